Source: an optimization exercise on an open RTL-to-GDS flow (aim: small area and a short achievable clock period). Production flows keep margins and buffers that such runs may drop. Function was checked by simulation only, so behaviour that the tests miss may differ from the original. Runs are listed by start time; runs that overlapped did not see each other's results, and the first one shown may already differ from the original design. Some runs may be left out. An edit can pass the tests and still lose a function that they never use. Power and IR drop assume default switching activity.

==> flow/run.sh <==
#!/bin/bash
# synth_recipe.tcl (not shown) runs the flow's synth.tcl, then flattens the netlist and writes it again
# the make line also repeats each setting of config.mk as NAME=value (left out here)
make -C /OpenROAD-flow-scripts/flow DESIGN_CONFIG=/design/flow/config.mk WORK_HOME=/design/flow/orfs CLKGATE_MAP_FILE= SYNTH_SCRIPT=/design/flow/synth_recipe.tcl finish
==> flow/design.v <==
module FA(
    input  logic a,
    input  logic b,
    input  logic cin,
    output logic sum,
    output logic cout
);
    assign sum  = a ^ b ^ cin;
    assign cout = (a & b) | (cin & (a ^ b));
endmodule
module adder32bit(
  input  logic [31:0] a,
  input  logic [31:0] b,
  input  logic        cin,
  output logic [31:0] sum,
  output logic        cout
);
  logic [31:0] carry;
FA fa0  (.a(a[ 0]),.b(b[ 0]),.cin(cin),      .sum(sum[ 0]),.cout(carry[ 0]));
FA fa1  (.a(a[ 1]),.b(b[ 1]),.cin(carry[ 0]),.sum(sum[ 1]),.cout(carry[ 1]));
FA fa2  (.a(a[ 2]),.b(b[ 2]),.cin(carry[ 1]),.sum(sum[ 2]),.cout(carry[ 2]));
FA fa3  (.a(a[ 3]),.b(b[ 3]),.cin(carry[ 2]),.sum(sum[ 3]),.cout(carry[ 3]));
FA fa4  (.a(a[ 4]),.b(b[ 4]),.cin(carry[ 3]),.sum(sum[ 4]),.cout(carry[ 4]));
FA fa5  (.a(a[ 5]),.b(b[ 5]),.cin(carry[ 4]),.sum(sum[ 5]),.cout(carry[ 5]));
FA fa6  (.a(a[ 6]),.b(b[ 6]),.cin(carry[ 5]),.sum(sum[ 6]),.cout(carry[ 6]));
FA fa7  (.a(a[ 7]),.b(b[ 7]),.cin(carry[ 6]),.sum(sum[ 7]),.cout(carry[ 7]));
FA fa8  (.a(a[ 8]),.b(b[ 8]),.cin(carry[ 7]),.sum(sum[ 8]),.cout(carry[ 8]));
FA fa9  (.a(a[ 9]),.b(b[ 9]),.cin(carry[ 8]),.sum(sum[ 9]),.cout(carry[ 9]));
FA fa10 (.a(a[10]),.b(b[10]),.cin(carry[ 9]),.sum(sum[10]),.cout(carry[10]));
FA fa11 (.a(a[11]),.b(b[11]),.cin(carry[10]),.sum(sum[11]),.cout(carry[11]));
FA fa12 (.a(a[12]),.b(b[12]),.cin(carry[11]),.sum(sum[12]),.cout(carry[12]));
FA fa13 (.a(a[13]),.b(b[13]),.cin(carry[12]),.sum(sum[13]),.cout(carry[13]));
FA fa14 (.a(a[14]),.b(b[14]),.cin(carry[13]),.sum(sum[14]),.cout(carry[14]));
FA fa15 (.a(a[15]),.b(b[15]),.cin(carry[14]),.sum(sum[15]),.cout(carry[15]));
FA fa16 (.a(a[16]),.b(b[16]),.cin(carry[15]),.sum(sum[16]),.cout(carry[16]));
FA fa17 (.a(a[17]),.b(b[17]),.cin(carry[16]),.sum(sum[17]),.cout(carry[17]));
FA fa18 (.a(a[18]),.b(b[18]),.cin(carry[17]),.sum(sum[18]),.cout(carry[18]));
FA fa19 (.a(a[19]),.b(b[19]),.cin(carry[18]),.sum(sum[19]),.cout(carry[19]));
FA fa20 (.a(a[20]),.b(b[20]),.cin(carry[19]),.sum(sum[20]),.cout(carry[20]));
FA fa21 (.a(a[21]),.b(b[21]),.cin(carry[20]),.sum(sum[21]),.cout(carry[21]));
FA fa22 (.a(a[22]),.b(b[22]),.cin(carry[21]),.sum(sum[22]),.cout(carry[22]));
FA fa23 (.a(a[23]),.b(b[23]),.cin(carry[22]),.sum(sum[23]),.cout(carry[23]));
FA fa24 (.a(a[24]),.b(b[24]),.cin(carry[23]),.sum(sum[24]),.cout(carry[24]));
FA fa25 (.a(a[25]),.b(b[25]),.cin(carry[24]),.sum(sum[25]),.cout(carry[25]));
FA fa26 (.a(a[26]),.b(b[26]),.cin(carry[25]),.sum(sum[26]),.cout(carry[26]));
FA fa27 (.a(a[27]),.b(b[27]),.cin(carry[26]),.sum(sum[27]),.cout(carry[27]));
FA fa28 (.a(a[28]),.b(b[28]),.cin(carry[27]),.sum(sum[28]),.cout(carry[28]));
FA fa29 (.a(a[29]),.b(b[29]),.cin(carry[28]),.sum(sum[29]),.cout(carry[29]));
FA fa30 (.a(a[30]),.b(b[30]),.cin(carry[29]),.sum(sum[30]),.cout(carry[30]));
FA fa31 (.a(a[31]),.b(b[31]),.cin(carry[30]),.sum(sum[31]),.cout(carry[31]));
    assign cout = carry[31];
endmodule
module arithmetic_unit(
  input  logic [31:0] operand_a,
  input  logic [31:0] operand_b,
  input  logic [ 1:0] sel,  
  output logic [31:0] arithmetic_result
);
  logic        sub_flag;
  logic [31:0] w_operand_b;
  logic [31:0] sum;
  logic        co;
  logic        signed_less, unsigned_less;
  adder32bit u_adder (
    .a (operand_a),
    .b (w_operand_b),
    .cin(sub_flag),    
    .sum(sum),
    .cout(co)
  );
  always_comb begin
    case(sel)
      2'b00: arithmetic_result = sum;                         
      2'b01: arithmetic_result = sum;                         
      2'b10: arithmetic_result = {31'b0, signed_less};        
      2'b11: arithmetic_result = {31'b0, unsigned_less};      
      default: arithmetic_result = 32'b0;
    endcase
  end
  assign sub_flag      = sel[1] | sel[0];
  assign w_operand_b   = operand_b ^ {32{sub_flag}};
  assign unsigned_less = ~co;
  assign signed_less   = operand_a[31] ^ operand_b[31] ? operand_a[31] : sum[31];
endmodule
module logical_unit(
  input  logic [31:0] operand_a,
  input  logic [31:0] operand_b,
  input  logic [ 1:0] sel,  
  output logic [31:0] logical_result
);
  always_comb begin
    case(sel)
      2'b00:   logical_result = operand_a & operand_b;
      2'b01:   logical_result = operand_a | operand_b;
      2'b10:   logical_result = operand_a ^ operand_b;
      default: logical_result = 32'd0;
    endcase
  end
endmodule
module shift_unit(
  input  logic [31:0] operand_a,
  input  logic [31:0] operand_b,
  input  logic [ 1:0] sel,   
  output logic [31:0] shift_result
);
  logic [ 4:0] shamt;
  logic        fill;
  logic [31:0] stage [0:5];
  assign stage[0] = sel[0] ? operand_a : {
    operand_a[ 0], operand_a[ 1], operand_a[ 2], operand_a[ 3],
    operand_a[ 4], operand_a[ 5], operand_a[ 6], operand_a[ 7],
    operand_a[ 8], operand_a[ 9], operand_a[10], operand_a[11],
    operand_a[12], operand_a[13], operand_a[14], operand_a[15],
    operand_a[16], operand_a[17], operand_a[18], operand_a[19],
    operand_a[20], operand_a[21], operand_a[22], operand_a[23],
    operand_a[24], operand_a[25], operand_a[26], operand_a[27],
    operand_a[28], operand_a[29], operand_a[30], operand_a[31]
  };
  assign stage[1] = shamt[0] ? {fill,       stage[0][31:1]}   : stage[0];
  assign stage[2] = shamt[1] ? {{2{fill}},  stage[1][31:2]}   : stage[1];
  assign stage[3] = shamt[2] ? {{4{fill}},  stage[2][31:4]}   : stage[2];
  assign stage[4] = shamt[3] ? {{8{fill}},  stage[3][31:8]}   : stage[3];
  assign stage[5] = shamt[4] ? {{16{fill}}, stage[4][31:16]}  : stage[4];
  assign shift_result = sel[0] ? stage[5] : {
    stage[5][ 0], stage[5][ 1], stage[5][ 2], stage[5][ 3],
    stage[5][ 4], stage[5][ 5], stage[5][ 6], stage[5][ 7],
    stage[5][ 8], stage[5][ 9], stage[5][10], stage[5][11],
    stage[5][12], stage[5][13], stage[5][14], stage[5][15],
    stage[5][16], stage[5][17], stage[5][18], stage[5][19],
    stage[5][20], stage[5][21], stage[5][22], stage[5][23],
    stage[5][24], stage[5][25], stage[5][26], stage[5][27],
    stage[5][28], stage[5][29], stage[5][30], stage[5][31]
  };
  assign shamt = operand_b[4:0];
  assign fill  = sel[1] ? operand_a[31] : 1'b0;
endmodule
module mux4to1(
  input  logic [31:0] a,
  input  logic [31:0] b,
  input  logic [31:0] c,
  input  logic [31:0] d,
  input  logic [ 1:0] sel,
  output logic [31:0] s
);
  always_comb begin
    case(sel)
      2'b00: s = a;
      2'b01: s = b;
      2'b10: s = c;
      2'b11: s = d;
    endcase
  end
endmodule
module alu(
  input  logic [31:0] operand_a,
  input  logic [31:0] operand_b,
  input  logic [ 3:0] alu_op,  
  output logic [31:0] alu_data
);
  logic [31:0] arithmetic_result;
  logic [31:0] logical_result;
  logic [31:0] shift_result;
arithmetic_unit au(
  .operand_a(operand_a),
  .operand_b(operand_b),
  .sel(alu_op[1:0]),
  .arithmetic_result(arithmetic_result)
);
logical_unit lu(
  .operand_a(operand_a),
  .operand_b(operand_b),
  .sel(alu_op[1:0]),
  .logical_result(logical_result)
);
shift_unit su(
  .operand_a(operand_a),
  .operand_b(operand_b),
  .sel(alu_op[1:0]),
  .shift_result(shift_result)
);
mux4to1 alu_mux(
  .a(arithmetic_result),
  .b(logical_result),
  .c(shift_result),
  .d(32'd0),
  .sel(alu_op[3:2]),
  .s(alu_data)
);
endmodule
module brc(
  input  logic [31:0] rs1_data,
  input  logic [31:0] rs2_data,
  input  logic        br_un,
  output logic        br_less,
  output logic        br_equal
);
  logic [31:0] br_diff;
  logic        co;
  logic        br_less_s;
  logic        br_less_u;
adder32bit u_adder (
  .a (rs1_data),
  .b (~rs2_data),
  .cin(1'b1),
  .sum (br_diff),
  .cout(co)
);
  assign br_less_u = ~co;
  assign br_less_s = rs1_data[31] ^ rs2_data[31] ? rs1_data[31] : br_diff[31];
  assign br_less   = br_un ? br_less_u : br_less_s;
  assign br_equal  = ~(|br_diff);
endmodule
module immgen(
  input  logic [31:0] i_instr,
  output logic [31:0] o_imm
);
  localparam OP     = 7'h33;
  localparam OP_IMM = 7'h13;
  localparam LOAD   = 7'h03;
  localparam STORE  = 7'h23;
  localparam BRANCH = 7'h63;
  localparam JAL    = 7'h6F;
  localparam JALR   = 7'h67;
  localparam LUI    = 7'h37;
  localparam AUIPC  = 7'h17;
  localparam SYS    = 7'h73;
  logic [31:0] imm_r_type;
  logic [31:0] imm_i_type;
  logic [31:0] imm_s_type;
  logic [31:0] imm_b_type;
  logic [31:0] imm_u_type;
  logic [31:0] imm_j_type;
  always_comb begin
    imm_r_type = 32'd0;
    imm_i_type = {{20{i_instr[31]}},i_instr[31:20]};
    imm_s_type = {{20{i_instr[31]}},i_instr[31:25],i_instr[11:7]};
    imm_b_type = {{19{i_instr[31]}},i_instr[31],i_instr[7],i_instr[30:25],i_instr[11:8],1'b0};
    imm_u_type = {i_instr[31:12],12'd0};
    imm_j_type = {{11{i_instr[31]}},i_instr[31],i_instr[19:12],i_instr[20],i_instr[30:21],1'b0};
    case(i_instr[6:0])
      OP:         o_imm = imm_r_type;
      OP_IMM, LOAD, JALR, SYS: 
                  o_imm = imm_i_type;
      STORE:      o_imm = imm_s_type;
      BRANCH:     o_imm = imm_b_type;
      JAL:        o_imm = imm_j_type;
      LUI, AUIPC: o_imm = imm_u_type;
      default:    o_imm = 32'd0;
    endcase
  end
endmodule
module regfile(
  input  logic        i_clk,
  input  logic        i_rst,
  input  logic [ 4:0] i_rs1_addr,
  input  logic [ 4:0] i_rs2_addr,
  output logic [31:0] o_rs1_data,
  output logic [31:0] o_rs2_data,
  input  logic [ 4:0] i_rd_addr,
  input  logic [31:0] i_rd_data,
  input  logic        i_rd_wren
);
  logic [31:0] wren;
  logic [31:0][31:0] reg_mem;
wren_decoder u_wren_decoder (
  .rd_addr (i_rd_addr),
  .rd_wren (i_rd_wren),
  .wren    (wren)
);
regmem u_regmem (
  .i_clk    (i_clk),
  .i_rst    (i_rst),
  .i_rd_data(i_rd_data),
  .wren     (wren),
  .reg_mem  (reg_mem)
);
mux5to32 u_mux_rs1 (
  .rsx_addr (i_rs1_addr),
  .register (reg_mem),
  .rsx_data (o_rs1_data)
);
mux5to32 u_mux_rs2 (
  .rsx_addr (i_rs2_addr),
  .register (reg_mem),
  .rsx_data (o_rs2_data)
);
endmodule
module register
#(parameter N = 32)(
  input  logic        i_clk,
  input  logic        i_rst,
  input  logic [N-1:0] d,
  input  logic        wren,
  output logic [N-1:0] q
);
  always_ff @(posedge i_clk or negedge i_rst)
  begin
    if (!i_rst)
      q <= 'd0;
    else if (wren)
      q <= d;
  end
endmodule
module regmem(
  input  logic        i_clk,
  input  logic        i_rst,
  input  logic [31:0] i_rd_data,
  input  logic [31:0] wren,
  output logic [31:0][31:0] reg_mem
);
  register u_reg0  (.i_clk(i_clk), .i_rst(i_rst), .d(i_rd_data), .wren(wren[0]),  .q(reg_mem[0]));
  register u_reg1  (.i_clk(i_clk), .i_rst(i_rst), .d(i_rd_data), .wren(wren[1]),  .q(reg_mem[1]));
  register u_reg2  (.i_clk(i_clk), .i_rst(i_rst), .d(i_rd_data), .wren(wren[2]),  .q(reg_mem[2]));
  register u_reg3  (.i_clk(i_clk), .i_rst(i_rst), .d(i_rd_data), .wren(wren[3]),  .q(reg_mem[3]));
  register u_reg4  (.i_clk(i_clk), .i_rst(i_rst), .d(i_rd_data), .wren(wren[4]),  .q(reg_mem[4]));
  register u_reg5  (.i_clk(i_clk), .i_rst(i_rst), .d(i_rd_data), .wren(wren[5]),  .q(reg_mem[5]));
  register u_reg6  (.i_clk(i_clk), .i_rst(i_rst), .d(i_rd_data), .wren(wren[6]),  .q(reg_mem[6]));
  register u_reg7  (.i_clk(i_clk), .i_rst(i_rst), .d(i_rd_data), .wren(wren[7]),  .q(reg_mem[7]));
  register u_reg8  (.i_clk(i_clk), .i_rst(i_rst), .d(i_rd_data), .wren(wren[8]),  .q(reg_mem[8]));
  register u_reg9  (.i_clk(i_clk), .i_rst(i_rst), .d(i_rd_data), .wren(wren[9]),  .q(reg_mem[9]));
  register u_reg10 (.i_clk(i_clk), .i_rst(i_rst), .d(i_rd_data), .wren(wren[10]), .q(reg_mem[10]));
  register u_reg11 (.i_clk(i_clk), .i_rst(i_rst), .d(i_rd_data), .wren(wren[11]), .q(reg_mem[11]));
  register u_reg12 (.i_clk(i_clk), .i_rst(i_rst), .d(i_rd_data), .wren(wren[12]), .q(reg_mem[12]));
  register u_reg13 (.i_clk(i_clk), .i_rst(i_rst), .d(i_rd_data), .wren(wren[13]), .q(reg_mem[13]));
  register u_reg14 (.i_clk(i_clk), .i_rst(i_rst), .d(i_rd_data), .wren(wren[14]), .q(reg_mem[14]));
  register u_reg15 (.i_clk(i_clk), .i_rst(i_rst), .d(i_rd_data), .wren(wren[15]), .q(reg_mem[15]));
  register u_reg16 (.i_clk(i_clk), .i_rst(i_rst), .d(i_rd_data), .wren(wren[16]), .q(reg_mem[16]));
  register u_reg17 (.i_clk(i_clk), .i_rst(i_rst), .d(i_rd_data), .wren(wren[17]), .q(reg_mem[17]));
  register u_reg18 (.i_clk(i_clk), .i_rst(i_rst), .d(i_rd_data), .wren(wren[18]), .q(reg_mem[18]));
  register u_reg19 (.i_clk(i_clk), .i_rst(i_rst), .d(i_rd_data), .wren(wren[19]), .q(reg_mem[19]));
  register u_reg20 (.i_clk(i_clk), .i_rst(i_rst), .d(i_rd_data), .wren(wren[20]), .q(reg_mem[20]));
  register u_reg21 (.i_clk(i_clk), .i_rst(i_rst), .d(i_rd_data), .wren(wren[21]), .q(reg_mem[21]));
  register u_reg22 (.i_clk(i_clk), .i_rst(i_rst), .d(i_rd_data), .wren(wren[22]), .q(reg_mem[22]));
  register u_reg23 (.i_clk(i_clk), .i_rst(i_rst), .d(i_rd_data), .wren(wren[23]), .q(reg_mem[23]));
  register u_reg24 (.i_clk(i_clk), .i_rst(i_rst), .d(i_rd_data), .wren(wren[24]), .q(reg_mem[24]));
  register u_reg25 (.i_clk(i_clk), .i_rst(i_rst), .d(i_rd_data), .wren(wren[25]), .q(reg_mem[25]));
  register u_reg26 (.i_clk(i_clk), .i_rst(i_rst), .d(i_rd_data), .wren(wren[26]), .q(reg_mem[26]));
  register u_reg27 (.i_clk(i_clk), .i_rst(i_rst), .d(i_rd_data), .wren(wren[27]), .q(reg_mem[27]));
  register u_reg28 (.i_clk(i_clk), .i_rst(i_rst), .d(i_rd_data), .wren(wren[28]), .q(reg_mem[28]));
  register u_reg29 (.i_clk(i_clk), .i_rst(i_rst), .d(i_rd_data), .wren(wren[29]), .q(reg_mem[29]));
  register u_reg30 (.i_clk(i_clk), .i_rst(i_rst), .d(i_rd_data), .wren(wren[30]), .q(reg_mem[30]));
  register u_reg31 (.i_clk(i_clk), .i_rst(i_rst), .d(i_rd_data), .wren(wren[31]), .q(reg_mem[31]));
endmodule
module mux5to32(
  input  logic [ 4:0] rsx_addr,
  input  logic [31:0][31:0] register,
  output logic [31:0] rsx_data
);
  always_comb begin
    case (rsx_addr)
      5'd0:  rsx_data = register[0];
      5'd1:  rsx_data = register[1];
      5'd2:  rsx_data = register[2];
      5'd3:  rsx_data = register[3];
      5'd4:  rsx_data = register[4];
      5'd5:  rsx_data = register[5];
      5'd6:  rsx_data = register[6];
      5'd7:  rsx_data = register[7];
      5'd8:  rsx_data = register[8];
      5'd9:  rsx_data = register[9];
      5'd10: rsx_data = register[10];
      5'd11: rsx_data = register[11];
      5'd12: rsx_data = register[12];
      5'd13: rsx_data = register[13];
      5'd14: rsx_data = register[14];
      5'd15: rsx_data = register[15];
      5'd16: rsx_data = register[16];
      5'd17: rsx_data = register[17];
      5'd18: rsx_data = register[18];
      5'd19: rsx_data = register[19];
      5'd20: rsx_data = register[20];
      5'd21: rsx_data = register[21];
      5'd22: rsx_data = register[22];
      5'd23: rsx_data = register[23];
      5'd24: rsx_data = register[24];
      5'd25: rsx_data = register[25];
      5'd26: rsx_data = register[26];
      5'd27: rsx_data = register[27];
      5'd28: rsx_data = register[28];
      5'd29: rsx_data = register[29];
      5'd30: rsx_data = register[30];
      5'd31: rsx_data = register[31];
      default: rsx_data = 32'b0;
    endcase
  end
endmodule
module wren_decoder(
  input  logic [ 4:0] rd_addr,
  input  logic        rd_wren,
  output logic [31:0] wren
);
  always_comb begin
    case(rd_addr)
      5'd0:  wren = 32'd0;
      5'd1:  wren = rd_wren ? 32'h0000_0002 : 32'd0;
      5'd2:  wren = rd_wren ? 32'h0000_0004 : 32'd0;
      5'd3:  wren = rd_wren ? 32'h0000_0008 : 32'd0;
      5'd4:  wren = rd_wren ? 32'h0000_0010 : 32'd0;
      5'd5:  wren = rd_wren ? 32'h0000_0020 : 32'd0;
      5'd6:  wren = rd_wren ? 32'h0000_0040 : 32'd0;
      5'd7:  wren = rd_wren ? 32'h0000_0080 : 32'd0;
      5'd8:  wren = rd_wren ? 32'h0000_0100 : 32'd0;
      5'd9:  wren = rd_wren ? 32'h0000_0200 : 32'd0;
      5'd10: wren = rd_wren ? 32'h0000_0400 : 32'd0;
      5'd11: wren = rd_wren ? 32'h0000_0800 : 32'd0;
      5'd12: wren = rd_wren ? 32'h0000_1000 : 32'd0;
      5'd13: wren = rd_wren ? 32'h0000_2000 : 32'd0;
      5'd14: wren = rd_wren ? 32'h0000_4000 : 32'd0;
      5'd15: wren = rd_wren ? 32'h0000_8000 : 32'd0;
      5'd16: wren = rd_wren ? 32'h0001_0000 : 32'd0;
      5'd17: wren = rd_wren ? 32'h0002_0000 : 32'd0;
      5'd18: wren = rd_wren ? 32'h0004_0000 : 32'd0;
      5'd19: wren = rd_wren ? 32'h0008_0000 : 32'd0;
      5'd20: wren = rd_wren ? 32'h0010_0000 : 32'd0;
      5'd21: wren = rd_wren ? 32'h0020_0000 : 32'd0;
      5'd22: wren = rd_wren ? 32'h0040_0000 : 32'd0;
      5'd23: wren = rd_wren ? 32'h0080_0000 : 32'd0;
      5'd24: wren = rd_wren ? 32'h0100_0000 : 32'd0;
      5'd25: wren = rd_wren ? 32'h0200_0000 : 32'd0;
      5'd26: wren = rd_wren ? 32'h0400_0000 : 32'd0;
      5'd27: wren = rd_wren ? 32'h0800_0000 : 32'd0;
      5'd28: wren = rd_wren ? 32'h1000_0000 : 32'd0;
      5'd29: wren = rd_wren ? 32'h2000_0000 : 32'd0;
      5'd30: wren = rd_wren ? 32'h4000_0000 : 32'd0;
      5'd31: wren = rd_wren ? 32'h8000_0000 : 32'd0;
      default: wren = 32'd0;
    endcase
  end
endmodule
module rv32i_datapath(
  input  logic        i_clk,
  input  logic        i_rst_n,     
  input  logic [31:0] i_instr,
  input  logic [31:0] i_pc,
  input  logic [31:0] i_ld_data,
  input  logic        i_rd_wren,
  input  logic        i_opa_sel,   
  input  logic        i_opb_sel,   
  input  logic [ 3:0] i_alu_op,
  input  logic        i_br_un,
  input  logic        i_wb_sel,    
  output logic [31:0] o_alu_data,
  output logic [31:0] o_rs2_data,
  output logic        o_br_less,
  output logic        o_br_equal
);
  logic [31:0] rs1_data;
  logic [31:0] rs2_data;
  logic [31:0] imm;
  logic [31:0] operand_a;
  logic [31:0] operand_b;
  logic [31:0] alu_data;
  logic [31:0] wb_data;
regfile u_regfile (
  .i_clk      (i_clk),
  .i_rst      (i_rst_n),
  .i_rs1_addr (i_instr[19:15]),
  .i_rs2_addr (i_instr[24:20]),
  .o_rs1_data (rs1_data),
  .o_rs2_data (rs2_data),
  .i_rd_addr  (i_instr[11:7]),
  .i_rd_data  (wb_data),
  .i_rd_wren  (i_rd_wren)
);
immgen u_immgen (
  .i_instr (i_instr),
  .o_imm   (imm)
);
brc u_brc (
  .rs1_data (rs1_data),
  .rs2_data (rs2_data),
  .br_un    (i_br_un),
  .br_less  (o_br_less),
  .br_equal (o_br_equal)
);
  assign operand_a = i_opa_sel ? i_pc : rs1_data;
  assign operand_b = i_opb_sel ? imm  : rs2_data;
alu u_alu (
  .operand_a (operand_a),
  .operand_b (operand_b),
  .alu_op    (i_alu_op),
  .alu_data  (alu_data)
);
  assign wb_data    = i_wb_sel ? i_ld_data : alu_data;
  assign o_alu_data = alu_data;
  assign o_rs2_data = rs2_data;
endmodule
==> flow/constraint.sdc <==
create_clock -name core_clock -period 32.0 [get_ports {i_clk}]
set_input_delay 6.4000 -clock core_clock [delete_from_list [all_inputs] [get_ports {i_clk}]]
set_output_delay 6.4000 -clock core_clock [all_outputs]
set_load 0.01 [all_outputs]
==> flow/config.mk <==
export PLATFORM = sky130hd
export DESIGN_NAME = rv32i_datapath
export DESIGN_NICKNAME = rv32i_datapath
export VERILOG_FILES = /design/flow/design.v
export SDC_FILE = /design/flow/constraint.sdc
export NUM_CORES = 4
export LEC_CHECK = 0
export CAP_MARGIN = 20
export CORE_MARGIN = 2
export CORE_UTILIZATION = 30
export PLACE_DENSITY = 0.35
export SLEW_MARGIN = 20
==> results of run 1 <==
==> final cells by class <==
cell class	instances	share of cell area
Antenna cell	32	0.00114
Clock buffer	190	0.0544
Clock inverter	45	0.00878
Inverter	98	0.00527
Multi-Input combinational cell	5184	0.466
Sequential cell	992	0.353
Tap cell	2656	0.0473
Timing Repair Buffer	528	0.0633
==> synth_stat cells, types with 54 or more instances <==
cell                        instances
sky130_fd_sc_hd__a2111oi_0         54
sky130_fd_sc_hd__a21oi_1          416
sky130_fd_sc_hd__a221oi_1         114
sky130_fd_sc_hd__a22o_1           128
sky130_fd_sc_hd__a22oi_1          367
sky130_fd_sc_hd__a31oi_1           68
sky130_fd_sc_hd__and3_1           210
sky130_fd_sc_hd__buf_2            114
sky130_fd_sc_hd__clkbuf_1         465
sky130_fd_sc_hd__dfrtp_1          992
sky130_fd_sc_hd__fa_1              62
sky130_fd_sc_hd__ha_1              66
sky130_fd_sc_hd__inv_1             85
sky130_fd_sc_hd__mux2i_1          101
sky130_fd_sc_hd__nand2_1          932
sky130_fd_sc_hd__nand3_1          318
sky130_fd_sc_hd__nand3b_1          63
sky130_fd_sc_hd__nand4_1          122
sky130_fd_sc_hd__nor2_1           556
sky130_fd_sc_hd__nor3_1            55
sky130_fd_sc_hd__o21ai_0          625
sky130_fd_sc_hd__o21ai_1          130
sky130_fd_sc_hd__o31ai_1           71
==> critical path: cells and delay by family <==
family                     cells  cell delay [ps]
AOI/OAI and AO/OA              6             1160
adders and majority gates     31            13950
buffers and inverters          8             2010
muxes                          1              280
and+or+nand+nor                5              880
==> where the power goes <==
part | total [mW] | switching [mW] | leakage [nW] | internal [mW]
sequential | 1.94 | 0.425 | 12.7 | 1.52
combinational | 1.18 | 0.794 | 14.9 | 0.390
clock | 1.55 | 0.649 | 2.18 | 0.903
total | 4.68 | 1.87 | 29.8 | 2.81
==> cells by family after synthesis <==
kind of cell / Yosys count
AO/OA/AOI/OAI: 2331
XOR/XNOR: 31
adder cells (fa/ha/maj): 128
buffers and inverters: 767
flip-flops: 992
multiplexers: 147
AND/OR/NAND/NOR: 2547
==> stage by stage <==
stage / setup slack, ps / cells
floorplan: 2600 / 6943
global placement: 427 / 9452
detailed placement: 483 / 9455
CTS: 480 / 9690
global route: 95.5 / 9698
finish: 873 / 9725
==> cell usage in the layout, fill, tap and decap left out, drive strengths merged, types with 29 or more instances in the layout <==
master and n:
a2111oi 56, a21oi 417, a221oi 114, a222oi 30
a22o 128, a22oi 368, a31oi 68, and2 35
and3 211, buf 371, clkbuf 190, clkdlybuf4s50 156
dfrtp 992, diode 32, fa 62, ha 66
inv 104, mux2 29, mux2i 102, nand2 933
nand2b 36, nand3 319, nand3b 65, nand4 122
nor2 562, nor3 56, nor4 31, o21ai 756
o22ai 31, o31ai 102
==> how the worst max path moves through the flow <==
stage,from,to,cells after the start
after floorplan,i_instr[22],o_alu_data[0],51
after global placement,i_instr[23],o_alu_data[0],48
after detailed placement,i_instr[23],o_alu_data[0],48
after CTS,i_instr[23],o_alu_data[0],48
after global routing,i_instr[18],o_alu_data[0],51
final,i_instr[18],o_alu_data[0],51
==> routing by layer <==
layer,up-vias,wire length [µm],track usage
met2,4800,185000,0.611
met4,18,31700,0.258
met5,-,119,0
li1,25718,-,-
met3,1323,48400,0.129
met1,32665,183000,0.571
==> notes.md, run 1 <==
# TYPE chip_impl_metric gauge
chip_impl_metric{name="finalWirelength",unit="µm"} 448000
chip_impl_metric{name="reg2reg_slack",unit="ps"} 13500
chip_impl_metric{name="design_area",unit="µm²"} 70200
chip_impl_info{name="r2r_start",value="u_regfile.u_regmem.u_reg29.q[0]"} 1
chip_impl_metric{name="synthDominantCellAreaShare",unit=""} 0.414
chip_impl_metric{name="drtIter0Drc",unit=""} 10780
chip_impl_metric{name="tritoncts.num_buffers",unit=""} 130
chip_impl_info{name="synth_area_leaders",value="sky130_fd_sc_hd__dfrtp_1 (41%), sky130_fd_sc_hd__nand2_1 (5.8%), sky130_fd_sc_hd__o21ai_0 (5.2%)"} 1
chip_impl_metric{name="post_synth_xor_area_fraction",unit=""} 0.00453
chip_impl_metric{name="async_flop_share",unit=""} 1.00
chip_impl_metric{name="multi_input_comb_area",unit="µm²"} 32700
chip_impl_metric{name="antenna_found_initial",unit=""} 57
chip_impl_metric{name="synth_simple_gate_area_share",unit=""} 0.203
chip_impl_metric{name="timing.hold.ws",unit="ps"} 498
chip_impl_metric{name="max_stage_delay",unit="ps"} 520
chip_impl_metric{name="maxSlewViolCount",unit=""} 0
chip_impl_info{name="clk_root_buffer_cell",value="sky130_fd_sc_hd__clkbuf_16"} 1
chip_impl_info{name="critical_path_class",value="input pin to output port"} 1
chip_impl_info{name="worst_path_most_repeated_cell",value="sky130_fd_sc_hd__fa_1"} 1
chip_impl_info{name="grt_setup_unrepaired",value="no"} 1
chip_impl_metric{name="number_of_global_route_vias_before_repair",unit=""} 59252
chip_impl_metric{name="die_h",unit="µm"} 451
chip_impl_metric{name="dieArea",unit="µm²"} 203000
chip_impl_metric{name="grt_max_degree",unit=""} 99
chip_impl_metric{name="n_fill_cell",unit=""} 20688
chip_impl_metric{name="synth_compound_area_frac",unit=""} 0.259
chip_impl_metric{name="num_vias",unit=""} 64524
chip_impl_info{name="combinational_family_with_the_most_area_after_synthesis",value="compound AO/OA/AOI/OAI gates"} 1
chip_impl_metric{name="setup_viol",unit=""} 0
chip_impl_metric{name="finish.utilization",unit=""} 0.353
chip_impl_metric{name="hold_depth",unit=""} 2
chip_impl_metric{name="number_of_buffers_inserted_by_hold_repair_at_cts",unit=""} 0
chip_impl_metric{name="grt_use_total",unit=""} 0.430
chip_impl_metric{name="report.final.hold_viol_count",unit=""} 0
chip_impl_info{name="cts_tree",value="yes"} 1
chip_impl_metric{name="tns",unit="ps"} 0
chip_impl_metric{name="cap_violations",unit=""} 0
chip_impl_metric{name="synth_mux_area_frac",unit=""} 0.0286
chip_impl_info{name="status",value="timing/DRC/antenna clean"} 1
chip_impl_metric{name="clock_latency",unit="ps"} 850
chip_impl_info{name="min_delay_path_class",value="flop to flop"} 1
chip_impl_metric{name="io_buffer_count",unit=""} 172
chip_impl_metric{name="cts.sink_count",unit=""} 992
chip_impl_metric{name="floorplan.io_pins",unit=""} 173
chip_impl_metric{name="synth_edf_count",unit=""} 0
chip_impl_metric{name="synthesis.area",unit="µm²"} 59900
chip_impl_metric{name="hpwlAfterDp",unit="µm"} 312000
chip_impl_metric{name="clock_skew",unit="ps"} 58.2
chip_impl_metric{name="overflow",unit=""} 0
chip_impl_metric{name="synthesis.nets",unit=""} 7178
chip_impl_metric{name="vdd.ir_drop.worst",unit="V"} 0.0000591
chip_impl_metric{name="final.period_utilization",unit=""} 0.973
chip_impl_metric{name="number_of_warnings_reported_in_the_yosys_synthesis_log",unit=""} 9
chip_impl_info{name="synth-main-ff-cell",value="sky130_fd_sc_hd__dfrtp_1"} 1
chip_impl_metric{name="grt_pass1_wl",unit="µm"} 588000
chip_impl_metric{name="drt-wirelength-per-cell",unit="µm"} 46.1
chip_impl_metric{name="post_synth.cell_area_avg",unit="µm²"} 8.63
chip_impl_info{name="hold_path_end",value="u_regfile.u_regmem.u_reg27.q[0]"} 1
chip_impl_metric{name="max_slew.worst_pin.slew",unit="ps"} 1260
chip_impl_metric{name="initial_core_util",unit=""} 0.301
chip_impl_metric{name="power.density",unit="nW/µm²"} 66.6
chip_impl_metric{name="postCtsResizedCells",unit=""} 0
chip_impl_metric{name="dpl_cell_area",unit="µm²"} 65600
chip_impl_metric{name="netlist_instances",unit=""} 6943
chip_impl_metric{name="detail_route.first_pass.iterations",unit=""} 12
chip_impl_metric{name="seqCellArea",unit="µm²"} 24800
chip_impl_metric{name="crit_required",unit="ps"} 25600
chip_impl_metric{name="post-route-min-period",unit="ps"} 31130
chip_impl_metric{name="cts.htree.levels",unit=""} 4
chip_impl_metric{name="number_of_vias_per_cell",unit=""} 6.63
chip_impl_metric{name="clock_tree.buffer_depth",unit=""} 3
chip_impl_info{name="crit-reg2reg-capture",value="u_regfile.u_regmem.u_reg3.q[0]"} 1
chip_impl_metric{name="critical_path.max_fanout",unit=""} 22
chip_impl_metric{name="post_route_cells_drive_above_1_share",unit=""} 0.126
chip_impl_metric{name="finish.net_count",unit=""} 7169
chip_impl_metric{name="arr_time_crit_path",unit="ps"} 24730
chip_impl_metric{name="std_cell_rows",unit=""} 164
chip_impl_info{name="worstSetupStartpointType",value="input pin"} 1
chip_impl_metric{name="synth_fa_ha_area_frac",unit=""} 0.0345
chip_impl_metric{name="antenna_left",unit=""} 0
chip_impl_info{name="cp_slowest_cell",value="sky130_fd_sc_hd__clkdlybuf4s50_1"} 1
chip_impl_metric{name="floorplan.core_area",unit="µm²"} 199000
chip_impl_info{name="hp-start",value="u_regfile.u_regmem.u_reg27.q[0]"} 1
chip_impl_metric{name="flow.area_growth_from_synthesis",unit="%"} 17.2
chip_impl_metric{name="die_width",unit="µm"} 451
chip_impl_metric{name="post_cts.repair.setup_buffers",unit=""} 0
chip_impl_metric{name="max_freq",unit="MHz"} 32.1
chip_impl_metric{name="timing.slew.headroom",unit=""} 0.155
chip_impl_metric{name="place_congestion",unit=""} 1.01
chip_impl_metric{name="worst_r2r_path_depth",unit=""} 47
chip_impl_info{name="end_kind",value="output port"} 1
chip_impl_metric{name="synth-seq-area-share",unit=""} 0.414
chip_impl_metric{name="worst_setup_hold_path_clk_slew",unit="ps"} 60
chip_impl_info{name="yosysTopAreaCell",value="sky130_fd_sc_hd__dfrtp_1"} 1
chip_impl_metric{name="final_routed_drc_violation_total",unit=""} 0
chip_impl_metric{name="synth_seq_cells",unit=""} 992
chip_impl_metric{name="post-layout-total-power",unit="mW"} 4.68
chip_impl_metric{name="synth_cell_type_count",unit=""} 124
chip_impl_metric{name="power.leakage",unit="nW"} 29.8
==> run 2, diff against run 1 <==
==> flow/design.v (replaced) <==
module FA(
    input  logic a,
    input  logic b,
    input  logic cin,
    output logic sum,
    output logic cout
);
    assign sum  = a ^ b ^ cin;
    assign cout = (a & b) | (cin & (a ^ b));
endmodule
module adder32bit(
  input  logic [31:0] a,
  input  logic [31:0] b,
  input  logic        cin,
  output logic [31:0] sum,
  output logic        cout
);
  logic [31:0] carry;
FA fa0  (.a(a[ 0]),.b(b[ 0]),.cin(cin),      .sum(sum[ 0]),.cout(carry[ 0]));
FA fa1  (.a(a[ 1]),.b(b[ 1]),.cin(carry[ 0]),.sum(sum[ 1]),.cout(carry[ 1]));
FA fa2  (.a(a[ 2]),.b(b[ 2]),.cin(carry[ 1]),.sum(sum[ 2]),.cout(carry[ 2]));
FA fa3  (.a(a[ 3]),.b(b[ 3]),.cin(carry[ 2]),.sum(sum[ 3]),.cout(carry[ 3]));
FA fa4  (.a(a[ 4]),.b(b[ 4]),.cin(carry[ 3]),.sum(sum[ 4]),.cout(carry[ 4]));
FA fa5  (.a(a[ 5]),.b(b[ 5]),.cin(carry[ 4]),.sum(sum[ 5]),.cout(carry[ 5]));
FA fa6  (.a(a[ 6]),.b(b[ 6]),.cin(carry[ 5]),.sum(sum[ 6]),.cout(carry[ 6]));
FA fa7  (.a(a[ 7]),.b(b[ 7]),.cin(carry[ 6]),.sum(sum[ 7]),.cout(carry[ 7]));
FA fa8  (.a(a[ 8]),.b(b[ 8]),.cin(carry[ 7]),.sum(sum[ 8]),.cout(carry[ 8]));
FA fa9  (.a(a[ 9]),.b(b[ 9]),.cin(carry[ 8]),.sum(sum[ 9]),.cout(carry[ 9]));
FA fa10 (.a(a[10]),.b(b[10]),.cin(carry[ 9]),.sum(sum[10]),.cout(carry[10]));
FA fa11 (.a(a[11]),.b(b[11]),.cin(carry[10]),.sum(sum[11]),.cout(carry[11]));
FA fa12 (.a(a[12]),.b(b[12]),.cin(carry[11]),.sum(sum[12]),.cout(carry[12]));
FA fa13 (.a(a[13]),.b(b[13]),.cin(carry[12]),.sum(sum[13]),.cout(carry[13]));
FA fa14 (.a(a[14]),.b(b[14]),.cin(carry[13]),.sum(sum[14]),.cout(carry[14]));
FA fa15 (.a(a[15]),.b(b[15]),.cin(carry[14]),.sum(sum[15]),.cout(carry[15]));
FA fa16 (.a(a[16]),.b(b[16]),.cin(carry[15]),.sum(sum[16]),.cout(carry[16]));
FA fa17 (.a(a[17]),.b(b[17]),.cin(carry[16]),.sum(sum[17]),.cout(carry[17]));
FA fa18 (.a(a[18]),.b(b[18]),.cin(carry[17]),.sum(sum[18]),.cout(carry[18]));
FA fa19 (.a(a[19]),.b(b[19]),.cin(carry[18]),.sum(sum[19]),.cout(carry[19]));
FA fa20 (.a(a[20]),.b(b[20]),.cin(carry[19]),.sum(sum[20]),.cout(carry[20]));
FA fa21 (.a(a[21]),.b(b[21]),.cin(carry[20]),.sum(sum[21]),.cout(carry[21]));
FA fa22 (.a(a[22]),.b(b[22]),.cin(carry[21]),.sum(sum[22]),.cout(carry[22]));
FA fa23 (.a(a[23]),.b(b[23]),.cin(carry[22]),.sum(sum[23]),.cout(carry[23]));
FA fa24 (.a(a[24]),.b(b[24]),.cin(carry[23]),.sum(sum[24]),.cout(carry[24]));
FA fa25 (.a(a[25]),.b(b[25]),.cin(carry[24]),.sum(sum[25]),.cout(carry[25]));
FA fa26 (.a(a[26]),.b(b[26]),.cin(carry[25]),.sum(sum[26]),.cout(carry[26]));
FA fa27 (.a(a[27]),.b(b[27]),.cin(carry[26]),.sum(sum[27]),.cout(carry[27]));
FA fa28 (.a(a[28]),.b(b[28]),.cin(carry[27]),.sum(sum[28]),.cout(carry[28]));
FA fa29 (.a(a[29]),.b(b[29]),.cin(carry[28]),.sum(sum[29]),.cout(carry[29]));
FA fa30 (.a(a[30]),.b(b[30]),.cin(carry[29]),.sum(sum[30]),.cout(carry[30]));
FA fa31 (.a(a[31]),.b(b[31]),.cin(carry[30]),.sum(sum[31]),.cout(carry[31]));
    assign cout = carry[31];
endmodule
module arithmetic_unit(
  input  logic [31:0] operand_a,
  input  logic [31:0] operand_b,
  input  logic [ 1:0] sel,  
  output logic [31:0] arithmetic_result
);
  logic        sub_flag;
  logic        signed_less, unsigned_less;
  assign sub_flag = sel[1] | sel[0];
  logic co;
  logic [31:0] res;
  always_comb begin
    {co, res} = {1'b0, operand_a} + {1'b0, operand_b ^ {32{sub_flag}}} + {32'd0, sub_flag};
  end
  assign unsigned_less = ~co;
  assign signed_less   = operand_a[31] ^ operand_b[31] ? operand_a[31] : res[31];
  always_comb begin
    case(sel)
      2'b00, 2'b01: arithmetic_result = res;
      2'b10:        arithmetic_result = {31'b0, signed_less};
      default:      arithmetic_result = {31'b0, unsigned_less};
    endcase
  end
endmodule
module logical_unit(
  input  logic [31:0] operand_a,
  input  logic [31:0] operand_b,
  input  logic [ 1:0] sel,  
  output logic [31:0] logical_result
);
  always_comb begin
    case(sel)
      2'b00:   logical_result = operand_a & operand_b;
      2'b01:   logical_result = operand_a | operand_b;
      2'b10:   logical_result = operand_a ^ operand_b;
      default: logical_result = 32'd0;
    endcase
  end
endmodule
module shift_unit(
  input  logic [31:0] operand_a,
  input  logic [31:0] operand_b,
  input  logic [ 1:0] sel,   
  output logic [31:0] shift_result
);
  logic [ 4:0] shamt;
  logic        fill;
  logic [31:0] rev_a, shifted, rev_s;
  assign shamt = operand_b[4:0];
  assign fill  = sel[1] & operand_a[31];
  always_comb
    for (int i = 0; i < 32; i++) begin
      rev_a[i] = operand_a[31-i];
      rev_s[i] = shifted[31-i];
    end
  logic [63:0] wide;
  assign wide    = {{32{fill}}, sel[0] ? operand_a : rev_a} >> shamt;
  assign shifted = wide[31:0];
  assign shift_result = sel[0] ? shifted : rev_s;
endmodule
module mux4to1(
  input  logic [31:0] a,
  input  logic [31:0] b,
  input  logic [31:0] c,
  input  logic [31:0] d,
  input  logic [ 1:0] sel,
  output logic [31:0] s
);
  always_comb begin
    case(sel)
      2'b00: s = a;
      2'b01: s = b;
      2'b10: s = c;
      2'b11: s = d;
    endcase
  end
endmodule
module alu(
  input  logic [31:0] operand_a,
  input  logic [31:0] operand_b,
  input  logic [ 3:0] alu_op,  
  output logic [31:0] alu_data
);
  logic        is_arith, is_logic, is_shift;
  logic        sub;
  logic [31:0] bx;
  logic [33:0] sum;
  logic        lt_u, lt_s;
  logic [31:0] arith, logic_r, shift_r;
  assign is_arith = alu_op[3:2] == 2'b00;
  assign is_logic = alu_op[3:2] == 2'b01;
  assign is_shift = alu_op[3:2] == 2'b10;
  assign sub = alu_op[1] | alu_op[0];
  assign bx  = operand_b ^ {32{sub}};
  assign sum = {1'b0, operand_a, 1'b1} + {1'b0, bx, sub};
  assign lt_u = ~sum[33];
  assign lt_s = (operand_a[31] ^ operand_b[31]) ? operand_a[31] : sum[32];
  always_comb begin
    case (alu_op[1:0])
      2'b00, 2'b01: arith = sum[32:1];
      2'b10:        arith = {31'b0, lt_s};
      default:      arith = {31'b0, lt_u};
    endcase
    case (alu_op[1:0])
      2'b00:   logic_r = operand_a & operand_b;
      2'b01:   logic_r = operand_a | operand_b;
      2'b10:   logic_r = operand_a ^ operand_b;
      default: logic_r = 32'd0;
    endcase
  end
  logic        fill;
  logic [31:0] st0, st1, st2, st3, st4, st5;
  assign fill = alu_op[1] & operand_a[31];
  always_comb
    for (int i = 0; i < 32; i++)
      st0[i] = alu_op[0] ? operand_a[i] : operand_a[31-i];
  assign st1 = operand_b[0] ? {fill,       st0[31:1]}  : st0;
  assign st2 = operand_b[1] ? {{2{fill}},  st1[31:2]}  : st1;
  assign st3 = operand_b[2] ? {{4{fill}},  st2[31:4]}  : st2;
  assign st4 = operand_b[3] ? {{8{fill}},  st3[31:8]}  : st3;
  assign st5 = operand_b[4] ? {{16{fill}}, st4[31:16]} : st4;
  logic is_shr, is_shl;
  assign is_shr = is_shift & alu_op[0];
  assign is_shl = is_shift & ~alu_op[0];
  always_comb
    for (int i = 0; i < 32; i++)
      shift_r[i] = (is_shr & st5[i]) | (is_shl & st5[31-i]);
  assign alu_data = ({32{is_arith}} & arith)
                  | ({32{is_logic}} & logic_r)
                  | shift_r;
endmodule
module brc(
  input  logic [31:0] rs1_data,
  input  logic [31:0] rs2_data,
  input  logic        br_un,
  output logic        br_less,
  output logic        br_equal
);
  assign br_less  = {rs1_data[31] ^ ~br_un, rs1_data[30:0]} < {rs2_data[31] ^ ~br_un, rs2_data[30:0]};
  assign br_equal = rs1_data == rs2_data;
endmodule
module immgen(
  input  logic [31:0] i_instr,
  output logic [31:0] o_imm
);
  localparam OP     = 7'h33;
  localparam OP_IMM = 7'h13;
  localparam LOAD   = 7'h03;
  localparam STORE  = 7'h23;
  localparam BRANCH = 7'h63;
  localparam JAL    = 7'h6F;
  localparam JALR   = 7'h67;
  localparam LUI    = 7'h37;
  localparam AUIPC  = 7'h17;
  localparam SYS    = 7'h73;
  logic [31:0] imm_r_type;
  logic [31:0] imm_i_type;
  logic [31:0] imm_s_type;
  logic [31:0] imm_b_type;
  logic [31:0] imm_u_type;
  logic [31:0] imm_j_type;
  always_comb begin
    imm_r_type = 32'd0;
    imm_i_type = {{20{i_instr[31]}},i_instr[31:20]};
    imm_s_type = {{20{i_instr[31]}},i_instr[31:25],i_instr[11:7]};
    imm_b_type = {{19{i_instr[31]}},i_instr[31],i_instr[7],i_instr[30:25],i_instr[11:8],1'b0};
    imm_u_type = {i_instr[31:12],12'd0};
    imm_j_type = {{11{i_instr[31]}},i_instr[31],i_instr[19:12],i_instr[20],i_instr[30:21],1'b0};
    case(i_instr[6:0])
      OP:         o_imm = imm_r_type;
      OP_IMM, LOAD, JALR, SYS: 
                  o_imm = imm_i_type;
      STORE:      o_imm = imm_s_type;
      BRANCH:     o_imm = imm_b_type;
      JAL:        o_imm = imm_j_type;
      LUI, AUIPC: o_imm = imm_u_type;
      default:    o_imm = 32'd0;
    endcase
  end
endmodule
module regfile(
  input  logic        i_clk,
  input  logic        i_rst,
  input  logic [ 4:0] i_rs1_addr,
  input  logic [ 4:0] i_rs2_addr,
  output logic [31:0] o_rs1_data,
  output logic [31:0] o_rs2_data,
  input  logic [ 4:0] i_rd_addr,
  input  logic [31:0] i_rd_data,
  input  logic        i_rd_wren
);
  logic [31:1][31:0] mem;
  logic [31:1]       valid;
  logic [31:1]       wren;
  logic [31:1]       sel1, sel2;
  genvar r;
  generate
    for (r = 1; r < 32; r = r + 1) begin : g_reg
      assign wren[r] = i_rd_wren & (i_rd_addr == r);
      always_ff @(posedge i_clk)
        if (wren[r]) mem[r] <= i_rd_data;
      always_ff @(posedge i_clk or negedge i_rst)
        if (!i_rst)       valid[r] <= 1'b0;
        else if (wren[r]) valid[r] <= 1'b1;
      assign sel1[r] = (i_rs1_addr == r) & valid[r];
      assign sel2[r] = (i_rs2_addr == r) & valid[r];
    end
  endgenerate
  rdport u_rd1 (.sel(sel1), .mem(mem), .q(o_rs1_data));
  rdport u_rd2 (.sel(sel2), .mem(mem), .q(o_rs2_data));
endmodule
module rdport(
  input  logic [31:1]       sel,
  input  logic [31:1][31:0] mem,
  output logic [31:0]       q
);
  genvar b, g;
  generate
    for (b = 0; b < 32; b = b + 1) begin : g_bit
      logic [10:0] n;   
      for (g = 0; g < 10; g = g + 1) begin : g_grp
        aoi222 u_aoi (
          .a1(sel[3*g+1]), .a2(mem[3*g+1][b]),
          .b1(sel[3*g+2]), .b2(mem[3*g+2][b]),
          .c1(sel[3*g+3]), .c2(mem[3*g+3][b]),
          .y(n[g]));
      end
      nand2g u_last (.a(sel[31]), .b(mem[31][b]), .y(n[10]));
      logic [2:0] p;    
      nand4g u_n0 (.a(n[0]), .b(n[1]), .c(n[2]), .d(n[3]), .y(p[0]));
      nand4g u_n1 (.a(n[4]), .b(n[5]), .c(n[6]), .d(n[7]), .y(p[1]));
      nand3g u_n2 (.a(n[8]), .b(n[9]), .c(n[10]), .y(p[2]));
      or3g   u_or (.a(p[0]), .b(p[1]), .c(p[2]), .y(q[b]));
    end
  endgenerate
endmodule
module aoi222(
  input  logic a1, a2, b1, b2, c1, c2,
  output logic y
);
  assign y = ~((a1 & a2) | (b1 & b2) | (c1 & c2));
endmodule
module nand2g(input logic a, b, output logic y);
  assign y = ~(a & b);
endmodule
module nand3g(input logic a, b, c, output logic y);
  assign y = ~(a & b & c);
endmodule
module nand4g(input logic a, b, c, d, output logic y);
  assign y = ~(a & b & c & d);
endmodule
module or3g(input logic a, b, c, output logic y);
  assign y = a | b | c;
endmodule
module rv32i_datapath(
  input  logic        i_clk,
  input  logic        i_rst_n,     
  input  logic [31:0] i_instr,
  input  logic [31:0] i_pc,
  input  logic [31:0] i_ld_data,
  input  logic        i_rd_wren,
  input  logic        i_opa_sel,   
  input  logic        i_opb_sel,   
  input  logic [ 3:0] i_alu_op,
  input  logic        i_br_un,
  input  logic        i_wb_sel,    
  output logic [31:0] o_alu_data,
  output logic [31:0] o_rs2_data,
  output logic        o_br_less,
  output logic        o_br_equal
);
  logic [31:0] rs1_data;
  logic [31:0] rs2_data;
  logic [31:0] imm;
  logic [31:0] operand_a;
  logic [31:0] operand_b;
  logic [31:0] alu_data;
  logic [31:0] wb_data;
regfile u_regfile (
  .i_clk      (i_clk),
  .i_rst      (i_rst_n),
  .i_rs1_addr (i_instr[19:15]),
  .i_rs2_addr (i_instr[24:20]),
  .o_rs1_data (rs1_data),
  .o_rs2_data (rs2_data),
  .i_rd_addr  (i_instr[11:7]),
  .i_rd_data  (wb_data),
  .i_rd_wren  (i_rd_wren)
);
immgen u_immgen (
  .i_instr (i_instr),
  .o_imm   (imm)
);
brc u_brc (
  .rs1_data (rs1_data),
  .rs2_data (rs2_data),
  .br_un    (i_br_un),
  .br_less  (o_br_less),
  .br_equal (o_br_equal)
);
  assign operand_a = i_opa_sel ? i_pc : rs1_data;
  assign operand_b = i_opb_sel ? imm  : rs2_data;
alu u_alu (
  .operand_a (operand_a),
  .operand_b (operand_b),
  .alu_op    (i_alu_op),
  .alu_data  (alu_data)
);
  assign wb_data    = i_wb_sel ? i_ld_data : alu_data;
  assign o_alu_data = alu_data;
  assign o_rs2_data = rs2_data;
endmodule
==> flow/flow/run.sh (new file) <==
#!/bin/bash
# Standard ORFS layout with: plain buffers on the ports, a clock tree
# without dummy loads and with larger sink clusters, and a setup margin
# that makes repair_timing work on the slowest paths.
set -euo pipefail
bash standard.sh \
  "CTS_ARGS=-sink_clustering_enable -repair_clock_nets -dont_use_dummy_load -sink_clustering_size 30 -sink_clustering_max_diameter 100" \
  "BUFFER_PORTS_ARGS=-buffer_cell sky130_fd_sc_hd__buf_4" \
  SETUP_SLACK_MARGIN=14 \
  finish > flow_make.log 2>&1
==> flow/standard.sh (new file) <==
#!/bin/bash
# synth_recipe.tcl (not shown) runs the flow's synth.tcl, then flattens the netlist and writes it again
# the make line also repeats each setting of config.mk as NAME=value (left out here)
make -C /OpenROAD-flow-scripts/flow DESIGN_CONFIG=/design/flow/config.mk WORK_HOME=/design/flow/orfs CLKGATE_MAP_FILE= SYNTH_SCRIPT=/design/flow/synth_recipe.tcl "${@:-finish}"
--- a/flow/config.mk
+++ b/flow/config.mk
@@ -7,6 +7,8 @@
 export LEC_CHECK = 0
 export CAP_MARGIN = 20
 export CORE_MARGIN = 2
-export CORE_UTILIZATION = 30
-export PLACE_DENSITY = 0.35
+export CORE_UTILIZATION = 55
+export PLACE_DENSITY = 0.65
 export SLEW_MARGIN = 20
+export SYNTH_HIERARCHICAL = 1
+export SYNTH_MINIMUM_KEEP_SIZE = 0
removed: flow/run.sh
==> notes.md, run 2 <==
# TYPE chip_impl_metric gauge
chip_impl_metric{name="grt_max_degree",unit=""} 49
chip_impl_info{name="end_kind",value="output port"} 1
chip_impl_info{name="post-synth-top-count-cell",value="sky130_fd_sc_hd__edfxtp_1"} 1
chip_impl_metric{name="synth_cell_type_count",unit=""} 88
chip_impl_info{name="synth_area_leaders",value="sky130_fd_sc_hd__edfxtp_1 (60%), sky130_fd_sc_hd__a222oi_1 (13%), sky130_fd_sc_hd__ha_1 (3.2%)"} 1
chip_impl_metric{name="power.leakage",unit="nW"} 18.8
chip_impl_metric{name="dpl_cell_area",unit="µm²"} 52900
chip_impl_metric{name="worst_setup_hold_path_clk_slew",unit="ps"} 120
chip_impl_metric{name="synth-seq-area-share",unit=""} 0.615
chip_impl_metric{name="initial_core_util",unit=""} 0.554
chip_impl_metric{name="antenna_left",unit=""} 0
chip_impl_metric{name="n_fill_cell",unit=""} 6758
chip_impl_metric{name="die_width",unit="µm"} 305
chip_impl_metric{name="vdd.ir_drop.worst",unit="V"} 0.0000552
chip_impl_metric{name="num_vias",unit=""} 40243
chip_impl_metric{name="place_congestion",unit=""} 1.06
chip_impl_metric{name="arr_time_crit_path",unit="ps"} 11710
chip_impl_metric{name="clock_latency",unit="ps"} 660
chip_impl_metric{name="std_cell_rows",unit=""} 110
chip_impl_metric{name="async_flop_share",unit=""} 0.0303
chip_impl_metric{name="hpwlAfterDp",unit="µm"} 135000
chip_impl_metric{name="max_freq",unit="MHz"} 55.2
chip_impl_metric{name="design_area",unit="µm²"} 55000
chip_impl_metric{name="max_stage_delay",unit="ps"} 700
chip_impl_metric{name="tritoncts.num_buffers",unit=""} 41
chip_impl_metric{name="synthesis.area",unit="µm²"} 49700
chip_impl_metric{name="finish.net_count",unit=""} 3898
chip_impl_info{name="status",value="timing/DRC/antenna clean"} 1
chip_impl_info{name="yosysTopAreaCell",value="sky130_fd_sc_hd__edfxtp_1"} 1
chip_impl_metric{name="number_of_global_route_vias_before_repair",unit=""} 36425
chip_impl_info{name="most-common-layout-cells",value="sky130_fd_sc_hd__edfxtp_1 (992), sky130_fd_sc_hd__a222oi_1 (643), sky130_fd_sc_hd__buf_4 (273)"} 1
chip_impl_metric{name="netlist_instances",unit=""} 3410
chip_impl_metric{name="cts.htree.levels",unit=""} 2
chip_impl_metric{name="clock_tree.buffer_depth",unit=""} 3
chip_impl_metric{name="cap_violations",unit=""} 0
chip_impl_metric{name="tns",unit="ps"} 0
chip_impl_info{name="critical_path_class",value="input pin to output port"} 1
chip_impl_metric{name="overflow",unit=""} 0
chip_impl_metric{name="hold_depth",unit=""} 1
chip_impl_info{name="cp_slowest_cell",value="sky130_fd_sc_hd__or3_1"} 1
chip_impl_metric{name="synth_seq_cells",unit=""} 1023
chip_impl_metric{name="timing.slew.headroom",unit=""} 0.236
chip_impl_metric{name="drt-wirelength-per-cell",unit="µm"} 42.9
chip_impl_metric{name="grt_use_total",unit=""} 0.431
chip_impl_metric{name="max_slew.worst_pin.slew",unit="ps"} 1150
chip_impl_metric{name="synthDominantCellAreaShare",unit=""} 0.600
chip_impl_metric{name="seqCellArea",unit="µm²"} 30600
chip_impl_metric{name="flow.area_growth_from_synthesis",unit="%"} 10.6
chip_impl_metric{name="detail_route.first_pass.iterations",unit=""} 14
chip_impl_metric{name="io_buffer_count",unit=""} 172
chip_impl_metric{name="critical_path.max_fanout",unit=""} 32
chip_impl_info{name="reg_top3",value="u_regfile.mem: 992 flops, u_regfile.valid: 31 flops"} 1
chip_impl_metric{name="die_h",unit="µm"} 305
chip_impl_metric{name="number_of_buffers_inserted_by_hold_repair_at_cts",unit=""} 0
chip_impl_metric{name="largest_register_ff_count",unit=""} 992
chip_impl_metric{name="floorplan.io_pins",unit=""} 173
chip_impl_metric{name="grt_pass1_wl",unit="µm"} 284000
chip_impl_info{name="cts_tree",value="yes"} 1
chip_impl_metric{name="drtIter0Drc",unit=""} 10888
chip_impl_metric{name="finalWirelength",unit="µm"} 208000
chip_impl_metric{name="number_of_warnings_reported_in_the_yosys_synthesis_log",unit=""} 9
chip_impl_info{name="min_delay_path_class",value="flop to flop"} 1
chip_impl_info{name="clk_root_buffer_cell",value="sky130_fd_sc_hd__clkbuf_16"} 1
chip_impl_info{name="worstSetupStartpointType",value="input pin"} 1
chip_impl_metric{name="dieArea",unit="µm²"} 92800
chip_impl_info{name="grt_setup_unrepaired",value="yes"} 1
chip_impl_metric{name="synth_edf_count",unit=""} 992
chip_impl_metric{name="worst_r2r_path_depth",unit=""} 16
chip_impl_metric{name="number_of_vias_per_cell",unit=""} 8.31
chip_impl_metric{name="clock_skew",unit="ps"} 157
chip_impl_info{name="path_cells",value="buf_4, nor2b_1, and3_1, buf_4, a222oi_1, nand4_1, or3_1, mux2_4, mux4_2, mux2_2, nor2_1, a311oi_1, a31oi_1, o21ai_0, a22oi_1, nand2_1, buf_4"} 1
chip_impl_metric{name="antenna_found_initial",unit=""} 18
chip_impl_metric{name="setup_viol",unit=""} 0
chip_impl_info{name="registers.top_by_ff_count",value="u_regfile.mem"} 1
chip_impl_metric{name="cts.sink_count",unit=""} 1023
chip_impl_metric{name="maxSlewViolCount",unit=""} 0
chip_impl_metric{name="crit_required",unit="ps"} 25600
chip_impl_metric{name="post-route-min-period",unit="ps"} 18110
chip_impl_metric{name="final_routed_drc_violation_total",unit=""} 0
chip_impl_info{name="worst_path_most_repeated_cell",value="sky130_fd_sc_hd__buf_4"} 1
chip_impl_info{name="cell_types_with_the_highest_counts_after_synthesis",value="sky130_fd_sc_hd__edfxtp_1 (992), sky130_fd_sc_hd__a222oi_1 (643), sky130_fd_sc_hd__nand2_1 (191), sky130_fd_sc_hd__nand4_1 (143), sky130_fd_sc_hd__ha_1 (127)"} 1
chip_impl_metric{name="report.final.hold_viol_count",unit=""} 0
chip_impl_metric{name="post_route_cells_drive_above_1_share",unit=""} 0.178
chip_impl_metric{name="synthesis.nets",unit=""} 3644
chip_impl_metric{name="final.period_utilization",unit=""} 0.566
chip_impl_metric{name="post_synth.cell_area_avg",unit="µm²"} 14.6
chip_impl_info{name="most_common_cell_after_layout_fill_and_taps_aside",value="sky130_fd_sc_hd__edfxtp_1"} 1
chip_impl_metric{name="power.density",unit="nW/µm²"} 53.1
chip_impl_metric{name="finish.utilization",unit=""} 0.612
chip_impl_info{name="synth-main-ff-cell",value="sky130_fd_sc_hd__edfxtp_1"} 1
chip_impl_metric{name="floorplan.core_area",unit="µm²"} 89700
chip_impl_metric{name="multi_input_comb_area",unit="µm²"} 19000
==> run 2: Yosys stat by module (local to each module, per instance), excerpt <==
module          cells  area, µm²  copies in the design
regfile          1202      31700                     1
alu               962       6920                     1
rv32i_datapath    108       1630                     1
brc               116        858                     1
immgen             62        434                     1
aoi222              1       10.0                   640
nand4g              1       6.26                   128
or3g                1       6.26                    64
nand3g              1       5.00                    64
nand2g              1       3.75                    64
==> run 2: cell families after synthesis <==
kind of cell,share of synthesized area
muxes,0.0607
AOI/OAI and AO/OA,0.181
and+or+nand+nor,0.0810
buffers and inverters,0.0203
xor gates and xnor gates,0.0102
adders and majority gates,0.0320
DFF,0.615
==> run 2: through the flow <==
step	hold WS (ps)	setup slack [ps]	instances	power [mW]
after floorplan	448	14460	3410	1.95
after detailed placement	472	13400	4762	2.25
after CTS	502	13940	4814	2.85
final	506	13890	4843	2.92
after global routing	516	13940	4838	2.98
after global placement	470	13400	4762	2.25
==> run 2: metal layers <==
layer  global-route usage  share of wire
met1                0.596           0.35
met2                0.632           0.43
met3                0.128           0.17
met4                0.195          0.060
met5                    0        0.00025
==> run 2: worst max-delay path: cells and delay by family <==
kind	cells	cell delay, ps
AO/OA/AOI/OAI	5	1560
buffers and inverters	3	620
multiplexers	3	1250
AND/OR/NAND/NOR	6	1830
==> run 2: repair_timing <==
| action | in CTS | in global routing |
|---|---|---|
| endpoints found under the setup margin | 32 | 27 |
| cloned | 4 | 4 |
| resized for setup | 72 | 104 |
| pin swaps | 48 | 86 |
| setup buffers | 7 | 20 |
==> run 2: where the power goes <==
part	switching [mW]	internal, mW
registers	0.0137	1.53
clock network	0.382	0.232
logic	0.515	0.245
==> run 2: final timing paths <==
kind	startpoint	end	slack, ps
min in group asynchronous	i_rst_n	u_regfile.valid[17]	5680
hold / removal	u_regfile.valid[24]	u_regfile.valid[24]	510
max in group asynchronous	i_rst_n	u_regfile.valid[6]	25920
setup reg to reg	u_regfile.valid[19]	u_regfile.mem[767]	25790
hold reg to reg	u_regfile.valid[24]	u_regfile.valid[24]	510
setup / recovery	i_instr[16]	o_alu_data[14]	13890
==> run 2: final cells by class <==
cell class,instances,area share
clock buffers,41,0.0187
well taps,1176,0.0268
repair inverters,1,0.000137
repair buffers,307,0.0456
inverters,105,0.00726
diodes,5,0.000228
multi-input cells,2185,0.345
flip-flops and latches,1023,0.556
==> run 3, diff against run 2 <==
==> flow/design.v (replaced) <==
module adder32bit(
  input  logic [31:0] a,
  input  logic [31:0] b,
  input  logic        cin,
  output logic [31:0] sum,
  output logic        cout
);
  logic [33:0] s;
  assign s    = {1'b0, a, 1'b1} + {1'b0, b, cin};
  assign sum  = s[32:1];
  assign cout = s[33];
endmodule
module shift_unit(
  input  logic [31:0] operand_a,
  input  logic [ 4:0] shamt,
  input  logic        right,    
  input  logic        fill,
  output logic [31:0] shifted
);
  logic [31:0] st [0:5];
  logic        fill_n;
  assign fill_n = ~fill;
  genvar i, k;
  generate
    for (i = 0; i < 32; i = i + 1) begin : g_rev
      mux2ig u_m (.a(operand_a[31-i]), .b(operand_a[i]), .s(right), .y(st[0][i]));
    end
    for (k = 0; k < 5; k = k + 1) begin : g_lvl
      for (i = 0; i < 32; i = i + 1) begin : g_bit
        if (i + (1 << k) < 32) begin : g_in
          mux2ig u_m (.a(st[k][i]), .b(st[k][i + (1 << k)]), .s(shamt[k]), .y(st[k+1][i]));
        end else begin : g_fill
          mux2ig u_m (.a(st[k][i]), .b((k % 2 == 0) ? fill_n : fill), .s(shamt[k]), .y(st[k+1][i]));
        end
      end
    end
  endgenerate
  assign shifted = st[5];
endmodule
module mux2ig(input logic a, b, s, output logic y);
  assign y = ~(s ? b : a);
endmodule
module alu(
  input  logic [31:0] operand_a,
  input  logic [31:0] operand_b,
  input  logic [ 3:0] alu_op,
  output logic [31:0] alu_data
);
  logic        is_arith, is_logic, is_shift;
  logic        sub, sel_sum, sel_g, sel_p, sel_shr, sel_shl, sel_slt, sel_sltu;
  logic        cout, lt_s, lt_u;
  logic [31:0] bx, p, g, s, shifted;
  assign is_arith = alu_op[3:2] == 2'b00;
  assign is_logic = alu_op[3:2] == 2'b01;
  assign is_shift = alu_op[3:2] == 2'b10;
  assign sub      = is_arith & (alu_op[1] | alu_op[0]);
  assign sel_sum  = is_arith & ~alu_op[1];
  assign sel_slt  = is_arith & alu_op[1] & ~alu_op[0];
  assign sel_sltu = is_arith & alu_op[1] & alu_op[0];
  assign sel_g    = is_logic & ~alu_op[1];
  assign sel_p    = is_logic & (alu_op[1] ^ alu_op[0]);
  assign sel_shr  = is_shift & alu_op[0];
  assign sel_shl  = is_shift & ~alu_op[0];
  logic gc0;
  logic gc0_x;
  logic G1_1;
  logic G1_2;
  logic P1_2;
  logic G1_3;
  logic P1_3;
  logic G1_4;
  logic P1_4;
  logic G1_5;
  logic P1_5;
  logic G1_6;
  logic P1_6;
  logic G1_7;
  logic P1_7;
  logic G1_8;
  logic P1_8;
  logic G1_9;
  logic P1_9;
  logic G1_10;
  logic P1_10;
  logic G1_11;
  logic P1_11;
  logic G1_12;
  logic P1_12;
  logic G1_13;
  logic P1_13;
  logic G1_14;
  logic P1_14;
  logic G1_15;
  logic P1_15;
  logic G1_16;
  logic P1_16;
  logic G1_17;
  logic P1_17;
  logic G1_18;
  logic P1_18;
  logic G1_19;
  logic P1_19;
  logic G1_20;
  logic P1_20;
  logic G1_21;
  logic P1_21;
  logic G1_22;
  logic P1_22;
  logic G1_23;
  logic P1_23;
  logic G1_24;
  logic P1_24;
  logic G1_25;
  logic P1_25;
  logic G1_26;
  logic P1_26;
  logic G1_27;
  logic P1_27;
  logic G1_28;
  logic P1_28;
  logic G1_29;
  logic P1_29;
  logic G1_30;
  logic P1_30;
  logic G1_31;
  logic P1_31;
  logic G2_2;
  logic G2_3;
  logic G2_4;
  logic P2_4;
  logic G2_5;
  logic P2_5;
  logic G2_6;
  logic P2_6;
  logic G2_7;
  logic P2_7;
  logic G2_8;
  logic P2_8;
  logic G2_9;
  logic P2_9;
  logic G2_10;
  logic P2_10;
  logic G2_11;
  logic P2_11;
  logic G2_12;
  logic P2_12;
  logic G2_13;
  logic P2_13;
  logic G2_14;
  logic P2_14;
  logic G2_15;
  logic P2_15;
  logic G2_16;
  logic P2_16;
  logic G2_17;
  logic P2_17;
  logic G2_18;
  logic P2_18;
  logic G2_19;
  logic P2_19;
  logic G2_20;
  logic P2_20;
  logic G2_21;
  logic P2_21;
  logic G2_22;
  logic P2_22;
  logic G2_23;
  logic P2_23;
  logic G2_24;
  logic P2_24;
  logic G2_25;
  logic P2_25;
  logic G2_26;
  logic P2_26;
  logic G2_27;
  logic P2_27;
  logic G2_28;
  logic P2_28;
  logic G2_29;
  logic P2_29;
  logic G2_30;
  logic P2_30;
  logic G2_31;
  logic P2_31;
  logic G3_4;
  logic G1_1_x;
  logic G3_5;
  logic G3_6;
  logic G3_7;
  logic G3_8;
  logic P3_8;
  logic G3_9;
  logic P3_9;
  logic G3_10;
  logic P3_10;
  logic G3_11;
  logic P3_11;
  logic G3_12;
  logic P3_12;
  logic G3_13;
  logic P3_13;
  logic G3_14;
  logic P3_14;
  logic G3_15;
  logic P3_15;
  logic G3_16;
  logic P3_16;
  logic G3_17;
  logic P3_17;
  logic G3_18;
  logic P3_18;
  logic G3_19;
  logic P3_19;
  logic G3_20;
  logic P3_20;
  logic G3_21;
  logic P3_21;
  logic G3_22;
  logic P3_22;
  logic G3_23;
  logic P3_23;
  logic G3_24;
  logic P3_24;
  logic G3_25;
  logic P3_25;
  logic G3_26;
  logic P3_26;
  logic G3_27;
  logic P3_27;
  logic G3_28;
  logic P3_28;
  logic G3_29;
  logic P3_29;
  logic G3_30;
  logic P3_30;
  logic G3_31;
  logic P3_31;
  logic G4_8;
  logic G4_9;
  logic G2_2_x;
  logic G4_10;
  logic G2_3_x;
  logic G4_11;
  logic G4_12;
  logic G4_13;
  logic G4_14;
  logic G4_15;
  logic G4_16;
  logic P4_16;
  logic G4_17;
  logic P4_17;
  logic G4_18;
  logic P4_18;
  logic G4_19;
  logic P4_19;
  logic G4_20;
  logic P4_20;
  logic G4_21;
  logic P4_21;
  logic G4_22;
  logic P4_22;
  logic G4_23;
  logic P4_23;
  logic G4_24;
  logic P4_24;
  logic G4_25;
  logic P4_25;
  logic G4_26;
  logic P4_26;
  logic G4_27;
  logic P4_27;
  logic G4_28;
  logic P4_28;
  logic G4_29;
  logic P4_29;
  logic G4_30;
  logic P4_30;
  logic G4_31;
  logic P4_31;
  logic G5_16;
  logic G5_17;
  logic G5_18;
  logic G5_19;
  logic G3_4_x;
  logic G5_20;
  logic G3_5_x;
  logic G5_21;
  logic G3_6_x;
  logic G5_22;
  logic G3_7_x;
  logic G5_23;
  logic G5_24;
  logic G5_25;
  logic G5_26;
  logic G5_27;
  logic G5_28;
  logic G5_29;
  logic G5_30;
  logic G5_31;
  logic n1_0;
  logic n2_0;
  logic n3_0;
  logic n1_1;
  logic n2_1;
  logic n1_2;
  logic n2_2;
  logic n1_3;
  logic n2_3;
  logic n1_4;
  logic n2_4;
  logic n1_5;
  logic n2_5;
  logic n1_6;
  logic n2_6;
  logic n1_7;
  logic n2_7;
  logic n1_8;
  logic n2_8;
  logic n1_9;
  logic n2_9;
  logic n1_10;
  logic n2_10;
  logic n1_11;
  logic n2_11;
  logic n1_12;
  logic n2_12;
  logic n1_13;
  logic n2_13;
  logic n1_14;
  logic n2_14;
  logic n1_15;
  logic n2_15;
  logic n1_16;
  logic n2_16;
  logic n1_17;
  logic n2_17;
  logic n1_18;
  logic n2_18;
  logic n1_19;
  logic n2_19;
  logic n1_20;
  logic n2_20;
  logic n1_21;
  logic n2_21;
  logic n1_22;
  logic n2_22;
  logic n1_23;
  logic n2_23;
  logic n1_24;
  logic n2_24;
  logic n1_25;
  logic n2_25;
  logic n1_26;
  logic n2_26;
  logic n1_27;
  logic n2_27;
  logic n1_28;
  logic n2_28;
  logic n1_29;
  logic n2_29;
  logic n1_30;
  logic n2_30;
  logic n1_31;
  logic n2_31;
  xor2g u1 (.a(operand_b[0]), .b(sub), .y(bx[0]));
  hag u2 (.a(operand_a[0]), .b(bx[0]), .s(p[0]), .c(g[0]));
  xor2g u3 (.a(operand_b[1]), .b(sub), .y(bx[1]));
  hag u4 (.a(operand_a[1]), .b(bx[1]), .s(p[1]), .c(g[1]));
  xor2g u5 (.a(operand_b[2]), .b(sub), .y(bx[2]));
  hag u6 (.a(operand_a[2]), .b(bx[2]), .s(p[2]), .c(g[2]));
  xor2g u7 (.a(operand_b[3]), .b(sub), .y(bx[3]));
  hag u8 (.a(operand_a[3]), .b(bx[3]), .s(p[3]), .c(g[3]));
  xor2g u9 (.a(operand_b[4]), .b(sub), .y(bx[4]));
  hag u10 (.a(operand_a[4]), .b(bx[4]), .s(p[4]), .c(g[4]));
  xor2g u11 (.a(operand_b[5]), .b(sub), .y(bx[5]));
  hag u12 (.a(operand_a[5]), .b(bx[5]), .s(p[5]), .c(g[5]));
  xor2g u13 (.a(operand_b[6]), .b(sub), .y(bx[6]));
  hag u14 (.a(operand_a[6]), .b(bx[6]), .s(p[6]), .c(g[6]));
  xor2g u15 (.a(operand_b[7]), .b(sub), .y(bx[7]));
  hag u16 (.a(operand_a[7]), .b(bx[7]), .s(p[7]), .c(g[7]));
  xor2g u17 (.a(operand_b[8]), .b(sub), .y(bx[8]));
  hag u18 (.a(operand_a[8]), .b(bx[8]), .s(p[8]), .c(g[8]));
  xor2g u19 (.a(operand_b[9]), .b(sub), .y(bx[9]));
  hag u20 (.a(operand_a[9]), .b(bx[9]), .s(p[9]), .c(g[9]));
  xor2g u21 (.a(operand_b[10]), .b(sub), .y(bx[10]));
  hag u22 (.a(operand_a[10]), .b(bx[10]), .s(p[10]), .c(g[10]));
  xor2g u23 (.a(operand_b[11]), .b(sub), .y(bx[11]));
  hag u24 (.a(operand_a[11]), .b(bx[11]), .s(p[11]), .c(g[11]));
  xor2g u25 (.a(operand_b[12]), .b(sub), .y(bx[12]));
  hag u26 (.a(operand_a[12]), .b(bx[12]), .s(p[12]), .c(g[12]));
  xor2g u27 (.a(operand_b[13]), .b(sub), .y(bx[13]));
  hag u28 (.a(operand_a[13]), .b(bx[13]), .s(p[13]), .c(g[13]));
  xor2g u29 (.a(operand_b[14]), .b(sub), .y(bx[14]));
  hag u30 (.a(operand_a[14]), .b(bx[14]), .s(p[14]), .c(g[14]));
  xor2g u31 (.a(operand_b[15]), .b(sub), .y(bx[15]));
  hag u32 (.a(operand_a[15]), .b(bx[15]), .s(p[15]), .c(g[15]));
  xor2g u33 (.a(operand_b[16]), .b(sub), .y(bx[16]));
  hag u34 (.a(operand_a[16]), .b(bx[16]), .s(p[16]), .c(g[16]));
  xor2g u35 (.a(operand_b[17]), .b(sub), .y(bx[17]));
  hag u36 (.a(operand_a[17]), .b(bx[17]), .s(p[17]), .c(g[17]));
  xor2g u37 (.a(operand_b[18]), .b(sub), .y(bx[18]));
  hag u38 (.a(operand_a[18]), .b(bx[18]), .s(p[18]), .c(g[18]));
  xor2g u39 (.a(operand_b[19]), .b(sub), .y(bx[19]));
  hag u40 (.a(operand_a[19]), .b(bx[19]), .s(p[19]), .c(g[19]));
  xor2g u41 (.a(operand_b[20]), .b(sub), .y(bx[20]));
  hag u42 (.a(operand_a[20]), .b(bx[20]), .s(p[20]), .c(g[20]));
  xor2g u43 (.a(operand_b[21]), .b(sub), .y(bx[21]));
  hag u44 (.a(operand_a[21]), .b(bx[21]), .s(p[21]), .c(g[21]));
  xor2g u45 (.a(operand_b[22]), .b(sub), .y(bx[22]));
  hag u46 (.a(operand_a[22]), .b(bx[22]), .s(p[22]), .c(g[22]));
  xor2g u47 (.a(operand_b[23]), .b(sub), .y(bx[23]));
  hag u48 (.a(operand_a[23]), .b(bx[23]), .s(p[23]), .c(g[23]));
  xor2g u49 (.a(operand_b[24]), .b(sub), .y(bx[24]));
  hag u50 (.a(operand_a[24]), .b(bx[24]), .s(p[24]), .c(g[24]));
  xor2g u51 (.a(operand_b[25]), .b(sub), .y(bx[25]));
  hag u52 (.a(operand_a[25]), .b(bx[25]), .s(p[25]), .c(g[25]));
  xor2g u53 (.a(operand_b[26]), .b(sub), .y(bx[26]));
  hag u54 (.a(operand_a[26]), .b(bx[26]), .s(p[26]), .c(g[26]));
  xor2g u55 (.a(operand_b[27]), .b(sub), .y(bx[27]));
  hag u56 (.a(operand_a[27]), .b(bx[27]), .s(p[27]), .c(g[27]));
  xor2g u57 (.a(operand_b[28]), .b(sub), .y(bx[28]));
  hag u58 (.a(operand_a[28]), .b(bx[28]), .s(p[28]), .c(g[28]));
  xor2g u59 (.a(operand_b[29]), .b(sub), .y(bx[29]));
  hag u60 (.a(operand_a[29]), .b(bx[29]), .s(p[29]), .c(g[29]));
  xor2g u61 (.a(operand_b[30]), .b(sub), .y(bx[30]));
  hag u62 (.a(operand_a[30]), .b(bx[30]), .s(p[30]), .c(g[30]));
  xor2g u63 (.a(operand_b[31]), .b(sub), .y(bx[31]));
  hag u64 (.a(operand_a[31]), .b(bx[31]), .s(p[31]), .c(g[31]));
  aoi21g u65 (.a1(p[0]), .a2(sub), .b1(g[0]), .y(gc0));
  invg u66 (.a(gc0), .y(gc0_x));
  aoi21g u67 (.a1(p[1]), .a2(gc0_x), .b1(g[1]), .y(G1_1));
  aoi21g u68 (.a1(p[2]), .a2(g[1]), .b1(g[2]), .y(G1_2));
  nand2g u69 (.a(p[2]), .b(p[1]), .y(P1_2));
  aoi21g u70 (.a1(p[3]), .a2(g[2]), .b1(g[3]), .y(G1_3));
  nand2g u71 (.a(p[3]), .b(p[2]), .y(P1_3));
  aoi21g u72 (.a1(p[4]), .a2(g[3]), .b1(g[4]), .y(G1_4));
  nand2g u73 (.a(p[4]), .b(p[3]), .y(P1_4));
  aoi21g u74 (.a1(p[5]), .a2(g[4]), .b1(g[5]), .y(G1_5));
  nand2g u75 (.a(p[5]), .b(p[4]), .y(P1_5));
  aoi21g u76 (.a1(p[6]), .a2(g[5]), .b1(g[6]), .y(G1_6));
  nand2g u77 (.a(p[6]), .b(p[5]), .y(P1_6));
  aoi21g u78 (.a1(p[7]), .a2(g[6]), .b1(g[7]), .y(G1_7));
  nand2g u79 (.a(p[7]), .b(p[6]), .y(P1_7));
  aoi21g u80 (.a1(p[8]), .a2(g[7]), .b1(g[8]), .y(G1_8));
  nand2g u81 (.a(p[8]), .b(p[7]), .y(P1_8));
  aoi21g u82 (.a1(p[9]), .a2(g[8]), .b1(g[9]), .y(G1_9));
  nand2g u83 (.a(p[9]), .b(p[8]), .y(P1_9));
  aoi21g u84 (.a1(p[10]), .a2(g[9]), .b1(g[10]), .y(G1_10));
  nand2g u85 (.a(p[10]), .b(p[9]), .y(P1_10));
  aoi21g u86 (.a1(p[11]), .a2(g[10]), .b1(g[11]), .y(G1_11));
  nand2g u87 (.a(p[11]), .b(p[10]), .y(P1_11));
  aoi21g u88 (.a1(p[12]), .a2(g[11]), .b1(g[12]), .y(G1_12));
  nand2g u89 (.a(p[12]), .b(p[11]), .y(P1_12));
  aoi21g u90 (.a1(p[13]), .a2(g[12]), .b1(g[13]), .y(G1_13));
  nand2g u91 (.a(p[13]), .b(p[12]), .y(P1_13));
  aoi21g u92 (.a1(p[14]), .a2(g[13]), .b1(g[14]), .y(G1_14));
  nand2g u93 (.a(p[14]), .b(p[13]), .y(P1_14));
  aoi21g u94 (.a1(p[15]), .a2(g[14]), .b1(g[15]), .y(G1_15));
  nand2g u95 (.a(p[15]), .b(p[14]), .y(P1_15));
  aoi21g u96 (.a1(p[16]), .a2(g[15]), .b1(g[16]), .y(G1_16));
  nand2g u97 (.a(p[16]), .b(p[15]), .y(P1_16));
  aoi21g u98 (.a1(p[17]), .a2(g[16]), .b1(g[17]), .y(G1_17));
  nand2g u99 (.a(p[17]), .b(p[16]), .y(P1_17));
  aoi21g u100 (.a1(p[18]), .a2(g[17]), .b1(g[18]), .y(G1_18));
  nand2g u101 (.a(p[18]), .b(p[17]), .y(P1_18));
  aoi21g u102 (.a1(p[19]), .a2(g[18]), .b1(g[19]), .y(G1_19));
  nand2g u103 (.a(p[19]), .b(p[18]), .y(P1_19));
  aoi21g u104 (.a1(p[20]), .a2(g[19]), .b1(g[20]), .y(G1_20));
  nand2g u105 (.a(p[20]), .b(p[19]), .y(P1_20));
  aoi21g u106 (.a1(p[21]), .a2(g[20]), .b1(g[21]), .y(G1_21));
  nand2g u107 (.a(p[21]), .b(p[20]), .y(P1_21));
  aoi21g u108 (.a1(p[22]), .a2(g[21]), .b1(g[22]), .y(G1_22));
  nand2g u109 (.a(p[22]), .b(p[21]), .y(P1_22));
  aoi21g u110 (.a1(p[23]), .a2(g[22]), .b1(g[23]), .y(G1_23));
  nand2g u111 (.a(p[23]), .b(p[22]), .y(P1_23));
  aoi21g u112 (.a1(p[24]), .a2(g[23]), .b1(g[24]), .y(G1_24));
  nand2g u113 (.a(p[24]), .b(p[23]), .y(P1_24));
  aoi21g u114 (.a1(p[25]), .a2(g[24]), .b1(g[25]), .y(G1_25));
  nand2g u115 (.a(p[25]), .b(p[24]), .y(P1_25));
  aoi21g u116 (.a1(p[26]), .a2(g[25]), .b1(g[26]), .y(G1_26));
  nand2g u117 (.a(p[26]), .b(p[25]), .y(P1_26));
  aoi21g u118 (.a1(p[27]), .a2(g[26]), .b1(g[27]), .y(G1_27));
  nand2g u119 (.a(p[27]), .b(p[26]), .y(P1_27));
  aoi21g u120 (.a1(p[28]), .a2(g[27]), .b1(g[28]), .y(G1_28));
  nand2g u121 (.a(p[28]), .b(p[27]), .y(P1_28));
  aoi21g u122 (.a1(p[29]), .a2(g[28]), .b1(g[29]), .y(G1_29));
  nand2g u123 (.a(p[29]), .b(p[28]), .y(P1_29));
  aoi21g u124 (.a1(p[30]), .a2(g[29]), .b1(g[30]), .y(G1_30));
  nand2g u125 (.a(p[30]), .b(p[29]), .y(P1_30));
  aoi21g u126 (.a1(p[31]), .a2(g[30]), .b1(g[31]), .y(G1_31));
  nand2g u127 (.a(p[31]), .b(p[30]), .y(P1_31));
  oai21g u128 (.a1(P1_2), .a2(gc0), .b1(G1_2), .y(G2_2));
  oai21g u129 (.a1(P1_3), .a2(G1_1), .b1(G1_3), .y(G2_3));
  oai21g u130 (.a1(P1_4), .a2(G1_2), .b1(G1_4), .y(G2_4));
  nor2g u131 (.a(P1_4), .b(P1_2), .y(P2_4));
  oai21g u132 (.a1(P1_5), .a2(G1_3), .b1(G1_5), .y(G2_5));
  nor2g u133 (.a(P1_5), .b(P1_3), .y(P2_5));
  oai21g u134 (.a1(P1_6), .a2(G1_4), .b1(G1_6), .y(G2_6));
  nor2g u135 (.a(P1_6), .b(P1_4), .y(P2_6));
  oai21g u136 (.a1(P1_7), .a2(G1_5), .b1(G1_7), .y(G2_7));
  nor2g u137 (.a(P1_7), .b(P1_5), .y(P2_7));
  oai21g u138 (.a1(P1_8), .a2(G1_6), .b1(G1_8), .y(G2_8));
  nor2g u139 (.a(P1_8), .b(P1_6), .y(P2_8));
  oai21g u140 (.a1(P1_9), .a2(G1_7), .b1(G1_9), .y(G2_9));
  nor2g u141 (.a(P1_9), .b(P1_7), .y(P2_9));
  oai21g u142 (.a1(P1_10), .a2(G1_8), .b1(G1_10), .y(G2_10));
  nor2g u143 (.a(P1_10), .b(P1_8), .y(P2_10));
  oai21g u144 (.a1(P1_11), .a2(G1_9), .b1(G1_11), .y(G2_11));
  nor2g u145 (.a(P1_11), .b(P1_9), .y(P2_11));
  oai21g u146 (.a1(P1_12), .a2(G1_10), .b1(G1_12), .y(G2_12));
  nor2g u147 (.a(P1_12), .b(P1_10), .y(P2_12));
  oai21g u148 (.a1(P1_13), .a2(G1_11), .b1(G1_13), .y(G2_13));
  nor2g u149 (.a(P1_13), .b(P1_11), .y(P2_13));
  oai21g u150 (.a1(P1_14), .a2(G1_12), .b1(G1_14), .y(G2_14));
  nor2g u151 (.a(P1_14), .b(P1_12), .y(P2_14));
  oai21g u152 (.a1(P1_15), .a2(G1_13), .b1(G1_15), .y(G2_15));
  nor2g u153 (.a(P1_15), .b(P1_13), .y(P2_15));
  oai21g u154 (.a1(P1_16), .a2(G1_14), .b1(G1_16), .y(G2_16));
  nor2g u155 (.a(P1_16), .b(P1_14), .y(P2_16));
  oai21g u156 (.a1(P1_17), .a2(G1_15), .b1(G1_17), .y(G2_17));
  nor2g u157 (.a(P1_17), .b(P1_15), .y(P2_17));
  oai21g u158 (.a1(P1_18), .a2(G1_16), .b1(G1_18), .y(G2_18));
  nor2g u159 (.a(P1_18), .b(P1_16), .y(P2_18));
  oai21g u160 (.a1(P1_19), .a2(G1_17), .b1(G1_19), .y(G2_19));
  nor2g u161 (.a(P1_19), .b(P1_17), .y(P2_19));
  oai21g u162 (.a1(P1_20), .a2(G1_18), .b1(G1_20), .y(G2_20));
  nor2g u163 (.a(P1_20), .b(P1_18), .y(P2_20));
  oai21g u164 (.a1(P1_21), .a2(G1_19), .b1(G1_21), .y(G2_21));
  nor2g u165 (.a(P1_21), .b(P1_19), .y(P2_21));
  oai21g u166 (.a1(P1_22), .a2(G1_20), .b1(G1_22), .y(G2_22));
  nor2g u167 (.a(P1_22), .b(P1_20), .y(P2_22));
  oai21g u168 (.a1(P1_23), .a2(G1_21), .b1(G1_23), .y(G2_23));
  nor2g u169 (.a(P1_23), .b(P1_21), .y(P2_23));
  oai21g u170 (.a1(P1_24), .a2(G1_22), .b1(G1_24), .y(G2_24));
  nor2g u171 (.a(P1_24), .b(P1_22), .y(P2_24));
  oai21g u172 (.a1(P1_25), .a2(G1_23), .b1(G1_25), .y(G2_25));
  nor2g u173 (.a(P1_25), .b(P1_23), .y(P2_25));
  oai21g u174 (.a1(P1_26), .a2(G1_24), .b1(G1_26), .y(G2_26));
  nor2g u175 (.a(P1_26), .b(P1_24), .y(P2_26));
  oai21g u176 (.a1(P1_27), .a2(G1_25), .b1(G1_27), .y(G2_27));
  nor2g u177 (.a(P1_27), .b(P1_25), .y(P2_27));
  oai21g u178 (.a1(P1_28), .a2(G1_26), .b1(G1_28), .y(G2_28));
  nor2g u179 (.a(P1_28), .b(P1_26), .y(P2_28));
  oai21g u180 (.a1(P1_29), .a2(G1_27), .b1(G1_29), .y(G2_29));
  nor2g u181 (.a(P1_29), .b(P1_27), .y(P2_29));
  oai21g u182 (.a1(P1_30), .a2(G1_28), .b1(G1_30), .y(G2_30));
  nor2g u183 (.a(P1_30), .b(P1_28), .y(P2_30));
  oai21g u184 (.a1(P1_31), .a2(G1_29), .b1(G1_31), .y(G2_31));
  nor2g u185 (.a(P1_31), .b(P1_29), .y(P2_31));
  aoi21g u186 (.a1(P2_4), .a2(gc0_x), .b1(G2_4), .y(G3_4));
  invg u187 (.a(G1_1), .y(G1_1_x));
  aoi21g u188 (.a1(P2_5), .a2(G1_1_x), .b1(G2_5), .y(G3_5));
  aoi21g u189 (.a1(P2_6), .a2(G2_2), .b1(G2_6), .y(G3_6));
  aoi21g u190 (.a1(P2_7), .a2(G2_3), .b1(G2_7), .y(G3_7));
  aoi21g u191 (.a1(P2_8), .a2(G2_4), .b1(G2_8), .y(G3_8));
  nand2g u192 (.a(P2_8), .b(P2_4), .y(P3_8));
  aoi21g u193 (.a1(P2_9), .a2(G2_5), .b1(G2_9), .y(G3_9));
  nand2g u194 (.a(P2_9), .b(P2_5), .y(P3_9));
  aoi21g u195 (.a1(P2_10), .a2(G2_6), .b1(G2_10), .y(G3_10));
  nand2g u196 (.a(P2_10), .b(P2_6), .y(P3_10));
  aoi21g u197 (.a1(P2_11), .a2(G2_7), .b1(G2_11), .y(G3_11));
  nand2g u198 (.a(P2_11), .b(P2_7), .y(P3_11));
  aoi21g u199 (.a1(P2_12), .a2(G2_8), .b1(G2_12), .y(G3_12));
  nand2g u200 (.a(P2_12), .b(P2_8), .y(P3_12));
  aoi21g u201 (.a1(P2_13), .a2(G2_9), .b1(G2_13), .y(G3_13));
  nand2g u202 (.a(P2_13), .b(P2_9), .y(P3_13));
  aoi21g u203 (.a1(P2_14), .a2(G2_10), .b1(G2_14), .y(G3_14));
  nand2g u204 (.a(P2_14), .b(P2_10), .y(P3_14));
  aoi21g u205 (.a1(P2_15), .a2(G2_11), .b1(G2_15), .y(G3_15));
  nand2g u206 (.a(P2_15), .b(P2_11), .y(P3_15));
  aoi21g u207 (.a1(P2_16), .a2(G2_12), .b1(G2_16), .y(G3_16));
  nand2g u208 (.a(P2_16), .b(P2_12), .y(P3_16));
  aoi21g u209 (.a1(P2_17), .a2(G2_13), .b1(G2_17), .y(G3_17));
  nand2g u210 (.a(P2_17), .b(P2_13), .y(P3_17));
  aoi21g u211 (.a1(P2_18), .a2(G2_14), .b1(G2_18), .y(G3_18));
  nand2g u212 (.a(P2_18), .b(P2_14), .y(P3_18));
  aoi21g u213 (.a1(P2_19), .a2(G2_15), .b1(G2_19), .y(G3_19));
  nand2g u214 (.a(P2_19), .b(P2_15), .y(P3_19));
  aoi21g u215 (.a1(P2_20), .a2(G2_16), .b1(G2_20), .y(G3_20));
  nand2g u216 (.a(P2_20), .b(P2_16), .y(P3_20));
  aoi21g u217 (.a1(P2_21), .a2(G2_17), .b1(G2_21), .y(G3_21));
  nand2g u218 (.a(P2_21), .b(P2_17), .y(P3_21));
  aoi21g u219 (.a1(P2_22), .a2(G2_18), .b1(G2_22), .y(G3_22));
  nand2g u220 (.a(P2_22), .b(P2_18), .y(P3_22));
  aoi21g u221 (.a1(P2_23), .a2(G2_19), .b1(G2_23), .y(G3_23));
  nand2g u222 (.a(P2_23), .b(P2_19), .y(P3_23));
  aoi21g u223 (.a1(P2_24), .a2(G2_20), .b1(G2_24), .y(G3_24));
  nand2g u224 (.a(P2_24), .b(P2_20), .y(P3_24));
  aoi21g u225 (.a1(P2_25), .a2(G2_21), .b1(G2_25), .y(G3_25));
  nand2g u226 (.a(P2_25), .b(P2_21), .y(P3_25));
  aoi21g u227 (.a1(P2_26), .a2(G2_22), .b1(G2_26), .y(G3_26));
  nand2g u228 (.a(P2_26), .b(P2_22), .y(P3_26));
  aoi21g u229 (.a1(P2_27), .a2(G2_23), .b1(G2_27), .y(G3_27));
  nand2g u230 (.a(P2_27), .b(P2_23), .y(P3_27));
  aoi21g u231 (.a1(P2_28), .a2(G2_24), .b1(G2_28), .y(G3_28));
  nand2g u232 (.a(P2_28), .b(P2_24), .y(P3_28));
  aoi21g u233 (.a1(P2_29), .a2(G2_25), .b1(G2_29), .y(G3_29));
  nand2g u234 (.a(P2_29), .b(P2_25), .y(P3_29));
  aoi21g u235 (.a1(P2_30), .a2(G2_26), .b1(G2_30), .y(G3_30));
  nand2g u236 (.a(P2_30), .b(P2_26), .y(P3_30));
  aoi21g u237 (.a1(P2_31), .a2(G2_27), .b1(G2_31), .y(G3_31));
  nand2g u238 (.a(P2_31), .b(P2_27), .y(P3_31));
  oai21g u239 (.a1(P3_8), .a2(gc0), .b1(G3_8), .y(G4_8));
  oai21g u240 (.a1(P3_9), .a2(G1_1), .b1(G3_9), .y(G4_9));
  invg u241 (.a(G2_2), .y(G2_2_x));
  oai21g u242 (.a1(P3_10), .a2(G2_2_x), .b1(G3_10), .y(G4_10));
  invg u243 (.a(G2_3), .y(G2_3_x));
  oai21g u244 (.a1(P3_11), .a2(G2_3_x), .b1(G3_11), .y(G4_11));
  oai21g u245 (.a1(P3_12), .a2(G3_4), .b1(G3_12), .y(G4_12));
  oai21g u246 (.a1(P3_13), .a2(G3_5), .b1(G3_13), .y(G4_13));
  oai21g u247 (.a1(P3_14), .a2(G3_6), .b1(G3_14), .y(G4_14));
  oai21g u248 (.a1(P3_15), .a2(G3_7), .b1(G3_15), .y(G4_15));
  oai21g u249 (.a1(P3_16), .a2(G3_8), .b1(G3_16), .y(G4_16));
  nor2g u250 (.a(P3_16), .b(P3_8), .y(P4_16));
  oai21g u251 (.a1(P3_17), .a2(G3_9), .b1(G3_17), .y(G4_17));
  nor2g u252 (.a(P3_17), .b(P3_9), .y(P4_17));
  oai21g u253 (.a1(P3_18), .a2(G3_10), .b1(G3_18), .y(G4_18));
  nor2g u254 (.a(P3_18), .b(P3_10), .y(P4_18));
  oai21g u255 (.a1(P3_19), .a2(G3_11), .b1(G3_19), .y(G4_19));
  nor2g u256 (.a(P3_19), .b(P3_11), .y(P4_19));
  oai21g u257 (.a1(P3_20), .a2(G3_12), .b1(G3_20), .y(G4_20));
  nor2g u258 (.a(P3_20), .b(P3_12), .y(P4_20));
  oai21g u259 (.a1(P3_21), .a2(G3_13), .b1(G3_21), .y(G4_21));
  nor2g u260 (.a(P3_21), .b(P3_13), .y(P4_21));
  oai21g u261 (.a1(P3_22), .a2(G3_14), .b1(G3_22), .y(G4_22));
  nor2g u262 (.a(P3_22), .b(P3_14), .y(P4_22));
  oai21g u263 (.a1(P3_23), .a2(G3_15), .b1(G3_23), .y(G4_23));
  nor2g u264 (.a(P3_23), .b(P3_15), .y(P4_23));
  oai21g u265 (.a1(P3_24), .a2(G3_16), .b1(G3_24), .y(G4_24));
  nor2g u266 (.a(P3_24), .b(P3_16), .y(P4_24));
  oai21g u267 (.a1(P3_25), .a2(G3_17), .b1(G3_25), .y(G4_25));
  nor2g u268 (.a(P3_25), .b(P3_17), .y(P4_25));
  oai21g u269 (.a1(P3_26), .a2(G3_18), .b1(G3_26), .y(G4_26));
  nor2g u270 (.a(P3_26), .b(P3_18), .y(P4_26));
  oai21g u271 (.a1(P3_27), .a2(G3_19), .b1(G3_27), .y(G4_27));
  nor2g u272 (.a(P3_27), .b(P3_19), .y(P4_27));
  oai21g u273 (.a1(P3_28), .a2(G3_20), .b1(G3_28), .y(G4_28));
  nor2g u274 (.a(P3_28), .b(P3_20), .y(P4_28));
  oai21g u275 (.a1(P3_29), .a2(G3_21), .b1(G3_29), .y(G4_29));
  nor2g u276 (.a(P3_29), .b(P3_21), .y(P4_29));
  oai21g u277 (.a1(P3_30), .a2(G3_22), .b1(G3_30), .y(G4_30));
  nor2g u278 (.a(P3_30), .b(P3_22), .y(P4_30));
  oai21g u279 (.a1(P3_31), .a2(G3_23), .b1(G3_31), .y(G4_31));
  nor2g u280 (.a(P3_31), .b(P3_23), .y(P4_31));
  aoi21g u281 (.a1(P4_16), .a2(gc0_x), .b1(G4_16), .y(G5_16));
  aoi21g u282 (.a1(P4_17), .a2(G1_1_x), .b1(G4_17), .y(G5_17));
  aoi21g u283 (.a1(P4_18), .a2(G2_2), .b1(G4_18), .y(G5_18));
  aoi21g u284 (.a1(P4_19), .a2(G2_3), .b1(G4_19), .y(G5_19));
  invg u285 (.a(G3_4), .y(G3_4_x));
  aoi21g u286 (.a1(P4_20), .a2(G3_4_x), .b1(G4_20), .y(G5_20));
  invg u287 (.a(G3_5), .y(G3_5_x));
  aoi21g u288 (.a1(P4_21), .a2(G3_5_x), .b1(G4_21), .y(G5_21));
  invg u289 (.a(G3_6), .y(G3_6_x));
  aoi21g u290 (.a1(P4_22), .a2(G3_6_x), .b1(G4_22), .y(G5_22));
  invg u291 (.a(G3_7), .y(G3_7_x));
  aoi21g u292 (.a1(P4_23), .a2(G3_7_x), .b1(G4_23), .y(G5_23));
  aoi21g u293 (.a1(P4_24), .a2(G4_8), .b1(G4_24), .y(G5_24));
  aoi21g u294 (.a1(P4_25), .a2(G4_9), .b1(G4_25), .y(G5_25));
  aoi21g u295 (.a1(P4_26), .a2(G4_10), .b1(G4_26), .y(G5_26));
  aoi21g u296 (.a1(P4_27), .a2(G4_11), .b1(G4_27), .y(G5_27));
  aoi21g u297 (.a1(P4_28), .a2(G4_12), .b1(G4_28), .y(G5_28));
  aoi21g u298 (.a1(P4_29), .a2(G4_13), .b1(G4_29), .y(G5_29));
  aoi21g u299 (.a1(P4_30), .a2(G4_14), .b1(G4_30), .y(G5_30));
  aoi21g u300 (.a1(P4_31), .a2(G4_15), .b1(G4_31), .y(G5_31));
  xor2g u301 (.a(p[0]), .b(sub), .y(s[0]));
  xnor2g u302 (.a(p[1]), .b(gc0), .y(s[1]));
  xnor2g u303 (.a(p[2]), .b(G1_1), .y(s[2]));
  xor2g u304 (.a(p[3]), .b(G2_2), .y(s[3]));
  xor2g u305 (.a(p[4]), .b(G2_3), .y(s[4]));
  xnor2g u306 (.a(p[5]), .b(G3_4), .y(s[5]));
  xnor2g u307 (.a(p[6]), .b(G3_5), .y(s[6]));
  xnor2g u308 (.a(p[7]), .b(G3_6), .y(s[7]));
  xnor2g u309 (.a(p[8]), .b(G3_7), .y(s[8]));
  xor2g u310 (.a(p[9]), .b(G4_8), .y(s[9]));
  xor2g u311 (.a(p[10]), .b(G4_9), .y(s[10]));
  xor2g u312 (.a(p[11]), .b(G4_10), .y(s[11]));
  xor2g u313 (.a(p[12]), .b(G4_11), .y(s[12]));
  xor2g u314 (.a(p[13]), .b(G4_12), .y(s[13]));
  xor2g u315 (.a(p[14]), .b(G4_13), .y(s[14]));
  xor2g u316 (.a(p[15]), .b(G4_14), .y(s[15]));
  xor2g u317 (.a(p[16]), .b(G4_15), .y(s[16]));
  xnor2g u318 (.a(p[17]), .b(G5_16), .y(s[17]));
  xnor2g u319 (.a(p[18]), .b(G5_17), .y(s[18]));
  xnor2g u320 (.a(p[19]), .b(G5_18), .y(s[19]));
  xnor2g u321 (.a(p[20]), .b(G5_19), .y(s[20]));
  xnor2g u322 (.a(p[21]), .b(G5_20), .y(s[21]));
  xnor2g u323 (.a(p[22]), .b(G5_21), .y(s[22]));
  xnor2g u324 (.a(p[23]), .b(G5_22), .y(s[23]));
  xnor2g u325 (.a(p[24]), .b(G5_23), .y(s[24]));
  xnor2g u326 (.a(p[25]), .b(G5_24), .y(s[25]));
  xnor2g u327 (.a(p[26]), .b(G5_25), .y(s[26]));
  xnor2g u328 (.a(p[27]), .b(G5_26), .y(s[27]));
  xnor2g u329 (.a(p[28]), .b(G5_27), .y(s[28]));
  xnor2g u330 (.a(p[29]), .b(G5_28), .y(s[29]));
  xnor2g u331 (.a(p[30]), .b(G5_29), .y(s[30]));
  xnor2g u332 (.a(p[31]), .b(G5_30), .y(s[31]));
  aoi222 u333 (.a1(sel_sum), .a2(s[0]), .b1(sel_g), .b2(g[0]), .c1(sel_p), .c2(p[0]), .y(n1_0));
  aoi22g u334 (.a1(sel_shr), .a2(shifted[0]), .b1(sel_shl), .b2(shifted[31]), .y(n2_0));
  aoi22g u335 (.a1(sel_slt), .a2(lt_s), .b1(sel_sltu), .b2(lt_u), .y(n3_0));
  nand3g u336 (.a(n1_0), .b(n2_0), .c(n3_0), .y(alu_data[0]));
  aoi222 u337 (.a1(sel_sum), .a2(s[1]), .b1(sel_g), .b2(g[1]), .c1(sel_p), .c2(p[1]), .y(n1_1));
  aoi22g u338 (.a1(sel_shr), .a2(shifted[1]), .b1(sel_shl), .b2(shifted[30]), .y(n2_1));
  nand2g u339 (.a(n1_1), .b(n2_1), .y(alu_data[1]));
  aoi222 u340 (.a1(sel_sum), .a2(s[2]), .b1(sel_g), .b2(g[2]), .c1(sel_p), .c2(p[2]), .y(n1_2));
  aoi22g u341 (.a1(sel_shr), .a2(shifted[2]), .b1(sel_shl), .b2(shifted[29]), .y(n2_2));
  nand2g u342 (.a(n1_2), .b(n2_2), .y(alu_data[2]));
  aoi222 u343 (.a1(sel_sum), .a2(s[3]), .b1(sel_g), .b2(g[3]), .c1(sel_p), .c2(p[3]), .y(n1_3));
  aoi22g u344 (.a1(sel_shr), .a2(shifted[3]), .b1(sel_shl), .b2(shifted[28]), .y(n2_3));
  nand2g u345 (.a(n1_3), .b(n2_3), .y(alu_data[3]));
  aoi222 u346 (.a1(sel_sum), .a2(s[4]), .b1(sel_g), .b2(g[4]), .c1(sel_p), .c2(p[4]), .y(n1_4));
  aoi22g u347 (.a1(sel_shr), .a2(shifted[4]), .b1(sel_shl), .b2(shifted[27]), .y(n2_4));
  nand2g u348 (.a(n1_4), .b(n2_4), .y(alu_data[4]));
  aoi222 u349 (.a1(sel_sum), .a2(s[5]), .b1(sel_g), .b2(g[5]), .c1(sel_p), .c2(p[5]), .y(n1_5));
  aoi22g u350 (.a1(sel_shr), .a2(shifted[5]), .b1(sel_shl), .b2(shifted[26]), .y(n2_5));
  nand2g u351 (.a(n1_5), .b(n2_5), .y(alu_data[5]));
  aoi222 u352 (.a1(sel_sum), .a2(s[6]), .b1(sel_g), .b2(g[6]), .c1(sel_p), .c2(p[6]), .y(n1_6));
  aoi22g u353 (.a1(sel_shr), .a2(shifted[6]), .b1(sel_shl), .b2(shifted[25]), .y(n2_6));
  nand2g u354 (.a(n1_6), .b(n2_6), .y(alu_data[6]));
  aoi222 u355 (.a1(sel_sum), .a2(s[7]), .b1(sel_g), .b2(g[7]), .c1(sel_p), .c2(p[7]), .y(n1_7));
  aoi22g u356 (.a1(sel_shr), .a2(shifted[7]), .b1(sel_shl), .b2(shifted[24]), .y(n2_7));
  nand2g u357 (.a(n1_7), .b(n2_7), .y(alu_data[7]));
  aoi222 u358 (.a1(sel_sum), .a2(s[8]), .b1(sel_g), .b2(g[8]), .c1(sel_p), .c2(p[8]), .y(n1_8));
  aoi22g u359 (.a1(sel_shr), .a2(shifted[8]), .b1(sel_shl), .b2(shifted[23]), .y(n2_8));
  nand2g u360 (.a(n1_8), .b(n2_8), .y(alu_data[8]));
  aoi222 u361 (.a1(sel_sum), .a2(s[9]), .b1(sel_g), .b2(g[9]), .c1(sel_p), .c2(p[9]), .y(n1_9));
  aoi22g u362 (.a1(sel_shr), .a2(shifted[9]), .b1(sel_shl), .b2(shifted[22]), .y(n2_9));
  nand2g u363 (.a(n1_9), .b(n2_9), .y(alu_data[9]));
  aoi222 u364 (.a1(sel_sum), .a2(s[10]), .b1(sel_g), .b2(g[10]), .c1(sel_p), .c2(p[10]), .y(n1_10));
  aoi22g u365 (.a1(sel_shr), .a2(shifted[10]), .b1(sel_shl), .b2(shifted[21]), .y(n2_10));
  nand2g u366 (.a(n1_10), .b(n2_10), .y(alu_data[10]));
  aoi222 u367 (.a1(sel_sum), .a2(s[11]), .b1(sel_g), .b2(g[11]), .c1(sel_p), .c2(p[11]), .y(n1_11));
  aoi22g u368 (.a1(sel_shr), .a2(shifted[11]), .b1(sel_shl), .b2(shifted[20]), .y(n2_11));
  nand2g u369 (.a(n1_11), .b(n2_11), .y(alu_data[11]));
  aoi222 u370 (.a1(sel_sum), .a2(s[12]), .b1(sel_g), .b2(g[12]), .c1(sel_p), .c2(p[12]), .y(n1_12));
  aoi22g u371 (.a1(sel_shr), .a2(shifted[12]), .b1(sel_shl), .b2(shifted[19]), .y(n2_12));
  nand2g u372 (.a(n1_12), .b(n2_12), .y(alu_data[12]));
  aoi222 u373 (.a1(sel_sum), .a2(s[13]), .b1(sel_g), .b2(g[13]), .c1(sel_p), .c2(p[13]), .y(n1_13));
  aoi22g u374 (.a1(sel_shr), .a2(shifted[13]), .b1(sel_shl), .b2(shifted[18]), .y(n2_13));
  nand2g u375 (.a(n1_13), .b(n2_13), .y(alu_data[13]));
  aoi222 u376 (.a1(sel_sum), .a2(s[14]), .b1(sel_g), .b2(g[14]), .c1(sel_p), .c2(p[14]), .y(n1_14));
  aoi22g u377 (.a1(sel_shr), .a2(shifted[14]), .b1(sel_shl), .b2(shifted[17]), .y(n2_14));
  nand2g u378 (.a(n1_14), .b(n2_14), .y(alu_data[14]));
  aoi222 u379 (.a1(sel_sum), .a2(s[15]), .b1(sel_g), .b2(g[15]), .c1(sel_p), .c2(p[15]), .y(n1_15));
  aoi22g u380 (.a1(sel_shr), .a2(shifted[15]), .b1(sel_shl), .b2(shifted[16]), .y(n2_15));
  nand2g u381 (.a(n1_15), .b(n2_15), .y(alu_data[15]));
  aoi222 u382 (.a1(sel_sum), .a2(s[16]), .b1(sel_g), .b2(g[16]), .c1(sel_p), .c2(p[16]), .y(n1_16));
  aoi22g u383 (.a1(sel_shr), .a2(shifted[16]), .b1(sel_shl), .b2(shifted[15]), .y(n2_16));
  nand2g u384 (.a(n1_16), .b(n2_16), .y(alu_data[16]));
  aoi222 u385 (.a1(sel_sum), .a2(s[17]), .b1(sel_g), .b2(g[17]), .c1(sel_p), .c2(p[17]), .y(n1_17));
  aoi22g u386 (.a1(sel_shr), .a2(shifted[17]), .b1(sel_shl), .b2(shifted[14]), .y(n2_17));
  nand2g u387 (.a(n1_17), .b(n2_17), .y(alu_data[17]));
  aoi222 u388 (.a1(sel_sum), .a2(s[18]), .b1(sel_g), .b2(g[18]), .c1(sel_p), .c2(p[18]), .y(n1_18));
  aoi22g u389 (.a1(sel_shr), .a2(shifted[18]), .b1(sel_shl), .b2(shifted[13]), .y(n2_18));
  nand2g u390 (.a(n1_18), .b(n2_18), .y(alu_data[18]));
  aoi222 u391 (.a1(sel_sum), .a2(s[19]), .b1(sel_g), .b2(g[19]), .c1(sel_p), .c2(p[19]), .y(n1_19));
  aoi22g u392 (.a1(sel_shr), .a2(shifted[19]), .b1(sel_shl), .b2(shifted[12]), .y(n2_19));
  nand2g u393 (.a(n1_19), .b(n2_19), .y(alu_data[19]));
  aoi222 u394 (.a1(sel_sum), .a2(s[20]), .b1(sel_g), .b2(g[20]), .c1(sel_p), .c2(p[20]), .y(n1_20));
  aoi22g u395 (.a1(sel_shr), .a2(shifted[20]), .b1(sel_shl), .b2(shifted[11]), .y(n2_20));
  nand2g u396 (.a(n1_20), .b(n2_20), .y(alu_data[20]));
  aoi222 u397 (.a1(sel_sum), .a2(s[21]), .b1(sel_g), .b2(g[21]), .c1(sel_p), .c2(p[21]), .y(n1_21));
  aoi22g u398 (.a1(sel_shr), .a2(shifted[21]), .b1(sel_shl), .b2(shifted[10]), .y(n2_21));
  nand2g u399 (.a(n1_21), .b(n2_21), .y(alu_data[21]));
  aoi222 u400 (.a1(sel_sum), .a2(s[22]), .b1(sel_g), .b2(g[22]), .c1(sel_p), .c2(p[22]), .y(n1_22));
  aoi22g u401 (.a1(sel_shr), .a2(shifted[22]), .b1(sel_shl), .b2(shifted[9]), .y(n2_22));
  nand2g u402 (.a(n1_22), .b(n2_22), .y(alu_data[22]));
  aoi222 u403 (.a1(sel_sum), .a2(s[23]), .b1(sel_g), .b2(g[23]), .c1(sel_p), .c2(p[23]), .y(n1_23));
  aoi22g u404 (.a1(sel_shr), .a2(shifted[23]), .b1(sel_shl), .b2(shifted[8]), .y(n2_23));
  nand2g u405 (.a(n1_23), .b(n2_23), .y(alu_data[23]));
  aoi222 u406 (.a1(sel_sum), .a2(s[24]), .b1(sel_g), .b2(g[24]), .c1(sel_p), .c2(p[24]), .y(n1_24));
  aoi22g u407 (.a1(sel_shr), .a2(shifted[24]), .b1(sel_shl), .b2(shifted[7]), .y(n2_24));
  nand2g u408 (.a(n1_24), .b(n2_24), .y(alu_data[24]));
  aoi222 u409 (.a1(sel_sum), .a2(s[25]), .b1(sel_g), .b2(g[25]), .c1(sel_p), .c2(p[25]), .y(n1_25));
  aoi22g u410 (.a1(sel_shr), .a2(shifted[25]), .b1(sel_shl), .b2(shifted[6]), .y(n2_25));
  nand2g u411 (.a(n1_25), .b(n2_25), .y(alu_data[25]));
  aoi222 u412 (.a1(sel_sum), .a2(s[26]), .b1(sel_g), .b2(g[26]), .c1(sel_p), .c2(p[26]), .y(n1_26));
  aoi22g u413 (.a1(sel_shr), .a2(shifted[26]), .b1(sel_shl), .b2(shifted[5]), .y(n2_26));
  nand2g u414 (.a(n1_26), .b(n2_26), .y(alu_data[26]));
  aoi222 u415 (.a1(sel_sum), .a2(s[27]), .b1(sel_g), .b2(g[27]), .c1(sel_p), .c2(p[27]), .y(n1_27));
  aoi22g u416 (.a1(sel_shr), .a2(shifted[27]), .b1(sel_shl), .b2(shifted[4]), .y(n2_27));
  nand2g u417 (.a(n1_27), .b(n2_27), .y(alu_data[27]));
  aoi222 u418 (.a1(sel_sum), .a2(s[28]), .b1(sel_g), .b2(g[28]), .c1(sel_p), .c2(p[28]), .y(n1_28));
  aoi22g u419 (.a1(sel_shr), .a2(shifted[28]), .b1(sel_shl), .b2(shifted[3]), .y(n2_28));
  nand2g u420 (.a(n1_28), .b(n2_28), .y(alu_data[28]));
  aoi222 u421 (.a1(sel_sum), .a2(s[29]), .b1(sel_g), .b2(g[29]), .c1(sel_p), .c2(p[29]), .y(n1_29));
  aoi22g u422 (.a1(sel_shr), .a2(shifted[29]), .b1(sel_shl), .b2(shifted[2]), .y(n2_29));
  nand2g u423 (.a(n1_29), .b(n2_29), .y(alu_data[29]));
  aoi222 u424 (.a1(sel_sum), .a2(s[30]), .b1(sel_g), .b2(g[30]), .c1(sel_p), .c2(p[30]), .y(n1_30));
  aoi22g u425 (.a1(sel_shr), .a2(shifted[30]), .b1(sel_shl), .b2(shifted[1]), .y(n2_30));
  nand2g u426 (.a(n1_30), .b(n2_30), .y(alu_data[30]));
  aoi222 u427 (.a1(sel_sum), .a2(s[31]), .b1(sel_g), .b2(g[31]), .c1(sel_p), .c2(p[31]), .y(n1_31));
  aoi22g u428 (.a1(sel_shr), .a2(shifted[31]), .b1(sel_shl), .b2(shifted[0]), .y(n2_31));
  nand2g u429 (.a(n1_31), .b(n2_31), .y(alu_data[31]));
  assign cout = ~G5_31;
  assign lt_u = ~cout;
  assign lt_s = (operand_a[31] ^ operand_b[31]) ? operand_a[31] : s[31];
shift_unit u_sh (
  .operand_a (operand_a),
  .shamt     (operand_b[4:0]),
  .right     (alu_op[0]),
  .fill      (alu_op[1] & operand_a[31]),
  .shifted   (shifted)
);
endmodule
module rdport(
  input  logic [31:1]       sel,
  input  logic [31:1][31:0] mem,
  output logic [31:0]       q
);
  genvar b, g;
  generate
    for (b = 0; b < 32; b = b + 1) begin : g_bit
      logic [10:0] n;   
      for (g = 0; g < 10; g = g + 1) begin : g_grp
        aoi222 u_aoi (
          .a1(sel[3*g+1]), .a2(mem[3*g+1][b]),
          .b1(sel[3*g+2]), .b2(mem[3*g+2][b]),
          .c1(sel[3*g+3]), .c2(mem[3*g+3][b]),
          .y(n[g]));
      end
      nand2g u_last (.a(sel[31]), .b(mem[31][b]), .y(n[10]));
      logic [2:0] p;    
      nand4g u_n0 (.a(n[0]), .b(n[1]), .c(n[2]), .d(n[3]), .y(p[0]));
      nand4g u_n1 (.a(n[4]), .b(n[5]), .c(n[6]), .d(n[7]), .y(p[1]));
      nand3g u_n2 (.a(n[8]), .b(n[9]), .c(n[10]), .y(p[2]));
      or3g   u_or (.a(p[0]), .b(p[1]), .c(p[2]), .y(q[b]));
    end
  endgenerate
endmodule
module aoi222(
  input  logic a1, a2, b1, b2, c1, c2,
  output logic y
);
  assign y = ~((a1 & a2) | (b1 & b2) | (c1 & c2));
endmodule
module nand2g(input logic a, b, output logic y);
  assign y = ~(a & b);
endmodule
module nand3g(input logic a, b, c, output logic y);
  assign y = ~(a & b & c);
endmodule
module nand4g(input logic a, b, c, d, output logic y);
  assign y = ~(a & b & c & d);
endmodule
module or3g(input logic a, b, c, output logic y);
  assign y = a | b | c;
endmodule
module nor2g(input logic a, b, output logic y);
  assign y = ~(a | b);
endmodule
module invg(input logic a, output logic y);
  assign y = ~a;
endmodule
module xor2g(input logic a, b, output logic y);
  assign y = a ^ b;
endmodule
module xnor2g(input logic a, b, output logic y);
  assign y = ~(a ^ b);
endmodule
module hag(input logic a, b, output logic s, c);
  assign s = a ^ b;
  assign c = a & b;
endmodule
module aoi21g(input logic a1, a2, b1, output logic y);
  assign y = ~((a1 & a2) | b1);
endmodule
module oai21g(input logic a1, a2, b1, output logic y);
  assign y = ~((a1 | a2) & b1);
endmodule
module aoi22g(input logic a1, a2, b1, b2, output logic y);
  assign y = ~((a1 & a2) | (b1 & b2));
endmodule
module rv32i_datapath(
  input  logic        i_clk,
  input  logic        i_rst_n,     
  input  logic [31:0] i_instr,
  input  logic [31:0] i_pc,
  input  logic [31:0] i_ld_data,
  input  logic        i_rd_wren,
  input  logic        i_opa_sel,   
  input  logic        i_opb_sel,   
  input  logic [ 3:0] i_alu_op,
  input  logic        i_br_un,
  input  logic        i_wb_sel,    
  output logic [31:0] o_alu_data,
  output logic [31:0] o_rs2_data,
  output logic        o_br_less,
  output logic        o_br_equal
);
  logic [ 4:0]       rs1_addr, rs2_addr, rd_addr;
  logic [31:1][31:0] mem;
  logic [31:1]       valid;
  logic [31:1]       wren;
  logic [31:1]       sel1, sel2;
  logic [31:0]       rs1_data, rs2_data;
  logic [31:0]       wb_data;
  assign rs1_addr = i_instr[19:15];
  assign rs2_addr = i_instr[24:20];
  assign rd_addr  = i_instr[11:7];
  genvar r;
  generate
    for (r = 1; r < 32; r = r + 1) begin : g_reg
      assign wren[r] = i_rd_wren & (rd_addr == r);
      always_ff @(posedge i_clk)
        if (wren[r]) mem[r] <= wb_data;
      always_ff @(posedge i_clk or negedge i_rst_n)
        if (!i_rst_n)     valid[r] <= 1'b0;
        else if (wren[r]) valid[r] <= 1'b1;
      assign sel1[r] = (rs1_addr == r) & valid[r];
      assign sel2[r] = (rs2_addr == r) & valid[r];
    end
  endgenerate
  rdport u_rd1 (.sel(sel1), .mem(mem), .q(rs1_data));
  rdport u_rd2 (.sel(sel2), .mem(mem), .q(rs2_data));
  logic [31:0] imm;
  always_comb begin
    case (i_instr[6:0])
      7'h13, 7'h03, 7'h67, 7'h73:
        imm = {{20{i_instr[31]}}, i_instr[31:20]};
      7'h23:
        imm = {{20{i_instr[31]}}, i_instr[31:25], i_instr[11:7]};
      7'h63:
        imm = {{20{i_instr[31]}}, i_instr[7], i_instr[30:25], i_instr[11:8], 1'b0};
      7'h6F:
        imm = {{12{i_instr[31]}}, i_instr[19:12], i_instr[20], i_instr[30:21], 1'b0};
      7'h37, 7'h17:
        imm = {i_instr[31:12], 12'd0};
      default:
        imm = 32'd0;
    endcase
  end
  logic [31:0] a, b;
  assign a = i_opa_sel ? i_pc : rs1_data;
  assign b = i_opb_sel ? imm  : rs2_data;
  logic [31:0] alu_data;
alu u_alu (
  .operand_a (a),
  .operand_b (b),
  .alu_op    (i_alu_op),
  .alu_data  (alu_data)
);
  assign o_br_less  = {rs1_data[31] ^ ~i_br_un, rs1_data[30:0]}
                    < {rs2_data[31] ^ ~i_br_un, rs2_data[30:0]};
  assign o_br_equal = rs1_data == rs2_data;
  assign wb_data    = i_wb_sel ? i_ld_data : alu_data;
  assign o_alu_data = alu_data;
  assign o_rs2_data = rs2_data;
endmodule
--- a/flow/flow/run.sh
+++ b/flow/flow/run.sh
@@ -5,6 +5,6 @@
 set -euo pipefail
 bash standard.sh \
   "CTS_ARGS=-sink_clustering_enable -repair_clock_nets -dont_use_dummy_load -sink_clustering_size 30 -sink_clustering_max_diameter 100" \
-  "BUFFER_PORTS_ARGS=-buffer_cell sky130_fd_sc_hd__buf_4" \
+  "BUFFER_PORTS_ARGS=-buffer_cell sky130_fd_sc_hd__buf_1" \
   SETUP_SLACK_MARGIN=14 \
   finish > flow_make.log 2>&1
==> notes.md, run 3 <==
# TYPE chip_impl_metric gauge
chip_impl_info{name="status",value="timing/DRC/antenna clean"} 1
chip_impl_info{name="path_cells",value="clkbuf_2, nor2b_1, and2_1, and3_1, buf_6, a222oi_1, nand4_1, or3_4, mux2_2, mux2i_1, mux2i_1, mux2i_1, mux2i_1, mux2i_1, mux2i_1, a22oi_2, nand2_1, buf_1"} 1
chip_impl_metric{name="floorplan.io_pins",unit=""} 173
chip_impl_metric{name="vdd.ir_drop.worst",unit="V"} 0.0000590
chip_impl_info{name="registers.top_by_ff_count",value="mem"} 1
chip_impl_info{name="end_kind",value="output port"} 1
chip_impl_metric{name="arr_time_crit_path",unit="ps"} 11690
chip_impl_metric{name="die_h",unit="µm"} 297
chip_impl_metric{name="std_cell_rows",unit=""} 107
chip_impl_metric{name="drt-wirelength-per-cell",unit="µm"} 42.9
chip_impl_metric{name="finalWirelength",unit="µm"} 195000
chip_impl_info{name="worstSetupStartpointType",value="input pin"} 1
chip_impl_metric{name="critical_path.max_fanout",unit=""} 32
chip_impl_metric{name="netlist_instances",unit=""} 3085
chip_impl_metric{name="flow.area_growth_from_synthesis",unit="%"} 11.5
chip_impl_metric{name="antenna_left",unit=""} 0
chip_impl_info{name="r2r_start",value="valid[4]"} 1
chip_impl_metric{name="report.final.hold_viol_count",unit=""} 0
chip_impl_info{name="min_delay_path_class",value="flop to flop"} 1
chip_impl_metric{name="hpwlAfterDp",unit="µm"} 126000
chip_impl_info{name="cts_tree",value="yes"} 1
chip_impl_info{name="reg_top3",value="mem: 992 flops, valid: 31 flops"} 1
chip_impl_metric{name="largest_register_ff_count",unit=""} 992
chip_impl_info{name="critical_path_class",value="input pin to output port"} 1
chip_impl_info{name="post-synth-top-count-cell",value="sky130_fd_sc_hd__edfxtp_1"} 1
chip_impl_info{name="grt_setup_unrepaired",value="yes"} 1
chip_impl_metric{name="clock_latency",unit="ps"} 660
chip_impl_metric{name="num_vias",unit=""} 37535
chip_impl_metric{name="seqCellArea",unit="µm²"} 30600
chip_impl_metric{name="number_of_vias_per_cell",unit=""} 8.25
chip_impl_metric{name="number_of_warnings_reported_in_the_yosys_synthesis_log",unit=""} 9
chip_impl_metric{name="worst_r2r_path_depth",unit=""} 19
chip_impl_metric{name="power.net_switching",unit="µW"} 820
chip_impl_metric{name="final.period_utilization",unit=""} 0.565
chip_impl_metric{name="post_synth.cell_area_avg",unit="µm²"} 15.3
chip_impl_metric{name="floorplan.core_area",unit="µm²"} 85000
chip_impl_info{name="most-common-layout-cells",value="sky130_fd_sc_hd__edfxtp_1 (992), sky130_fd_sc_hd__a222oi_1 (673), sky130_fd_sc_hd__mux2i_1 (192)"} 1
chip_impl_metric{name="dpl_cell_area",unit="µm²"} 50200
chip_impl_metric{name="async_flop_share",unit=""} 0.0303
chip_impl_metric{name="grt_use_total",unit=""} 0.430
chip_impl_metric{name="final_routed_drc_violation_total",unit=""} 0
chip_impl_metric{name="synth_edf_count",unit=""} 992
chip_impl_metric{name="cap_violations",unit=""} 0
chip_impl_metric{name="cts.htree.levels",unit=""} 2
chip_impl_info{name="crit-reg2reg-capture",value="mem[32]"} 1
chip_impl_metric{name="io_buffer_count",unit=""} 172
chip_impl_metric{name="synth_cell_type_count",unit=""} 55
chip_impl_metric{name="synthDominantCellAreaShare",unit=""} 0.633
chip_impl_metric{name="power.share.switching",unit=""} 0.297
chip_impl_metric{name="maxSlewViolCount",unit=""} 0
chip_impl_info{name="clk_root_buffer_cell",value="sky130_fd_sc_hd__clkbuf_16"} 1
chip_impl_metric{name="tritoncts.num_buffers",unit=""} 41
chip_impl_info{name="most_common_cell_after_layout_fill_and_taps_aside",value="sky130_fd_sc_hd__edfxtp_1"} 1
chip_impl_metric{name="grt_pass1_wl",unit="µm"} 263000
chip_impl_metric{name="n_fill_cell",unit=""} 6409
chip_impl_metric{name="post-route-min-period",unit="ps"} 18090
chip_impl_metric{name="post_synth_xor_area_fraction",unit=""} 0.0119
chip_impl_metric{name="portion_of_total_power_attributed_to_the_clock_network",unit=""} 0.223
chip_impl_metric{name="power.density",unit="nW/µm²"} 52.5
chip_impl_metric{name="timing.slew.headroom",unit=""} 0.270
chip_impl_metric{name="detail_route.first_pass.iterations",unit=""} 14
chip_impl_metric{name="worst_setup_hold_path_clk_slew",unit="ps"} 100
chip_impl_metric{name="synth-seq-area-share",unit=""} 0.649
chip_impl_info{name="synth-main-ff-cell",value="sky130_fd_sc_hd__edfxtp_1"} 1
chip_impl_metric{name="setup_viol",unit=""} 0
chip_impl_metric{name="max_slew.worst_pin.slew",unit="ps"} 1100
chip_impl_metric{name="drtIter0Drc",unit=""} 9452
chip_impl_metric{name="overflow",unit=""} 0
chip_impl_metric{name="synth_compound_area_frac",unit=""} 0.183
chip_impl_metric{name="die_width",unit="µm"} 297
chip_impl_info{name="cell_types_with_the_highest_counts_after_synthesis",value="sky130_fd_sc_hd__edfxtp_1 (992), sky130_fd_sc_hd__a222oi_1 (673), sky130_fd_sc_hd__mux2i_1 (192), sky130_fd_sc_hd__nand2_1 (185), sky130_fd_sc_hd__nand4_1 (135)"} 1
chip_impl_metric{name="initial_core_util",unit=""} 0.554
chip_impl_metric{name="seq_power_share",unit=""} 0.558
chip_impl_metric{name="max_freq",unit="MHz"} 55.3
chip_impl_metric{name="synth_simple_gate_area_share",unit=""} 0.0772
chip_impl_metric{name="place_congestion",unit=""} 1.04
chip_impl_metric{name="tns",unit="ps"} 0
chip_impl_metric{name="max_stage_delay",unit="ps"} 650
chip_impl_metric{name="design_area",unit="µm²"} 52500
chip_impl_info{name="cp_slowest_cell",value="sky130_fd_sc_hd__or3_4"} 1
chip_impl_metric{name="grt_max_degree",unit=""} 37
chip_impl_metric{name="power.leakage",unit="nW"} 16.8
chip_impl_metric{name="synth_mux_area_frac",unit=""} 0.0561
chip_impl_metric{name="synth_seq_cells",unit=""} 1023
chip_impl_metric{name="dieArea",unit="µm²"} 88000
chip_impl_info{name="yosysTopAreaCell",value="sky130_fd_sc_hd__edfxtp_1"} 1
chip_impl_info{name="synth_area_leaders",value="sky130_fd_sc_hd__edfxtp_1 (63%), sky130_fd_sc_hd__a222oi_1 (14%), sky130_fd_sc_hd__mux2i_1 (4.1%)"} 1
chip_impl_metric{name="post_route_cells_drive_above_1_share",unit=""} 0.174
chip_impl_metric{name="finish.net_count",unit=""} 3575
chip_impl_info{name="destination_of_the_critical_timing_path",value="o_alu_data[15]"} 1
chip_impl_info{name="hp-start",value="valid[27]"} 1
chip_impl_metric{name="synthesis.nets",unit=""} 3256
chip_impl_metric{name="multi_input_comb_area",unit="µm²"} 17300
chip_impl_metric{name="clock_tree.buffer_depth",unit=""} 3
chip_impl_metric{name="reg2reg_slack",unit="ps"} 25970
chip_impl_metric{name="synthesis.area",unit="µm²"} 47100
chip_impl_metric{name="cts.sink_count",unit=""} 1023
chip_impl_info{name="crit_start",value="i_instr[18]"} 1
chip_impl_info{name="worst_path_most_repeated_cell",value="sky130_fd_sc_hd__mux2i_1"} 1
chip_impl_metric{name="combinationalPowerShare",unit=""} 0.220
chip_impl_metric{name="number_of_global_route_vias_before_repair",unit=""} 34358
chip_impl_metric{name="antenna_found_initial",unit=""} 11
chip_impl_metric{name="synth_fa_ha_area_frac",unit=""} 0.0172
chip_impl_metric{name="internal_power",unit="mW"} 1.94
chip_impl_metric{name="crit_required",unit="ps"} 25600
chip_impl_metric{name="clock_skew",unit="ps"} 140
chip_impl_info{name="combinational_family_with_the_most_area_after_synthesis",value="compound AO/OA/AOI/OAI gates"} 1
run 3: routing by layer:
metal	up-vias	routed length [µm]	global-route usage	part of all wire
li1	14741	-	-	-
met3	563	30900	0.119	0.16
met4	18	12500	0.210	0.064
met5	-	223	0.0111	0.0011
met2	3595	85500	0.651	0.44
met1	18618	66200	0.575	0.34
run 3: layout make-up:
type                            instances  area share
Sequential cell                      1023       0.582
Multi-Input combinational cell       1991       0.330
Timing Repair Buffer                  296      0.0367
Tap cell                             1144      0.0273
Clock buffer                           41      0.0195
Inverter                               50     0.00381
Antenna cell                            4    0.000191
Timing Repair inverter                  1   0.0000953
run 3: cell families after synthesis:
kind of cell / Yosys count
compound gates: 908
mux: 256
xor+xnor: 64
simple gates: 698
buf+inv: 71
fa+ha+maj: 65
flops: 1023
run 3: per-module statistics from Yosys, one instance, submodules excluded, excerpt:
module | cells | times used
rv32i_datapath | 1489 | 1
nand2g | 1 | 149
nor2g | 1 | 44
mux2ig | 1 | 192
aoi22g | 1 | 33
xor2g | 1 | 43
xnor2g | 1 | 21
shift_unit | 1 | 1
nand3g | 1 | 65
alu | 14 | 1
hag | 1 | 32
or3g | 1 | 64
run 3: per-stage QoR:
step                total power [mW]  utilization  hold WS, ps  instances  setup slack (ps)
detailed placement              2.10        0.590          462       4483             13170
finish                          2.76        0.618          495       4550             13910
global placement                2.10        0.590          460       4483             13190
floorplan                       1.86            -          446       3085             14020
CTS                             2.70        0.608          485       4530             13970
global route                    2.81        0.617          507       4546             13980
run 3: worst min-delay path by stage:
stage	to	slack (ps)	cells past startpoint
2_1_floorplan	valid[10]	450	1
3_3_place_gp	valid[31]	460	1
3_5_place_dp	valid[22]	460	1
4_1_cts	valid[22]	490	1
5_1_grt	valid[28]	510	1
6_report	valid[27]	490	1
run 3: power groups by stage:
stage               Combinational [mW]  Sequential (mW)  Clock, mW
CTS                              0.557             1.54      0.608
global route                     0.621             1.54      0.653
global placement                 0.532             1.57          0
detailed placement               0.537             1.57          0
floorplan                        0.303             1.56          0
finish                           0.607             1.54      0.614
run 3: critical path: cells and delay by family:
family          cells  cell delay, ps
simple gates        6            2230
mux                 7            1730
compound gates      2             750
buf+inv             3             530
run 3: what timing repair did:
item	in CTS	in global routing
gates resized for setup	121	163
setup buffers	5	12
cloned	1	2
pin swaps	64	111
setup endpoints to repair	32	32
hold buffers	0	0
==> run 4, diff against run 3 <==
--- a/flow/design.v
+++ b/flow/design.v
@@ -40,10 +40,19 @@
 module mux2ig(input logic a, b, s, output logic y);
   assign y = ~(s ? b : a);
 endmodule
+module opmux5(
+  input  logic       sel,
+  input  logic [4:0] a,
+  input  logic [4:0] b,
+  output logic [4:0] y
+);
+  assign y = sel ? b : a;
+endmodule
 module alu(
   input  logic [31:0] operand_a,
   input  logic [31:0] operand_b,
   input  logic [ 3:0] alu_op,
+  input  logic [ 4:0] shamt,    
   output logic [31:0] alu_data
 );
   logic        is_arith, is_logic, is_shift;
@@ -793,10 +802,10 @@
   nand2g u429 (.a(n1_31), .b(n2_31), .y(alu_data[31]));
   assign cout = ~G5_31;
   assign lt_u = ~cout;
-  assign lt_s = (operand_a[31] ^ operand_b[31]) ? operand_a[31] : s[31];
+  assign lt_s = p[31] ? G5_30 : operand_a[31];
 shift_unit u_sh (
   .operand_a (operand_a),
-  .shamt     (operand_b[4:0]),
+  .shamt     (shamt),
   .right     (alu_op[0]),
   .fill      (alu_op[1] & operand_a[31]),
   .shifted   (shifted)
@@ -805,7 +814,7 @@
 module rdport(
   input  logic [31:1]       sel,
   input  logic [31:1][31:0] mem,
-  output logic [31:0]       q
+  output logic [31:0]       qn
 );
   genvar b, g;
   generate
@@ -823,7 +832,7 @@
       nand4g u_n0 (.a(n[0]), .b(n[1]), .c(n[2]), .d(n[3]), .y(p[0]));
       nand4g u_n1 (.a(n[4]), .b(n[5]), .c(n[6]), .d(n[7]), .y(p[1]));
       nand3g u_n2 (.a(n[8]), .b(n[9]), .c(n[10]), .y(p[2]));
-      or3g   u_or (.a(p[0]), .b(p[1]), .c(p[2]), .y(q[b]));
+      nor3g  u_or (.a(p[0]), .b(p[1]), .c(p[2]), .y(qn[b]));
     end
   endgenerate
 endmodule
@@ -842,8 +851,8 @@
 module nand4g(input logic a, b, c, d, output logic y);
   assign y = ~(a & b & c & d);
 endmodule
-module or3g(input logic a, b, c, output logic y);
-  assign y = a | b | c;
+module nor3g(input logic a, b, c, output logic y);
+  assign y = ~(a | b | c);
 endmodule
 module nor2g(input logic a, b, output logic y);
   assign y = ~(a | b);
@@ -892,7 +901,7 @@
   logic [31:1]       valid;
   logic [31:1]       wren;
   logic [31:1]       sel1, sel2;
-  logic [31:0]       rs1_data, rs2_data;
+  logic [31:0]       rs1_n, rs2_n;        
   logic [31:0]       wb_data;
   assign rs1_addr = i_instr[19:15];
   assign rs2_addr = i_instr[24:20];
@@ -910,8 +919,8 @@
       assign sel2[r] = (rs2_addr == r) & valid[r];
     end
   endgenerate
-  rdport u_rd1 (.sel(sel1), .mem(mem), .q(rs1_data));
-  rdport u_rd2 (.sel(sel2), .mem(mem), .q(rs2_data));
+  rdport u_rd1 (.sel(sel1), .mem(mem), .qn(rs1_n));
+  rdport u_rd2 (.sel(sel2), .mem(mem), .qn(rs2_n));
   logic [31:0] imm;
   always_comb begin
     case (i_instr[6:0])
@@ -930,19 +939,35 @@
     endcase
   end
   logic [31:0] a, b;
-  assign a = i_opa_sel ? i_pc : rs1_data;
-  assign b = i_opb_sel ? imm  : rs2_data;
+  logic [31:0] pc_n, imm_n;
+  assign pc_n  = ~i_pc;
+  assign imm_n = ~imm;
+  genvar k;
+  generate
+    for (k = 0; k < 32; k = k + 1) begin : g_opmux
+      mux2ig u_a (.a(rs1_n[k]), .b(pc_n[k]),  .s(i_opa_sel), .y(a[k]));
+      mux2ig u_b (.a(rs2_n[k]), .b(imm_n[k]), .s(i_opb_sel), .y(b[k]));
+    end
+  endgenerate
+  logic [4:0] shamt;
+opmux5 u_shamt (
+  .sel (i_opb_sel),
+  .a   (~rs2_n[4:0]),
+  .b   (imm[4:0]),
+  .y   (shamt)
+);
   logic [31:0] alu_data;
 alu u_alu (
   .operand_a (a),
   .operand_b (b),
   .alu_op    (i_alu_op),
+  .shamt     (shamt),
   .alu_data  (alu_data)
 );
-  assign o_br_less  = {rs1_data[31] ^ ~i_br_un, rs1_data[30:0]}
-                    < {rs2_data[31] ^ ~i_br_un, rs2_data[30:0]};
-  assign o_br_equal = rs1_data == rs2_data;
+  assign o_br_less  = {rs2_n[31] ^ ~i_br_un, rs2_n[30:0]}
+                    < {rs1_n[31] ^ ~i_br_un, rs1_n[30:0]};
+  assign o_br_equal = rs1_n == rs2_n;
   assign wb_data    = i_wb_sel ? i_ld_data : alu_data;
   assign o_alu_data = alu_data;
-  assign o_rs2_data = rs2_data;
+  assign o_rs2_data = ~rs2_n;
 endmodule
==> flow/flow/run.sh (replaced) <==
#!/bin/bash
# Standard ORFS layout with: synthesis's sized-up gates set back to their
# smallest size before floorplan (downsize.tcl), plain buffers on the ports,
# a clock tree without dummy loads and with larger sink clusters, and a
# setup margin that makes repair_timing work on the slowest paths.
set -euo pipefail
bash standard.sh \
  "PRE_FLOORPLAN_TCL=$PWD/flow/downsize.tcl" \
  "CTS_ARGS=-sink_clustering_enable -repair_clock_nets -dont_use_dummy_load -sink_clustering_size 24 -sink_clustering_max_diameter 70" \
  "BUFFER_PORTS_ARGS=-buffer_cell sky130_fd_sc_hd__buf_1" \
  SETUP_SLACK_MARGIN=14 \
  finish > flow_make.log 2>&1
==> flow/flow/downsize.tcl (new file) <==
# Before floorplan: each combinational cell that synthesis sized up is
# swapped for the smallest cell of its footprint; the resizer sizes up
# again the cells whose timing needs it.
set downsize_map {
  sky130_fd_sc_hd__a2111o_2 sky130_fd_sc_hd__a2111o_1
  sky130_fd_sc_hd__a2111o_4 sky130_fd_sc_hd__a2111o_1
  sky130_fd_sc_hd__a2111oi_1 sky130_fd_sc_hd__a2111oi_0
  sky130_fd_sc_hd__a2111oi_2 sky130_fd_sc_hd__a2111oi_0
  sky130_fd_sc_hd__a2111oi_4 sky130_fd_sc_hd__a2111oi_0
  sky130_fd_sc_hd__a211o_2 sky130_fd_sc_hd__a211o_1
  sky130_fd_sc_hd__a211o_4 sky130_fd_sc_hd__a211o_1
  sky130_fd_sc_hd__a211oi_2 sky130_fd_sc_hd__a211oi_1
  sky130_fd_sc_hd__a211oi_4 sky130_fd_sc_hd__a211oi_1
  sky130_fd_sc_hd__a21bo_4 sky130_fd_sc_hd__a21bo_1
  sky130_fd_sc_hd__a21boi_2 sky130_fd_sc_hd__a21boi_0
  sky130_fd_sc_hd__a21boi_4 sky130_fd_sc_hd__a21boi_0
  sky130_fd_sc_hd__a21o_2 sky130_fd_sc_hd__a21o_1
  sky130_fd_sc_hd__a21o_4 sky130_fd_sc_hd__a21o_1
  sky130_fd_sc_hd__a21oi_2 sky130_fd_sc_hd__a21oi_1
  sky130_fd_sc_hd__a21oi_4 sky130_fd_sc_hd__a21oi_1
  sky130_fd_sc_hd__a221o_2 sky130_fd_sc_hd__a221o_1
  sky130_fd_sc_hd__a221o_4 sky130_fd_sc_hd__a221o_1
  sky130_fd_sc_hd__a221oi_2 sky130_fd_sc_hd__a221oi_1
  sky130_fd_sc_hd__a221oi_4 sky130_fd_sc_hd__a221oi_1
  sky130_fd_sc_hd__a22o_2 sky130_fd_sc_hd__a22o_1
  sky130_fd_sc_hd__a22o_4 sky130_fd_sc_hd__a22o_1
  sky130_fd_sc_hd__a22oi_2 sky130_fd_sc_hd__a22oi_1
  sky130_fd_sc_hd__a22oi_4 sky130_fd_sc_hd__a22oi_1
  sky130_fd_sc_hd__a2bb2o_2 sky130_fd_sc_hd__a2bb2o_1
  sky130_fd_sc_hd__a2bb2o_4 sky130_fd_sc_hd__a2bb2o_1
  sky130_fd_sc_hd__a2bb2oi_2 sky130_fd_sc_hd__a2bb2oi_1
  sky130_fd_sc_hd__a2bb2oi_4 sky130_fd_sc_hd__a2bb2oi_1
  sky130_fd_sc_hd__a311o_2 sky130_fd_sc_hd__a311o_1
  sky130_fd_sc_hd__a311o_4 sky130_fd_sc_hd__a311o_1
  sky130_fd_sc_hd__a311oi_2 sky130_fd_sc_hd__a311oi_1
  sky130_fd_sc_hd__a311oi_4 sky130_fd_sc_hd__a311oi_1
  sky130_fd_sc_hd__a31o_4 sky130_fd_sc_hd__a31o_1
  sky130_fd_sc_hd__a31oi_2 sky130_fd_sc_hd__a31oi_1
  sky130_fd_sc_hd__a31oi_4 sky130_fd_sc_hd__a31oi_1
  sky130_fd_sc_hd__a32o_2 sky130_fd_sc_hd__a32o_1
  sky130_fd_sc_hd__a32o_4 sky130_fd_sc_hd__a32o_1
  sky130_fd_sc_hd__a32oi_2 sky130_fd_sc_hd__a32oi_1
  sky130_fd_sc_hd__a32oi_4 sky130_fd_sc_hd__a32oi_1
  sky130_fd_sc_hd__a41o_2 sky130_fd_sc_hd__a41o_1
  sky130_fd_sc_hd__a41o_4 sky130_fd_sc_hd__a41o_1
  sky130_fd_sc_hd__a41oi_2 sky130_fd_sc_hd__a41oi_1
  sky130_fd_sc_hd__a41oi_4 sky130_fd_sc_hd__a41oi_1
  sky130_fd_sc_hd__and2_2 sky130_fd_sc_hd__and2_0
  sky130_fd_sc_hd__and2_4 sky130_fd_sc_hd__and2_0
  sky130_fd_sc_hd__and2b_2 sky130_fd_sc_hd__and2b_1
  sky130_fd_sc_hd__and2b_4 sky130_fd_sc_hd__and2b_1
  sky130_fd_sc_hd__and3_2 sky130_fd_sc_hd__and3_1
  sky130_fd_sc_hd__and3_4 sky130_fd_sc_hd__and3_1
  sky130_fd_sc_hd__and3b_2 sky130_fd_sc_hd__and3b_1
  sky130_fd_sc_hd__and3b_4 sky130_fd_sc_hd__and3b_1
  sky130_fd_sc_hd__and4_2 sky130_fd_sc_hd__and4_1
  sky130_fd_sc_hd__and4_4 sky130_fd_sc_hd__and4_1
  sky130_fd_sc_hd__and4b_2 sky130_fd_sc_hd__and4b_1
  sky130_fd_sc_hd__and4b_4 sky130_fd_sc_hd__and4b_1
  sky130_fd_sc_hd__and4bb_4 sky130_fd_sc_hd__and4bb_1
  sky130_fd_sc_hd__buf_12 sky130_fd_sc_hd__buf_2
  sky130_fd_sc_hd__buf_16 sky130_fd_sc_hd__buf_2
  sky130_fd_sc_hd__buf_6 sky130_fd_sc_hd__buf_2
  sky130_fd_sc_hd__buf_8 sky130_fd_sc_hd__buf_2
  sky130_fd_sc_hd__fa_2 sky130_fd_sc_hd__fa_1
  sky130_fd_sc_hd__fa_4 sky130_fd_sc_hd__fa_1
  sky130_fd_sc_hd__ha_2 sky130_fd_sc_hd__ha_1
  sky130_fd_sc_hd__ha_4 sky130_fd_sc_hd__ha_1
  sky130_fd_sc_hd__inv_12 sky130_fd_sc_hd__inv_1
  sky130_fd_sc_hd__inv_16 sky130_fd_sc_hd__inv_1
  sky130_fd_sc_hd__inv_4 sky130_fd_sc_hd__inv_1
  sky130_fd_sc_hd__inv_6 sky130_fd_sc_hd__inv_1
  sky130_fd_sc_hd__inv_8 sky130_fd_sc_hd__inv_1
  sky130_fd_sc_hd__maj3_2 sky130_fd_sc_hd__maj3_1
  sky130_fd_sc_hd__maj3_4 sky130_fd_sc_hd__maj3_1
  sky130_fd_sc_hd__mux2_4 sky130_fd_sc_hd__mux2_1
  sky130_fd_sc_hd__mux2_8 sky130_fd_sc_hd__mux2_1
  sky130_fd_sc_hd__mux2i_2 sky130_fd_sc_hd__mux2i_1
  sky130_fd_sc_hd__mux2i_4 sky130_fd_sc_hd__mux2i_1
  sky130_fd_sc_hd__mux4_1 sky130_fd_sc_hd__mux4_2
  sky130_fd_sc_hd__mux4_4 sky130_fd_sc_hd__mux4_2
  sky130_fd_sc_hd__nand2_2 sky130_fd_sc_hd__nand2_1
  sky130_fd_sc_hd__nand2_4 sky130_fd_sc_hd__nand2_1
  sky130_fd_sc_hd__nand2_8 sky130_fd_sc_hd__nand2_1
  sky130_fd_sc_hd__nand2b_2 sky130_fd_sc_hd__nand2b_1
  sky130_fd_sc_hd__nand2b_4 sky130_fd_sc_hd__nand2b_1
  sky130_fd_sc_hd__nand3_2 sky130_fd_sc_hd__nand3_1
  sky130_fd_sc_hd__nand3_4 sky130_fd_sc_hd__nand3_1
  sky130_fd_sc_hd__nand3b_2 sky130_fd_sc_hd__nand3b_1
  sky130_fd_sc_hd__nand3b_4 sky130_fd_sc_hd__nand3b_1
  sky130_fd_sc_hd__nand4_2 sky130_fd_sc_hd__nand4_1
  sky130_fd_sc_hd__nand4_4 sky130_fd_sc_hd__nand4_1
  sky130_fd_sc_hd__nand4b_2 sky130_fd_sc_hd__nand4b_1
  sky130_fd_sc_hd__nand4b_4 sky130_fd_sc_hd__nand4b_1
  sky130_fd_sc_hd__nand4bb_2 sky130_fd_sc_hd__nand4bb_1
  sky130_fd_sc_hd__nand4bb_4 sky130_fd_sc_hd__nand4bb_1
  sky130_fd_sc_hd__nor2_2 sky130_fd_sc_hd__nor2_1
  sky130_fd_sc_hd__nor2_4 sky130_fd_sc_hd__nor2_1
  sky130_fd_sc_hd__nor2_8 sky130_fd_sc_hd__nor2_1
  sky130_fd_sc_hd__nor2b_2 sky130_fd_sc_hd__nor2b_1
  sky130_fd_sc_hd__nor2b_4 sky130_fd_sc_hd__nor2b_1
  sky130_fd_sc_hd__nor3_2 sky130_fd_sc_hd__nor3_1
  sky130_fd_sc_hd__nor3_4 sky130_fd_sc_hd__nor3_1
  sky130_fd_sc_hd__nor3b_2 sky130_fd_sc_hd__nor3b_1
  sky130_fd_sc_hd__nor3b_4 sky130_fd_sc_hd__nor3b_1
  sky130_fd_sc_hd__nor4_2 sky130_fd_sc_hd__nor4_1
  sky130_fd_sc_hd__nor4_4 sky130_fd_sc_hd__nor4_1
  sky130_fd_sc_hd__nor4b_2 sky130_fd_sc_hd__nor4b_1
  sky130_fd_sc_hd__nor4b_4 sky130_fd_sc_hd__nor4b_1
  sky130_fd_sc_hd__nor4bb_2 sky130_fd_sc_hd__nor4bb_1
  sky130_fd_sc_hd__nor4bb_4 sky130_fd_sc_hd__nor4bb_1
  sky130_fd_sc_hd__o2111a_2 sky130_fd_sc_hd__o2111a_1
  sky130_fd_sc_hd__o2111a_4 sky130_fd_sc_hd__o2111a_1
  sky130_fd_sc_hd__o2111ai_2 sky130_fd_sc_hd__o2111ai_1
  sky130_fd_sc_hd__o2111ai_4 sky130_fd_sc_hd__o2111ai_1
  sky130_fd_sc_hd__o211a_4 sky130_fd_sc_hd__o211a_1
  sky130_fd_sc_hd__o211ai_2 sky130_fd_sc_hd__o211ai_1
  sky130_fd_sc_hd__o211ai_4 sky130_fd_sc_hd__o211ai_1
  sky130_fd_sc_hd__o21a_2 sky130_fd_sc_hd__o21a_1
  sky130_fd_sc_hd__o21a_4 sky130_fd_sc_hd__o21a_1
  sky130_fd_sc_hd__o21ai_2 sky130_fd_sc_hd__o21ai_0
  sky130_fd_sc_hd__o21ai_4 sky130_fd_sc_hd__o21ai_0
  sky130_fd_sc_hd__o21ba_4 sky130_fd_sc_hd__o21ba_1
  sky130_fd_sc_hd__o21bai_2 sky130_fd_sc_hd__o21bai_1
  sky130_fd_sc_hd__o21bai_4 sky130_fd_sc_hd__o21bai_1
  sky130_fd_sc_hd__o221a_4 sky130_fd_sc_hd__o221a_1
  sky130_fd_sc_hd__o221ai_2 sky130_fd_sc_hd__o221ai_1
  sky130_fd_sc_hd__o221ai_4 sky130_fd_sc_hd__o221ai_1
  sky130_fd_sc_hd__o22a_2 sky130_fd_sc_hd__o22a_1
  sky130_fd_sc_hd__o22a_4 sky130_fd_sc_hd__o22a_1
  sky130_fd_sc_hd__o22ai_2 sky130_fd_sc_hd__o22ai_1
  sky130_fd_sc_hd__o22ai_4 sky130_fd_sc_hd__o22ai_1
  sky130_fd_sc_hd__o2bb2a_2 sky130_fd_sc_hd__o2bb2a_1
  sky130_fd_sc_hd__o2bb2a_4 sky130_fd_sc_hd__o2bb2a_1
  sky130_fd_sc_hd__o2bb2ai_2 sky130_fd_sc_hd__o2bb2ai_1
  sky130_fd_sc_hd__o2bb2ai_4 sky130_fd_sc_hd__o2bb2ai_1
  sky130_fd_sc_hd__o311a_2 sky130_fd_sc_hd__o311a_1
  sky130_fd_sc_hd__o311a_4 sky130_fd_sc_hd__o311a_1
  sky130_fd_sc_hd__o311ai_2 sky130_fd_sc_hd__o311ai_0
  sky130_fd_sc_hd__o311ai_4 sky130_fd_sc_hd__o311ai_0
  sky130_fd_sc_hd__o31a_2 sky130_fd_sc_hd__o31a_1
  sky130_fd_sc_hd__o31a_4 sky130_fd_sc_hd__o31a_1
  sky130_fd_sc_hd__o31ai_2 sky130_fd_sc_hd__o31ai_1
  sky130_fd_sc_hd__o31ai_4 sky130_fd_sc_hd__o31ai_1
  sky130_fd_sc_hd__o32a_2 sky130_fd_sc_hd__o32a_1
  sky130_fd_sc_hd__o32a_4 sky130_fd_sc_hd__o32a_1
  sky130_fd_sc_hd__o32ai_2 sky130_fd_sc_hd__o32ai_1
  sky130_fd_sc_hd__o32ai_4 sky130_fd_sc_hd__o32ai_1
  sky130_fd_sc_hd__o41a_2 sky130_fd_sc_hd__o41a_1
  sky130_fd_sc_hd__o41a_4 sky130_fd_sc_hd__o41a_1
  sky130_fd_sc_hd__o41ai_2 sky130_fd_sc_hd__o41ai_1
  sky130_fd_sc_hd__o41ai_4 sky130_fd_sc_hd__o41ai_1
  sky130_fd_sc_hd__or2_4 sky130_fd_sc_hd__or2_0
  sky130_fd_sc_hd__or2b_2 sky130_fd_sc_hd__or2b_1
  sky130_fd_sc_hd__or2b_4 sky130_fd_sc_hd__or2b_1
  sky130_fd_sc_hd__or3_2 sky130_fd_sc_hd__or3_1
  sky130_fd_sc_hd__or3_4 sky130_fd_sc_hd__or3_1
  sky130_fd_sc_hd__or3b_4 sky130_fd_sc_hd__or3b_1
  sky130_fd_sc_hd__or4_2 sky130_fd_sc_hd__or4_1
  sky130_fd_sc_hd__or4_4 sky130_fd_sc_hd__or4_1
  sky130_fd_sc_hd__or4b_4 sky130_fd_sc_hd__or4b_1
  sky130_fd_sc_hd__or4bb_2 sky130_fd_sc_hd__or4bb_1
  sky130_fd_sc_hd__or4bb_4 sky130_fd_sc_hd__or4bb_1
  sky130_fd_sc_hd__xnor2_2 sky130_fd_sc_hd__xnor2_1
  sky130_fd_sc_hd__xnor2_4 sky130_fd_sc_hd__xnor2_1
  sky130_fd_sc_hd__xnor3_2 sky130_fd_sc_hd__xnor3_1
  sky130_fd_sc_hd__xnor3_4 sky130_fd_sc_hd__xnor3_1
  sky130_fd_sc_hd__xor2_2 sky130_fd_sc_hd__xor2_1
  sky130_fd_sc_hd__xor2_4 sky130_fd_sc_hd__xor2_1
  sky130_fd_sc_hd__xor3_2 sky130_fd_sc_hd__xor3_1
  sky130_fd_sc_hd__xor3_4 sky130_fd_sc_hd__xor3_1
}
set db [ord::get_db]
set n 0
foreach inst [[ord::get_db_block] getInsts] {
  set name [[$inst getMaster] getName]
  if { [dict exists $downsize_map $name] } {
    set new [$db findMaster [dict get $downsize_map $name]]
    if { $new != "NULL" } {
      $inst swapMaster $new
      incr n
    }
  }
}
puts "downsize: swapped $n cells"
==> notes.md, run 4 <==
# TYPE chip_impl_metric gauge
chip_impl_metric{name="final.period_utilization",unit=""} 0.567
chip_impl_metric{name="synthesis.nets",unit=""} 3321
chip_impl_info{name="worstSetupStartpointType",value="input pin"} 1
chip_impl_info{name="reg_top3",value="mem: 992 flops, valid: 31 flops"} 1
chip_impl_metric{name="detail_route.first_pass.iterations",unit=""} 17
chip_impl_info{name="min_delay_path_class",value="flop to flop"} 1
chip_impl_metric{name="max_slew.worst_pin.slew",unit="ps"} 1200
chip_impl_metric{name="antenna_found_initial",unit=""} 6
chip_impl_metric{name="place_congestion",unit=""} 1.07
chip_impl_metric{name="dieArea",unit="µm²"} 87500
chip_impl_metric{name="floorplan.core_area",unit="µm²"} 84700
chip_impl_metric{name="crit_required",unit="ps"} 25600
chip_impl_metric{name="setup_viol",unit=""} 0
chip_impl_info{name="cts_tree",value="yes"} 1
chip_impl_metric{name="critical_path.max_fanout",unit=""} 32
chip_impl_metric{name="clock_tree.buffer_depth",unit=""} 3
chip_impl_metric{name="number_of_vias_per_cell",unit=""} 8.12
chip_impl_metric{name="internal_power",unit="mW"} 1.98
chip_impl_metric{name="portion_of_total_power_attributed_to_the_clock_network",unit=""} 0.241
chip_impl_metric{name="post_route_cells_drive_above_1_share",unit=""} 0.121
chip_impl_metric{name="vdd.ir_drop.worst",unit="V"} 0.0000598
chip_impl_metric{name="finish.net_count",unit=""} 3696
chip_impl_metric{name="power.share.switching",unit=""} 0.293
chip_impl_metric{name="combinationalPowerShare",unit=""} 0.210
chip_impl_metric{name="max_freq",unit="MHz"} 55.1
chip_impl_metric{name="clock_skew",unit="ps"} 114
chip_impl_metric{name="number_of_global_route_vias_before_repair",unit=""} 35051
chip_impl_info{name="end_kind",value="output port"} 1
chip_impl_metric{name="floorplan.io_pins",unit=""} 173
chip_impl_metric{name="timing.slew.headroom",unit=""} 0.195
chip_impl_metric{name="netlist_instances",unit=""} 3150
chip_impl_info{name="registers.top_by_ff_count",value="mem"} 1
chip_impl_metric{name="post-route-min-period",unit="ps"} 18140
chip_impl_metric{name="worst_setup_hold_path_clk_slew",unit="ps"} 70
chip_impl_metric{name="final_routed_drc_violation_total",unit=""} 0
chip_impl_metric{name="maxSlewViolCount",unit=""} 0
chip_impl_metric{name="tns",unit="ps"} 0
chip_impl_metric{name="cap_violations",unit=""} 0
chip_impl_metric{name="die_width",unit="µm"} 296
chip_impl_metric{name="tritoncts.num_buffers",unit=""} 51
chip_impl_metric{name="finalWirelength",unit="µm"} 191000
chip_impl_metric{name="die_h",unit="µm"} 296
chip_impl_metric{name="io_buffer_count",unit=""} 172
chip_impl_metric{name="num_vias",unit=""} 37878
chip_impl_info{name="most-common-layout-cells",value="sky130_fd_sc_hd__edfxtp_1 (992), sky130_fd_sc_hd__a222oi_1 (672), sky130_fd_sc_hd__mux2i_1 (240)"} 1
chip_impl_info{name="status",value="timing/DRC/antenna clean"} 1
chip_impl_metric{name="grt_use_total",unit=""} 0.425
chip_impl_metric{name="grt_pass1_wl",unit="µm"} 261000
chip_impl_metric{name="clock_latency",unit="ps"} 660
chip_impl_metric{name="grt_max_degree",unit=""} 38
chip_impl_metric{name="antenna_left",unit=""} 0
chip_impl_metric{name="dpl_cell_area",unit="µm²"} 50300
chip_impl_metric{name="seq_power_share",unit=""} 0.549
chip_impl_metric{name="power.leakage",unit="nW"} 17.5
chip_impl_metric{name="std_cell_rows",unit=""} 107
chip_impl_metric{name="report.final.hold_viol_count",unit=""} 0
chip_impl_metric{name="antenna_cells_inserted",unit=""} 0
chip_impl_metric{name="initial_core_util",unit=""} 0.553
chip_impl_info{name="clk_root_buffer_cell",value="sky130_fd_sc_hd__clkbuf_16"} 1
chip_impl_metric{name="drtIter0Drc",unit=""} 9344
chip_impl_metric{name="hpwlAfterDp",unit="µm"} 127000
chip_impl_info{name="critical_path_class",value="input pin to output port"} 1
chip_impl_metric{name="power.net_switching",unit="µW"} 824
chip_impl_metric{name="cts.htree.levels",unit=""} 2
chip_impl_metric{name="overflow",unit=""} 0
chip_impl_info{name="most_common_cell_after_layout_fill_and_taps_aside",value="sky130_fd_sc_hd__edfxtp_1"} 1
chip_impl_metric{name="largest_register_ff_count",unit=""} 992
chip_impl_metric{name="number_of_warnings_reported_in_the_yosys_synthesis_log",unit=""} 9
chip_impl_metric{name="power.density",unit="nW/µm²"} 53.6
chip_impl_metric{name="design_area",unit="µm²"} 52400
chip_impl_info{name="grt_setup_unrepaired",value="yes"} 1
chip_impl_metric{name="arr_time_crit_path",unit="ps"} 11740
chip_impl_metric{name="cts.sink_count",unit=""} 1023
chip_impl_metric{name="drt-wirelength-per-cell",unit="µm"} 40.9
==> run 4: area by class of cell <==
class,instances,area [µm²]
Sequential cell,1023,30600
Multi-Input combinational cell,1995,16600
Fill cell,6391,32300
Tap cell,1144,1430
Timing Repair Buffer,340,2120
Clock buffer,51,1280
Inverter,113,428
Timing Repair inverter,1,5.00
==> run 4: final timing paths <==
path / slack [ps] / cells past startpoint / start / end
setup / recovery: 13860 / 22 / i_instr[21] / o_alu_data[16]
hold / removal: 480 / 1 / valid[30] / valid[30]
setup reg to reg: 25760 / 20 / valid[4] / mem[304]
hold reg to reg: 480 / 1 / valid[30] / valid[30]
max in group asynchronous: 25420 / 1 / i_rst_n / valid[6]
min in group asynchronous: 5920 / 1 / i_rst_n / valid[14]
==> run 4: repair_timing <==
action	CTS	global route
pin swaps	16	77
gates resized for setup	59	79
cloned	1	0
setup endpoints to repair	32	29
setup buffers	4	24
hold buffers	0	0
==> run 4: power groups by stage <==
stage	Clock (mW)	Sequential, mW	Combinational [mW]
finish	0.677	1.54	0.590
global route	0.718	1.54	0.606
CTS	0.677	1.54	0.541
detailed placement	0	1.57	0.532
global placement	0	1.57	0.523
floorplan	0	1.57	0.291
==> run 4: per-stage QoR <==
step / hold WS (ps) / power, mW / worst slack [ps] / utilization / cells
after CTS: 480 / 2.76 / 13960 / 0.612 / 4642
after global placement: 461 / 2.09 / 12280 / 0.591 / 4579
final: 481 / 2.81 / 13860 / 0.619 / 4667
after detailed placement: 462 / 2.10 / 12380 / 0.593 / 4586
after global routing: 518 / 2.87 / 13910 / 0.619 / 4667
after floorplan: 446 / 1.86 / 14890 / - / 3150
==> run 4: routing by layer <==
layer,track usage,vias to the layer above,part of all wire
li1,-,14964,-
met1,0.560,18646,0.34
met2,0.632,3633,0.43
met3,0.133,623,0.16
met4,0.224,12,0.069
met5,0.00222,-,0.0013
==> run 4: worst max-delay path: stages <==
cell and delay [ps]:
sky130_fd_sc_hd__buf_2 150, sky130_fd_sc_hd__and2_0 160, sky130_fd_sc_hd__buf_4 210, sky130_fd_sc_hd__and3_1 210
sky130_fd_sc_hd__buf_6 210, sky130_fd_sc_hd__a222oi_1 410, sky130_fd_sc_hd__nand4_1 360, sky130_fd_sc_hd__nor3_4 390
sky130_fd_sc_hd__mux2i_2 160, sky130_fd_sc_hd__xor2_1 190, sky130_fd_sc_hd__ha_1 400, sky130_fd_sc_hd__a21oi_4 250
sky130_fd_sc_hd__inv_2 130, sky130_fd_sc_hd__a21oi_4 250, sky130_fd_sc_hd__o21ai_4 130, sky130_fd_sc_hd__a21oi_2 240
sky130_fd_sc_hd__o21ai_4 120, sky130_fd_sc_hd__xor2_1 190, sky130_fd_sc_hd__a222oi_1 710, sky130_fd_sc_hd__nand2_1 110
sky130_fd_sc_hd__buf_4 190, sky130_fd_sc_hd__buf_1 130
==> run 5, diff against run 4 <==
--- a/flow/config.mk
+++ b/flow/config.mk
@@ -7,8 +7,8 @@
 export LEC_CHECK = 0
 export CAP_MARGIN = 20
 export CORE_MARGIN = 2
-export CORE_UTILIZATION = 55
-export PLACE_DENSITY = 0.65
+export CORE_UTILIZATION = 62
+export PLACE_DENSITY = 0.72
 export SLEW_MARGIN = 20
 export SYNTH_HIERARCHICAL = 1
 export SYNTH_MINIMUM_KEEP_SIZE = 0
==> notes.md, run 5 <==
# TYPE chip_impl_metric gauge
chip_impl_info{name="end_kind",value="output port"} 1
chip_impl_info{name="cp_slowest_cell",value="sky130_fd_sc_hd__nand4_1"} 1
chip_impl_metric{name="cap_violations",unit=""} 0
chip_impl_info{name="reg_top3",value="mem: 992 flops, valid: 31 flops"} 1
chip_impl_metric{name="num_vias",unit=""} 38429
chip_impl_metric{name="floorplan.io_pins",unit=""} 173
chip_impl_metric{name="worst_r2r_path_depth",unit=""} 19
chip_impl_metric{name="critical_path.max_fanout",unit=""} 32
chip_impl_metric{name="max_stage_delay",unit="ps"} 580
chip_impl_metric{name="power.density",unit="nW/µm²"} 54.0
chip_impl_metric{name="drtIter0Drc",unit=""} 11401
chip_impl_metric{name="dieArea",unit="µm²"} 77800
chip_impl_metric{name="number_of_buffers_inserted_by_hold_repair_at_cts",unit=""} 0
chip_impl_metric{name="n_fill_cell",unit=""} 4984
chip_impl_info{name="hp-start",value="valid[28]"} 1
chip_impl_metric{name="power.leakage",unit="nW"} 17.5
chip_impl_metric{name="final.period_utilization",unit=""} 0.566
chip_impl_info{name="grt_setup_unrepaired",value="yes"} 1
chip_impl_metric{name="vdd.ir_drop.worst",unit="V"} 0.0000656
chip_impl_metric{name="final_routed_drc_violation_total",unit=""} 0
chip_impl_metric{name="reg2reg_slack",unit="ps"} 25810
chip_impl_metric{name="finalWirelength",unit="µm"} 185000
chip_impl_metric{name="maxSlewViolCount",unit=""} 0
chip_impl_info{name="worstSetupStartpointType",value="input pin"} 1
chip_impl_metric{name="arr_time_crit_path",unit="ps"} 11720
chip_impl_metric{name="clock_latency",unit="ps"} 700
chip_impl_metric{name="floorplan.core_area",unit="µm²"} 74600
chip_impl_metric{name="timing.hold.ws",unit="ps"} 493
chip_impl_metric{name="tns",unit="ps"} 0
chip_impl_metric{name="seq_power_share",unit=""} 0.548
chip_impl_info{name="cts_tree",value="yes"} 1
chip_impl_metric{name="report.final.hold_viol_count",unit=""} 0
chip_impl_metric{name="grt_use_total",unit=""} 0.460
chip_impl_metric{name="drt-wirelength-per-cell",unit="µm"} 41.2
chip_impl_metric{name="finish.utilization",unit=""} 0.699
chip_impl_metric{name="internal_power",unit="mW"} 1.99
chip_impl_metric{name="grt_max_degree",unit=""} 38
chip_impl_metric{name="timing.critical_path.depth",unit=""} 19
chip_impl_info{name="cp_top_family",value="compound AO/OA/AOI/OAI gates"} 1
chip_impl_info{name="destination_of_the_critical_timing_path",value="o_alu_data[23]"} 1
chip_impl_metric{name="finish.net_count",unit=""} 3679
chip_impl_metric{name="timing.slew.headroom",unit=""} 0.270
chip_impl_metric{name="worst_setup_hold_path_clk_slew",unit="ps"} 70
chip_impl_info{name="registers.top_by_ff_count",value="mem"} 1
chip_impl_info{name="clk_root_buffer_cell",value="sky130_fd_sc_hd__clkbuf_16"} 1
chip_impl_metric{name="antenna_found_initial",unit=""} 8
chip_impl_info{name="most_common_cell_after_layout_fill_and_taps_aside",value="sky130_fd_sc_hd__edfxtp_1"} 1
chip_impl_metric{name="number_of_global_route_vias_before_repair",unit=""} 35247
chip_impl_metric{name="die_width",unit="µm"} 279
chip_impl_metric{name="crit_required",unit="ps"} 25600
chip_impl_info{name="worst_path_most_repeated_cell",value="sky130_fd_sc_hd__a21oi_1"} 1
chip_impl_metric{name="number_of_warnings_reported_in_the_yosys_synthesis_log",unit=""} 9
chip_impl_info{name="path_cells",value="buf_2, nor3b_2, and3_1, buf_4, a222oi_1, nand4_1, nor3_4, mux2i_1, xor2_1, ha_1, a21oi_1, o21ai_1, a21oi_1, o21ai_1, a21oi_1, xnor2_1, a222oi_1, nand2_1, buf_1"} 1
chip_impl_metric{name="netlist_instances",unit=""} 3150
chip_impl_metric{name="finish.cell_count_without_fillers",unit=""} 4476
chip_impl_info{name="crit_start",value="i_instr[23]"} 1
chip_impl_metric{name="portion_of_total_power_attributed_to_the_clock_network",unit=""} 0.247
chip_impl_metric{name="setup_viol",unit=""} 0
chip_impl_info{name="most-common-layout-cells",value="sky130_fd_sc_hd__edfxtp_1 (992), sky130_fd_sc_hd__a222oi_1 (672), sky130_fd_sc_hd__mux2i_1 (241)"} 1
chip_impl_metric{name="placedCellCount",unit=""} 4394
chip_impl_info{name="r2r_start",value="valid[10]"} 1
chip_impl_metric{name="largest_register_ff_count",unit=""} 992
chip_impl_metric{name="grt_pass1_wl",unit="µm"} 255000
chip_impl_metric{name="die_h",unit="µm"} 279
chip_impl_metric{name="max_freq",unit="MHz"} 55.2
chip_impl_info{name="min_delay_path_class",value="flop to flop"} 1
chip_impl_metric{name="initial_core_util",unit=""} 0.628
chip_impl_metric{name="detail_route.first_pass.iterations",unit=""} 14
chip_impl_metric{name="post_route_cells_drive_above_1_share",unit=""} 0.120
chip_impl_info{name="status",value="timing/DRC/antenna clean"} 1
chip_impl_metric{name="place_congestion",unit=""} 1.03
chip_impl_metric{name="worstPathBufferInverterCount",unit=""} 3
chip_impl_info{name="critical_path_class",value="input pin to output port"} 1
chip_impl_metric{name="antenna_left",unit=""} 0
chip_impl_metric{name="combinationalPowerShare",unit=""} 0.205
chip_impl_metric{name="cts.htree.levels",unit=""} 2
chip_impl_metric{name="number_of_vias_per_cell",unit=""} 8.59
chip_impl_metric{name="clock_skew",unit="ps"} 129
chip_impl_metric{name="synthesis.nets",unit=""} 3321
chip_impl_metric{name="tritoncts.num_buffers",unit=""} 53
chip_impl_metric{name="power.net_switching",unit="µW"} 824
chip_impl_metric{name="post-route-min-period",unit="ps"} 18120
chip_impl_metric{name="power.share.switching",unit=""} 0.293
chip_impl_metric{name="clock_tree.buffer_depth",unit=""} 3
chip_impl_metric{name="max_slew.worst_pin.slew",unit="ps"} 1090
chip_impl_metric{name="io_buffer_count",unit=""} 172
chip_impl_metric{name="overflow",unit=""} 0
chip_impl_info{name="crit-reg2reg-capture",value="mem[756]"} 1
chip_impl_metric{name="cts.sink_count",unit=""} 1023
chip_impl_metric{name="hpwlAfterDp",unit="µm"} 120000
chip_impl_metric{name="std_cell_rows",unit=""} 100
==> run 5: power groups by stage <==
stage | logic [mW] | clock network [mW] | registers [mW]
2_1_floorplan | 0.291 | 0 | 1.57
3_3_place_gp | 0.507 | 0 | 1.57
3_5_place_dp | 0.517 | 0 | 1.57
4_1_cts | 0.527 | 0.684 | 1.54
5_1_grt | 0.590 | 0.729 | 1.54
6_report | 0.576 | 0.695 | 1.54
==> run 5: cell type report <==
cell class,instances,area [µm²],share of cell area
antenna,1,2.50,0.0000480
clock buffer,53,1330,0.0255
inverter,113,430,0.00826
multi-input combinational,1995,16600,0.319
sequential,1023,30600,0.587
tap,969,1210,0.0233
timing repair buffer,321,1930,0.0370
timing repair inverter,1,5.00,0.0000961
==> run 5: per-stage QoR <==
stage / worst slack (ps) / instance area, µm² / power (mW)
after floorplan: 14890 / 46900 / 1.86
after global placement: 12560 / 49800 / 2.08
after detailed placement: 12610 / 49900 / 2.09
after CTS: 13960 / 51500 / 2.75
after global routing: 13930 / 52100 / 2.86
final: 13880 / 52100 / 2.81
==> run 5: how the worst min path moves through the flow <==
stage / endpoint / slack [ps] / cells past startpoint
2_1_floorplan: valid[10] / 450 / 1
3_3_place_gp: valid[27] / 460 / 1
3_5_place_dp: valid[28] / 460 / 1
4_1_cts: valid[31] / 490 / 1
5_1_grt: valid[7] / 510 / 1
6_report: valid[28] / 490 / 1
==> run 5: metal layers <==
metal	global-route usage	vias up	wire, µm
met4	0.263	6	14900
li1	-	14936	-
met5	0	-	40
met3	0.149	770	33600
met2	0.674	4451	76800
met1	0.610	18266	59100
==> run 5: what timing repair did <==
action,in CTS,in global routing
pin swaps,14,63
setup buffers,4,19
cloned,1,1
setup endpoints to repair,32,28
resized for setup,63,89
==> run 6, diff against run 5 <==
--- a/flow/design.v
+++ b/flow/design.v
@@ -306,69 +306,101 @@
   logic G5_29;
   logic G5_30;
   logic G5_31;
+  logic ns_0;
   logic n1_0;
   logic n2_0;
   logic n3_0;
+  logic ns_1;
   logic n1_1;
   logic n2_1;
+  logic ns_2;
   logic n1_2;
   logic n2_2;
+  logic ns_3;
   logic n1_3;
   logic n2_3;
+  logic ns_4;
   logic n1_4;
   logic n2_4;
+  logic ns_5;
   logic n1_5;
   logic n2_5;
+  logic ns_6;
   logic n1_6;
   logic n2_6;
+  logic ns_7;
   logic n1_7;
   logic n2_7;
+  logic ns_8;
   logic n1_8;
   logic n2_8;
+  logic ns_9;
   logic n1_9;
   logic n2_9;
+  logic ns_10;
   logic n1_10;
   logic n2_10;
+  logic ns_11;
   logic n1_11;
   logic n2_11;
+  logic ns_12;
   logic n1_12;
   logic n2_12;
+  logic ns_13;
   logic n1_13;
   logic n2_13;
+  logic ns_14;
   logic n1_14;
   logic n2_14;
+  logic ns_15;
   logic n1_15;
   logic n2_15;
+  logic ns_16;
   logic n1_16;
   logic n2_16;
+  logic ns_17;
   logic n1_17;
   logic n2_17;
+  logic ns_18;
   logic n1_18;
   logic n2_18;
+  logic ns_19;
   logic n1_19;
   logic n2_19;
+  logic ns_20;
   logic n1_20;
   logic n2_20;
+  logic ns_21;
   logic n1_21;
   logic n2_21;
+  logic ns_22;
   logic n1_22;
   logic n2_22;
+  logic ns_23;
   logic n1_23;
   logic n2_23;
+  logic ns_24;
   logic n1_24;
   logic n2_24;
+  logic ns_25;
   logic n1_25;
   logic n2_25;
+  logic ns_26;
   logic n1_26;
   logic n2_26;
+  logic ns_27;
   logic n1_27;
   logic n2_27;
+  logic ns_28;
   logic n1_28;
   logic n2_28;
+  logic ns_29;
   logic n1_29;
   logic n2_29;
+  logic ns_30;
   logic n1_30;
   logic n2_30;
+  logic ns_31;
   logic n1_31;
   logic n2_31;
   xor2g u1 (.a(operand_b[0]), .b(sub), .y(bx[0]));
@@ -703,103 +735,135 @@
   xnor2g u330 (.a(p[29]), .b(G5_28), .y(s[29]));
   xnor2g u331 (.a(p[30]), .b(G5_29), .y(s[30]));
   xnor2g u332 (.a(p[31]), .b(G5_30), .y(s[31]));
-  aoi222 u333 (.a1(sel_sum), .a2(s[0]), .b1(sel_g), .b2(g[0]), .c1(sel_p), .c2(p[0]), .y(n1_0));
-  aoi22g u334 (.a1(sel_shr), .a2(shifted[0]), .b1(sel_shl), .b2(shifted[31]), .y(n2_0));
-  aoi22g u335 (.a1(sel_slt), .a2(lt_s), .b1(sel_sltu), .b2(lt_u), .y(n3_0));
-  nand3g u336 (.a(n1_0), .b(n2_0), .c(n3_0), .y(alu_data[0]));
-  aoi222 u337 (.a1(sel_sum), .a2(s[1]), .b1(sel_g), .b2(g[1]), .c1(sel_p), .c2(p[1]), .y(n1_1));
-  aoi22g u338 (.a1(sel_shr), .a2(shifted[1]), .b1(sel_shl), .b2(shifted[30]), .y(n2_1));
-  nand2g u339 (.a(n1_1), .b(n2_1), .y(alu_data[1]));
-  aoi222 u340 (.a1(sel_sum), .a2(s[2]), .b1(sel_g), .b2(g[2]), .c1(sel_p), .c2(p[2]), .y(n1_2));
-  aoi22g u341 (.a1(sel_shr), .a2(shifted[2]), .b1(sel_shl), .b2(shifted[29]), .y(n2_2));
-  nand2g u342 (.a(n1_2), .b(n2_2), .y(alu_data[2]));
-  aoi222 u343 (.a1(sel_sum), .a2(s[3]), .b1(sel_g), .b2(g[3]), .c1(sel_p), .c2(p[3]), .y(n1_3));
-  aoi22g u344 (.a1(sel_shr), .a2(shifted[3]), .b1(sel_shl), .b2(shifted[28]), .y(n2_3));
-  nand2g u345 (.a(n1_3), .b(n2_3), .y(alu_data[3]));
-  aoi222 u346 (.a1(sel_sum), .a2(s[4]), .b1(sel_g), .b2(g[4]), .c1(sel_p), .c2(p[4]), .y(n1_4));
-  aoi22g u347 (.a1(sel_shr), .a2(shifted[4]), .b1(sel_shl), .b2(shifted[27]), .y(n2_4));
-  nand2g u348 (.a(n1_4), .b(n2_4), .y(alu_data[4]));
-  aoi222 u349 (.a1(sel_sum), .a2(s[5]), .b1(sel_g), .b2(g[5]), .c1(sel_p), .c2(p[5]), .y(n1_5));
-  aoi22g u350 (.a1(sel_shr), .a2(shifted[5]), .b1(sel_shl), .b2(shifted[26]), .y(n2_5));
-  nand2g u351 (.a(n1_5), .b(n2_5), .y(alu_data[5]));
-  aoi222 u352 (.a1(sel_sum), .a2(s[6]), .b1(sel_g), .b2(g[6]), .c1(sel_p), .c2(p[6]), .y(n1_6));
-  aoi22g u353 (.a1(sel_shr), .a2(shifted[6]), .b1(sel_shl), .b2(shifted[25]), .y(n2_6));
-  nand2g u354 (.a(n1_6), .b(n2_6), .y(alu_data[6]));
-  aoi222 u355 (.a1(sel_sum), .a2(s[7]), .b1(sel_g), .b2(g[7]), .c1(sel_p), .c2(p[7]), .y(n1_7));
-  aoi22g u356 (.a1(sel_shr), .a2(shifted[7]), .b1(sel_shl), .b2(shifted[24]), .y(n2_7));
-  nand2g u357 (.a(n1_7), .b(n2_7), .y(alu_data[7]));
-  aoi222 u358 (.a1(sel_sum), .a2(s[8]), .b1(sel_g), .b2(g[8]), .c1(sel_p), .c2(p[8]), .y(n1_8));
-  aoi22g u359 (.a1(sel_shr), .a2(shifted[8]), .b1(sel_shl), .b2(shifted[23]), .y(n2_8));
-  nand2g u360 (.a(n1_8), .b(n2_8), .y(alu_data[8]));
-  aoi222 u361 (.a1(sel_sum), .a2(s[9]), .b1(sel_g), .b2(g[9]), .c1(sel_p), .c2(p[9]), .y(n1_9));
-  aoi22g u362 (.a1(sel_shr), .a2(shifted[9]), .b1(sel_shl), .b2(shifted[22]), .y(n2_9));
-  nand2g u363 (.a(n1_9), .b(n2_9), .y(alu_data[9]));
-  aoi222 u364 (.a1(sel_sum), .a2(s[10]), .b1(sel_g), .b2(g[10]), .c1(sel_p), .c2(p[10]), .y(n1_10));
-  aoi22g u365 (.a1(sel_shr), .a2(shifted[10]), .b1(sel_shl), .b2(shifted[21]), .y(n2_10));
-  nand2g u366 (.a(n1_10), .b(n2_10), .y(alu_data[10]));
-  aoi222 u367 (.a1(sel_sum), .a2(s[11]), .b1(sel_g), .b2(g[11]), .c1(sel_p), .c2(p[11]), .y(n1_11));
-  aoi22g u368 (.a1(sel_shr), .a2(shifted[11]), .b1(sel_shl), .b2(shifted[20]), .y(n2_11));
-  nand2g u369 (.a(n1_11), .b(n2_11), .y(alu_data[11]));
-  aoi222 u370 (.a1(sel_sum), .a2(s[12]), .b1(sel_g), .b2(g[12]), .c1(sel_p), .c2(p[12]), .y(n1_12));
-  aoi22g u371 (.a1(sel_shr), .a2(shifted[12]), .b1(sel_shl), .b2(shifted[19]), .y(n2_12));
-  nand2g u372 (.a(n1_12), .b(n2_12), .y(alu_data[12]));
-  aoi222 u373 (.a1(sel_sum), .a2(s[13]), .b1(sel_g), .b2(g[13]), .c1(sel_p), .c2(p[13]), .y(n1_13));
-  aoi22g u374 (.a1(sel_shr), .a2(shifted[13]), .b1(sel_shl), .b2(shifted[18]), .y(n2_13));
-  nand2g u375 (.a(n1_13), .b(n2_13), .y(alu_data[13]));
-  aoi222 u376 (.a1(sel_sum), .a2(s[14]), .b1(sel_g), .b2(g[14]), .c1(sel_p), .c2(p[14]), .y(n1_14));
-  aoi22g u377 (.a1(sel_shr), .a2(shifted[14]), .b1(sel_shl), .b2(shifted[17]), .y(n2_14));
-  nand2g u378 (.a(n1_14), .b(n2_14), .y(alu_data[14]));
-  aoi222 u379 (.a1(sel_sum), .a2(s[15]), .b1(sel_g), .b2(g[15]), .c1(sel_p), .c2(p[15]), .y(n1_15));
-  aoi22g u380 (.a1(sel_shr), .a2(shifted[15]), .b1(sel_shl), .b2(shifted[16]), .y(n2_15));
-  nand2g u381 (.a(n1_15), .b(n2_15), .y(alu_data[15]));
-  aoi222 u382 (.a1(sel_sum), .a2(s[16]), .b1(sel_g), .b2(g[16]), .c1(sel_p), .c2(p[16]), .y(n1_16));
-  aoi22g u383 (.a1(sel_shr), .a2(shifted[16]), .b1(sel_shl), .b2(shifted[15]), .y(n2_16));
-  nand2g u384 (.a(n1_16), .b(n2_16), .y(alu_data[16]));
-  aoi222 u385 (.a1(sel_sum), .a2(s[17]), .b1(sel_g), .b2(g[17]), .c1(sel_p), .c2(p[17]), .y(n1_17));
-  aoi22g u386 (.a1(sel_shr), .a2(shifted[17]), .b1(sel_shl), .b2(shifted[14]), .y(n2_17));
-  nand2g u387 (.a(n1_17), .b(n2_17), .y(alu_data[17]));
-  aoi222 u388 (.a1(sel_sum), .a2(s[18]), .b1(sel_g), .b2(g[18]), .c1(sel_p), .c2(p[18]), .y(n1_18));
-  aoi22g u389 (.a1(sel_shr), .a2(shifted[18]), .b1(sel_shl), .b2(shifted[13]), .y(n2_18));
-  nand2g u390 (.a(n1_18), .b(n2_18), .y(alu_data[18]));
-  aoi222 u391 (.a1(sel_sum), .a2(s[19]), .b1(sel_g), .b2(g[19]), .c1(sel_p), .c2(p[19]), .y(n1_19));
-  aoi22g u392 (.a1(sel_shr), .a2(shifted[19]), .b1(sel_shl), .b2(shifted[12]), .y(n2_19));
-  nand2g u393 (.a(n1_19), .b(n2_19), .y(alu_data[19]));
-  aoi222 u394 (.a1(sel_sum), .a2(s[20]), .b1(sel_g), .b2(g[20]), .c1(sel_p), .c2(p[20]), .y(n1_20));
-  aoi22g u395 (.a1(sel_shr), .a2(shifted[20]), .b1(sel_shl), .b2(shifted[11]), .y(n2_20));
-  nand2g u396 (.a(n1_20), .b(n2_20), .y(alu_data[20]));
-  aoi222 u397 (.a1(sel_sum), .a2(s[21]), .b1(sel_g), .b2(g[21]), .c1(sel_p), .c2(p[21]), .y(n1_21));
-  aoi22g u398 (.a1(sel_shr), .a2(shifted[21]), .b1(sel_shl), .b2(shifted[10]), .y(n2_21));
-  nand2g u399 (.a(n1_21), .b(n2_21), .y(alu_data[21]));
-  aoi222 u400 (.a1(sel_sum), .a2(s[22]), .b1(sel_g), .b2(g[22]), .c1(sel_p), .c2(p[22]), .y(n1_22));
-  aoi22g u401 (.a1(sel_shr), .a2(shifted[22]), .b1(sel_shl), .b2(shifted[9]), .y(n2_22));
-  nand2g u402 (.a(n1_22), .b(n2_22), .y(alu_data[22]));
-  aoi222 u403 (.a1(sel_sum), .a2(s[23]), .b1(sel_g), .b2(g[23]), .c1(sel_p), .c2(p[23]), .y(n1_23));
-  aoi22g u404 (.a1(sel_shr), .a2(shifted[23]), .b1(sel_shl), .b2(shifted[8]), .y(n2_23));
-  nand2g u405 (.a(n1_23), .b(n2_23), .y(alu_data[23]));
-  aoi222 u406 (.a1(sel_sum), .a2(s[24]), .b1(sel_g), .b2(g[24]), .c1(sel_p), .c2(p[24]), .y(n1_24));
-  aoi22g u407 (.a1(sel_shr), .a2(shifted[24]), .b1(sel_shl), .b2(shifted[7]), .y(n2_24));
-  nand2g u408 (.a(n1_24), .b(n2_24), .y(alu_data[24]));
-  aoi222 u409 (.a1(sel_sum), .a2(s[25]), .b1(sel_g), .b2(g[25]), .c1(sel_p), .c2(p[25]), .y(n1_25));
-  aoi22g u410 (.a1(sel_shr), .a2(shifted[25]), .b1(sel_shl), .b2(shifted[6]), .y(n2_25));
-  nand2g u411 (.a(n1_25), .b(n2_25), .y(alu_data[25]));
-  aoi222 u412 (.a1(sel_sum), .a2(s[26]), .b1(sel_g), .b2(g[26]), .c1(sel_p), .c2(p[26]), .y(n1_26));
-  aoi22g u413 (.a1(sel_shr), .a2(shifted[26]), .b1(sel_shl), .b2(shifted[5]), .y(n2_26));
-  nand2g u414 (.a(n1_26), .b(n2_26), .y(alu_data[26]));
-  aoi222 u415 (.a1(sel_sum), .a2(s[27]), .b1(sel_g), .b2(g[27]), .c1(sel_p), .c2(p[27]), .y(n1_27));
-  aoi22g u416 (.a1(sel_shr), .a2(shifted[27]), .b1(sel_shl), .b2(shifted[4]), .y(n2_27));
-  nand2g u417 (.a(n1_27), .b(n2_27), .y(alu_data[27]));
-  aoi222 u418 (.a1(sel_sum), .a2(s[28]), .b1(sel_g), .b2(g[28]), .c1(sel_p), .c2(p[28]), .y(n1_28));
-  aoi22g u419 (.a1(sel_shr), .a2(shifted[28]), .b1(sel_shl), .b2(shifted[3]), .y(n2_28));
-  nand2g u420 (.a(n1_28), .b(n2_28), .y(alu_data[28]));
-  aoi222 u421 (.a1(sel_sum), .a2(s[29]), .b1(sel_g), .b2(g[29]), .c1(sel_p), .c2(p[29]), .y(n1_29));
-  aoi22g u422 (.a1(sel_shr), .a2(shifted[29]), .b1(sel_shl), .b2(shifted[2]), .y(n2_29));
-  nand2g u423 (.a(n1_29), .b(n2_29), .y(alu_data[29]));
-  aoi222 u424 (.a1(sel_sum), .a2(s[30]), .b1(sel_g), .b2(g[30]), .c1(sel_p), .c2(p[30]), .y(n1_30));
-  aoi22g u425 (.a1(sel_shr), .a2(shifted[30]), .b1(sel_shl), .b2(shifted[1]), .y(n2_30));
-  nand2g u426 (.a(n1_30), .b(n2_30), .y(alu_data[30]));
-  aoi222 u427 (.a1(sel_sum), .a2(s[31]), .b1(sel_g), .b2(g[31]), .c1(sel_p), .c2(p[31]), .y(n1_31));
-  aoi22g u428 (.a1(sel_shr), .a2(shifted[31]), .b1(sel_shl), .b2(shifted[0]), .y(n2_31));
-  nand2g u429 (.a(n1_31), .b(n2_31), .y(alu_data[31]));
+  nand2g u333 (.a(sel_sum), .b(s[0]), .y(ns_0));
+  aoi22g u334 (.a1(sel_g), .a2(g[0]), .b1(sel_p), .b2(p[0]), .y(n1_0));
+  aoi22g u335 (.a1(sel_shr), .a2(shifted[0]), .b1(sel_shl), .b2(shifted[31]), .y(n2_0));
+  aoi22g u336 (.a1(sel_slt), .a2(lt_s), .b1(sel_sltu), .b2(lt_u), .y(n3_0));
+  nand4g u337 (.a(ns_0), .b(n1_0), .c(n2_0), .d(n3_0), .y(alu_data[0]));
+  nand2g u338 (.a(sel_sum), .b(s[1]), .y(ns_1));
+  aoi22g u339 (.a1(sel_g), .a2(g[1]), .b1(sel_p), .b2(p[1]), .y(n1_1));
+  aoi22g u340 (.a1(sel_shr), .a2(shifted[1]), .b1(sel_shl), .b2(shifted[30]), .y(n2_1));
+  nand3g u341 (.a(ns_1), .b(n1_1), .c(n2_1), .y(alu_data[1]));
+  nand2g u342 (.a(sel_sum), .b(s[2]), .y(ns_2));
+  aoi22g u343 (.a1(sel_g), .a2(g[2]), .b1(sel_p), .b2(p[2]), .y(n1_2));
+  aoi22g u344 (.a1(sel_shr), .a2(shifted[2]), .b1(sel_shl), .b2(shifted[29]), .y(n2_2));
+  nand3g u345 (.a(ns_2), .b(n1_2), .c(n2_2), .y(alu_data[2]));
+  nand2g u346 (.a(sel_sum), .b(s[3]), .y(ns_3));
+  aoi22g u347 (.a1(sel_g), .a2(g[3]), .b1(sel_p), .b2(p[3]), .y(n1_3));
+  aoi22g u348 (.a1(sel_shr), .a2(shifted[3]), .b1(sel_shl), .b2(shifted[28]), .y(n2_3));
+  nand3g u349 (.a(ns_3), .b(n1_3), .c(n2_3), .y(alu_data[3]));
+  nand2g u350 (.a(sel_sum), .b(s[4]), .y(ns_4));
+  aoi22g u351 (.a1(sel_g), .a2(g[4]), .b1(sel_p), .b2(p[4]), .y(n1_4));
+  aoi22g u352 (.a1(sel_shr), .a2(shifted[4]), .b1(sel_shl), .b2(shifted[27]), .y(n2_4));
+  nand3g u353 (.a(ns_4), .b(n1_4), .c(n2_4), .y(alu_data[4]));
+  nand2g u354 (.a(sel_sum), .b(s[5]), .y(ns_5));
+  aoi22g u355 (.a1(sel_g), .a2(g[5]), .b1(sel_p), .b2(p[5]), .y(n1_5));
+  aoi22g u356 (.a1(sel_shr), .a2(shifted[5]), .b1(sel_shl), .b2(shifted[26]), .y(n2_5));
+  nand3g u357 (.a(ns_5), .b(n1_5), .c(n2_5), .y(alu_data[5]));
+  nand2g u358 (.a(sel_sum), .b(s[6]), .y(ns_6));
+  aoi22g u359 (.a1(sel_g), .a2(g[6]), .b1(sel_p), .b2(p[6]), .y(n1_6));
+  aoi22g u360 (.a1(sel_shr), .a2(shifted[6]), .b1(sel_shl), .b2(shifted[25]), .y(n2_6));
+  nand3g u361 (.a(ns_6), .b(n1_6), .c(n2_6), .y(alu_data[6]));
+  nand2g u362 (.a(sel_sum), .b(s[7]), .y(ns_7));
+  aoi22g u363 (.a1(sel_g), .a2(g[7]), .b1(sel_p), .b2(p[7]), .y(n1_7));
+  aoi22g u364 (.a1(sel_shr), .a2(shifted[7]), .b1(sel_shl), .b2(shifted[24]), .y(n2_7));
+  nand3g u365 (.a(ns_7), .b(n1_7), .c(n2_7), .y(alu_data[7]));
+  nand2g u366 (.a(sel_sum), .b(s[8]), .y(ns_8));
+  aoi22g u367 (.a1(sel_g), .a2(g[8]), .b1(sel_p), .b2(p[8]), .y(n1_8));
+  aoi22g u368 (.a1(sel_shr), .a2(shifted[8]), .b1(sel_shl), .b2(shifted[23]), .y(n2_8));
+  nand3g u369 (.a(ns_8), .b(n1_8), .c(n2_8), .y(alu_data[8]));
+  nand2g u370 (.a(sel_sum), .b(s[9]), .y(ns_9));
+  aoi22g u371 (.a1(sel_g), .a2(g[9]), .b1(sel_p), .b2(p[9]), .y(n1_9));
+  aoi22g u372 (.a1(sel_shr), .a2(shifted[9]), .b1(sel_shl), .b2(shifted[22]), .y(n2_9));
+  nand3g u373 (.a(ns_9), .b(n1_9), .c(n2_9), .y(alu_data[9]));
+  nand2g u374 (.a(sel_sum), .b(s[10]), .y(ns_10));
+  aoi22g u375 (.a1(sel_g), .a2(g[10]), .b1(sel_p), .b2(p[10]), .y(n1_10));
+  aoi22g u376 (.a1(sel_shr), .a2(shifted[10]), .b1(sel_shl), .b2(shifted[21]), .y(n2_10));
+  nand3g u377 (.a(ns_10), .b(n1_10), .c(n2_10), .y(alu_data[10]));
+  nand2g u378 (.a(sel_sum), .b(s[11]), .y(ns_11));
+  aoi22g u379 (.a1(sel_g), .a2(g[11]), .b1(sel_p), .b2(p[11]), .y(n1_11));
+  aoi22g u380 (.a1(sel_shr), .a2(shifted[11]), .b1(sel_shl), .b2(shifted[20]), .y(n2_11));
+  nand3g u381 (.a(ns_11), .b(n1_11), .c(n2_11), .y(alu_data[11]));
+  nand2g u382 (.a(sel_sum), .b(s[12]), .y(ns_12));
+  aoi22g u383 (.a1(sel_g), .a2(g[12]), .b1(sel_p), .b2(p[12]), .y(n1_12));
+  aoi22g u384 (.a1(sel_shr), .a2(shifted[12]), .b1(sel_shl), .b2(shifted[19]), .y(n2_12));
+  nand3g u385 (.a(ns_12), .b(n1_12), .c(n2_12), .y(alu_data[12]));
+  nand2g u386 (.a(sel_sum), .b(s[13]), .y(ns_13));
+  aoi22g u387 (.a1(sel_g), .a2(g[13]), .b1(sel_p), .b2(p[13]), .y(n1_13));
+  aoi22g u388 (.a1(sel_shr), .a2(shifted[13]), .b1(sel_shl), .b2(shifted[18]), .y(n2_13));
+  nand3g u389 (.a(ns_13), .b(n1_13), .c(n2_13), .y(alu_data[13]));
+  nand2g u390 (.a(sel_sum), .b(s[14]), .y(ns_14));
+  aoi22g u391 (.a1(sel_g), .a2(g[14]), .b1(sel_p), .b2(p[14]), .y(n1_14));
+  aoi22g u392 (.a1(sel_shr), .a2(shifted[14]), .b1(sel_shl), .b2(shifted[17]), .y(n2_14));
+  nand3g u393 (.a(ns_14), .b(n1_14), .c(n2_14), .y(alu_data[14]));
+  nand2g u394 (.a(sel_sum), .b(s[15]), .y(ns_15));
+  aoi22g u395 (.a1(sel_g), .a2(g[15]), .b1(sel_p), .b2(p[15]), .y(n1_15));
+  aoi22g u396 (.a1(sel_shr), .a2(shifted[15]), .b1(sel_shl), .b2(shifted[16]), .y(n2_15));
+  nand3g u397 (.a(ns_15), .b(n1_15), .c(n2_15), .y(alu_data[15]));
+  nand2g u398 (.a(sel_sum), .b(s[16]), .y(ns_16));
+  aoi22g u399 (.a1(sel_g), .a2(g[16]), .b1(sel_p), .b2(p[16]), .y(n1_16));
+  aoi22g u400 (.a1(sel_shr), .a2(shifted[16]), .b1(sel_shl), .b2(shifted[15]), .y(n2_16));
+  nand3g u401 (.a(ns_16), .b(n1_16), .c(n2_16), .y(alu_data[16]));
+  nand2g u402 (.a(sel_sum), .b(s[17]), .y(ns_17));
+  aoi22g u403 (.a1(sel_g), .a2(g[17]), .b1(sel_p), .b2(p[17]), .y(n1_17));
+  aoi22g u404 (.a1(sel_shr), .a2(shifted[17]), .b1(sel_shl), .b2(shifted[14]), .y(n2_17));
+  nand3g u405 (.a(ns_17), .b(n1_17), .c(n2_17), .y(alu_data[17]));
+  nand2g u406 (.a(sel_sum), .b(s[18]), .y(ns_18));
+  aoi22g u407 (.a1(sel_g), .a2(g[18]), .b1(sel_p), .b2(p[18]), .y(n1_18));
+  aoi22g u408 (.a1(sel_shr), .a2(shifted[18]), .b1(sel_shl), .b2(shifted[13]), .y(n2_18));
+  nand3g u409 (.a(ns_18), .b(n1_18), .c(n2_18), .y(alu_data[18]));
+  nand2g u410 (.a(sel_sum), .b(s[19]), .y(ns_19));
+  aoi22g u411 (.a1(sel_g), .a2(g[19]), .b1(sel_p), .b2(p[19]), .y(n1_19));
+  aoi22g u412 (.a1(sel_shr), .a2(shifted[19]), .b1(sel_shl), .b2(shifted[12]), .y(n2_19));
+  nand3g u413 (.a(ns_19), .b(n1_19), .c(n2_19), .y(alu_data[19]));
+  nand2g u414 (.a(sel_sum), .b(s[20]), .y(ns_20));
+  aoi22g u415 (.a1(sel_g), .a2(g[20]), .b1(sel_p), .b2(p[20]), .y(n1_20));
+  aoi22g u416 (.a1(sel_shr), .a2(shifted[20]), .b1(sel_shl), .b2(shifted[11]), .y(n2_20));
+  nand3g u417 (.a(ns_20), .b(n1_20), .c(n2_20), .y(alu_data[20]));
+  nand2g u418 (.a(sel_sum), .b(s[21]), .y(ns_21));
+  aoi22g u419 (.a1(sel_g), .a2(g[21]), .b1(sel_p), .b2(p[21]), .y(n1_21));
+  aoi22g u420 (.a1(sel_shr), .a2(shifted[21]), .b1(sel_shl), .b2(shifted[10]), .y(n2_21));
+  nand3g u421 (.a(ns_21), .b(n1_21), .c(n2_21), .y(alu_data[21]));
+  nand2g u422 (.a(sel_sum), .b(s[22]), .y(ns_22));
+  aoi22g u423 (.a1(sel_g), .a2(g[22]), .b1(sel_p), .b2(p[22]), .y(n1_22));
+  aoi22g u424 (.a1(sel_shr), .a2(shifted[22]), .b1(sel_shl), .b2(shifted[9]), .y(n2_22));
+  nand3g u425 (.a(ns_22), .b(n1_22), .c(n2_22), .y(alu_data[22]));
+  nand2g u426 (.a(sel_sum), .b(s[23]), .y(ns_23));
+  aoi22g u427 (.a1(sel_g), .a2(g[23]), .b1(sel_p), .b2(p[23]), .y(n1_23));
+  aoi22g u428 (.a1(sel_shr), .a2(shifted[23]), .b1(sel_shl), .b2(shifted[8]), .y(n2_23));
+  nand3g u429 (.a(ns_23), .b(n1_23), .c(n2_23), .y(alu_data[23]));
+  nand2g u430 (.a(sel_sum), .b(s[24]), .y(ns_24));
+  aoi22g u431 (.a1(sel_g), .a2(g[24]), .b1(sel_p), .b2(p[24]), .y(n1_24));
+  aoi22g u432 (.a1(sel_shr), .a2(shifted[24]), .b1(sel_shl), .b2(shifted[7]), .y(n2_24));
+  nand3g u433 (.a(ns_24), .b(n1_24), .c(n2_24), .y(alu_data[24]));
+  nand2g u434 (.a(sel_sum), .b(s[25]), .y(ns_25));
+  aoi22g u435 (.a1(sel_g), .a2(g[25]), .b1(sel_p), .b2(p[25]), .y(n1_25));
+  aoi22g u436 (.a1(sel_shr), .a2(shifted[25]), .b1(sel_shl), .b2(shifted[6]), .y(n2_25));
+  nand3g u437 (.a(ns_25), .b(n1_25), .c(n2_25), .y(alu_data[25]));
+  nand2g u438 (.a(sel_sum), .b(s[26]), .y(ns_26));
+  aoi22g u439 (.a1(sel_g), .a2(g[26]), .b1(sel_p), .b2(p[26]), .y(n1_26));
+  aoi22g u440 (.a1(sel_shr), .a2(shifted[26]), .b1(sel_shl), .b2(shifted[5]), .y(n2_26));
+  nand3g u441 (.a(ns_26), .b(n1_26), .c(n2_26), .y(alu_data[26]));
+  nand2g u442 (.a(sel_sum), .b(s[27]), .y(ns_27));
+  aoi22g u443 (.a1(sel_g), .a2(g[27]), .b1(sel_p), .b2(p[27]), .y(n1_27));
+  aoi22g u444 (.a1(sel_shr), .a2(shifted[27]), .b1(sel_shl), .b2(shifted[4]), .y(n2_27));
+  nand3g u445 (.a(ns_27), .b(n1_27), .c(n2_27), .y(alu_data[27]));
+  nand2g u446 (.a(sel_sum), .b(s[28]), .y(ns_28));
+  aoi22g u447 (.a1(sel_g), .a2(g[28]), .b1(sel_p), .b2(p[28]), .y(n1_28));
+  aoi22g u448 (.a1(sel_shr), .a2(shifted[28]), .b1(sel_shl), .b2(shifted[3]), .y(n2_28));
+  nand3g u449 (.a(ns_28), .b(n1_28), .c(n2_28), .y(alu_data[28]));
+  nand2g u450 (.a(sel_sum), .b(s[29]), .y(ns_29));
+  aoi22g u451 (.a1(sel_g), .a2(g[29]), .b1(sel_p), .b2(p[29]), .y(n1_29));
+  aoi22g u452 (.a1(sel_shr), .a2(shifted[29]), .b1(sel_shl), .b2(shifted[2]), .y(n2_29));
+  nand3g u453 (.a(ns_29), .b(n1_29), .c(n2_29), .y(alu_data[29]));
+  nand2g u454 (.a(sel_sum), .b(s[30]), .y(ns_30));
+  aoi22g u455 (.a1(sel_g), .a2(g[30]), .b1(sel_p), .b2(p[30]), .y(n1_30));
+  aoi22g u456 (.a1(sel_shr), .a2(shifted[30]), .b1(sel_shl), .b2(shifted[1]), .y(n2_30));
+  nand3g u457 (.a(ns_30), .b(n1_30), .c(n2_30), .y(alu_data[30]));
+  nand2g u458 (.a(sel_sum), .b(s[31]), .y(ns_31));
+  aoi22g u459 (.a1(sel_g), .a2(g[31]), .b1(sel_p), .b2(p[31]), .y(n1_31));
+  aoi22g u460 (.a1(sel_shr), .a2(shifted[31]), .b1(sel_shl), .b2(shifted[0]), .y(n2_31));
+  nand3g u461 (.a(ns_31), .b(n1_31), .c(n2_31), .y(alu_data[31]));
   assign cout = ~G5_31;
   assign lt_u = ~cout;
   assign lt_s = p[31] ? G5_30 : operand_a[31];
--- a/flow/flow/run.sh
+++ b/flow/flow/run.sh
@@ -8,5 +8,5 @@
   "PRE_FLOORPLAN_TCL=$PWD/flow/downsize.tcl" \
   "CTS_ARGS=-sink_clustering_enable -repair_clock_nets -dont_use_dummy_load -sink_clustering_size 24 -sink_clustering_max_diameter 70" \
   "BUFFER_PORTS_ARGS=-buffer_cell sky130_fd_sc_hd__buf_1" \
-  SETUP_SLACK_MARGIN=14 \
+  SETUP_SLACK_MARGIN=14.5 \
   finish > flow_make.log 2>&1
--- a/flow/config.mk
+++ b/flow/config.mk
@@ -7,8 +7,8 @@
 export LEC_CHECK = 0
 export CAP_MARGIN = 20
 export CORE_MARGIN = 2
-export CORE_UTILIZATION = 62
-export PLACE_DENSITY = 0.72
+export CORE_UTILIZATION = 55
+export PLACE_DENSITY = 0.65
 export SLEW_MARGIN = 20
 export SYNTH_HIERARCHICAL = 1
 export SYNTH_MINIMUM_KEEP_SIZE = 0
==> notes.md, run 6 <==
# TYPE chip_impl_metric gauge
chip_impl_info{name="status",value="timing/DRC/antenna clean"} 1
chip_impl_metric{name="power.leakage",unit="nW"} 17.7
chip_impl_metric{name="setup_viol",unit=""} 0
chip_impl_metric{name="std_cell_rows",unit=""} 107
chip_impl_metric{name="clock_skew",unit="ps"} 118
chip_impl_metric{name="setup_slack",unit="ps"} 14390
chip_impl_metric{name="dieArea",unit="µm²"} 87700
chip_impl_metric{name="cts.sink_count",unit=""} 1023
chip_impl_metric{name="worst_setup_hold_path_clk_slew",unit="ps"} 80
chip_impl_metric{name="number_of_buffers_inserted_by_hold_repair_at_cts",unit=""} 0
chip_impl_metric{name="n_fill_cell",unit=""} 6384
chip_impl_metric{name="number_of_vias_per_cell",unit=""} 8.11
chip_impl_metric{name="grt.met2_usage",unit=""} 0.659
chip_impl_metric{name="design_area",unit="µm²"} 53300
chip_impl_metric{name="number_of_global_route_vias_before_repair",unit=""} 35404
chip_impl_metric{name="number_of_warnings_reported_in_the_yosys_synthesis_log",unit=""} 9
chip_impl_metric{name="grt_use_total",unit=""} 0.430
chip_impl_metric{name="cts.htree.levels",unit=""} 2
chip_impl_metric{name="final.period_utilization",unit=""} 0.550
chip_impl_info{name="registers.top_by_ff_count",value="mem"} 1
chip_impl_metric{name="timing.slew.headroom",unit=""} 0.260
chip_impl_metric{name="initial_core_util",unit=""} 0.553
chip_impl_info{name="clk_root_buffer_cell",value="sky130_fd_sc_hd__clkbuf_16"} 1
chip_impl_metric{name="grt_pass1_wl",unit="µm"} 265000
chip_impl_info{name="min_delay_path_class",value="flop to flop"} 1
chip_impl_metric{name="clock_tree.buffer_depth",unit=""} 3
chip_impl_info{name="path_cells",value="buf_1, buf_6, and3b_2, and3_1, buf_12, a222oi_1, nand4_1, nor3_2, buf_4, mux2i_2, xor2_2, ha_4, nand2_2, o21ai_4, a21oi_4, o21ai_2, a21oi_2, mux2_2, a22oi_2, nand4_1, buf_2"} 1
chip_impl_metric{name="power.density",unit="nW/µm²"} 53.4
chip_impl_metric{name="antenna_found_initial",unit=""} 6
chip_impl_info{name="grt.busiest_layer",value="met2"} 1
chip_impl_metric{name="finish.net_count",unit=""} 3731
chip_impl_metric{name="max_slew.worst_pin.slew",unit="ps"} 1110
chip_impl_metric{name="max_freq",unit="MHz"} 56.8
chip_impl_metric{name="largest_register_ff_count",unit=""} 992
chip_impl_metric{name="die_width",unit="µm"} 296
chip_impl_metric{name="tns",unit="ps"} 0
chip_impl_metric{name="io_buffer_count",unit=""} 172
chip_impl_metric{name="globalRouteMet1Util",unit=""} 0.557
chip_impl_metric{name="drt-wirelength-per-cell",unit="µm"} 41.2
chip_impl_info{name="most-common-layout-cells",value="sky130_fd_sc_hd__edfxtp_1 (992), sky130_fd_sc_hd__a222oi_1 (640), sky130_fd_sc_hd__mux2i_1 (212)"} 1
chip_impl_metric{name="worstPathBufferInverterCount",unit=""} 5
chip_impl_info{name="most_common_cell_after_layout_fill_and_taps_aside",value="sky130_fd_sc_hd__edfxtp_1"} 1
chip_impl_metric{name="worst_slack_placed",unit="ps"} 12730
chip_impl_info{name="worst_path_most_repeated_cell",value="sky130_fd_sc_hd__nand4_1"} 1
chip_impl_metric{name="floorplan.core_area",unit="µm²"} 84900
chip_impl_info{name="grt_setup_unrepaired",value="yes"} 1
chip_impl_metric{name="tritoncts.num_buffers",unit=""} 51
chip_impl_metric{name="netlist_instances",unit=""} 3182
chip_impl_metric{name="critical_path.max_fanout",unit=""} 32
chip_impl_info{name="cts_tree",value="yes"} 1
chip_impl_metric{name="die_h",unit="µm"} 296
chip_impl_metric{name="floorplan.io_pins",unit=""} 173
chip_impl_metric{name="overflow",unit=""} 0
chip_impl_metric{name="globalRouteMet3Util",unit=""} 0.129
chip_impl_metric{name="grt_max_degree",unit=""} 38
chip_impl_metric{name="drtIter0Drc",unit=""} 8700
chip_impl_metric{name="arr_time_crit_path",unit="ps"} 11210
chip_impl_metric{name="clock_latency",unit="ps"} 670
chip_impl_metric{name="antenna_left",unit=""} 0
chip_impl_metric{name="place_congestion",unit=""} 1.09
chip_impl_info{name="cp_top_family",value="simple AND/OR/NAND/NOR gates"} 1
chip_impl_info{name="critical_path_class",value="input pin to output port"} 1
chip_impl_metric{name="dpl_cell_area",unit="µm²"} 50300
chip_impl_metric{name="report.final.hold_viol_count",unit=""} 0
chip_impl_metric{name="post_route_cells_drive_above_1_share",unit=""} 0.156
chip_impl_metric{name="num_vias",unit=""} 38214
chip_impl_metric{name="post-route-min-period",unit="ps"} 17610
chip_impl_info{name="end_kind",value="output port"} 1
chip_impl_metric{name="crit_required",unit="ps"} 25600
chip_impl_metric{name="maxSlewViolCount",unit=""} 0
chip_impl_info{name="worstSetupStartpointType",value="input pin"} 1
chip_impl_metric{name="final_routed_drc_violation_total",unit=""} 0
chip_impl_metric{name="hpwlAfterDp",unit="µm"} 127000
chip_impl_metric{name="max_stage_delay",unit="ps"} 650
chip_impl_metric{name="timing.hold.ws",unit="ps"} 491
chip_impl_metric{name="cap_violations",unit=""} 0
chip_impl_info{name="cp_slowest_cell",value="sky130_fd_sc_hd__nand4_1"} 1
chip_impl_metric{name="detail_route.first_pass.iterations",unit=""} 14
chip_impl_info{name="reg_top3",value="mem: 992 flops, valid: 31 flops"} 1
chip_impl_metric{name="finalWirelength",unit="µm"} 194000
chip_impl_metric{name="post-layout-total-power",unit="mW"} 2.84
chip_impl_metric{name="synthesis.nets",unit=""} 3353
chip_impl_metric{name="vdd.ir_drop.worst",unit="V"} 0.0000487
## run 6: cell type report
cell class              count  area, µm²  share of cell area
repair buffers            343       2250              0.0423
inverters                 113        428             0.00803
clock buffers              51       1280              0.0239
well taps                1144       1430              0.0269
flip-flops and latches   1023      30600               0.574
multi-input cells        2027      17300               0.325
diodes                      8       20.0            0.000376
repair inverters            1       5.00           0.0000939
## run 6: worst reg2reg max path: cells and delay by family, from the launching register on
kind	cells	cell delay (ps)
simple gates	5	1480
compound gates	6	1260
mux	3	1010
flops	1	430
buf+inv	2	420
fa+ha+maj	1	360
xor+xnor	1	220
## run 6: what timing repair did
| item | in CTS | in global routing |
|---|---|---|
| setup endpoints to repair | 34 | 34 |
| gates resized for setup | 156 | 178 |
| pin swaps | 48 | 86 |
| cloned | 1 | 3 |
| buffers inserted | 17 | 16 |
## run 6: worst paths after layout
path / startpoint / end / slack (ps) / cells past startpoint
max: i_instr[20] / o_alu_data[0] / 14390 / 21
min: valid[25] / valid[25] / 490 / 1
max reg2reg: valid[7] / mem[96] / 26340 / 18
min reg2reg: valid[25] / valid[25] / 490 / 1
max in group asynchronous: i_rst_n / valid[10] / 25420 / 1
min in group asynchronous: i_rst_n / valid[26] / 5890 / 1
## run 6: report_power, final
| group | internal [mW] | switching [mW] | leakage (nW) |
|---|---|---|---|
| logic | 0.184 | 0.436 | 7.66 |
| registers | 1.53 | 0.0126 | 9.38 |
| clock network | 0.284 | 0.398 | 0.629 |
## run 6: metrics by stage
| stage | utilization | instances |
|---|---|---|
| 6_report | 0.628 | 4710 |
| 5_1_grt | 0.628 | 4702 |
| 4_1_cts | 0.616 | 4683 |
| 3_5_place_dp | 0.592 | 4614 |
| 3_3_place_gp | 0.591 | 4611 |
| 2_1_floorplan | - | 3182 |
## run 6: layer usage
metal | share of wire | wire length, µm | vias up
met3 | 0.16 | 30500 | 673
li1 | - | - | 15056
met5 | 0.00094 | 183 | -
met4 | 0.069 | 13400 | 12
met1 | 0.34 | 65100 | 18801
met2 | 0.44 | 85100 | 3672
==> run 7, diff against run 6 <==
--- a/flow/flow/run.sh
+++ b/flow/flow/run.sh
@@ -8,5 +8,5 @@
   "PRE_FLOORPLAN_TCL=$PWD/flow/downsize.tcl" \
   "CTS_ARGS=-sink_clustering_enable -repair_clock_nets -dont_use_dummy_load -sink_clustering_size 24 -sink_clustering_max_diameter 70" \
   "BUFFER_PORTS_ARGS=-buffer_cell sky130_fd_sc_hd__buf_1" \
-  SETUP_SLACK_MARGIN=14.5 \
+  SETUP_SLACK_MARGIN=14.8 \
   finish > flow_make.log 2>&1
==> notes.md, run 7 <==
# TYPE chip_impl_metric gauge
chip_impl_info{name="status",value="timing/DRC/antenna clean"} 1
chip_impl_info{name="reg_top3",value="mem: 992 flops, valid: 31 flops"} 1
chip_impl_metric{name="post-route-min-period",unit="ps"} 17490
chip_impl_metric{name="critical_path.max_fanout",unit=""} 5
chip_impl_metric{name="overflow",unit=""} 0
chip_impl_info{name="registers.top_by_ff_count",value="mem"} 1
chip_impl_metric{name="floorplan.core_area",unit="µm²"} 84900
chip_impl_metric{name="io_buffer_count",unit=""} 172
chip_impl_metric{name="power.density",unit="nW/µm²"} 52.4
chip_impl_info{name="end_kind",value="output port"} 1
chip_impl_metric{name="max_slew.worst_pin.slew",unit="ps"} 1160
chip_impl_metric{name="cts.htree.levels",unit=""} 2
chip_impl_metric{name="finalWirelength",unit="µm"} 204000
chip_impl_metric{name="tritoncts.num_buffers",unit=""} 51
chip_impl_metric{name="clock_latency",unit="ps"} 670
chip_impl_info{name="most-common-layout-cells",value="sky130_fd_sc_hd__edfxtp_1 (992), sky130_fd_sc_hd__a222oi_1 (640), sky130_fd_sc_hd__nand2_1 (176)"} 1
chip_impl_metric{name="setup_viol",unit=""} 0
chip_impl_metric{name="arr_time_crit_path",unit="ps"} 11090
chip_impl_metric{name="die_h",unit="µm"} 296
chip_impl_metric{name="grt_pass1_wl",unit="µm"} 269000
chip_impl_metric{name="finish.net_count",unit=""} 3825
chip_impl_metric{name="cap_violations",unit=""} 0
chip_impl_metric{name="cts.sink_count",unit=""} 1023
chip_impl_metric{name="grt_max_degree",unit=""} 39
chip_impl_metric{name="hpwlAfterDp",unit="µm"} 127000
chip_impl_info{name="worstSetupStartpointType",value="input pin"} 1
chip_impl_metric{name="dieArea",unit="µm²"} 87700
chip_impl_metric{name="antenna_left",unit=""} 0
chip_impl_metric{name="tns",unit="ps"} 0
chip_impl_metric{name="vdd.ir_drop.worst",unit="V"} 0.0000483
chip_impl_metric{name="largest_register_ff_count",unit=""} 992
chip_impl_metric{name="post-layout-total-power",unit="mW"} 2.94
chip_impl_info{name="grt_setup_unrepaired",value="yes"} 1
chip_impl_metric{name="grt_use_total",unit=""} 0.436
chip_impl_metric{name="number_of_vias_per_cell",unit=""} 8.21
chip_impl_metric{name="clock_skew",unit="ps"} 113
chip_impl_metric{name="num_vias",unit=""} 39411
chip_impl_metric{name="drtIter0Drc",unit=""} 9834
chip_impl_metric{name="antenna_found_initial",unit=""} 5
chip_impl_metric{name="dpl_cell_area",unit="µm²"} 50300
chip_impl_metric{name="number_of_warnings_reported_in_the_yosys_synthesis_log",unit=""} 9
chip_impl_metric{name="clock_tree.buffer_depth",unit=""} 3
chip_impl_metric{name="die_width",unit="µm"} 296
chip_impl_metric{name="power.leakage",unit="nW"} 18.7
chip_impl_info{name="min_delay_path_class",value="flop to flop"} 1
chip_impl_metric{name="post_route_cells_drive_above_1_share",unit=""} 0.225
chip_impl_metric{name="timing.hold.ws",unit="ps"} 493
chip_impl_info{name="cts_tree",value="yes"} 1
chip_impl_metric{name="timing.slew.headroom",unit=""} 0.224
chip_impl_metric{name="std_cell_rows",unit=""} 107
chip_impl_metric{name="worst_setup_hold_path_clk_slew",unit="ps"} 80
chip_impl_metric{name="design_area",unit="µm²"} 56100
chip_impl_metric{name="final.period_utilization",unit=""} 0.547
chip_impl_metric{name="number_of_global_route_vias_before_repair",unit=""} 35955
chip_impl_metric{name="crit_required",unit="ps"} 25600
chip_impl_info{name="clk_root_buffer_cell",value="sky130_fd_sc_hd__clkbuf_16"} 1
chip_impl_metric{name="synthesis.nets",unit=""} 3353
chip_impl_metric{name="max_freq",unit="MHz"} 57.2
chip_impl_metric{name="final_routed_drc_violation_total",unit=""} 0
chip_impl_metric{name="detail_route.first_pass.iterations",unit=""} 14
chip_impl_metric{name="floorplan.io_pins",unit=""} 173
chip_impl_info{name="critical_path_class",value="input pin to output port"} 1
chip_impl_metric{name="netlist_instances",unit=""} 3182
chip_impl_metric{name="initial_core_util",unit=""} 0.553
chip_impl_metric{name="maxSlewViolCount",unit=""} 0
chip_impl_info{name="most_common_cell_after_layout_fill_and_taps_aside",value="sky130_fd_sc_hd__edfxtp_1"} 1
chip_impl_metric{name="drt-wirelength-per-cell",unit="µm"} 42.5
chip_impl_metric{name="report.final.hold_viol_count",unit=""} 0
chip_impl_metric{name="place_congestion",unit=""} 1.09
==> run 7: critical path, stage by stage <==
cell                        delay (ps)
sky130_fd_sc_hd__buf_12            110
sky130_fd_sc_hd__buf_8             130
sky130_fd_sc_hd__nor3b_4           170
sky130_fd_sc_hd__and3_4            240
sky130_fd_sc_hd__clkbuf_16         190
sky130_fd_sc_hd__a222oi_1          440
sky130_fd_sc_hd__nand4_1           510
sky130_fd_sc_hd__nor3_2            370
sky130_fd_sc_hd__buf_4             170
sky130_fd_sc_hd__mux2i_1            90
sky130_fd_sc_hd__xor2_2            220
sky130_fd_sc_hd__ha_4              330
sky130_fd_sc_hd__a21oi_4            50
sky130_fd_sc_hd__buf_4             180
sky130_fd_sc_hd__o21ai_4           190
sky130_fd_sc_hd__a21oi_4            90
sky130_fd_sc_hd__o21ai_2           210
sky130_fd_sc_hd__a21oi_2           120
sky130_fd_sc_hd__mux2_2            300
sky130_fd_sc_hd__a22oi_2           180
sky130_fd_sc_hd__nand4_1           150
sky130_fd_sc_hd__buf_2             190
==> run 7: metrics by stage <==
step	instances	setup WS, ps	utilization
final	4798	14510	0.660
after global routing	4796	14530	0.660
after CTS	4716	14650	0.630
after detailed placement	4614	12730	0.592
after global placement	4611	12800	0.591
after floorplan	3182	15020	-
==> run 7: final timing paths <==
kind | from | end | slack (ps) | cells past startpoint
worst min-delay path | valid[25] | valid[25] | 490 | 1
worst max register to register | valid[4] | mem[96] | 26160 | 19
worst min register to register | valid[25] | valid[25] | 490 | 1
worst max-delay path | i_instr[20] | o_alu_data[0] | 14510 | 22
max in group asynchronous | i_rst_n | valid[10] | 25440 | 1
min in group asynchronous | i_rst_n | valid[26] | 5880 | 1
==> run 7: report_power, final <==
part	switching, mW	internal, mW
Combinational	0.475	0.237
Clock	0.401	0.284
Sequential	0.0133	1.53
Total	0.889	2.05
==> run 7: layout make-up <==
cell class                      count  area, µm²
Antenna cell                        2       5.00
Clock buffer                       51       1280
Fill cell                        6088      28800
Inverter                          113        430
Multi-Input combinational cell   2030      18600
Sequential cell                  1023      30600
Tap cell                         1144       1430
Timing Repair Buffer              434       3770
Timing Repair inverter              1       5.00
==> run 7: metal layers <==
metal  track usage  wire length (µm)  up-vias  part of all wire
met3         0.136             33000      803              0.16
met4         0.239             15700        6             0.077
met1         0.559             67100    19396              0.33
li1              -                 -    15251                 -
met5             0               110        -           0.00054
met2         0.665             87800     3955              0.43
==> run 7: what timing repair did <==
action,in CTS,in global routing
setup buffers,43,59
hold buffers,0,0
gates cloned,8,21
resized for setup,327,372
pin swaps,114,196
endpoints found under the hold margin,0,0
setup endpoints to repair,34,34
==> run 8, diff against run 7 <==
--- a/flow/flow/run.sh
+++ b/flow/flow/run.sh
@@ -8,5 +8,5 @@
   "PRE_FLOORPLAN_TCL=$PWD/flow/downsize.tcl" \
   "CTS_ARGS=-sink_clustering_enable -repair_clock_nets -dont_use_dummy_load -sink_clustering_size 24 -sink_clustering_max_diameter 70" \
   "BUFFER_PORTS_ARGS=-buffer_cell sky130_fd_sc_hd__buf_1" \
-  SETUP_SLACK_MARGIN=14.8 \
+  SETUP_SLACK_MARGIN=14.5 \
   finish > flow_make.log 2>&1
--- a/flow/config.mk
+++ b/flow/config.mk
@@ -7,8 +7,8 @@
 export LEC_CHECK = 0
 export CAP_MARGIN = 20
 export CORE_MARGIN = 2
-export CORE_UTILIZATION = 55
-export PLACE_DENSITY = 0.65
+export CORE_UTILIZATION = 62
+export PLACE_DENSITY = 0.72
 export SLEW_MARGIN = 20
 export SYNTH_HIERARCHICAL = 1
 export SYNTH_MINIMUM_KEEP_SIZE = 0
==> notes.md, run 8 <==
# TYPE chip_impl_metric gauge
chip_impl_info{name="status",value="timing/DRC/antenna clean"} 1
chip_impl_metric{name="tritoncts.num_buffers",unit=""} 50
chip_impl_metric{name="maxSlewViolCount",unit=""} 0
chip_impl_metric{name="number_of_vias_per_cell",unit=""} 8.54
chip_impl_metric{name="max_freq",unit="MHz"} 56.6
chip_impl_metric{name="report.final.hold_viol_count",unit=""} 0
chip_impl_info{name="grt_setup_unrepaired",value="yes"} 1
chip_impl_metric{name="netlist_instances",unit=""} 3182
chip_impl_info{name="most-common-layout-cells",value="sky130_fd_sc_hd__edfxtp_1 (992), sky130_fd_sc_hd__a222oi_1 (640), sky130_fd_sc_hd__mux2i_1 (232)"} 1
chip_impl_metric{name="clock_tree.buffer_depth",unit=""} 3
chip_impl_metric{name="timing.slew.headroom",unit=""} 0.283
chip_impl_metric{name="dpl_cell_area",unit="µm²"} 50100
chip_impl_metric{name="finalWirelength",unit="µm"} 185000
chip_impl_metric{name="vdd.ir_drop.worst",unit="V"} 0.0000506
chip_impl_info{name="worstSetupStartpointType",value="input pin"} 1
chip_impl_metric{name="critical_path.max_fanout",unit=""} 32
chip_impl_metric{name="number_of_buffers_inserted_by_hold_repair_at_cts",unit=""} 0
chip_impl_metric{name="drtIter0Drc",unit=""} 10204
chip_impl_metric{name="floorplan.io_pins",unit=""} 173
chip_impl_info{name="hp-start",value="valid[19]"} 1
chip_impl_metric{name="place_congestion",unit=""} 1.03
chip_impl_metric{name="cts.htree.levels",unit=""} 2
chip_impl_metric{name="finish.cell_count_without_fillers",unit=""} 4533
chip_impl_metric{name="initial_core_util",unit=""} 0.628
chip_impl_metric{name="setup_slack",unit="ps"} 14330
chip_impl_metric{name="internal_power",unit="mW"} 2.00
chip_impl_metric{name="power.net_switching",unit="µW"} 827
chip_impl_metric{name="post_route_cells_drive_above_1_share",unit=""} 0.149
chip_impl_metric{name="overflow",unit=""} 0
chip_impl_metric{name="max_slew.worst_pin.slew",unit="ps"} 1080
chip_impl_metric{name="number_of_warnings_reported_in_the_yosys_synthesis_log",unit=""} 9
chip_impl_metric{name="combinationalPowerShare",unit=""} 0.216
chip_impl_info{name="registers.top_by_ff_count",value="mem"} 1
chip_impl_metric{name="worst_setup_hold_path_clk_slew",unit="ps"} 90
chip_impl_info{name="critical_path_class",value="input pin to output port"} 1
chip_impl_metric{name="dieArea",unit="µm²"} 77900
chip_impl_info{name="crit_start",value="i_instr[22]"} 1
chip_impl_info{name="r2r_start",value="valid[4]"} 1
chip_impl_metric{name="design_area",unit="µm²"} 53100
chip_impl_metric{name="placedCellCount",unit=""} 4436
chip_impl_metric{name="die_width",unit="µm"} 279
chip_impl_metric{name="crit_required",unit="ps"} 25600
chip_impl_metric{name="reg2reg_slack",unit="ps"} 26340
chip_impl_info{name="most_common_cell_after_layout_fill_and_taps_aside",value="sky130_fd_sc_hd__edfxtp_1"} 1
chip_impl_metric{name="number_of_global_route_vias_before_repair",unit=""} 35979
chip_impl_metric{name="clock_skew",unit="ps"} 104
chip_impl_metric{name="n_fill_cell",unit=""} 4974
chip_impl_info{name="routed.top_layer",value="met5"} 1
chip_impl_metric{name="final.period_utilization",unit=""} 0.552
chip_impl_metric{name="power.leakage",unit="nW"} 17.6
chip_impl_metric{name="post-route-min-period",unit="ps"} 17670
chip_impl_metric{name="clock_latency",unit="ps"} 680
chip_impl_metric{name="floorplan.core_area",unit="µm²"} 74700
chip_impl_metric{name="detail_route.first_pass.iterations",unit=""} 12
chip_impl_metric{name="std_cell_rows",unit=""} 100
chip_impl_metric{name="grt_max_degree",unit=""} 38
chip_impl_metric{name="cap_violations",unit=""} 0
chip_impl_metric{name="die_h",unit="µm"} 279
chip_impl_metric{name="drt-wirelength-per-cell",unit="µm"} 40.9
chip_impl_info{name="reg_top3",value="mem: 992 flops, valid: 31 flops"} 1
chip_impl_metric{name="largest_register_ff_count",unit=""} 992
chip_impl_metric{name="antenna_left",unit=""} 0
chip_impl_metric{name="tns",unit="ps"} 0
chip_impl_metric{name="met2_length",unit="µm"} 78600
chip_impl_info{name="min_delay_path_class",value="flop to flop"} 1
chip_impl_metric{name="power.density",unit="nW/µm²"} 53.2
chip_impl_metric{name="final_routed_drc_violation_total",unit=""} 0
chip_impl_metric{name="power.share.switching",unit=""} 0.293
chip_impl_info{name="clk_root_buffer_cell",value="sky130_fd_sc_hd__clkbuf_16"} 1
chip_impl_metric{name="setup_viol",unit=""} 0
chip_impl_metric{name="hpwlAfterDp",unit="µm"} 120000
chip_impl_metric{name="antenna_found_initial",unit=""} 6
chip_impl_metric{name="finish.utilization",unit=""} 0.711
chip_impl_info{name="cts_tree",value="yes"} 1
chip_impl_metric{name="finish.net_count",unit=""} 3731
chip_impl_metric{name="m1WireLength",unit="µm"} 59100
chip_impl_metric{name="worst_slack_placed",unit="ps"} 13380
chip_impl_metric{name="num_vias",unit=""} 38727
chip_impl_metric{name="seq_power_share",unit=""} 0.546
chip_impl_metric{name="cts.sink_count",unit=""} 1023
chip_impl_metric{name="arr_time_crit_path",unit="ps"} 11270
chip_impl_metric{name="io_buffer_count",unit=""} 172
chip_impl_metric{name="met3_length",unit="µm"} 32600
chip_impl_metric{name="grt_pass1_wl",unit="µm"} 256000
chip_impl_metric{name="grt_use_total",unit=""} 0.461
chip_impl_info{name="end_kind",value="output port"} 1
chip_impl_metric{name="portion_of_total_power_attributed_to_the_clock_network",unit=""} 0.237
chip_impl_metric{name="synthesis.nets",unit=""} 3353
-- run 8: power by group through the flow --
stage               sequential, mW  clock [mW]  combinational [mW]
finish                        1.54       0.670               0.611
global placement              1.57           0               0.507
floorplan                     1.57           0               0.290
global route                  1.54       0.709               0.627
CTS                           1.54       0.665               0.535
detailed placement            1.57           0               0.519
-- run 8: through the flow --
stage	hold slack, ps	power [mW]
after floorplan	446	1.86
after global placement	458	2.08
after detailed placement	463	2.09
after CTS	484	2.74
after global routing	508	2.88
final	488	2.82
-- run 8: metal layers --
metal	global-route usage	up-vias
met2	0.681	4242
met3	0.166	784
met5	0.0113	-
met4	0.261	10
met1	0.592	18644
li1	-	15047
-- run 8: what timing repair did --
| item | 4_1_cts | 5_1_grt |
|---|---|---|
| setup endpoints to repair | 34 | 34 |
| gates cloned | 1 | 2 |
| gates resized for setup | 109 | 207 |
| pin swaps | 34 | 129 |
| setup buffers | 6 | 32 |
-- run 8: path summary, 6_finish.rpt --
path	end	depth (start not counted)
max reg2reg	mem[821]	17
min in group asynchronous	valid[14]	1
min	valid[19]	1
min reg2reg	valid[19]	1
max in group asynchronous	valid[27]	1
max	o_alu_data[21]	19
-- run 8: final cells by class --
cell class / count / area, µm² / share of cell area
Antenna cell: 6 / 15.0 / 0.000283
Clock buffer: 50 / 1250 / 0.0236
Inverter: 113 / 428 / 0.00806
Multi-Input combinational cell: 2028 / 17300 / 0.326
Sequential cell: 1023 / 30600 / 0.576
Tap cell: 969 / 1210 / 0.0228
Timing Repair Buffer: 343 / 2300 / 0.0433
Timing Repair inverter: 1 / 5.00 / 0.0000943
-- run 8: worst max-delay path: stages --
cell and delay, ps:
sky130_fd_sc_hd__buf_2 170, sky130_fd_sc_hd__nor2b_4 210, sky130_fd_sc_hd__and3_1 230, sky130_fd_sc_hd__buf_8 200
sky130_fd_sc_hd__a222oi_1 590, sky130_fd_sc_hd__nand4_1 630, sky130_fd_sc_hd__nor3_4 400, sky130_fd_sc_hd__mux2i_1 120
sky130_fd_sc_hd__xor2_1 280, sky130_fd_sc_hd__ha_2 360, sky130_fd_sc_hd__a21oi_2 210, sky130_fd_sc_hd__o21ai_1 160
sky130_fd_sc_hd__a21oi_2 200, sky130_fd_sc_hd__o21ai_1 90, sky130_fd_sc_hd__a21oi_1 270, sky130_fd_sc_hd__xnor2_1 170
sky130_fd_sc_hd__nand2_1 90, sky130_fd_sc_hd__nand3_1 250, sky130_fd_sc_hd__buf_1 190
==> run 9, diff against run 8 <==
--- a/flow/flow/run.sh
+++ b/flow/flow/run.sh
@@ -6,7 +6,7 @@
 set -euo pipefail
 bash standard.sh \
   "PRE_FLOORPLAN_TCL=$PWD/flow/downsize.tcl" \
-  "CTS_ARGS=-sink_clustering_enable -repair_clock_nets -dont_use_dummy_load -sink_clustering_size 24 -sink_clustering_max_diameter 70" \
+  "CTS_ARGS=-sink_clustering_enable -repair_clock_nets -dont_use_dummy_load -sink_clustering_size 28 -sink_clustering_max_diameter 85" \
   "BUFFER_PORTS_ARGS=-buffer_cell sky130_fd_sc_hd__buf_1" \
   SETUP_SLACK_MARGIN=14.5 \
   finish > flow_make.log 2>&1
--- a/flow/config.mk
+++ b/flow/config.mk
@@ -7,8 +7,8 @@
 export LEC_CHECK = 0
 export CAP_MARGIN = 20
 export CORE_MARGIN = 2
-export CORE_UTILIZATION = 62
-export PLACE_DENSITY = 0.72
+export CORE_UTILIZATION = 55
+export PLACE_DENSITY = 0.65
 export SLEW_MARGIN = 20
 export SYNTH_HIERARCHICAL = 1
 export SYNTH_MINIMUM_KEEP_SIZE = 0
==> notes.md, run 9 <==
# TYPE chip_impl_metric gauge
chip_impl_metric{name="die_h",unit="µm"} 296
chip_impl_info{name="cts_tree",value="yes"} 1
chip_impl_metric{name="max_slew.worst_pin.slew",unit="ps"} 1100
chip_impl_info{name="crit-reg2reg-capture",value="mem[282]"} 1
chip_impl_metric{name="floorplan.core_area",unit="µm²"} 84900
chip_impl_metric{name="critical_path.max_fanout",unit=""} 32
chip_impl_info{name="min_delay_path_class",value="flop to flop"} 1
chip_impl_metric{name="reg2reg_slack",unit="ps"} 26290
chip_impl_info{name="most-common-layout-cells",value="sky130_fd_sc_hd__edfxtp_1 (992), sky130_fd_sc_hd__a222oi_1 (640), sky130_fd_sc_hd__mux2i_1 (216)"} 1
chip_impl_metric{name="tritoncts.num_buffers",unit=""} 44
chip_impl_metric{name="grt_pass1_wl",unit="µm"} 265000
chip_impl_metric{name="synthesis.nets",unit=""} 3353
chip_impl_info{name="status",value="timing/DRC/antenna clean"} 1
chip_impl_metric{name="finalWirelength",unit="µm"} 194000
chip_impl_info{name="most_common_cell_after_layout_fill_and_taps_aside",value="sky130_fd_sc_hd__edfxtp_1"} 1
chip_impl_metric{name="setup_viol",unit=""} 0
chip_impl_info{name="reg_top3",value="mem: 992 flops, valid: 31 flops"} 1
chip_impl_metric{name="internal_power",unit="mW"} 1.96
chip_impl_metric{name="dieArea",unit="µm²"} 87700
chip_impl_metric{name="std_cell_rows",unit=""} 107
chip_impl_metric{name="seq_power_share",unit=""} 0.552
chip_impl_metric{name="netlist_instances",unit=""} 3182
chip_impl_metric{name="largest_register_ff_count",unit=""} 992
chip_impl_metric{name="setup_slack",unit="ps"} 14440
chip_impl_metric{name="power.net_switching",unit="µW"} 833
chip_impl_metric{name="worst_setup_hold_path_clk_slew",unit="ps"} 100
chip_impl_metric{name="hpwlAfterDp",unit="µm"} 127000
chip_impl_metric{name="dpl_cell_area",unit="µm²"} 50300
chip_impl_metric{name="detail_route.first_pass.iterations",unit=""} 14
chip_impl_metric{name="power.density",unit="nW/µm²"} 52.6
chip_impl_metric{name="cap_violations",unit=""} 0
chip_impl_metric{name="io_buffer_count",unit=""} 172
chip_impl_metric{name="power.share.switching",unit=""} 0.298
chip_impl_metric{name="worst_r2r_path_depth",unit=""} 16
chip_impl_metric{name="clock_latency",unit="ps"} 670
chip_impl_metric{name="die_width",unit="µm"} 296
chip_impl_metric{name="number_of_global_route_vias_before_repair",unit=""} 35319
chip_impl_metric{name="arr_time_crit_path",unit="ps"} 11160
chip_impl_metric{name="vdd.ir_drop.worst",unit="V"} 0.0000492
chip_impl_metric{name="portion_of_total_power_attributed_to_the_clock_network",unit=""} 0.227
chip_impl_metric{name="clock_skew",unit="ps"} 141
chip_impl_metric{name="post_route_cells_drive_above_1_share",unit=""} 0.153
chip_impl_metric{name="max_freq",unit="MHz"} 56.9
chip_impl_metric{name="power.leakage",unit="nW"} 17.6
chip_impl_metric{name="num_vias",unit=""} 38097
chip_impl_metric{name="grt_use_total",unit=""} 0.429
chip_impl_metric{name="antenna_found_initial",unit=""} 8
chip_impl_metric{name="initial_core_util",unit=""} 0.553
chip_impl_metric{name="clock_tree.buffer_depth",unit=""} 3
chip_impl_info{name="crit_start",value="i_instr[20]"} 1
chip_impl_metric{name="tns",unit="ps"} 0
chip_impl_metric{name="crit_required",unit="ps"} 25600
chip_impl_metric{name="number_of_vias_per_cell",unit=""} 8.10
chip_impl_info{name="clk_root_buffer_cell",value="sky130_fd_sc_hd__clkbuf_16"} 1
chip_impl_metric{name="seqCellArea",unit="µm²"} 30600
chip_impl_metric{name="timing.slew.headroom",unit=""} 0.266
chip_impl_info{name="registers.top_by_ff_count",value="mem"} 1
chip_impl_metric{name="final.period_utilization",unit=""} 0.549
chip_impl_metric{name="overflow",unit=""} 0
chip_impl_metric{name="grt_max_degree",unit=""} 38
chip_impl_metric{name="drtIter0Drc",unit=""} 9112
chip_impl_info{name="critical_path_class",value="input pin to output port"} 1
chip_impl_metric{name="drt-wirelength-per-cell",unit="µm"} 41.2
chip_impl_metric{name="number_of_warnings_reported_in_the_yosys_synthesis_log",unit=""} 9
chip_impl_metric{name="cts.htree.levels",unit=""} 2
chip_impl_metric{name="cts.sink_count",unit=""} 1023
chip_impl_info{name="destination_of_the_critical_timing_path",value="o_alu_data[0]"} 1
chip_impl_info{name="end_kind",value="output port"} 1
chip_impl_metric{name="multi_input_comb_area",unit="µm²"} 17300
chip_impl_metric{name="maxSlewViolCount",unit=""} 0
chip_impl_metric{name="antenna_left",unit=""} 0
chip_impl_metric{name="combinationalPowerShare",unit=""} 0.221
chip_impl_metric{name="finish.net_count",unit=""} 3728
chip_impl_metric{name="place_congestion",unit=""} 1.09
chip_impl_info{name="r2r_start",value="valid[1]"} 1
chip_impl_metric{name="final_routed_drc_violation_total",unit=""} 0
chip_impl_info{name="grt_setup_unrepaired",value="yes"} 1
chip_impl_metric{name="floorplan.io_pins",unit=""} 173
chip_impl_info{name="worstSetupStartpointType",value="input pin"} 1
chip_impl_metric{name="report.final.hold_viol_count",unit=""} 0
chip_impl_metric{name="worst_slack_placed",unit="ps"} 12730
chip_impl_metric{name="design_area",unit="µm²"} 53100
chip_impl_metric{name="post-route-min-period",unit="ps"} 17560
chip_impl_metric{name="n_fill_cell",unit=""} 6378
-- run 9: cell count changes in the layout (fill, tap and decap cells not counted), moves of 4 or more --
| cell | previous run | this run |
|---|---|---|
| sky130_fd_sc_hd__mux2i_2 | 16 | 33 |
| sky130_fd_sc_hd__buf_4 | 125 | 141 |
| sky130_fd_sc_hd__mux2i_1 | 232 | 216 |
| sky130_fd_sc_hd__buf_6 | 33 | 19 |
| sky130_fd_sc_hd__ha_1 | 41 | 51 |
| sky130_fd_sc_hd__ha_4 | 13 | 3 |
| sky130_fd_sc_hd__and3_4 | 1 | 9 |
| sky130_fd_sc_hd__a22oi_1 | 54 | 48 |
| sky130_fd_sc_hd__a22oi_2 | 15 | 21 |
| sky130_fd_sc_hd__nand3_1 | 93 | 87 |
| sky130_fd_sc_hd__and3_1 | 58 | 54 |
| sky130_fd_sc_hd__and3_2 | 7 | 3 |
| sky130_fd_sc_hd__nor3_2 | 22 | 26 |
-- run 9: power groups by stage --
stage / clock [mW] / combinational (mW) / sequential, mW
CTS: 0.632 / 0.561 / 1.54
global route: 0.673 / 0.636 / 1.54
finish: 0.634 / 0.618 / 1.54
detailed placement: 0 / 0.536 / 1.57
global placement: 0 / 0.530 / 1.57
floorplan: 0 / 0.290 / 1.57
-- run 9: layout make-up --
cell class	count	share of cell area
tap	1144	0.0269
antenna	4	0.000188
clock buffer	44	0.0207
inverter	113	0.00805
timing repair inverter	1	0.0000942
sequential	1023	0.575
timing repair buffer	347	0.0429
multi-input combinational	2027	0.326
-- run 9: metrics by stage --
stage / power [mW] / hold slack, ps / instances / utilization
finish: 2.79 / 494 / 4703 / 0.626
global route: 2.85 / 510 / 4699 / 0.626
CTS: 2.73 / 489 / 4675 / 0.614
detailed placement: 2.11 / 468 / 4614 / 0.592
global placement: 2.10 / 459 / 4611 / 0.591
floorplan: 1.86 / 446 / 3182 / -
-- run 9: how the worst min path moves through the flow --
stage / start / to / cells after the start
CTS: valid[5] / valid[5] / 1
global placement: valid[31] / valid[31] / 1
finish: valid[25] / valid[25] / 1
global route: valid[25] / valid[25] / 1
detailed placement: valid[9] / valid[9] / 1
floorplan: valid[10] / valid[10] / 1
-- run 9: routing by layer --
metal  part of all wire  global-route usage  up-vias
li1                   -                   -    15040
met1               0.33               0.559    18798
met2               0.44               0.662     3646
met3               0.16               0.122      601
met4              0.067               0.212       12
met5            0.00039                   0        -
-- run 9: what timing repair did --
| action | 4_1_cts | 5_1_grt |
|---|---|---|
| gates cloned | 1 | 4 |
| setup buffers | 16 | 20 |
| hold buffers | 0 | 0 |
| pin swaps | 47 | 97 |
| setup endpoints to repair | 34 | 34 |
| hold endpoints to repair | 0 | 0 |
| gates resized for setup | 150 | 180 |
-- run 9: worst max-delay path: stages --
cell	delay, ps
sky130_fd_sc_hd__buf_1	80
sky130_fd_sc_hd__buf_6	170
sky130_fd_sc_hd__and3b_2	260
sky130_fd_sc_hd__and3_1	190
sky130_fd_sc_hd__buf_4	270
sky130_fd_sc_hd__a222oi_1	570
sky130_fd_sc_hd__nand4_1	400
sky130_fd_sc_hd__nor3_1	290
sky130_fd_sc_hd__buf_4	230
sky130_fd_sc_hd__mux2i_1	110
sky130_fd_sc_hd__xor2_1	190
sky130_fd_sc_hd__ha_2	440
sky130_fd_sc_hd__nand2_1	120
sky130_fd_sc_hd__nor2_2	210
sky130_fd_sc_hd__a21oi_1	130
sky130_fd_sc_hd__o21ai_1	180
sky130_fd_sc_hd__a21oi_2	80
sky130_fd_sc_hd__mux2_2	290
sky130_fd_sc_hd__a22oi_2	170
sky130_fd_sc_hd__nand4_1	140
sky130_fd_sc_hd__buf_2	190

## re-timing with driven ports
How much do the figures lean on ideal ports? The routed layouts below were timed once more, with nothing changed but the port constraints.
Step 1 assumes that a clkbuf_16 drives the clock port and a buf_2 every other input.
Step 2 moves the port delays by t, midway between the first and last clock arrival at a register: inputs arrive t later, outputs are due t later. That takes back most of the time a late clock gives input paths.
Three values: no drivers, after step 1, after step 2; two values: the first two.
| run | t, ns | setup WS [ns] | worst setup path after step 2 | worst register clock-pin slew, ns |
|---|---|---|---|---|
| run 1 | 0.910 | 0.873 / 0.847 / 0.847 | input to output | 0.07 / 0.07 |
| run 2 | 0.660 | 13.889 / 13.850 / 13.850 | input to output | 0.12 / 0.12 |
| run 3 | 0.662 | 13.906 / 13.826 / 13.826 | input to output | 0.12 / 0.12 |
| run 4 | 0.682 | 13.861 / 13.829 / 13.829 | input to output | 0.10 / 0.10 |
| run 5 | 0.709 | 13.883 / 13.861 / 13.861 | input to output | 0.10 / 0.10 |
| run 6 | 0.685 | 14.387 / 14.334 / 14.334 | input to output | 0.10 / 0.10 |
| run 7 | 0.686 | 14.512 / 14.462 / 14.462 | input to output | 0.10 / 0.10 |
| run 8 | 0.703 | 14.330 / 14.299 / 14.299 | input to output | 0.10 / 0.10 |
| run 9 | 0.673 | 14.437 / 14.372 / 14.372 | input to output | 0.11 / 0.11 |
After both steps setup and hold are still met in every run listed. The setup slack of run 3, which loses most, moves by -0.080 ns with the drivers and by -0.080 ns with both steps.
